This is an optimization exercise on Yosys and OpenROAD, whose aim is small area, not a production implementation. At most, simulation tests tie the RTL to the original design; equivalence was not proved. The runs stand in the order in which they began. Some may have run side by side, so a run need not build on the results above it, and the first need not be the original design. Some runs may be left out. An edit can pass the tests and still lose a function that they never use. No functional check of the RTL was part of runs 3 to 12. The flow treats the clock pin as an ideal source, which a real chip does not have. Power figures rest on the tool's default switching activity, not on a simulated workload.

**flow/config.mk**
```make
export PLATFORM = sky130hd
export DESIGN_NAME = stopwatchController
export DESIGN_NICKNAME = stopwatchController
export VERILOG_FILES = /design/flow/design.v
export SDC_FILE = /design/flow/constraint.sdc
export NUM_CORES = 4
export LEC_CHECK = 0
export CAP_MARGIN = 20
export CORE_MARGIN = 2
export CORE_UTILIZATION = 40
export SLEW_MARGIN = 20
```
**flow/design.v**
```verilog
`timescale 1ns / 1ps
module sevensegdecoder(Seg,Val);
	output 	[0:6] Seg;
	input 	[3:0] Val;
	reg 	[0:6] Seg;
	always @(Val)
	begin
		case(Val)  
			4'h0: Seg = 7'b000_0001;
			4'h1: Seg = 7'b100_1111;  
			4'h2: Seg = 7'b001_0010;  
			4'h3: Seg = 7'b000_0110;  
			4'h4: Seg = 7'b100_1100;  
			4'h5: Seg = 7'b010_0100;  
			4'h6: Seg = 7'b010_0000;  
			4'h7: Seg = 7'b000_1111;  
			4'h8: Seg = 7'b000_0000;
			4'h9: Seg = 7'b000_0100;
			default: Seg = 7'b000_0000;
		endcase
	end
endmodule
`timescale 1ns / 1ps
module fourdigitdriver(A, B, C, D, clk, rst, dots, seg, an, dp, flashing);
    input clk;
    input rst;
    input [3:0] A, B, C, D;
    input [0:3] dots;
    input flashing;
    output reg [3:0] an;
    output [0:6] seg;
    output reg dp;
    reg [7:0] refreshCount;
    reg [15:0] flashingCount;
    reg [1:0] select;
    reg [3:0] Hex;
    reg flashState;
    sevensegdecoder  u1(.Seg(seg[0:6]), .Val(Hex));
    always @(posedge clk)
    if(rst)
    begin
        refreshCount = 0;
        flashingCount = 1;
        select = 0;
        flashState = 0;
        Hex = 0;
        an = 0;
        dp = 0;
    end
    else
    begin
        if(flashingCount == 0)
            flashState = !flashState;
        if(refreshCount == 0)
        begin
            case(select)
                2'b00:
                begin
                    Hex = A;
                    an = 4'b0111;
                    if(!dots[0]) dp = 1;
                    else dp = 0;
                end
                2'b01:
                begin
                    Hex = B;
                    an = 4'b1011;
                    if(!dots[1]) dp = 1;
                    else dp = 0;
                end
                2'b10:
                begin
                    Hex = C;
                    an = 4'b1101;
                    if(!dots[2]) dp = 1;
                    else dp = 0;
                end
                2'b11:
                begin
                    Hex = D;
                    an = 4'b1110;
                    if(!dots[3]) dp = 1;
                    else dp = 0;
                end
            endcase
            select = select + 1'b1;
        end
        if(flashState == 1 && flashing == 1)
            an = 4'b1111;
        refreshCount = refreshCount + 1'b1;
        flashingCount = flashingCount + 1'b1;
    end
endmodule
`timescale 1ns / 1ps
module counter(min,secmsd,seclsd,ten,clk,rst,tick,clr,en,up);
	output [3:0] min,secmsd,seclsd,ten;
	input  clk,rst,tick,clr,en,up;
	wire  upen,bken,mupen,mbken,minupen,minbken,lsden,msden,minen;
	count_to9 tenth(ten,clk,rst,tick,clr,en,up,upen,bken);
	count_to9 lsdig_second(seclsd,clk,rst,tick,clr,lsden,up,mupen,mbken);
	count_to5 msdig_second(secmsd,clk,rst,tick,clr,msden,up,minupen,minbken);
	count_to9 minute(min,clk,rst,tick,clr,minen,up, , );
	assign lsden = (clr && en) || upen || bken;
	assign msden = (clr && en) || mupen || mbken;
	assign minen = (clr && en) || minupen || minbken;
endmodule
module count_to9(cnt,clk,rst,tick,clr,en,up,upen,bken);
	output reg [3:0] cnt;
	output       upen, bken;
	input        clk, rst, tick, clr, en, up;
	reg    [3:0] ncnt;
	always @(posedge clk)
	begin
		if(rst)
			cnt <= 0;
		else if(tick)
		begin
		if(en)
			cnt <= ncnt;
		else
			cnt <= cnt;
        if(clr)
            cnt <= 0;
		end
	end
	always @(cnt or up)
	begin
		if(up)
			ncnt=(cnt==9) ? 0 : cnt+4'b0001;
		else
			ncnt=(cnt==0) ? 9 : cnt-4'b0001;
	end
	assign upen = (cnt==9) && up && en;
	assign bken = (cnt==0) && !up && en;
endmodule
module count_to5(cnt,clk,rst,tick,clr,en,up,upen,bken);
	output reg [3:0] cnt;
	output       upen, bken;
	input        clk, rst, tick, clr, en, up;
	reg    [3:0] ncnt;
	always @(posedge clk)
	begin
		if(rst)
			cnt <= 0;
		else if(tick)
		begin
		if(en)
            cnt <= ncnt;
        else
            cnt <= cnt;
        if(clr)
            cnt <= 0;
		end
	end
	always @(cnt or up)
	begin
		if(up)
			ncnt=(cnt==5) ? 0 : cnt+4'b0001;
		else
			ncnt=(cnt==0) ? 5 : cnt-4'b0001;
	end
	assign upen = (cnt==5) && up && en;
	assign bken = (cnt==0) && !up && en;
endmodule
`timescale 1ns / 1ps
module stopwatchController(seg, an, clk, dp, start, stop, up, reset, lap, set, rst);
    output [0:6] seg;
    output [3:0] an;
    output [0:0] dp;
    input clk;
    input start;
    input stop;
    input up;
    input reset;
    input lap;
    input set;
    input rst;
    wire [0:3] dots = 4'b1010;
    reg tick;
    reg tickLast;
    reg running;
    reg flashing;
    reg started;
    reg countDirection;
    reg resetState;
    reg lapState;
    reg setState;
    wire [3:0] A;
    wire [3:0] B;
    wire [3:0] C;
    wire [3:0] D;
    reg [3:0] lapA;
    reg [3:0] lapB;
    reg [3:0] lapC;
    reg [3:0] lapD;
    integer count;
    reg n_tick, n_running, n_flashing, n_started, n_countDirection;
    reg n_resetState, n_lapState, n_setState;
    reg [3:0] n_lapA, n_lapB, n_lapC, n_lapD;
    integer n_count;
    always @(posedge clk)
    begin
        if(rst)
        begin
            tick <= 1'b0;
            tickLast <= 1'b0;
            running <= 1'b0;
            flashing <= 1'b0;
            started <= 1'b0;
            countDirection <= 1'b1;
            resetState <= 1'b0;
            lapState <= 1'b0;
            setState <= 1'b0;
            lapA <= 4'd0;
            lapB <= 4'd0;
            lapC <= 4'd0;
            lapD <= 4'd0;
            count <= 0;
        end
        else
        begin
        n_tick = tick;
        n_running = running;
        n_flashing = flashing;
        n_started = started;
        n_countDirection = countDirection;
        n_resetState = resetState;
        n_lapState = lapState;
        n_setState = setState;
        n_lapA = lapA;
        n_lapB = lapB;
        n_lapC = lapC;
        n_lapD = lapD;
        n_count = count;
        if(start)
        begin
            n_running = 1'b1;
            n_flashing = 1'b0;
            n_lapState = 1'b0;
        end
        if(stop)
        begin
            n_running = 1'b0;
            n_flashing = 1'b0;
        end
        if(!n_running)
            n_countDirection = up;
        if(!n_running)
            n_resetState = reset;
        if(reset)
            n_started = 0;
        if(n_resetState)
            n_lapState = 0;
        if(A == 0 && B == 0 && C == 0 && D == 0 && n_started && n_setState == 0)
        begin
            n_running = 0;
            n_flashing = 1;
            n_started = 0;
        end
        if(A != 0 || B != 0 || C != 0 || D != 0)
        begin
            n_started = 1;
            n_flashing = 0;
        end
        if(lap)
            n_lapState = 1'b1;
        if(!n_lapState)
        begin
            n_lapA = A;
            n_lapB = B;
            n_lapC = C;
            n_lapD = D;
        end
        if(!n_running)
            n_setState = set;
        if(!n_setState)
            n_count = n_count + 1;
        else
            n_count = n_count + 5;
        if(n_count >= 5000)
        begin
            n_tick = n_tick + 1'b1;
            n_count = 0;
        end
        tick <= n_tick;
        tickLast <= tick;
        running <= n_running;
        flashing <= n_flashing;
        started <= n_started;
        countDirection <= n_countDirection;
        resetState <= n_resetState;
        lapState <= n_lapState;
        setState <= n_setState;
        lapA <= n_lapA;
        lapB <= n_lapB;
        lapC <= n_lapC;
        lapD <= n_lapD;
        count <= n_count;
        end
    end
    wire tickRise = tick & ~tickLast;
    counter counter1(A, B, C, D, clk, rst, tickRise, resetState, running, countDirection);
    fourdigitdriver driver1(lapA, lapB, lapC, lapD, clk, rst, dots, seg, an, dp, flashing);
endmodule
```
**flow/run.sh**
```bash
#!/bin/bash
# synth_recipe.tcl (not shown) runs the flow's synth.tcl, then flattens the netlist and writes it again
# the make line also repeats each setting of config.mk as NAME=value (left out here)
make -C /OpenROAD-flow-scripts/flow DESIGN_CONFIG=/design/flow/config.mk WORK_HOME=/design/flow/orfs CLKGATE_MAP_FILE= SYNTH_SCRIPT=/design/flow/synth_recipe.tcl finish
```
**flow/constraint.sdc**
```tcl
create_clock -name core_clock -period 10.0 [get_ports {clk}]
set_input_delay 2.0000 -clock core_clock [delete_from_list [all_inputs] [get_ports {clk}]]
set_output_delay 2.0000 -clock core_clock [all_outputs]
set_load 0.01 [all_outputs]
```
==> flow_summary.yaml, run 1 <==
run_status:
  outcome: "no timing/DRC/antenna violations"
place:
  gp_congestion: 0.834
  dp_slack_ns: 3.58
  port_buffers: 19
  placed_cells: 883
  dpl.hpwl_um: 8730
floorplanning:
  io_pins: 20
  rows: 45
  dieArea_sq_um: 16200
  die_h_um: 127
  core_area_sq_um: 15000
  fp.dieW_um: 127
  initial_utilization_pct: 40.4
route:
  via_per_inst: 5.45
  ant_nets: 0
  wl_per_cell_um: 14.2
  dr.pass1.iters: 4
  first_iter_violations: 367
  dr_total_vias: 4989
  wl_um: 13000
  remaining_drc_errors: 0
cts:
  clock_latency_ns: 0.41
  cts_made_buffers: 17
  cts_resized: 0
  postCtsSetupRepairBufs: 0
  cts.htree.levels: 4
  ctsHoldBuffers: 0
  root_buffer: "clkbuf_16"
  clockBufferDepth: 2
  clk_pin_slew_ns: 0.05
  clock_sinks: 116
  cts_tree: "yes"
logic_synthesis:
  synthCells: 721
  synth_top_family_by_area: "simple AND/OR/NAND/NOR gates"
  ys.warnings.count: 5
  synth_area_per_cell_sq_um: 8.43
  ys.flop_type: "dfxtp_1"
  postSynth.asyncResetShare_pct: 0
  ys_types: 66
  synth_compound_area_share_pct: 12.8
  synthXorXnorAreaFrac_pct: 8.64
  yosys.area_share.simple_pct: 28.2
  yosysTopAreaCellShare_pct: 38.2
  synth_nets: 747
  yosysTopAreaCell: "dfxtp_1"
  syn_area_sq_um: 6080
  synth_edf_count: 0
  yosysSeqAreaShare_pct: 38.2
  yosys-top-cells-area: "dfxtp_1 (38%), nor2_1 (6.1%), xnor2_1 (5.2%)"
  synth_mux_area_share_pct: 3.81
  synth_seq_cells: 116
  synthAdderAreaFrac_pct: 3.70
pwr:
  p_per_area_nw_per_um2: 174
  p_leak_nw: 2.52
  vdd_drop_max_mv: 0.0902
grt:
  gr-total-overflow: 0
  grt_pass1_vias: 4625
  grt_pass1_wl_um: 22100
  grt_max_degree: 70
  gr-usage-all-layers_pct: 16.6
  antenna_found_initial: 0
critical_path:
  cp.required_ns: 10.32
  endpoint_kind: "register"
  crit_fanout: 29
  cpMaxStageDelayCell: "nor4_1"
  arrival_ns: 6.33
  path_cells: "clkdlybuf4s50_1, o21bai_1, a21o_1, mux2_2, ha_1, a21oi_1, nor4_1, nand4_1, xnor2_1, a311oi_1, a31oi_4, nor3_1"
  cp_num_buf_inv: 1
  cpLargestDelayFamily: "compound AO/OA/AOI/OAI gates"
  startpoint_type: "primary input"
  critPathMaxStageDelay_ns: 0.63
  worstSetupPathType: "in2reg"
cells_and_area:
  final_cell_mix: "dfxtp_1 (116), nor2_1 (98), a21oi_1 (53), nor3_1 (43), nand2_1 (40)"
  final_common_cell: "dfxtp_1"
  nets: 740
  syn_to_final_growth_pct: 13.9
  seqCellArea_sq_um: 2320
  fillerInstances: 1401
  antenna_cells: 0
  layout-drive-gt1-share_pct: 8.25
  multi_input_comb_area_sq_um: 3480
  layout.cells.non_filler: 915
sta:
  timing.final.hold_violations: 0
  grt_setup_unrepaired: "no"
  period_needed_ns: 6.01
  worst_pin_slew_ns: 0.956
  final.setup_skew_ns: 0.00555
  slew_viol_final: 0
  setup_ws_ns: 3.99
  period_share_pct: 60.1
  max_freq_ghz: 0.166
  setup_viol: 0
  slew_headroom_pct: 36.3
  setup_tns_ns: 0
run:
  maxCapViolations: 0
min_path:
  hold_class: "reg2reg"
final timing paths:
path                                             startpoint                                   to  slack [ns]  cells after the start
setup / recovery                                      start                  count[4]$_SDFF_PP0_        3.99                     12
setup reg to reg  counter1.msdig_second.cnt[0]$_SDFFE_PP0P_                  count[4]$_SDFF_PP0_        4.49                     13
hold / removal          driver1.flashingCount[0]$_SDFF_PP1_  driver1.flashingCount[0]$_SDFF_PP1_        0.43                      1
hold reg to reg         driver1.flashingCount[0]$_SDFF_PP1_  driver1.flashingCount[0]$_SDFF_PP1_        0.43                      1
metrics by stage:
stage	hold slack (ns)	power (mW)	cell area [sq um]	util, %
finish	0.429	1.20	6920	46.1
floorplan	0.401	0.562	6080	-
global placement	0.416	0.586	6310	42.0
CTS	0.435	1.21	6920	46.1
detailed placement	0.422	0.589	6310	42.0
global route	0.458	1.25	6920	46.1
cell families after synthesis:
logic type	Yosys count
AND/OR/NAND/NOR	317
AO/OA/AOI/OAI	122
flip-flops	116
buffers and inverters	65
XOR/XNOR	60
multiplexers	23
adder cells (fa/ha/maj)	18
metal layers:
metal	vias to the layer above	share of wire, %	track usage (%)
met2	83	49	28.2
met4	0	1.4	6.08
met5	-	0	0
li1	2534	-	-
met1	2357	46	20.5
met3	15	3.3	4.10
Yosys cell counts (all sizes together) (4+ instances only):
cell / count
dfxtp: 116
o21ai: 22
nand4: 14
xor2: 24
nor3b: 5
and3: 8
a222oi: 4
ha: 18
o21bai: 4
or4: 6
xnor2: 36
nand3: 35
mux2i: 22
nor2b: 11
nand2b: 5
clkbuf: 31
nor3: 52
nor2: 98
buf: 17
nor4: 16
or3: 13
a21oi: 53
nand2: 40
inv: 17
a31oi: 6
registers in the layout, indices dropped and copies added (netlist names), 2 cells and up:
name / flops
counter1.minute.cnt: 4
driver1.an: 4
counter1.tenth.cnt: 4
counter1.lsdig_second.cnt: 4
lapA: 4
lapD: 4
seg: 7
driver1.refreshCount: 8
lapC: 4
counter1.msdig_second.cnt: 4
lapB: 4
driver1.select: 2
count: 32
driver1.Hex: 4
driver1.flashingCount: 16
worst reg2reg max path, delay by kind of cell (launching register included):
kind | cells | cell delay (ns)
xor gates and xnor gates | 1 | 0.19
muxes | 1 | 0.34
and+or+nand+nor | 6 | 2.63
adders and majority gates | 1 | 0.42
AOI/OAI and AO/OA | 4 | 1.44
DFF | 1 | 0.40
layout make-up:
class	instances	area share [%]
multi-input combinational	540	50.3
timing repair buffer	22	3.04
inverter	17	0.922
clock inverter	10	1.84
tap	188	3.40
sequential	116	33.5
clock buffer	22	6.99
power by group:
part | internal (mW) | switching, mW
clock | 0.415 | 0.208
combinational | 0.0373 | 0.0526
sequential | 0.475 | 0.0142
total | 0.928 | 0.275
==> run 2, diff against run 1 <==
==> flow/design.v (replaced) <==
`timescale 1ns / 1ps
module sevensegdecoder(Seg, Val);
    output reg [0:6] Seg;
    input [3:0] Val;
    always @*
        case (Val)  
            4'h0: Seg = 7'b000_0001;
            4'h1: Seg = 7'b100_1111;
            4'h2: Seg = 7'b001_0010;
            4'h3: Seg = 7'b000_0110;
            4'h4: Seg = 7'b100_1100;
            4'h5: Seg = 7'b010_0100;
            4'h6: Seg = 7'b010_0000;
            4'h7: Seg = 7'b000_1111;
            4'h8: Seg = 7'b000_0000;
            4'h9: Seg = 7'b000_0100;
            default: Seg = 7'bxxx_xxxx;
        endcase
endmodule
`timescale 1ns / 1ps
module fourdigitdriver(A, B, C, D, clk, rst, rstd, seg, an, dp, flashing);
    input clk;
    input rst;
    input rstd;
    input [3:0] A, B, C, D;
    input flashing;
    output [3:0] an;
    output [0:6] seg;
    output dp;
    reg [7:0] l;
    reg [8:0] u;
    reg [3:0] Hex;
    reg blank;
    wire z7 = ~|l[6:0];
    wire refresh = z7 & ~l[7];       
    wire last = z7 & l[7];           
    wire fb = l[7] ^ l[5] ^ l[4] ^ l[3] ^ z7;
    wire [8:0] un = u + {8'd0, last};
    reg [3:0] sel;
    always @*
        case (u[1:0])
            2'd0: sel = A;
            2'd1: sel = B;
            2'd2: sel = C;
            default: sel = D;
        endcase
    always @(posedge clk)
    begin
        l <= rst ? 8'd0 : {l[6:0], fb};
        u <= rst ? 9'd0 : un;
        if (rst | rstd)
            Hex <= 4'd0;
        else if (refresh)
            Hex <= sel;
        blank <= ~rst & ((un[8] & flashing) | (~refresh & blank));
    end
    wire [1:0] dd = u[1:0] - {1'b0, refresh};
    assign an = rstd ? 4'b0000 : (blank ? 4'b1111 : ~(4'b1000 >> dd));
    assign dp = ~rstd & dd[0];
    sevensegdecoder u1(.Seg(seg), .Val(Hex));
endmodule
`timescale 1ns / 1ps
module counter(min, secmsd, seclsd, ten, clk, rst, tick, clr, en, up);
    output [3:0] min, secmsd, seclsd, ten;
    input clk, rst, tick, clr, en, up;
    reg [3:0] d0, d1, d3;    
    reg [2:0] d2;            
    assign ten = d0;
    assign seclsd = d1;
    assign secmsd = {1'b0, d2};
    assign min = d3;
    wire clear = rst | (tick & clr);
    wire e0 = tick & en;
    function automatic endd(input [3:0] x, input u);
        endd = u ? (x[3] & x[0]) : ~|x;
    endfunction
    function automatic [3:0] tgl10(input [3:0] x, input u);
        tgl10 = u ? {(x[2] & x[1] & x[0]) | (x[3] & x[0]), x[1] & x[0], x[0] & ~x[3], 1'b1}
                  : {~|x[2:0], ~x[1] & ~x[0] & (x[3] | x[2]), ~x[0] & |x[3:1], 1'b1};
    endfunction
    wire e1 = e0 & endd(d0, up);
    wire e2 = e1 & endd(d1, up);
    wire e3 = e2 & (up ? (d2[2] & d2[0]) : ~|d2);
    wire [2:0] t2 = up ? {(d2[1] & d2[0]) | (d2[2] & d2[0]), d2[0] & ~d2[2], 1'b1}
                       : {~d2[1] & ~d2[0], ~d2[0] & (d2[1] | d2[2]), 1'b1};
    always @(posedge clk)
    begin
        d0 <= clear ? 4'd0 : d0 ^ ({4{e0}} & tgl10(d0, up));
        d1 <= clear ? 4'd0 : d1 ^ ({4{e1}} & tgl10(d1, up));
        d2 <= clear ? 3'd0 : d2 ^ ({3{e2}} & t2);
        d3 <= clear ? 4'd0 : d3 ^ ({4{e3}} & tgl10(d3, up));
    end
endmodule
`timescale 1ns / 1ps
module stopwatchController(seg, an, clk, dp, start, stop, up, reset, lap, set, rst);
    output [0:6] seg;
    output [3:0] an;
    output [0:0] dp;
    input clk;
    input start;
    input stop;
    input up;
    input reset;
    input lap;
    input set;
    input rst;
    reg running, flashing, started, countDirection, resetState, lapState, setState;
    reg rstd;            
    reg tickRise;
    reg [10:0] q;        
    reg [2:0] r;         
    wire [3:0] A, B, C, D;
    reg [3:0] lapA, lapC, lapD;
    reg [2:0] lapB;
    wire zero = ~|{A, B, C, D};
    wire run0   = stop ? 1'b0 : (start ? 1'b1 : running);
    wire flash0 = (start | stop) ? 1'b0 : flashing;
    wire lap0   = start ? 1'b0 : lapState;
    wire n_countDirection = run0 ? countDirection : up;
    wire n_resetState = run0 ? resetState : reset;
    wire started0 = reset ? 1'b0 : started;
    wire stopz = zero & started0 & ~setState;
    wire n_running = stopz ? 1'b0 : run0;
    wire n_flashing = ~zero ? 1'b0 : (stopz ? 1'b1 : flash0);
    wire n_started = ~zero | (started0 & setState);
    wire n_lapState = lap | (lap0 & ~n_resetState);
    wire n_setState = n_running ? setState : set;
    wire r4 = r[2] & ~r[0];
    wire qen = n_setState | r4;
    wire [10:0] qinc = q + {10'd0, qen};
    wire wrap = qen & (&q[9:0]);
    wire [2:0] rinc = {r[1] & r[0], r[0], ~r[2]};
    always @(posedge clk)
    begin
        if (rst)
        begin
            running <= 1'b0;
            flashing <= 1'b0;
            started <= 1'b0;
            countDirection <= 1'b1;
            resetState <= 1'b0;
            lapState <= 1'b0;
            setState <= 1'b0;
            tickRise <= 1'b0;
            q <= 11'd24;
            r <= 3'b000;
        end
        else
        begin
            running <= n_running;
            flashing <= n_flashing;
            started <= n_started;
            countDirection <= n_countDirection;
            resetState <= n_resetState;
            lapState <= n_lapState;
            setState <= n_setState;
            tickRise <= wrap & ~q[10];
            q <= wrap ? {qinc[10], 10'd24} : qinc;
            r <= wrap ? 3'b000 : (n_setState ? r : rinc);
        end
        rstd <= rst;
    end
    always @(posedge clk)
        if (rstd | ~n_lapState)
        begin
            lapA <= A;
            lapB <= B;
            lapC <= C;
            lapD <= D;
        end
    counter counter1(A, B, C, D, clk, rst, tickRise, resetState, running, countDirection);
    fourdigitdriver driver1(lapA, {1'b0, lapB}, lapC, lapD, clk, rst, rstd, seg, an, dp, flashing);
endmodule
==> run 2 against run 1 <==
Still clean on timing, DRC and antenna. Critical path depth decreased by 5. Sequential share of layout area increased by 9.4 points. Utilization decreased by 0.22 points. Die area decreased by 38%. Routed wire length decreased by 47%. First-iteration DRC count decreased by 80%. Maximum frequency increased by 25%. Clock-buffer cell count decreased by 10. Critical path type is now reg2out. Critical endpoint is now an[1].
==> flow_summary.yaml, run 2 <==
route:
  dr.pass1.iters: 4
  first_iter_violations: 74
  wl_um: 6880
  wl_per_cell_um: 13.4
  remaining_drc_errors: 0
  dr_total_vias: 2693
  ant_nets: 0
  via_per_inst: 5.24
sta:
  final.setup_skew_ns: 0.0104
  grt_setup_unrepaired: "no"
  slew_viol_final: 0
  max_freq_ghz: 0.208
  period_share_pct: 48.1
  setup_viol: 0
  setup_tns_ns: 0
  setup_ws_ns: 5.19
  period_needed_ns: 4.81
  slew_headroom_pct: 37.1
  finalHoldWorstSlack_ns: 0.463
  timing.final.hold_violations: 0
  worst_pin_slew_ns: 0.942
cts:
  root_buffer: "clkbuf_8"
  ctsHoldBuffers: 0
  clock_sinks: 82
  clk_pin_slew_ns: 0.08
  postCtsSetupRepairBufs: 0
  clockBufferDepth: 2
  clock_latency_ns: 0.34
  cts_made_buffers: 9
  cts_tree: "yes"
  cts_resized: 0
  cts.htree.levels: 3
logic_synthesis:
  synth_common_cells: "dfxtp_1 (67), nor2_1 (41), a21oi_1 (24)"
  synth_compound_area_share_pct: 11.0
  yosysSeqAreaShare_pct: 48.4
  synthXorXnorAreaFrac_pct: 6.39
  synth_seq_cells: 82
  synthCells: 384
  synth_edf_count: 15
  synth_area_per_cell_sq_um: 9.64
  synth_nets: 402
  postSynth.asyncResetShare_pct: 0
  yosysTopAreaCellShare_pct: 36.2
  ys_types: 53
  syn_area_sq_um: 3700
  ys.flop_type: "dfxtp_1"
  ys.warnings.count: 4
  synth_mux_area_share_pct: 4.39
  yosys.area_share.simple_pct: 23.0
  yosysMostFrequentCell: "dfxtp_1"
  synthAdderAreaFrac_pct: 3.38
  yosysTopAreaCell: "dfxtp_1"
  synth_top_family_by_area: "simple AND/OR/NAND/NOR gates"
  yosys-top-cells-area: "dfxtp_1 (36%), edfxtp_1 (12%), xnor2_1 (4.3%)"
cells_and_area:
  largest_register_ff_count: 11
  regMostFlops: "q"
  seqCellArea_sq_um: 1790
  final_common_cell: "dfxtp_1"
  fillerInstances: 892
  final_cell_mix: "dfxtp_1 (67), nor2_1 (41), a21oi_1 (24), nand3_1 (20)"
  antenna_cells: 0
  nets: 416
  syn_to_final_growth_pct: 12.7
  layout-drive-gt1-share_pct: 8.19
  multi_input_comb_area_sq_um: 1780
place:
  dpl.hpwl_um: 4880
  gp_congestion: 0.831
  dp_slack_ns: 5.54
  port_buffers: 19
pwr:
  p_per_area_nw_per_um2: 158
  vdd_drop_max_mv: 0.0656
  p_leak_nw: 1.49
  power.total_uw: 660
run:
  maxCapViolations: 0
critical_path:
  r2r_setup_slack_ns: 7.16
  r2r_end: "q[4]$_SDFF_PP1_"
  endpoint_kind: "output port"
  startpoint_type: "register"
  r2r_cells: 9
  cp.required_ns: 8.00
  arrival_ns: 2.81
  crit_fanout: 5
  cp-startpoint: "driver1.l[4]$_SDFF_PP0_"
  worstSetupPathType: "reg2out"
  rr_startpoint: "counter1.d0[0]$_SDFF_PP0_"
floorplanning:
  fp.dieW_um: 100
  rows: 35
  die_h_um: 100
  core_area_sq_um: 9110
  dieArea_sq_um: 10000
  io_pins: 20
  initial_utilization_pct: 40.7
min_path:
  hold_class: "reg2reg"
  min_to: "tickRise$_SDFF_PP0_"
  hold_depth: 1
  worstHoldStart: "q[10]$_SDFF_PP0_"
grt:
  grt_pass1_wl_um: 11900
  grt_max_degree: 43
  gr-total-overflow: 0
  grt_pass1_vias: 2520
  gr-usage-all-layers_pct: 14.9
  antenna_found_initial: 0
run_status:
  outcome: "no timing/DRC/antenna violations"
[run 2: cell count changes in the layout (fill, tap and decap cells not counted), moves of 9 or more]
cell       change
clkbuf_16     -16
edfxtp_1      +15
xnor2_1       -18
nor3_1        -24
dfxtp_1       -49
nand2_1       -22
nor3_2         -9
nand3_1       -12
o21ai_0       -12
xor2_1        -15
mux2i_1       -17
nor2_1        -57
a21oi_1       -29
[run 2: metal layers]
| metal | part of all wire (%) | track usage, % | up-vias |
|---|---|---|---|
| li1 | - | - | 1394 |
| met1 | 49 | 20.2 | 1254 |
| met2 | 47 | 23.3 | 41 |
| met3 | 2.8 | 4.32 | 4 |
| met4 | 1.2 | 3.79 | 0 |
| met5 | 0 | 0 | - |
[run 2: cell families (layout without fill, tap and decap cells)]
logic type | count (synthesis) | after routing
DFF | 82 | 82
and+or+nand+nor | 162 | 162
AOI/OAI and AO/OA | 62 | 62
buffers and inverters | 29 | 48
muxes | 12 | 12
xor gates and xnor gates | 27 | 27
adders and majority gates | 10 | 10
[run 2: worst max path at each step]
stage	depth (start not counted)	slack [ns]	endpoint
2_1_floorplan	9	6.19	q[4]$_SDFF_PP1_
3_3_place_gp	10	5.61	q[4]$_SDFF_PP1_
3_5_place_dp	10	5.54	q[4]$_SDFF_PP1_
4_1_cts	7	5.16	an[1]
5_1_grt	7	4.87	an[3]
6_report	7	5.19	an[1]
[run 2: report_power, final]
group          switching [mW]  total (mW)  internal [mW]
Combinational          0.0289      0.0563         0.0274
Sequential            0.00694       0.353          0.346
Clock                   0.114       0.251          0.137
[run 2: critical path, stage by stage, from the launching register on]
cell and delay [ns]:
dfxtp_1 0.33, nor4_1 0.62, nand2_1 0.31, inv_1 0.12, ha_1 0.25, nor2b_1 0.16
a21oi_1 0.14, clkdlybuf4s50_1 0.55
[run 2: cell type report]
class                           count  area share [%]
Clock inverter                      4            1.14
Inverter                           11           0.989
Clock buffer                       12            3.99
Sequential cell                    82            42.9
Tap cell                          111            3.33
Timing Repair Buffer               21            4.91
Multi-Input combinational cell    273            42.7
[run 2: per-stage QoR]
step           utilization [%]  cells  instance area [sq um]
5_1_grt                   45.8    514                   4180
6_report                  45.8    514                   4180
3_5_place_dp              43.5    498                   3960
3_3_place_gp              43.5    498                   3960
2_1_floorplan                -    384                   3700
4_1_cts                   45.8    514                   4180
==> run 3, diff against run 2 <==
--- a/flow/design.v
+++ b/flow/design.v
@@ -4,16 +4,16 @@
     input [3:0] Val;
     always @*
         case (Val)  
-            4'h0: Seg = 7'b000_0001;
-            4'h1: Seg = 7'b100_1111;
-            4'h2: Seg = 7'b001_0010;
-            4'h3: Seg = 7'b000_0110;
-            4'h4: Seg = 7'b100_1100;
-            4'h5: Seg = 7'b010_0100;
-            4'h6: Seg = 7'b010_0000;
-            4'h7: Seg = 7'b000_1111;
-            4'h8: Seg = 7'b000_0000;
-            4'h9: Seg = 7'b000_0100;
+            4'h3: Seg = 7'b000_0001;
+            4'h4: Seg = 7'b100_1111;
+            4'h5: Seg = 7'b001_0010;
+            4'h6: Seg = 7'b000_0110;
+            4'h7: Seg = 7'b100_1100;
+            4'h8: Seg = 7'b010_0100;
+            4'h9: Seg = 7'b010_0000;
+            4'ha: Seg = 7'b000_1111;
+            4'hb: Seg = 7'b000_0000;
+            4'hc: Seg = 7'b000_0100;
             default: Seg = 7'bxxx_xxxx;
         endcase
 endmodule
@@ -49,7 +49,7 @@
         l <= rst ? 8'd0 : {l[6:0], fb};
         u <= rst ? 9'd0 : un;
         if (rst | rstd)
-            Hex <= 4'd0;
+            Hex <= 4'd3;
         else if (refresh)
             Hex <= sel;
         blank <= ~rst & ((un[8] & flashing) | (~refresh & blank));
@@ -63,32 +63,27 @@
 module counter(min, secmsd, seclsd, ten, clk, rst, tick, clr, en, up);
     output [3:0] min, secmsd, seclsd, ten;
     input clk, rst, tick, clr, en, up;
-    reg [3:0] d0, d1, d3;    
-    reg [2:0] d2;            
-    assign ten = d0;
-    assign seclsd = d1;
-    assign secmsd = {1'b0, d2};
-    assign min = d3;
+    reg [3:0] d0, d1, d3; reg [2:0] d2;
+    assign ten = d0; assign seclsd = d1; assign secmsd = {1'b0, d2}; assign min = d3;
     wire clear = rst | (tick & clr);
+    wire dn = ~up;
     wire e0 = tick & en;
-    function automatic endd(input [3:0] x, input u);
-        endd = u ? (x[3] & x[0]) : ~|x;
+    wire [3:0] a0 = d0 ^ {4{dn}}, a1 = d1 ^ {4{dn}}, a3 = d3 ^ {4{dn}};
+    wire [2:0] a2 = d2 ^ {3{dn}};
+    wire w0 = a0[3] & a0[2], w1 = a1[3] & a1[2], w2 = a2[2] & a2[1], w3 = a3[3] & a3[2];
+    wire e1 = e0 & w0, e2 = e1 & w1, e3 = e2 & w2;
+    function automatic [3:0] t10(input [3:0] a, input w);
+        t10 = {(a[2] & a[1] & a[0]) | w, (a[1] & a[0]) | w, a[0] | w, 1'b1};
     endfunction
-    function automatic [3:0] tgl10(input [3:0] x, input u);
-        tgl10 = u ? {(x[2] & x[1] & x[0]) | (x[3] & x[0]), x[1] & x[0], x[0] & ~x[3], 1'b1}
-                  : {~|x[2:0], ~x[1] & ~x[0] & (x[3] | x[2]), ~x[0] & |x[3:1], 1'b1};
-    endfunction
-    wire e1 = e0 & endd(d0, up);
-    wire e2 = e1 & endd(d1, up);
-    wire e3 = e2 & (up ? (d2[2] & d2[0]) : ~|d2);
-    wire [2:0] t2 = up ? {(d2[1] & d2[0]) | (d2[2] & d2[0]), d2[0] & ~d2[2], 1'b1}
-                       : {~d2[1] & ~d2[0], ~d2[0] & (d2[1] | d2[2]), 1'b1};
-    always @(posedge clk)
-    begin
-        d0 <= clear ? 4'd0 : d0 ^ ({4{e0}} & tgl10(d0, up));
-        d1 <= clear ? 4'd0 : d1 ^ ({4{e1}} & tgl10(d1, up));
-        d2 <= clear ? 3'd0 : d2 ^ ({3{e2}} & t2);
-        d3 <= clear ? 4'd0 : d3 ^ ({4{e3}} & tgl10(d3, up));
+    wire [2:0] t2 = {(a2[1] & a2[0]) | w2, a2[0] | w2, 1'b1};
+    always @(posedge clk) begin
+        if (clear) begin d0 <= 4'd3; d1 <= 4'd3; d2 <= 3'd1; d3 <= 4'd3; end
+        else begin
+            d0 <= d0 ^ ({4{e0}} & t10(a0, w0));
+            d1 <= d1 ^ ({4{e1}} & t10(a1, w1));
+            d2 <= d2 ^ ({3{e2}} & t2);
+            d3 <= d3 ^ ({4{e3}} & t10(a3, w3));
+        end
     end
 endmodule
 `timescale 1ns / 1ps
@@ -112,7 +107,7 @@
     wire [3:0] A, B, C, D;
     reg [3:0] lapA, lapC, lapD;
     reg [2:0] lapB;
-    wire zero = ~|{A, B, C, D};
+    wire zero = (A == 4'd3) & (B == 4'd1) & (C == 4'd3) & (D == 4'd3);
     wire run0   = stop ? 1'b0 : (start ? 1'b1 : running);
     wire flash0 = (start | stop) ? 1'b0 : flashing;
     wire lap0   = start ? 1'b0 : lapState;
@@ -169,5 +164,5 @@
             lapD <= D;
         end
     counter counter1(A, B, C, D, clk, rst, tickRise, resetState, running, countDirection);
-    fourdigitdriver driver1(lapA, {1'b0, lapB}, lapC, lapD, clk, rst, rstd, seg, an, dp, flashing);
+    fourdigitdriver driver1(lapA, {lapB[2] & lapB[1], lapB[2] ^ lapB[1], ~lapB[1], lapB[0]}, lapC, lapD, clk, rst, rstd, seg, an, dp, flashing);
 endmodule
==> flow/flow/run.sh (new file) <==
#!/bin/bash
# Layout flow: the standard ORFS flow with three changes:
#  - synthesis maps the logic with an area-oriented ABC script (flow/area.abc)
#    in place of ORFS's delay-oriented one; everything else in synthesis,
#    including the registers, is the standard synthesis (synth_recipe.tcl);
#  - the port buffers are the smallest buffer cell;
#  - clock tree synthesis inserts no dummy loads and uses small buffers.
# Each tool's output goes to the ORFS logs under orfs/logs and make.log.
set -euo pipefail
here=$(pwd)
source flow/knobs.sh
# synthesis script: replace the ABC script, then the standard flow's own synthesis
{
  echo "proc abc {args} {"
  echo "  set i [lsearch -exact \$args -script]"
  echo "  if {\$i >= 0} { lset args [expr {\$i + 1}] {$here/flow/area.abc} }"
  echo "  yosys abc {*}\$args"
  echo "}"
  cat synth_recipe.tcl
} > flow_synth.tcl
bash standard.sh SYNTH_SCRIPT="$here/flow_synth.tcl" \
  BUFFER_PORTS_ARGS="$PORTBUF" \
  CTS_ARGS="$CTSARGS" \
  $EXTRA finish > make.log 2>&1
==> flow/flow/area.abc (new file) <==
strash
dc2
dch -f
amap
==> flow/flow/knobs.sh (new file) <==
PORTBUF="-buffer_cell sky130_fd_sc_hd__buf_1"
CTSARGS="-sink_clustering_enable -repair_clock_nets -dont_use_dummy_load -buf_list sky130_fd_sc_hd__clkbuf_4 sky130_fd_sc_hd__clkbuf_8"
EXTRA=""
==> flow/standard.sh (new file) <==
#!/bin/bash
# synth_recipe.tcl (not shown) runs the flow's synth.tcl, then flattens the netlist and writes it again
# the make line also repeats each setting of config.mk as NAME=value (left out here)
make -C /OpenROAD-flow-scripts/flow DESIGN_CONFIG=/design/flow/config.mk WORK_HOME=/design/flow/orfs CLKGATE_MAP_FILE= SYNTH_SCRIPT=/design/flow/synth_recipe.tcl "${@:-finish}"
removed: flow/run.sh
==> run 3 against run 2 <==
The flow now stops in clock tree synthesis (4_1_cts). Synthesized area shrank 11%. Synthesized cell count decreased by 4.4%.
==> flow_summary.yaml, run 3 <==
logic_synthesis:
  synth_common_cells: "dfxtp_1 (67), nor2_1 (65), clkinv_1 (57)"
  ys.flop_type: "dfxtp_1"
  synthCells: 367
  yosysMostFrequentCell: "dfxtp_1"
  ys.warnings.count: 4
  synth_nets: 385
  synth_seq_cells: 82
  yosysTopAreaCellShare_pct: 40.7
  synth_area_per_cell_sq_um: 8.97
  ys_types: 31
  yosysSeqAreaShare_pct: 54.4
  syn_area_sq_um: 3290
  postSynth.asyncResetShare_pct: 0
  yosysTopAreaCell: "dfxtp_1"
  synth_edf_count: 15
  yosys-top-cells-area: "dfxtp_1 (41%), edfxtp_1 (14%), nor2_1 (7.4%)"
floorplanning:
  io_pins: 20
  rows: 33
  die_h_um: 94.7
  fp.dieW_um: 94.7
  initial_utilization_pct: 40.7
run_status:
  error: "[ERROR STA-0564] clock_tree_synthesis positional arguments not supported."
  outcome: "stopped before the end"
  stop_stage: "clock tree synthesis (4_1_cts)"
place:
  gp_congestion: 0.768
  dpl.hpwl_um: 4440
  port_buffers: 19
  dp_slack_ns: 5.12
==> run 3: worst max path at each step <==
stage                  endpoint  slack, ns  cells after the start   from
3_3_place_gp   q[10]$_SDFF_PP0_       5.29                     19  start
3_5_place_dp   q[10]$_SDFF_PP0_       5.12                     19  start
2_1_floorplan  q[10]$_SDFF_PP0_       5.60                     18  start
==> run 3: cells by family after synthesis <==
logic type	after synthesis	synth area share [%]
buf+inv	59	6.73
fa+ha+maj	10	3.80
compound gates	97	18.6
xor+xnor	1	0.266
flops	82	54.4
simple gates	118	16.2
==> run 3: stage by stage <==
step | instances | instance area (sq um) | hold slack [ns] | power, mW
floorplan | 367 | 3290 | 0.400 | 0.390
global placement | 490 | 3490 | 0.421 | 0.404
detailed placement | 490 | 3490 | 0.426 | 0.405
==> run 3: power by group through the flow <==
stage | Sequential, mW | Combinational, mW | Clock [mW]
floorplan | 0.358 | 0.0324 | 0
global placement | 0.358 | 0.0459 | 0
detailed placement | 0.358 | 0.0467 | 0
==> run 4, diff against run 3 <==
==> flow/flow/knobs.sh (replaced) <==
PORTBUF="-buffer_cell sky130_fd_sc_hd__buf_1"
CTSARGS="-sink_clustering_enable -repair_clock_nets -dont_use_dummy_load -buf_list {sky130_fd_sc_hd__clkbuf_4 sky130_fd_sc_hd__clkbuf_8}"
EXTRA=""
==> run 4 against run 3 <==
Now clean on timing, DRC and antenna. Synthesized area unchanged. Synthesized cell count unchanged.
==> flow_summary.yaml, run 4 <==
logic_synthesis:
  synth_seq_cells: 82
  syn_area_sq_um: 3290
  synthAdderAreaFrac_pct: 3.80
  synth_mux_area_share_pct: 0
  synth_nets: 385
  synth_top_family_by_area: "compound AO/OA/AOI/OAI gates"
  ys.flop_type: "dfxtp_1"
  yosysMostFrequentCell: "dfxtp_1"
  synth_edf_count: 15
  yosysTopAreaCell: "dfxtp_1"
  ys.warnings.count: 4
  yosysTopAreaCellShare_pct: 40.7
  yosys-top-cells-area: "dfxtp_1 (41%), edfxtp_1 (14%), nor2_1 (7.4%)"
  ys_types: 31
  synth_common_cells: "dfxtp_1 (67), nor2_1 (65), clkinv_1 (57)"
  postSynth.asyncResetShare_pct: 0
  synthXorXnorAreaFrac_pct: 0.266
  synth_compound_area_share_pct: 18.6
  yosysSeqAreaShare_pct: 54.4
  synth_area_per_cell_sq_um: 8.97
  yosys.area_share.simple_pct: 16.2
  synthCells: 367
place:
  dp_slack_ns: 5.12
  port_buffers: 19
  placed_cells: 490
  gp_congestion: 0.768
  dpl_cell_area_sq_um: 3490
  dpl.hpwl_um: 4440
critical_path:
  path_cells: "buf_1, o21ai_0, clkinv_1, o31ai_1, a22oi_1, clkinv_1, nor2b_1, nor2_1, ha_1, ha_1, clkinv_1, nor3_1, nand2_1, nor2_1, nand2_1, nor2_1, nand3_1, o21ai_0, a21oi_1"
  cp.required_ns: 10.22
  rr_startpoint: "counter1.d0[1]$_SDFF_PP1_"
  crit_fanout: 5
  endpoint_kind: "register"
  worstSetupPathType: "in2reg"
  startpoint_type: "primary input"
  cpMaxStageDelayCell: "o21ai_0"
  critPathMaxStageDelay_ns: 0.35
  cp-startpoint: "start"
  arrival_ns: 4.80
sta:
  setup_viol: 0
  timing.final.hold_violations: 0
  final.setup_skew_ns: 0.0175
  max_freq_ghz: 0.218
  period_needed_ns: 4.58
  period_share_pct: 45.8
  slew_viol_final: 0
  grt_setup_unrepaired: "no"
  slew_headroom_pct: 36.4
  setup_tns_ns: 0
  setup_ws_ns: 5.42
  worst_pin_slew_ns: 0.954
min_path:
  hold_class: "reg2reg"
  worstHoldStart: "driver1.l[2]$_SDFF_PP0_"
route:
  via_per_inst: 5.08
  wl_per_cell_um: 11.9
  wl_um: 5950
  remaining_drc_errors: 0
  dr_total_vias: 2536
  ant_nets: 0
  first_iter_violations: 170
  dr.pass1.iters: 4
floorplanning:
  fp.dieW_um: 94.7
  die_h_um: 94.7
  dieArea_sq_um: 8970
  initial_utilization_pct: 40.7
  core_area_sq_um: 8090
  rows: 33
  io_pins: 20
pwr:
  p_per_area_nw_per_um2: 159
  p_leak_nw: 1.33
  vdd_drop_max_mv: 0.0784
cts:
  ctsHoldBuffers: 0
  clock_sinks: 82
  root_buffer: "clkbuf_8"
  cts.htree.levels: 3
  clock_latency_ns: 0.33
  clk_pin_slew_ns: 0.08
  cts_resized: 0
  cts_made_buffers: 9
  cts_tree: "yes"
  clockBufferDepth: 2
  postCtsSetupRepairBufs: 0
cells_and_area:
  fillerInstances: 776
  regMostFlops: "q"
  nets: 414
  final_common_cell: "dfxtp_1"
  layout-drive-gt1-share_pct: 2.54
  multi_input_comb_area_sq_um: 1280
  largest_register_ff_count: 11
  final_cell_mix: "dfxtp_1 (67), nor2_1 (65), clkinv_1 (57), o21ai_0 (28)"
  final_area_sq_um: 3620
  syn_to_final_growth_pct: 9.92
  antenna_cells: 0
  layout.cells.non_filler: 499
  seqCellArea_sq_um: 1790
run:
  maxCapViolations: 0
grt:
  gr-usage-all-layers_pct: 14.8
  grt_pass1_vias: 2432
  gr-total-overflow: 0
  grt_pass1_wl_um: 10500
  antenna_found_initial: 0
  grt_max_degree: 28
run_status:
  outcome: "no timing/DRC/antenna violations"
## run 4: cell counts after synthesis
No cell type changed its count.
## run 4: cell type report
class / count / area share, %
well taps: 105 / 3.63
multi-input cells: 226 / 35.3
repair buffers: 20 / 2.18
flip-flops and latches: 82 / 49.5
inverters: 57 / 5.91
clock buffers: 9 / 3.42
## run 4: layer usage
metal / global-route usage, % / part of all wire (%) / vias up
met2: 26.0 / 49 / 36
met1: 17.4 / 47 / 1147
met5: 0 / 0 / -
met4: 4.47 / 0.57 / 0
met3: 4.31 / 3.1 / 2
li1: - / - / 1351
## run 4: metrics by stage
step	utilization, %	hold slack (ns)	total power [mW]
after floorplan	-	0.400	0.390
after global placement	43.2	0.421	0.404
after detailed placement	43.2	0.426	0.405
after CTS	44.7	0.439	0.584
after global routing	44.7	0.452	0.605
final	44.7	0.433	0.575
## run 4: final timing paths
check	to	slack, ns	cells after the start
max reg2reg	q[10]$_SDFF_PP0_	6.15	19
min reg2reg	driver1.l[3]$_SDFF_PP0_	0.43	2
max	q[10]$_SDFF_PP0_	5.42	19
min	driver1.l[3]$_SDFF_PP0_	0.43	2
## run 4: logic make-up (layout without fill, tap and decap cells)
group	Yosys count	count (layout)
AND/OR/NAND/NOR	118	118
AO/OA/AOI/OAI	97	97
flip-flops	82	82
adder cells (fa/ha/maj)	10	10
XOR/XNOR	1	1
buffers and inverters	59	86
## run 4: critical path, delay by kind of cell
family | cells | cell delay, ns
compound gates | 5 | 0.85
buf+inv | 4 | 0.48
fa+ha+maj | 2 | 0.38
simple gates | 8 | 1.07
## run 4: power by group
group / total (mW) / switching, mW / leakage, nW / internal [mW]
Combinational: 0.0464 / 0.0307 / 0.579 / 0.0157
Clock: 0.178 / 0.0970 / 0.0647 / 0.0805
Sequential: 0.351 / 0.00519 / 0.685 / 0.345
==> run 5, diff against run 4 <==
==> flow/flow/area.abc (replaced) <==
strash
&get -n
&deepsyn -T 60
&put
dch -f
amap
==> run 5 against run 4 <==
Still clean. Clock power about the same. Synthesized cell count up 4.1%. Worst hold slack worse by 0.0076 ns. Via count up 1.5%. Register-to-register slack better by 0.64 ns. Sequential power about the same. Setup slack better by 0.099 ns. Synthesized area up 0.91%. Final area up 0.83%. Critical path type is now reg2out. Critical endpoint is now an[0]. Highest routed layer unchanged.
==> flow_summary.yaml, run 5 <==
run_status:
  outcome: "no timing/DRC/antenna violations"
critical_path:
  startpoint_type: "register"
  cp.required_ns: 8.00
  rr_startpoint: "counter1.d0[0]$_SDFF_PP1_"
  r2r_end: "q[8]$_SDFF_PP0_"
  worstSetupPathType: "reg2out"
  arrival_ns: 2.48
  r2r_setup_slack_ns: 6.79
  crit_fanout: 6
  endpoint_kind: "output port"
  r2r_cells: 15
floorplanning:
  initial_utilization_pct: 40.8
  dieArea_sq_um: 9050
  rows: 33
  fp.dieW_um: 95.1
  die_h_um: 95.1
  core_area_sq_um: 8130
  io_pins: 20
grt:
  grt_max_degree: 29
  antenna_found_initial: 0
  gr-usage-all-layers_pct: 14.3
  grt_pass1_wl_um: 10100
  grt_pass1_vias: 2363
  gr-total-overflow: 0
sta:
  period_share_pct: 44.8
  slew_headroom_pct: 37.0
  max_freq_ghz: 0.223
  setup_viol: 0
  timing.final.hold_violations: 0
  grt_setup_unrepaired: "no"
  period_needed_ns: 4.48
  finalHoldWorstSlack_ns: 0.425
  setup_tns_ns: 0
  slew_viol_final: 0
  final.setup_skew_ns: 0.0156
  worst_pin_slew_ns: 0.945
place:
  dpl.hpwl_um: 4390
  placed_cells: 505
  port_buffers: 19
  gp_congestion: 0.766
cts:
  cts_tree: "yes"
  root_buffer: "clkbuf_8"
  clk_pin_slew_ns: 0.08
  cts_resized: 0
  ctsHoldBuffers: 0
  postCtsSetupRepairBufs: 0
  cts.htree.levels: 3
  cts_made_buffers: 9
  clock_sinks: 82
  clockBufferDepth: 2
  clock_latency_ns: 0.33
min_path:
  hold_depth: 2
  worstHoldStart: "driver1.l[1]$_SDFF_PP0_"
  hold_class: "reg2reg"
  min_to: "driver1.l[2]$_SDFF_PP0_"
logic_synthesis:
  ys.warnings.count: 4
  synth_seq_cells: 82
  synthCells: 382
  yosys-top-cells-area: "dfxtp_1 (40%), edfxtp_1 (14%), nor2_1 (8.9%)"
  yosysSeqAreaShare_pct: 53.9
  yosysTopAreaCell: "dfxtp_1"
  yosysTopAreaCellShare_pct: 40.4
  ys_types: 38
  syn_area_sq_um: 3320
  ys.flop_type: "dfxtp_1"
  synth_edf_count: 15
  yosysMostFrequentCell: "nor2_1"
  postSynth.asyncResetShare_pct: 0
  synth_nets: 400
  synth_area_per_cell_sq_um: 8.70
  synth_common_cells: "nor2_1 (79), dfxtp_1 (67), clkinv_1 (50)"
pwr:
  p_sw_uw: 128
  power_frac_seq_pct: 61.5
  vdd_drop_max_mv: 0.0794
  p_leak_nw: 1.36
  p_per_area_nw_per_um2: 156
  power.clock.fraction_pct: 31.1
  pwr-share-comb_pct: 7.4
  swShare_pct: 22.5
  p_int_uw: 439
route:
  wl_um: 5840
  dr_total_vias: 2575
  dr.pass1.iters: 4
  first_iter_violations: 129
  via_per_inst: 5.01
  wl_per_cell_um: 11.4
  ant_nets: 0
  remaining_drc_errors: 0
cells_and_area:
  largest_register_ff_count: 11
  antenna_cells: 0
  final_cell_mix: "nor2_1 (79), dfxtp_1 (67), clkinv_1 (50), nand2_1 (30), o21ai_0 (25)"
  fin_util_pct: 44.9
  final_common_cell: "nor2_1"
  syn_to_final_growth_pct: 9.83
  layout.cells.non_filler: 514
  fillerInstances: 797
  layout-drive-gt1-share_pct: 2.44
  nets: 429
  regMostFlops: "q"
run:
  maxCapViolations: 0
==> run 5: changes by cell type after synthesis, moves of 3 or more <==
| cell | before | now |
|---|---|---|
| o21ai_0 | 28 | 25 |
| clkinv_1 | 57 | 50 |
| a211oi_1 | 8 | 11 |
| nor4_1 | 1 | 4 |
| and3_1 | 7 | 4 |
| a221oi_1 | 10 | 1 |
| nor2_1 | 65 | 79 |
| a22oi_1 | 7 | 1 |
| nand2_1 | 13 | 30 |
==> run 5: layout make-up <==
cell class	instances	area, sq um	share of cell area [%]
clock buffers	9	124	3.40
flip-flops and latches	82	1790	49.1
inverters	50	188	5.14
multi-input cells	248	1340	36.6
well taps	105	131	3.60
repair buffers	20	78.8	2.16
==> run 5: through the flow <==
| step | worst slack (ns) | instance area [sq um] | total power, mW |
|---|---|---|---|
| floorplan | 6.12 | 3320 | 0.385 |
| global placement | 5.93 | 3520 | 0.398 |
| detailed placement | 5.85 | 3520 | 0.399 |
| CTS | 5.48 | 3650 | 0.576 |
| global route | 5.12 | 3650 | 0.596 |
| finish | 5.52 | 3650 | 0.567 |
==> run 5: kinds of logic after synthesis <==
kind of cell	after synthesis	share of synthesized area (%)
simple gates	152	20.2
compound gates	85	15.9
xor+xnor	1	0.264
flops	82	53.9
fa+ha+maj	10	3.77
buf+inv	52	5.88
==> run 5: worst max path at each step <==
stage	startpoint	end	depth (start not counted)
5_1_grt	driver1.l[4]$_SDFF_PP0_	an[0]	11
6_report	driver1.l[4]$_SDFF_PP0_	an[0]	11
4_1_cts	driver1.l[4]$_SDFF_PP0_	an[0]	11
3_3_place_gp	start	q[8]$_SDFF_PP0_	16
3_5_place_dp	start	q[8]$_SDFF_PP0_	16
2_1_floorplan	driver1.l[4]$_SDFF_PP0_	an[0]	10
==> run 5: worst max-delay path, cell delays in order (launching register included) <==
cell	delay, ns
dfxtp_1	0.32
clkinv_1	0.06
nand4_1	0.09
nor4_1	0.27
clkinv_1	0.14
nor2_1	0.33
ha_1	0.23
nor2_1	0.04
a21oi_1	0.20
clkinv_1	0.12
a31oi_1	0.18
buf_1	0.17
==> run 5: power groups by stage <==
stage	clock (mW)	sequential (mW)	combinational, mW
after global routing	0.198	0.350	0.0489
after CTS	0.184	0.349	0.0424
final	0.176	0.349	0.0420
after global placement	0	0.357	0.0418
after floorplan	0	0.356	0.0292
after detailed placement	0	0.357	0.0422
==> run 5: routing by layer <==
metal	GRT usage [%]	up-vias	part of all wire [%]
met1	17.1	1157	48
met3	4.51	2	3.6
met2	24.5	40	47
met5	0	-	0
li1	-	1376	-
met4	4.35	0	0.51
==> run 6, diff against run 5 <==
==> flow/flow/area.abc (replaced) <==
&get -n
&st
&dch -f
&nf -R 1000 -p -F 8 -A 8
&put
==> run 6 against run 5 <==
Routed wire length decreased by 4.8%. Setup slack improved by 0.21 ns. Clock-buffer cell count unchanged. Combinational power increased by 24%. Worst hold slack improved by 0.028 ns. Still clean on timing, DRC and antenna. Global-route usage fell by 0.55 points. Via count decreased by 11%. Clock power about the same. Critical path type unchanged. Utilization unchanged.
==> flow_summary.yaml, run 6 <==
cts:
  ctsHoldBuffers: 0
  clk_pin_slew_ns: 0.08
  cts_tree: "yes"
  root_buffer: "clkbuf_8"
  cts_resized: 0
  cts_made_buffers: 9
  cts.htree.levels: 3
  clock_latency_ns: 0.35
  postCtsSetupRepairBufs: 0
  clockBufferDepth: 2
  clock_sinks: 82
critical_path:
  cpLargestDelayFamily: "simple AND/OR/NAND/NOR gates"
  cp-startpoint: "driver1.l[1]$_SDFF_PP0_"
  cp.depth: 7
  crit_fanout: 8
  worstSetupPathType: "reg2out"
  cpMaxStageDelayCell: "nor2_1"
  cp.required_ns: 8.00
  startpoint_type: "register"
  r2r_cells: 7
  endpoint_kind: "output port"
  arrival_ns: 2.27
  critPathMaxStageDelay_ns: 0.40
  r2r_end: "counter1.d3[3]$_SDFF_PP0_"
  path_cells: "nor4_1, nand2_1, nor2_1, ha_1, nor2b_1, a21oi_1, buf_1"
  cp_num_buf_inv: 1
  rr_startpoint: "countDirection$_SDFFE_PP1N_"
  r2r_setup_slack_ns: 6.86
  crit_end: "an[3]"
route:
  dr_total_vias: 2302
  wl_per_cell_um: 11.9
  first_iter_violations: 97
  via_per_inst: 4.92
  remaining_drc_errors: 0
  dr.pass1.iters: 4
  ant_nets: 0
  wl_um: 5560
min_path:
  worstHoldStart: "q[10]$_SDFF_PP0_"
  hold_class: "reg2reg"
floorplanning:
  dieArea_sq_um: 9030
  rows: 33
  fp.dieW_um: 95.0
  io_pins: 20
  initial_utilization_pct: 40.7
  core_area_sq_um: 8130
  die_h_um: 95.0
cells_and_area:
  fillerInstances: 799
  nets: 383
  final_common_cell: "dfxtp_1"
  layout.cells.non_filler: 468
  regMostFlops: "q"
  layout-drive-gt1-share_pct: 2.75
  seqCellArea_sq_um: 1790
  multi_input_comb_area_sq_um: 1490
  syn_to_final_growth_pct: 10.1
  largest_register_ff_count: 11
  final_cell_mix: "dfxtp_1 (67), nor2_1 (43), nand2_1 (26), xor2_1 (26), o21ai_0 (24)"
  antenna_cells: 0
  fin_util_pct: 44.9
sta:
  worst_pin_slew_ns: 0.968
  timing.final.hold_violations: 0
  slew_viol_final: 0
  setup_tns_ns: 0
  setup_ws_ns: 5.73
  setup_viol: 0
  final.setup_skew_ns: 0.0333
  slew_headroom_pct: 35.5
  grt_setup_unrepaired: "no"
  period_needed_ns: 4.27
  period_share_pct: 42.7
  max_freq_ghz: 0.234
place:
  placed_cells: 459
  gp_congestion: 0.777
  port_buffers: 19
  dp_slack_ns: 5.61
  dpl.hpwl_um: 4020
logic_synthesis:
  ys_types: 33
  synth_edf_count: 15
  yosysTopAreaCell: "dfxtp_1"
  yosysMostFrequentCell: "dfxtp_1"
  synth_common_cells: "dfxtp_1 (67), nor2_1 (43), nand2_1 (26), xor2_1 (26), o21ai_0 (24)"
  yosys-top-cells-area: "dfxtp_1 (40%), edfxtp_1 (14%), xor2_1 (6.9%)"
  synth_seq_cells: 82
  synthCells: 334
  ys.flop_type: "dfxtp_1"
  synth_area_per_cell_sq_um: 9.92
  ys.warnings.count: 4
  yosysSeqAreaShare_pct: 54.1
  yosysTopAreaCellShare_pct: 40.5
  postSynth.asyncResetShare_pct: 0
  syn_area_sq_um: 3310
  synth_nets: 352
grt:
  gr-total-overflow: 0
  met3_usage_pct: 5.38
  grt_pass1_wl_um: 9530
  gr-usage-all-layers_pct: 13.7
  grt_use_met1_pct: 15.9
  grt_pass1_vias: 2132
  use_met2_pct: 22.9
  antenna_found_initial: 0
  grt_max_degree: 34
  top_usage_layer: "met2"
pwr:
  p_per_area_nw_per_um2: 160
  p_leak_nw: 1.35
  vdd_drop_max_mv: 0.0870
run:
  maxCapViolations: 0
run_status:
  outcome: "no timing/DRC/antenna violations"
==> run 6: cell count changes after synthesis, sizes merged, moves of 4 or more <==
cell,previous run,this run
a211oi,11,2
nor2b,9,13
nand2b,1,5
nand2,30,26
nor2,79,43
nor3,4,14
xnor2,1,16
o22ai,9,0
mux2i,0,5
xor2,0,26
clkinv,50,8
==> run 6: worst min-delay path by stage <==
stage	to	slack, ns	cells past startpoint
after global routing	tickRise$_SDFF_PP0_	0.47	1
final	tickRise$_SDFF_PP0_	0.45	1
after detailed placement	tickRise$_SDFF_PP0_	0.44	1
after global placement	tickRise$_SDFF_PP0_	0.44	1
after CTS	tickRise$_SDFF_PP0_	0.45	1
after floorplan	tickRise$_SDFF_PP0_	0.42	1
==> run 6: area by class of cell <==
type	instances	area share, %
Clock buffer	9	3.40
Inverter	8	0.823
Multi-Input combinational cell	244	40.9
Sequential cell	82	49.1
Tap cell	105	3.60
Timing Repair Buffer	20	2.16
==> run 6: metal layers <==
| metal | vias to the layer above | routed length (um) |
|---|---|---|
| met2 | 36 | 2600 |
| met1 | 1038 | 2610 |
| met3 | 11 | 239 |
| met4 | 0 | 106 |
| met5 | - | 0 |
| li1 | 1217 | - |
==> run 6: kinds of logic (layout without fill, tap and decap cells) <==
family / after synthesis / count (layout) / share of synthesized area (%)
AOI/OAI and AO/OA: 56 / 56 / 9.48
xor gates and xnor gates: 42 / 42 / 11.1
adders and majority gates: 10 / 10 / 3.78
buffers and inverters: 8 / 37 / 0.906
DFF: 82 / 82 / 54.1
muxes: 5 / 5 / 1.51
and+or+nand+nor: 131 / 131 / 19.2
==> run 6: power by group <==
part / internal [mW] / leakage [nW] / switching, mW / total (mW)
clock network: 0.0803 / 0.0647 / 0.0984 / 0.179
registers: 0.346 / 0.685 / 0.00703 / 0.353
logic: 0.0204 / 0.603 / 0.0316 / 0.0520
==> run 6: through the flow <==
step	power, mW	instance area, sq um	hold slack [ns]
final	0.583	3650	0.454
after global routing	0.613	3650	0.471
after CTS	0.592	3650	0.450
after detailed placement	0.413	3520	0.439
after global placement	0.411	3520	0.445
after floorplan	0.396	3310	0.421
==> run 7, diff against run 6 <==
==> flow/flow/area.abc (replaced) <==
strash
&get -n
&deepsyn -T 20
&dch -f
&nf -R 1000 -p -F 8 -A 8
&put
==> run 7 against run 6 <==
Still clean on timing, DRC and antenna. Final area down 1.2%. Sequential cell count is the same. Clock skew fell by 0.015 ns. Maximum frequency is 3.7% lower. Critical path depth is the same. Die area decreased by 1.2%. Global-route usage up 0.46 points. Synthesized cell count fell by 2.4%. Sequential power about the same. Non-clock buffer count unchanged. Via count increased by 2.6%. Combinational power shrank 23%. Largest power group unchanged.
==> flow_summary.yaml, run 7 <==
grt:
  grt_pass1_wl_um: 9890
  gr-usage-all-layers_pct: 14.2
  gr-total-overflow: 0
  grt_pass1_vias: 2239
  grt_max_degree: 32
  antenna_found_initial: 0
sta:
  max_freq_ghz: 0.226
  setup_viol: 0
  grt_setup_unrepaired: "no"
  setup_tns_ns: 0
  period_needed_ns: 4.43
  final.setup_skew_ns: 0.0185
  slew_headroom_pct: 36.5
  setup_ws_ns: 5.57
  worst_pin_slew_ns: 0.953
  timing.final.hold_violations: 0
  period_share_pct: 44.3
  slew_viol_final: 0
cells_and_area:
  antenna_cells: 0
  final_common_cell: "dfxtp_1"
  regMostFlops: "q"
  layout-drive-gt1-share_pct: 3.66
  nets: 375
  fin_util_pct: 45.9
  layout.cells.non_filler: 457
  largest_register_ff_count: 11
  syn_to_final_growth_pct: 10.1
  final_cell_mix: "dfxtp_1 (67), nor2_1 (32), nand2_1 (30), a21oi_1 (25)"
logic_synthesis:
  synthCells: 326
  ys.warnings.count: 4
  syn_area_sq_um: 3270
  synth_area_per_cell_sq_um: 10.0
  yosysTopAreaCell: "dfxtp_1"
  yosys-top-cells-area: "dfxtp_1 (41%), edfxtp_1 (14%), a21oi_1 (3.8%)"
  synth_common_cells: "dfxtp_1 (67), nor2_1 (32), nand2_1 (30)"
  ys.flop_type: "dfxtp_1"
  synth_nets: 344
  yosysTopAreaCellShare_pct: 41.0
  postSynth.asyncResetShare_pct: 0
  synth_edf_count: 15
  yosysMostFrequentCell: "dfxtp_1"
  synth_seq_cells: 82
  ys_types: 39
  yosysSeqAreaShare_pct: 54.7
critical_path:
  startpoint_type: "register"
  arrival_ns: 2.43
  cpMaxStageDelayCell: "nor2_1"
  r2r_setup_slack_ns: 6.89
  cp_num_buf_inv: 1
  cpLargestDelayFamily: "simple AND/OR/NAND/NOR gates"
  critPathMaxStageDelay_ns: 0.48
  endpoint_kind: "output port"
  crit_fanout: 7
  path_cells: "nor4_1, nand2_1, nor2_1, ha_1, nor2b_1, a21oi_1, buf_1"
  cp.required_ns: 8.00
  worstSetupPathType: "reg2out"
run:
  maxCapViolations: 0
cts:
  clk_pin_slew_ns: 0.08
  root_buffer: "clkbuf_8"
  ctsHoldBuffers: 0
  postCtsSetupRepairBufs: 0
  cts.htree.levels: 3
  clockBufferDepth: 2
  clock_latency_ns: 0.35
  cts_made_buffers: 9
  cts_resized: 0
  clock_sinks: 82
  cts_tree: "yes"
floorplanning:
  initial_utilization_pct: 41.7
  dieArea_sq_um: 8930
  core_area_sq_um: 7850
  fp.dieW_um: 94.5
  io_pins: 20
  die_h_um: 94.5
  rows: 32
place:
  dpl.hpwl_um: 4100
  dp_slack_ns: 5.84
  placed_cells: 448
  port_buffers: 19
  gp_congestion: 0.853
pwr:
  p_leak_nw: 1.34
  p_int_uw: 440
  swShare_pct: 22.7
  power.total_uw: 569
  power_frac_seq_pct: 61.4
  p_per_area_nw_per_um2: 158
  power.clock.fraction_pct: 31.6
  pwr-share-comb_pct: 7.0
  p_sw_uw: 129
  vdd_drop_max_mv: 0.0581
route:
  dr.pass1.iters: 4
  dr_total_vias: 2361
  first_iter_violations: 69
  wl_um: 5670
  via_per_inst: 5.17
  ant_nets: 0
  remaining_drc_errors: 0
  wl_per_cell_um: 12.4
min_path:
  hold_class: "reg2reg"
run_status:
  outcome: "no timing/DRC/antenna violations"
## run 7: cell types whose count changed after synthesis, moves of 4 or more
cell / before / now
xor2_1: 26 / 10
nand2_1: 26 / 30
and3_1: 5 / 12
nor3_1: 14 / 21
nor2_1: 43 / 32
xnor2_1: 16 / 10
a21oi_1: 16 / 25
## run 7: logic make-up (layout without fill, tap and decap cells)
| group | after synthesis | in the layout | share of synthesized area, % |
|---|---|---|---|
| simple gates | 134 | 134 | 20.2 |
| flops | 82 | 82 | 54.7 |
| compound gates | 64 | 64 | 11.2 |
| xor+xnor | 20 | 20 | 5.35 |
| fa+ha+maj | 10 | 10 | 3.82 |
| mux | 9 | 9 | 3.90 |
| buf+inv | 7 | 36 | 0.803 |
## run 7: area by class of cell
cell class | instances | area (sq um)
Sequential cell | 82 | 1790
Multi-Input combinational cell | 237 | 1460
Clock buffer | 9 | 124
Fill cell | 767 | 4240
Inverter | 7 | 26.3
Timing Repair Buffer | 20 | 78.8
Tap cell | 102 | 128
## run 7: power by group through the flow
stage / logic [mW] / clock network [mW] / registers (mW)
2_1_floorplan: 0.0283 / 0 / 0.355
3_5_place_dp: 0.0401 / 0 / 0.357
4_1_cts: 0.0403 / 0.187 / 0.350
3_3_place_gp: 0.0392 / 0 / 0.357
5_1_grt: 0.0451 / 0.200 / 0.350
6_report: 0.0399 / 0.180 / 0.350
## run 7: worst reg2reg max path, delay by kind of cell (launching register included)
kind	cells	cell delay, ns
DFF	1	0.43
adders and majority gates	2	0.48
and+or+nand+nor	7	1.41
AOI/OAI and AO/OA	2	0.39
muxes	1	0.34
## run 7: metal layers
layer | GRT usage [%] | wire length [um]
met1 | 17.5 | 2770
met2 | 23.5 | 2610
met3 | 2.63 | 141
met4 | 7.97 | 146
met5 | 0 | 0
## run 7: final timing paths
check / cells past startpoint / endpoint / start
min: 2 / driver1.l[4]$_SDFF_PP0_ / driver1.l[3]$_SDFF_PP0_
min reg2reg: 2 / driver1.l[4]$_SDFF_PP0_ / driver1.l[3]$_SDFF_PP0_
max reg2reg: 12 / q[10]$_SDFF_PP0_ / counter1.d1[0]$_SDFF_PP1_
max: 7 / an[1] / driver1.l[1]$_SDFF_PP0_
## run 7: per-stage QoR
stage / hold slack, ns / instance area (sq um)
final: 0.461 / 3600
after global routing: 0.469 / 3600
after CTS: 0.458 / 3600
after detailed placement: 0.445 / 3480
after global placement: 0.436 / 3480
after floorplan: 0.413 / 3270
==> run 8, diff against run 7 <==
==> flow/flow/area.abc (replaced) <==
strash
dc2
dch -f
amap
==> flow/flow/knobs.sh (replaced) <==
PORTBUF="-buffer_cell sky130_fd_sc_hd__buf_1"
CTSARGS="-sink_clustering_enable -repair_clock_nets -dont_use_dummy_load -buf_list {sky130_fd_sc_hd__clkbuf_4}"
EXTRA=""
==> run 8 against run 7 <==
Still clean. Critical path depth up 12. Maximum frequency down 1.1%. Final area down 1.2%. Power down 6.5%. Routed wire length up 4.9%. Cell count up 9.2%. Critical path type is now in2reg. Critical endpoint is now q[10]$_SDFF_PP0_. Largest cell class unchanged.
==> flow_summary.yaml, run 8 <==
sta:
  period_share_pct: 44.8
  grt_setup_unrepaired: "no"
  setup_tns_ns: 0
  worst_pin_slew_ns: 0.958
  final.setup_skew_ns: 0.0300
  period_needed_ns: 4.48
  slew_headroom_pct: 36.1
  max_freq_ghz: 0.223
  slew_viol_final: 0
  setup_ws_ns: 5.52
  setup_viol: 0
  timing.final.hold_violations: 0
run_status:
  outcome: "no timing/DRC/antenna violations"
cts:
  root_buffer: "clkbuf_4"
  clock_latency_ns: 0.40
  cts_tree: "yes"
  cts.htree.levels: 3
  cts_made_buffers: 9
  cts_resized: 0
  clock_sinks: 82
  postCtsSetupRepairBufs: 0
  clk_pin_slew_ns: 0.12
  ctsHoldBuffers: 0
  clockBufferDepth: 2
floorplanning:
  initial_utilization_pct: 40.7
  fp.dieW_um: 94.7
  io_pins: 20
  rows: 33
  core_area_sq_um: 8090
  dieArea_sq_um: 8970
  die_h_um: 94.7
critical_path:
  r2r_end: "q[10]$_SDFF_PP0_"
  endpoint_kind: "register"
  rr_startpoint: "counter1.d0[1]$_SDFF_PP1_"
  r2r_setup_slack_ns: 6.16
  arrival_ns: 4.78
  crit_fanout: 5
  cp.required_ns: 10.30
  r2r_cells: 19
  worstSetupPathType: "in2reg"
  startpoint_type: "primary input"
pwr:
  p_leak_nw: 1.31
  vdd_drop_max_mv: 0.0434
  power.total_uw: 532
  p_per_area_nw_per_um2: 149
cells_and_area:
  nets: 414
  antenna_cells: 0
  regMostFlops: "q"
  final_cell_mix: "dfxtp_1 (67), nor2_1 (65), clkinv_1 (57), o21ai_0 (28)"
  syn_to_final_growth_pct: 8.21
  layout-drive-gt1-share_pct: 2.54
  largest_register_ff_count: 11
  final_area_sq_um: 3560
  final_common_cell: "dfxtp_1"
  layout.cells.non_filler: 499
min_path:
  worstHoldStart: "driver1.l[2]$_SDFF_PP0_"
  hold_class: "reg2reg"
  hold_depth: 2
  min_to: "driver1.l[3]$_SDFF_PP0_"
logic_synthesis:
  synth_seq_cells: 82
  yosys.area_share.simple_pct: 16.2
  synthXorXnorAreaFrac_pct: 0.266
  synthAdderAreaFrac_pct: 3.80
  yosysMostFrequentCell: "dfxtp_1"
  synth_edf_count: 15
  synth_area_per_cell_sq_um: 8.97
  postSynth.asyncResetShare_pct: 0
  synth_compound_area_share_pct: 18.6
  yosysTopAreaCellShare_pct: 40.7
  synth_nets: 385
  yosys-top-cells-area: "dfxtp_1 (41%), edfxtp_1 (14%), nor2_1 (7.4%)"
  ys.flop_type: "dfxtp_1"
  yosysTopAreaCell: "dfxtp_1"
  yosysSeqAreaShare_pct: 54.4
  synthCells: 367
  ys_types: 31
  synth_mux_area_share_pct: 0
  synth_common_cells: "dfxtp_1 (67), nor2_1 (65), clkinv_1 (57)"
  synth_top_family_by_area: "compound AO/OA/AOI/OAI gates"
  ys.warnings.count: 4
  syn_area_sq_um: 3290
route:
  dr.pass1.iters: 4
  dr_total_vias: 2521
  wl_per_cell_um: 11.9
  via_per_inst: 5.05
  ant_nets: 0
  first_iter_violations: 120
  wl_um: 5940
  remaining_drc_errors: 0
place:
  port_buffers: 19
  dp_slack_ns: 5.12
  dpl_cell_area_sq_um: 3490
  gp_congestion: 0.768
  dpl.hpwl_um: 4440
  placed_cells: 490
grt:
  grt_pass1_wl_um: 10500
  gr-total-overflow: 0
  gr-usage-all-layers_pct: 14.8
  grt_max_degree: 28
  grt_pass1_vias: 2419
  antenna_found_initial: 0
run:
  maxCapViolations: 0
==> run 8: cell count changes after synthesis, sizes merged, moves of 7 or more <==
cell and delta:
a211oi +8, a221oi +10, clkinv +50, nand2 -17
nor2 +33, nor3 -15, o21ai +7, o22ai +9
xnor2 -10, xor2 -9
==> run 8: through the flow <==
| stage | util (%) | hold WS (ns) |
|---|---|---|
| 4_1_cts | 44.0 | 0.446 |
| 3_3_place_gp | 43.2 | 0.421 |
| 2_1_floorplan | - | 0.400 |
| 5_1_grt | 44.0 | 0.459 |
| 6_report | 44.0 | 0.439 |
| 3_5_place_dp | 43.2 | 0.426 |
==> run 8: routing by layer <==
metal	track usage, %	up-vias	wire (um)
met5	0	-	0
met4	4.47	0	70
met3	4.55	5	239
met2	25.8	44	2860
met1	17.4	1127	2780
li1	-	1345	-
==> run 8: logic make-up (layout without fill, tap and decap cells) <==
logic type | after synthesis | count (layout)
buffers and inverters | 59 | 86
DFF | 82 | 82
and+or+nand+nor | 118 | 118
xor gates and xnor gates | 1 | 1
adders and majority gates | 10 | 10
AOI/OAI and AO/OA | 97 | 97
==> run 8: area by class of cell <==
type | count | area, sq um
Fill cell | 785 | 4530
Sequential cell | 82 | 1790
Multi-Input combinational cell | 226 | 1280
Inverter | 57 | 214
Tap cell | 105 | 131
Timing Repair Buffer | 20 | 78.8
Clock buffer | 9 | 67.6
==> run 8: critical path, stage by stage <==
cell and delay (ns):
buf_1 0.09, o21ai_0 0.35, clkinv_1 0.19, o31ai_1 0.12
a22oi_1 0.16, clkinv_1 0.11, nor2b_1 0.08, nor2_1 0.12
ha_1 0.20, ha_1 0.18, clkinv_1 0.09, nor3_1 0.27
nand2_1 0.12, nor2_1 0.12, nand2_1 0.07, nor2_1 0.16
nand3_1 0.11, o21ai_0 0.16, a21oi_1 0.05
==> run 8: worst max-delay path by stage <==
stage	from	endpoint	slack [ns]	depth (start not counted)
after floorplan	start	q[10]$_SDFF_PP0_	5.60	18
after global placement	start	q[10]$_SDFF_PP0_	5.29	19
after detailed placement	start	q[10]$_SDFF_PP0_	5.12	19
after CTS	driver1.l[3]$_SDFF_PP0_	an[2]	5.49	11
after global routing	start	q[10]$_SDFF_PP0_	5.07	19
final	start	q[10]$_SDFF_PP0_	5.52	19
==> run 8: power by group <==
| part | switching, mW | internal (mW) |
|---|---|---|
| Combinational | 0.0306 | 0.0157 |
| Sequential | 0.00524 | 0.345 |
| Clock | 0.0935 | 0.0420 |
| Total | 0.129 | 0.403 |
==> run 9, diff against run 8 <==
==> flow/flow/knobs.sh (replaced) <==
PORTBUF="-buffer_cell sky130_fd_sc_hd__buf_1"
CTSARGS="-sink_clustering_enable -repair_clock_nets -dont_use_dummy_load -buf_list {sky130_fd_sc_hd__clkbuf_8} -sink_clustering_size 25 -sink_clustering_max_diameter 200"
EXTRA=""
==> run 9 against run 8 <==
Largest cell class unchanged. Die area unchanged. Still clean on timing, DRC and antenna. Power grew 7.9%. Setup slack lost 0.10 ns.
==> flow_summary.yaml, run 9 <==
cells_and_area:
  largest_register_ff_count: 11
  layout-drive-gt1-share_pct: 2.54
  nets: 414
  antenna_cells: 0
  seqCellArea_sq_um: 1790
  final_cell_mix: "dfxtp_1 (67), nor2_1 (65), clkinv_1 (57), o21ai_0 (28)"
  multi_input_comb_area_sq_um: 1280
  fin_util_pct: 44.7
  syn_to_final_growth_pct: 9.92
  final_area_sq_um: 3620
  fillerInstances: 776
  final_common_cell: "dfxtp_1"
  regMostFlops: "q"
logic_synthesis:
  syn_area_sq_um: 3290
  ys.flop_type: "dfxtp_1"
  yosys-top-cells-area: "dfxtp_1 (41%), edfxtp_1 (14%), nor2_1 (7.4%)"
  yosys.area_share.simple_pct: 16.2
  synth_compound_area_share_pct: 18.6
  synth_edf_count: 15
  synthXorXnorAreaFrac_pct: 0.266
  synth_area_per_cell_sq_um: 8.97
  yosysMostFrequentCell: "dfxtp_1"
  yosysTopAreaCell: "dfxtp_1"
  postSynth.asyncResetShare_pct: 0
  ys.warnings.count: 4
  synth_common_cells: "dfxtp_1 (67), nor2_1 (65), clkinv_1 (57)"
  yosysTopAreaCellShare_pct: 40.7
  synth_nets: 385
  synthAdderAreaFrac_pct: 3.80
  synth_top_family_by_area: "compound AO/OA/AOI/OAI gates"
  yosysSeqAreaShare_pct: 54.4
  synth_mux_area_share_pct: 0
  synth_seq_cells: 82
  synthCells: 367
  ys_types: 31
critical_path:
  cp.required_ns: 10.22
  r2r_cells: 19
  crit_fanout: 5
  worstSetupPathType: "in2reg"
  r2r_end: "q[10]$_SDFF_PP0_"
  r2r_setup_slack_ns: 6.15
  endpoint_kind: "register"
  rr_startpoint: "counter1.d0[1]$_SDFF_PP1_"
  arrival_ns: 4.80
  startpoint_type: "primary input"
cts:
  cts.htree.levels: 3
  ctsHoldBuffers: 0
  clock_sinks: 82
  clockBufferDepth: 2
  cts_tree: "yes"
  root_buffer: "clkbuf_8"
  postCtsSetupRepairBufs: 0
  cts_resized: 0
  clock_latency_ns: 0.33
  clk_pin_slew_ns: 0.08
  cts_made_buffers: 9
floorplanning:
  rows: 33
  fp.dieW_um: 94.7
  core_area_sq_um: 8090
  initial_utilization_pct: 40.7
  io_pins: 20
  dieArea_sq_um: 8970
  die_h_um: 94.7
pwr:
  vdd_drop_max_mv: 0.0784
  power.total_uw: 575
  p_leak_nw: 1.33
  p_per_area_nw_per_um2: 159
route:
  dr.pass1.iters: 4
  ant_nets: 0
  first_iter_violations: 170
  wl_per_cell_um: 11.9
  dr_total_vias: 2536
  remaining_drc_errors: 0
  wl_um: 5950
  via_per_inst: 5.08
run:
  maxCapViolations: 0
grt:
  gr-total-overflow: 0
  antenna_found_initial: 0
  grt_pass1_vias: 2432
  grt_max_degree: 28
  gr-usage-all-layers_pct: 14.8
  grt_pass1_wl_um: 10500
sta:
  worst_pin_slew_ns: 0.954
  setup_tns_ns: 0
  slew_viol_final: 0
  slew_headroom_pct: 36.4
  grt_setup_unrepaired: "no"
  finalHoldWorstSlack_ns: 0.433
  max_freq_ghz: 0.218
  setup_viol: 0
  timing.final.hold_violations: 0
  period_needed_ns: 4.58
  period_share_pct: 45.8
  final.setup_skew_ns: 0.0175
place:
  dpl_cell_area_sq_um: 3490
  port_buffers: 19
  dpl.hpwl_um: 4440
  gp_congestion: 0.768
min_path:
  worstHoldStart: "driver1.l[2]$_SDFF_PP0_"
  hold_depth: 2
  hold_class: "reg2reg"
  min_to: "driver1.l[3]$_SDFF_PP0_"
run_status:
  outcome: "no timing/DRC/antenna violations"
==> run 9: worst max path at each step <==
stage                from                to  slack, ns  cells after the start
floorplan           start  q[10]$_SDFF_PP0_       5.60                     18
global placement    start  q[10]$_SDFF_PP0_       5.29                     19
detailed placement  start  q[10]$_SDFF_PP0_       5.12                     19
CTS                 start  q[10]$_SDFF_PP0_       5.48                     19
global route        start  q[10]$_SDFF_PP0_       4.98                     19
finish              start  q[10]$_SDFF_PP0_       5.42                     19
==> run 9: final cells by class <==
type / instances / share of cell area, %
clock buffer: 9 / 3.42
multi-input combinational: 226 / 35.3
timing repair buffer: 20 / 2.18
sequential: 82 / 49.5
tap: 105 / 3.63
inverter: 57 / 5.91
==> run 9: where the power goes <==
group,leakage [nW],internal (mW),total [mW],switching (mW)
Clock,0.0647,0.0805,0.178,0.0970
Combinational,0.579,0.0157,0.0464,0.0307
Sequential,0.685,0.345,0.351,0.00519
==> run 9: cells by family (layout without fill, tap and decap cells) <==
logic type      after synthesis  in the layout
simple gates                118            118
compound gates               97             97
flops                        82             82
buf+inv                      59             86
fa+ha+maj                    10             10
xor+xnor                      1              1
==> run 9: critical path, cell delays in order <==
cell and delay [ns]:
buf_1 0.09, o21ai_0 0.35, clkinv_1 0.19, o31ai_1 0.12
a22oi_1 0.16, clkinv_1 0.11, nor2b_1 0.08, nor2_1 0.13
ha_1 0.20, ha_1 0.18, clkinv_1 0.09, nor3_1 0.28
nand2_1 0.12, nor2_1 0.12, nand2_1 0.07, nor2_1 0.16
nand3_1 0.11, o21ai_0 0.17, a21oi_1 0.05
==> run 9: per-layer routing <==
layer,track usage (%),vias up,part of all wire (%)
li1,-,1351,-
met1,17.4,1147,47
met2,26.0,36,49
met3,4.31,2,3.1
met4,4.47,0,0.57
met5,0,-,0
==> run 9: metrics by stage <==
stage          worst slack (ns)  std cells
2_1_floorplan              5.60        367
3_3_place_gp               5.29        490
3_5_place_dp               5.12        490
4_1_cts                    5.48        499
5_1_grt                    4.98        499
6_report                   5.42        499
==> run 10, diff against run 9 <==
==> flow/flow/knobs.sh (replaced) <==
PORTBUF="-buffer_cell sky130_fd_sc_hd__buf_1"
CTSARGS="-sink_clustering_enable -repair_clock_nets -dont_use_dummy_load -buf_list {sky130_fd_sc_hd__clkbuf_4}"
EXTRA=""
--- a/flow/config.mk
+++ b/flow/config.mk
@@ -7,5 +7,5 @@
 export LEC_CHECK = 0
 export CAP_MARGIN = 20
 export CORE_MARGIN = 2
-export CORE_UTILIZATION = 40
+export CORE_UTILIZATION = 60
 export SLEW_MARGIN = 20
==> run 10 against run 9 <==
Register-to-register slack gained 0.07 ns. Power shrank 7.1%. Non-clock buffer count is the same. Worst hold slack gained 0.0083 ns. Critical endpoint is now an[2]. Critical path type is now reg2out. Routed wire length shrank 1.6%. Clock-buffer cell count is the same. Maximum frequency grew 2.5%. Critical path depth shrank 8. Global-route usage grew 6.5 points. Largest power group unchanged.
==> flow_summary.yaml, run 10 <==
cells_and_area:
  layout-drive-gt1-share_pct: 2.54
  final_cell_mix: "dfxtp_1 (67), nor2_1 (65), clkinv_1 (57), o21ai_0 (28)"
  syn_to_final_growth_pct: 6.88
  nets: 414
  largest_register_ff_count: 11
  final_common_cell: "dfxtp_1"
  antenna_cells: 0
  regMostFlops: "q"
logic_synthesis:
  ys_types: 31
  synth_common_cells: "dfxtp_1 (67), nor2_1 (65), clkinv_1 (57)"
  yosysTopAreaCell: "dfxtp_1"
  synth_area_per_cell_sq_um: 8.97
  synth_seq_cells: 82
  syn_area_sq_um: 3290
  yosysTopAreaCellShare_pct: 40.7
  postSynth.asyncResetShare_pct: 0
  synthCells: 367
  synth_nets: 385
  yosysSeqAreaShare_pct: 54.4
  ys.flop_type: "dfxtp_1"
  yosys-top-cells-area: "dfxtp_1 (41%), edfxtp_1 (14%), nor2_1 (7.4%)"
  synth_edf_count: 15
  ys.warnings.count: 4
  yosysMostFrequentCell: "dfxtp_1"
critical_path:
  worstSetupPathType: "reg2out"
  startpoint_type: "register"
  arrival_ns: 2.47
  crit_fanout: 6
  endpoint_kind: "output port"
  cp.required_ns: 8.00
place:
  port_buffers: 19
  dpl.hpwl_um: 4350
  gp_congestion: 0.803
  dp_slack_ns: 5.17
sta:
  setup_tns_ns: 0
  timing.final.hold_violations: 0
  setup_ws_ns: 5.53
  final.setup_skew_ns: 0.0145
  slew_headroom_pct: 36.4
  grt_setup_unrepaired: "no"
  slew_viol_final: 0
  setup_viol: 0
  period_needed_ns: 4.47
  period_share_pct: 44.7
  max_freq_ghz: 0.224
  worst_pin_slew_ns: 0.954
min_path:
  hold_class: "reg2reg"
grt:
  antenna_found_initial: 0
  gr-total-overflow: 0
  gr-usage-all-layers_pct: 21.3
  grt_max_degree: 28
  grt_pass1_vias: 2388
  grt_pass1_wl_um: 10200
floorplanning:
  dieArea_sq_um: 6090
  core_area_sq_um: 5200
  die_h_um: 78.1
  initial_utilization_pct: 63.2
  io_pins: 20
  rows: 26
  fp.dieW_um: 78.1
cts:
  cts.htree.levels: 3
  root_buffer: "clkbuf_4"
  cts_resized: 0
  ctsHoldBuffers: 0
  postCtsSetupRepairBufs: 0
  clock_sinks: 82
  cts_made_buffers: 9
  clk_pin_slew_ns: 0.11
  clock_latency_ns: 0.40
  cts_tree: "yes"
  clockBufferDepth: 2
route:
  via_per_inst: 5.61
  dr.pass1.iters: 4
  ant_nets: 0
  remaining_drc_errors: 0
  dr_total_vias: 2602
  first_iter_violations: 159
  wl_um: 5860
  wl_per_cell_um: 12.6
run_status:
  outcome: "no timing/DRC/antenna violations"
pwr:
  vdd_drop_max_mv: 0.0740
  p_leak_nw: 1.31
  p_per_area_nw_per_um2: 152
run:
  maxCapViolations: 0
## run 10: cell counts after synthesis
No cell type changed its count.
## run 10: power by group
part / switching, mW / internal, mW / leakage, nW
clock: 0.0945 / 0.0420 / 0.0414
sequential: 0.00514 / 0.345 / 0.685
combinational: 0.0306 / 0.0159 / 0.579
## run 10: worst paths after layout
| kind | startpoint | endpoint | slack (ns) | cells after the start |
|---|---|---|---|---|
| worst max-delay path | driver1.l[5]$_SDFF_PP0_ | an[2] | 5.53 | 11 |
| worst min-delay path | driver1.l[2]$_SDFF_PP0_ | driver1.l[3]$_SDFF_PP0_ | 0.44 | 2 |
| worst max register to register | counter1.d0[1]$_SDFF_PP1_ | q[10]$_SDFF_PP0_ | 6.22 | 19 |
| worst min register to register | driver1.l[2]$_SDFF_PP0_ | driver1.l[3]$_SDFF_PP0_ | 0.44 | 2 |
## run 10: final cells by class
type,instances,area [sq um]
Sequential cell,82,1790
Fill cell,431,1690
Multi-Input combinational cell,226,1280
Inverter,57,214
Tap cell,70,87.6
Timing Repair Buffer,20,78.8
Clock buffer,9,67.6
## run 10: worst max-delay path: stages, from the launching register on
cell	delay, ns
dfxtp_1	0.31
clkinv_1	0.06
nand2_1	0.06
nor3_1	0.13
nand4_1	0.15
nor2_1	0.34
ha_1	0.26
nor2_1	0.05
a21oi_1	0.22
clkinv_1	0.13
a31oi_1	0.18
buf_1	0.17
## run 10: metrics by stage
| step | total power, mW | std cells | area (sq um) | hold WS, ns | util, % |
|---|---|---|---|---|---|
| after floorplan | 0.390 | 367 | 3290 | 0.400 | - |
| after global placement | 0.404 | 455 | 3450 | 0.417 | 66.3 |
| after detailed placement | 0.405 | 455 | 3450 | 0.426 | 66.3 |
| after CTS | 0.537 | 464 | 3520 | 0.442 | 67.6 |
| after global routing | 0.558 | 464 | 3520 | 0.455 | 67.6 |
| final | 0.534 | 464 | 3520 | 0.441 | 67.6 |
## run 10: layer usage
| layer | track usage [%] | wire length (um) |
|---|---|---|
| met4 | 12.6 | 177 |
| met1 | 26.1 | 2800 |
| met5 | 0 | 0 |
| met3 | 3.33 | 194 |
| met2 | 35.5 | 2680 |
## run 10: cells by family (layout without fill, tap and decap cells)
kind of cell	Yosys count	count (layout)	synth area share [%]
adders and majority gates	10	10	3.80
AOI/OAI and AO/OA	97	97	18.6
DFF	82	82	54.4
and+or+nand+nor	118	118	16.2
xor gates and xnor gates	1	1	0.266
buffers and inverters	59	86	6.73
==> run 11, diff against run 10 <==
==> flow/flow/knobs.sh (replaced) <==
PORTBUF="-buffer_cell sky130_fd_sc_hd__buf_1"
CTSARGS="-sink_clustering_enable -repair_clock_nets -dont_use_dummy_load -buf_list {sky130_fd_sc_hd__clkbuf_4} -sink_buffer_max_cap_derate 0.6"
EXTRA=""
==> run 11 against run 10 <==
First-iteration DRC count unchanged. Non-clock buffer count stayed put. Final area unchanged. Register-to-register slack about the same. Clock-buffer cell count unchanged. Routed wire length did not move. Critical path depth unchanged. Clock power about the same. Power did not move. Global-route usage did not move. Combinational power hardly changed.
==> flow_summary.yaml, run 11 <==
cells_and_area:
  nets: 414
  final_cell_mix: "dfxtp_1 (67), nor2_1 (65), clkinv_1 (57), o21ai_0 (28)"
  fillerInstances: 431
  antenna_cells: 0
  syn_to_final_growth_pct: 6.88
  fin_util_pct: 67.6
  largest_register_ff_count: 11
  regMostFlops: "q"
  layout-drive-gt1-share_pct: 2.54
  final_common_cell: "dfxtp_1"
pwr:
  p_leak_nw: 1.31
  swShare_pct: 24.4
  p_int_uw: 403
  p_per_area_nw_per_um2: 152
  power_frac_seq_pct: 65.7
  pwr-share-comb_pct: 8.7
  vdd_drop_max_mv: 0.0740
  power.clock.fraction_pct: 25.6
  p_sw_uw: 130
place:
  gp_congestion: 0.803
  dpl.hpwl_um: 4350
  port_buffers: 19
  dp_slack_ns: 5.17
min_path:
  hold_class: "reg2reg"
  min_to: "driver1.l[3]$_SDFF_PP0_"
  worstHoldStart: "driver1.l[2]$_SDFF_PP0_"
  hold_depth: 2
sta:
  setup_viol: 0
  timing.final.hold_violations: 0
  period_needed_ns: 4.47
  final.setup_skew_ns: 0.0145
  grt_setup_unrepaired: "no"
  max_freq_ghz: 0.224
  setup_ws_ns: 5.53
  setup_tns_ns: 0
  slew_headroom_pct: 36.4
  slew_viol_final: 0
  worst_pin_slew_ns: 0.954
  period_share_pct: 44.7
route:
  via_per_inst: 5.61
  dr_total_vias: 2602
  remaining_drc_errors: 0
  dr.pass1.iters: 4
  ant_nets: 0
  first_iter_violations: 159
  wl_per_cell_um: 12.6
  wl_um: 5860
floorplanning:
  core_area_sq_um: 5200
  dieArea_sq_um: 6090
  io_pins: 20
  rows: 26
  fp.dieW_um: 78.1
  initial_utilization_pct: 63.2
  die_h_um: 78.1
critical_path:
  r2r_cells: 19
  startpoint_type: "register"
  cpLargestDelayFamily: "simple AND/OR/NAND/NOR gates"
  path_cells: "clkinv_1, nand2_1, nor3_1, nand4_1, nor2_1, ha_1, nor2_1, a21oi_1, clkinv_1, a31oi_1, buf_1"
  critPathMaxStageDelay_ns: 0.34
  cp.depth: 11
  cp.required_ns: 8.00
  arrival_ns: 2.47
  crit_fanout: 6
  cpMaxStageDelayCell: "nor2_1"
  r2r_setup_slack_ns: 6.22
  rr_startpoint: "counter1.d0[1]$_SDFF_PP1_"
  cp_num_buf_inv: 3
  worstSetupPathType: "reg2out"
  r2r_end: "q[10]$_SDFF_PP0_"
  endpoint_kind: "output port"
logic_synthesis:
  synth_common_cells: "dfxtp_1 (67), nor2_1 (65), clkinv_1 (57)"
  synth_seq_cells: 82
  synth_nets: 385
  ys_types: 31
  yosysMostFrequentCell: "dfxtp_1"
  yosysSeqAreaShare_pct: 54.4
  synth_area_per_cell_sq_um: 8.97
  synthCells: 367
  synth_edf_count: 15
  ys.flop_type: "dfxtp_1"
  postSynth.asyncResetShare_pct: 0
  ys.warnings.count: 4
  yosysTopAreaCellShare_pct: 40.7
  yosys-top-cells-area: "dfxtp_1 (41%), edfxtp_1 (14%), nor2_1 (7.4%)"
  syn_area_sq_um: 3290
  yosysTopAreaCell: "dfxtp_1"
grt:
  antenna_found_initial: 0
  grt_pass1_wl_um: 10200
  gr-usage-all-layers_pct: 21.3
  gr-total-overflow: 0
  grt_pass1_vias: 2388
  grt_max_degree: 28
cts:
  clock_sinks: 82
  root_buffer: "clkbuf_4"
  cts_made_buffers: 9
  clock_latency_ns: 0.40
  ctsHoldBuffers: 0
  clk_pin_slew_ns: 0.11
  postCtsSetupRepairBufs: 0
  cts_resized: 0
  cts_tree: "yes"
  cts.htree.levels: 3
  clockBufferDepth: 2
run_status:
  outcome: "no timing/DRC/antenna violations"
run:
  maxCapViolations: 0
## run 11: cell counts after synthesis
Identical to the previous run, type by type.
## run 11: per-layer routing
metal | vias to the layer above | share of wire [%] | track usage (%) | wire length (um)
met5 | - | 0 | 0 | 0
met4 | 0 | 3.0 | 12.6 | 177
met3 | 13 | 3.3 | 3.33 | 194
met2 | 64 | 46 | 35.5 | 2680
met1 | 1180 | 48 | 26.1 | 2800
li1 | 1345 | - | - | -
## run 11: kinds of logic after synthesis
group / after synthesis / synth area share [%]
xor+xnor: 1 / 0.266
simple gates: 118 / 16.2
flops: 82 / 54.4
compound gates: 97 / 18.6
fa+ha+maj: 10 / 3.80
buf+inv: 59 / 6.73
## run 11: cell type report
class                      instances  area, sq um  share of cell area, %
clock buffer                       9         67.6                   1.92
multi-input combinational        226         1280                   36.3
sequential                        82         1790                   50.9
inverter                          57          214                   6.08
tap                               70         87.6                   2.49
timing repair buffer              20         78.8                   2.24
## run 11: power by group through the flow
| stage | clock, mW | sequential [mW] | combinational [mW] |
|---|---|---|---|
| detailed placement | 0 | 0.358 | 0.0468 |
| global placement | 0 | 0.358 | 0.0455 |
| global route | 0.153 | 0.352 | 0.0530 |
| floorplan | 0 | 0.358 | 0.0324 |
| finish | 0.137 | 0.351 | 0.0466 |
| CTS | 0.139 | 0.351 | 0.0470 |
## run 11: per-stage QoR
step                      total power [mW]  instance area [sq um]  hold WS (ns)  instances
after floorplan                      0.390                   3290         0.400        367
after global placement               0.404                   3450         0.417        455
after detailed placement             0.405                   3450         0.426        455
after CTS                            0.537                   3520         0.442        464
after global routing                 0.558                   3520         0.455        464
final                                0.534                   3520         0.441        464
## run 11: worst reg2reg max path, stage by stage, from the launching register on
cell,delay [ns]
dfxtp_1,0.38
clkinv_1,0.13
or4_1,0.52
or3_1,0.41
o31ai_1,0.28
a22oi_1,0.15
clkinv_1,0.11
nor2b_1,0.09
nor2_1,0.12
ha_1,0.20
ha_1,0.19
clkinv_1,0.09
nor3_1,0.23
nand2_1,0.11
nor2_1,0.12
nand2_1,0.08
nor2_1,0.16
nand3_1,0.11
o21ai_0,0.16
a21oi_1,0.06
## run 11: how the worst max path moves through the flow
stage	from	end	slack, ns
2_1_floorplan	start	q[10]$_SDFF_PP0_	5.60
3_3_place_gp	start	q[10]$_SDFF_PP0_	5.31
3_5_place_dp	start	q[10]$_SDFF_PP0_	5.17
4_1_cts	driver1.l[3]$_SDFF_PP0_	an[2]	5.52
5_1_grt	start	q[10]$_SDFF_PP0_	5.29
6_report	driver1.l[5]$_SDFF_PP0_	an[2]	5.53
==> run 12, diff against run 11 <==
--- a/flow/design.v
+++ b/flow/design.v
@@ -4,17 +4,22 @@
     input [3:0] Val;
     always @*
         case (Val)  
-            4'h3: Seg = 7'b000_0001;
-            4'h4: Seg = 7'b100_1111;
-            4'h5: Seg = 7'b001_0010;
-            4'h6: Seg = 7'b000_0110;
-            4'h7: Seg = 7'b100_1100;
-            4'h8: Seg = 7'b010_0100;
-            4'h9: Seg = 7'b010_0000;
-            4'ha: Seg = 7'b000_1111;
-            4'hb: Seg = 7'b000_0000;
-            4'hc: Seg = 7'b000_0100;
-            default: Seg = 7'bxxx_xxxx;
+            4'h0: Seg = 7'b110_1111;  
+            4'h1: Seg = 7'b011_1011;  
+            4'h2: Seg = 7'b000_0111;  
+            4'h3: Seg = 7'b000_0001;  
+            4'h4: Seg = 7'b100_1111;  
+            4'h5: Seg = 7'b001_0010;  
+            4'h6: Seg = 7'b000_0110;  
+            4'h7: Seg = 7'b100_1100;  
+            4'h8: Seg = 7'b010_0100;  
+            4'h9: Seg = 7'b010_0000;  
+            4'ha: Seg = 7'b000_1111;  
+            4'hb: Seg = 7'b000_0000;  
+            4'hc: Seg = 7'b000_0100;  
+            4'hd: Seg = 7'b100_0000;  
+            4'he: Seg = 7'b000_1110;  
+            4'hf: Seg = 7'b100_0100;  
         endcase
 endmodule
 `timescale 1ns / 1ps
@@ -35,7 +40,16 @@
     wire refresh = z7 & ~l[7];       
     wire last = z7 & l[7];           
     wire fb = l[7] ^ l[5] ^ l[4] ^ l[3] ^ z7;
-    wire [8:0] un = u + {8'd0, last};
+    wire [9:0] uc;
+    assign uc[0] = last;
+    genvar i;
+    generate
+        for (i = 0; i < 9; i = i + 1)
+        begin : ucarry
+            assign uc[i + 1] = uc[i] & u[i];
+        end
+    endgenerate
+    wire [8:0] un = u ^ uc[8:0];
     reg [3:0] sel;
     always @*
         case (u[1:0])
@@ -122,8 +136,17 @@
     wire n_setState = n_running ? setState : set;
     wire r4 = r[2] & ~r[0];
     wire qen = n_setState | r4;
-    wire [10:0] qinc = q + {10'd0, qen};
-    wire wrap = qen & (&q[9:0]);
+    wire [11:0] qc;
+    assign qc[0] = qen;
+    genvar i;
+    generate
+        for (i = 0; i < 11; i = i + 1)
+        begin : qcarry
+            assign qc[i + 1] = qc[i] & q[i];
+        end
+    endgenerate
+    wire [10:0] qinc = q ^ qc[10:0];
+    wire wrap = qc[10];
     wire [2:0] rinc = {r[1] & r[0], r[0], ~r[2]};
     always @(posedge clk)
     begin
==> flow/flow/area.abc (replaced) <==
strash
&get -n
&deepsyn -T 20
&dch -f
&nf -R 1000 -p -F 8 -A 8
&put
==> flow/flow/knobs.sh (replaced) <==
PORTBUF="-buffer_cell sky130_fd_sc_hd__buf_1"
CTSARGS="-sink_clustering_enable -repair_clock_nets -dont_use_dummy_load -buf_list {sky130_fd_sc_hd__clkbuf_4}"
EXTRA="ADDER_MAP_FILE="
==> run 12 against run 11 <==
Still clean. Register-to-register slack got worse by 0.48 ns. Die area fell by 4.7%. Sequential share of layout area rose by 2.3 points. Sequential power barely moved. Utilization fell by 1.3 points. Clock skew rose by 0.011 ns. Critical endpoint is now an[0].
==> flow_summary.yaml, run 12 <==
cts:
  clock_latency_ns: 0.41
  clock_sinks: 82
  cts_resized: 0
  cts_tree: "yes"
  postCtsSetupRepairBufs: 0
  clk_pin_slew_ns: 0.11
  root_buffer: "clkbuf_4"
  cts_made_buffers: 9
  cts.htree.levels: 3
  clockBufferDepth: 2
  ctsHoldBuffers: 0
grt:
  grt_use_met1_pct: 25.5
  antenna_found_initial: 0
  top_usage_layer: "met2"
  gr-usage-all-layers_pct: 20.0
  grt_pass1_vias: 2129
  grt_pass1_wl_um: 9250
  gr-total-overflow: 0
  met3_usage_pct: 3.91
  grt_max_degree: 36
  use_met2_pct: 31.9
critical_path:
  r2r_setup_slack_ns: 5.74
  rr_startpoint: "counter1.d0[2]$_SDFF_PP0_"
  r2r_end: "r[2]$_SDFFE_PP0P_"
  worstSetupPathType: "reg2out"
  cp-startpoint: "driver1.l[1]$_SDFF_PP0_"
  cp.required_ns: 8.00
  endpoint_kind: "output port"
  r2r_cells: 16
  crit_fanout: 10
  arrival_ns: 2.96
  startpoint_type: "register"
logic_synthesis:
  synth_nets: 332
  synth_seq_cells: 82
  syn_area_sq_um: 3130
  yosysTopAreaCellShare_pct: 42.8
  yosysTopAreaCell: "dfxtp_1"
  synth_common_cells: "dfxtp_1 (67), nor2_1 (44), nand2_1 (30)"
  postSynth.asyncResetShare_pct: 0
  yosysSeqAreaShare_pct: 57.2
  synth_area_per_cell_sq_um: 9.66
  synthCells: 324
  ys.flop_type: "dfxtp_1"
  ys_types: 38
  yosysMostFrequentCell: "dfxtp_1"
  synth_edf_count: 15
  yosys-top-cells-area: "dfxtp_1 (43%), edfxtp_1 (14%), nor2_1 (5.3%)"
  ys.warnings.count: 4
cells_and_area:
  layout-drive-gt1-share_pct: 3.12
  antenna_cells: 0
  final_area_sq_um: 3360
  largest_register_ff_count: 11
  regMostFlops: "q"
  nets: 363
  final_cell_mix: "dfxtp_1 (67), nor2_1 (44), nand2_1 (30), a21oi_1 (26), buf_1 (19)"
  layout.cells.non_filler: 423
  final_common_cell: "dfxtp_1"
  syn_to_final_growth_pct: 7.47
sta:
  setup_viol: 0
  slew_headroom_pct: 36.4
  timing.final.hold_violations: 0
  setup_tns_ns: 0
  slew_viol_final: 0
  final.setup_skew_ns: 0.0251
  period_share_pct: 49.6
  grt_setup_unrepaired: "no"
  period_needed_ns: 4.96
  setup_ws_ns: 5.04
  worst_pin_slew_ns: 0.953
  max_freq_ghz: 0.202
floorplanning:
  core_area_sq_um: 5070
  die_h_um: 76.2
  io_pins: 20
  rows: 26
  initial_utilization_pct: 61.7
  fp.dieW_um: 76.2
  dieArea_sq_um: 5810
pwr:
  p_int_uw: 402
  vdd_drop_max_mv: 0.0887
  power.clock.fraction_pct: 25.7
  p_per_area_nw_per_um2: 156
  pwr-share-comb_pct: 7.5
  p_sw_uw: 124
  swShare_pct: 23.6
  power_frac_seq_pct: 66.8
  p_leak_nw: 1.25
run:
  maxCapViolations: 0
route:
  dr_total_vias: 2308
  via_per_inst: 5.46
  dr.pass1.iters: 5
  wl_per_cell_um: 12.6
  wl_um: 5340
  first_iter_violations: 87
  remaining_drc_errors: 0
  ant_nets: 0
place:
  gp_congestion: 0.823
  dp_slack_ns: 5.35
  dpl_cell_area_sq_um: 3300
  port_buffers: 19
  placed_cells: 414
  dpl.hpwl_um: 3750
min_path:
  min_to: "r[1]$_SDFFE_PP0P_"
  worstHoldStart: "r[1]$_SDFFE_PP0P_"
  hold_class: "reg2reg"
  hold_depth: 2
run_status:
  outcome: "no timing/DRC/antenna violations"
## run 12: logic make-up (layout without fill, tap and decap cells)
logic type | count (synthesis) | count (layout) | share of synthesized area, %
compound gates | 69 | 69 | 13.2
xor+xnor | 18 | 18 | 5.04
buf+inv | 10 | 39 | 1.20
flops | 82 | 82 | 57.2
mux | 3 | 3 | 1.36
simple gates | 142 | 142 | 21.9
## run 12: worst max-delay path by stage
stage / endpoint / slack [ns] / depth (start not counted)
2_1_floorplan: an[1] / 5.80 / 6
3_3_place_gp: r[2]$_SDFFE_PP0P_ / 5.46 / 14
3_5_place_dp: r[2]$_SDFFE_PP0P_ / 5.35 / 14
4_1_cts: an[0] / 4.98 / 7
5_1_grt: an[2] / 4.69 / 7
6_report: an[0] / 5.04 / 7
## run 12: layout make-up
class / instances / area [sq um]
inverters: 10 / 37.5
fillers: 441 / 1710
well taps: 70 / 87.6
repair buffers: 20 / 78.8
clock buffers: 9 / 67.6
multi-input cells: 232 / 1300
flip-flops and latches: 82 / 1790
## run 12: metrics by stage
| stage | total power, mW | utilization [%] | hold WS [ns] |
|---|---|---|---|
| 5_1_grt | 0.548 | 66.3 | 0.490 |
| 2_1_floorplan | 0.386 | - | 0.409 |
| 3_3_place_gp | 0.398 | 65.0 | 0.435 |
| 6_report | 0.526 | 66.3 | 0.451 |
| 4_1_cts | 0.531 | 66.3 | 0.454 |
| 3_5_place_dp | 0.399 | 65.0 | 0.441 |
## run 12: per-layer routing
layer / part of all wire [%] / up-vias
li1: - / 1219
met1: 50 / 1044
met2: 44 / 32
met3: 2.3 / 13
met5: 0 / -
met4: 3.1 / 0
## run 12: power by group through the flow
stage | Sequential (mW) | Clock [mW] | Combinational, mW
final | 0.351 | 0.135 | 0.0395
after global routing | 0.352 | 0.150 | 0.0457
after CTS | 0.351 | 0.139 | 0.0402
after detailed placement | 0.359 | 0 | 0.0400
after global placement | 0.359 | 0 | 0.0389
after floorplan | 0.358 | 0 | 0.0272
## run 12: critical path, stage by stage, from the launching register on
cell and delay [ns]:
dfxtp_1 0.32, or4_1 0.51, nor4_1 0.48, nor2b_1 0.65
xnor2_1 0.21, nor2_1 0.09, a21oi_1 0.13, buf_1 0.16
==> run 13, diff against run 12 <==
--- a/flow/design.v
+++ b/flow/design.v
@@ -1,26 +1,17 @@
 `timescale 1ns / 1ps
 module sevensegdecoder(Seg, Val);
-    output reg [0:6] Seg;
+    output [0:6] Seg;
     input [3:0] Val;
-    always @*
-        case (Val)  
-            4'h0: Seg = 7'b110_1111;  
-            4'h1: Seg = 7'b011_1011;  
-            4'h2: Seg = 7'b000_0111;  
-            4'h3: Seg = 7'b000_0001;  
-            4'h4: Seg = 7'b100_1111;  
-            4'h5: Seg = 7'b001_0010;  
-            4'h6: Seg = 7'b000_0110;  
-            4'h7: Seg = 7'b100_1100;  
-            4'h8: Seg = 7'b010_0100;  
-            4'h9: Seg = 7'b010_0000;  
-            4'ha: Seg = 7'b000_1111;  
-            4'hb: Seg = 7'b000_0000;  
-            4'hc: Seg = 7'b000_0100;  
-            4'hd: Seg = 7'b100_0000;  
-            4'he: Seg = 7'b000_1110;  
-            4'hf: Seg = 7'b100_0100;  
-        endcase
+    function automatic any(input [15:0] codes, input [3:0] v);
+        any = codes[v];
+    endfunction
+    assign Seg[0] = any(16'b1010000010010001, Val);
+    assign Seg[1] = any(16'b0000001100000011, Val);
+    assign Seg[2] = any(16'b0000000000100010, Val);
+    assign Seg[3] = any(16'b0100010010010011, Val);
+    assign Seg[4] = any(16'b1101010111010101, Val);
+    assign Seg[5] = any(16'b0100010001110111, Val);
+    assign Seg[6] = any(16'b0000010000011111, Val);
 endmodule
 `timescale 1ns / 1ps
 module fourdigitdriver(A, B, C, D, clk, rst, rstd, seg, an, dp, flashing);
==> flow/flow/area.abc (replaced) <==
&get -n
&st
&dch -f
&nf -R 1000 -p -F 8 -A 8
&put
==> flow/flow/knobs.sh (replaced) <==
PORTBUF="-buffer_cell sky130_fd_sc_hd__buf_1"
CTSARGS="-sink_clustering_enable -repair_clock_nets -dont_use_dummy_load -buf_list {sky130_fd_sc_hd__clkbuf_8}"
EXTRA="ADDER_MAP_FILE="
==> run 13 against run 12 <==
Clock power rose by 26%. First-iteration DRC count fell by 14%. Via count fell by 7.0%. Largest cell class unchanged. Sequential power fell by 8.3%. Worst hold slack got worse by 0.015 ns. Register-to-register slack improved by 0.35 ns. Die area fell by 2.2%. Synthesized cell count fell by 2.8%. Sequential share of layout area fell by 3.1 points. Critical path depth rose by 7. Routed wire length fell by 4.6%.
==> flow_summary.yaml, run 13 <==
run_status:
  outcome: "no timing/DRC/antenna violations"
route:
  dr.pass1.iters: 4
  remaining_drc_errors: 0
  via_per_inst: 5.31
  first_iter_violations: 75
  wl_per_cell_um: 12.6
  dr_total_vias: 2146
  ant_nets: 0
  wl_um: 5090
sta:
  setup_tns_ns: 0
  period_needed_ns: 4.82
  setup_ws_ns: 5.18
  final.setup_skew_ns: 0.00918
  grt_setup_unrepaired: "no"
  slew_headroom_pct: 34.5
  worst_pin_slew_ns: 0.982
  setup_viol: 0
  timing.final.hold_violations: 0
  finalHoldWorstSlack_ns: 0.436
  period_share_pct: 48.2
  max_freq_ghz: 0.208
  slew_viol_final: 0
logic_synthesis:
  yosysSeqAreaShare_pct: 54.0
  postSynth.asyncResetShare_pct: 0
  yosys-top-cells-area: "dfxtp_1 (39%), edfxtp_1 (15%), xor2_1 (5.4%)"
  yosysTopAreaCell: "dfxtp_1"
  syn_area_sq_um: 3060
  yosysMostFrequentCell: "dfxtp_1"
  synth_common_cells: "dfxtp_1 (60), nor2_1 (43), nand2_1 (25)"
  synth_edf_count: 15
  yosysTopAreaCellShare_pct: 39.3
  synth_area_per_cell_sq_um: 9.70
  synth_nets: 323
  synthCells: 315
  synth_seq_cells: 75
  ys.flop_type: "dfxtp_1"
  ys_types: 31
  ys.warnings.count: 4
floorplanning:
  core_area_sq_um: 4820
  die_h_um: 75.4
  fp.dieW_um: 75.4
  io_pins: 20
  dieArea_sq_um: 5680
  initial_utilization_pct: 63.5
  rows: 25
cells_and_area:
  largest_register_ff_count: 11
  layout-drive-gt1-share_pct: 3.56
  antenna_cells: 0
  nets: 347
  final_common_cell: "dfxtp_1"
  final_cell_mix: "dfxtp_1 (60), nor2_1 (43), nand2_1 (25), a21oi_1 (22), o21ai_0 (20)"
  syn_to_final_growth_pct: 7.65
  regMostFlops: "q"
cts:
  cts_made_buffers: 9
  clockBufferDepth: 2
  ctsHoldBuffers: 0
  clk_pin_slew_ns: 0.06
  clock_latency_ns: 0.33
  cts.htree.levels: 3
  postCtsSetupRepairBufs: 0
  cts_resized: 0
  root_buffer: "clkbuf_8"
  cts_tree: "yes"
  clock_sinks: 75
critical_path:
  cpMaxStageDelayCell: "mux2i_1"
  arrival_ns: 5.04
  cp.required_ns: 10.22
  startpoint_type: "primary input"
  crit_top_cell: "and3_1"
  crit_fanout: 11
  worstSetupPathType: "in2reg"
  path_cells: "buf_1, clkinv_1, nand3b_1, o21ai_0, mux2i_1, o21ai_0, and3_1, and3_1, and3_1, and2_0, and3_1, nand2_1, nand2b_1, o21bai_1"
  critPathMaxStageDelay_ns: 0.50
  endpoint_kind: "register"
pwr:
  p_leak_nw: 1.21
  p_per_area_nw_per_um2: 162
  vdd_drop_max_mv: 0.128
place:
  gp_congestion: 0.813
  dp_slack_ns: 4.82
  dpl.hpwl_um: 3650
  port_buffers: 19
grt:
  grt_max_degree: 35
  grt_pass1_wl_um: 8600
  antenna_found_initial: 0
  grt_pass1_vias: 1935
  gr-usage-all-layers_pct: 20.4
  gr-total-overflow: 0
run:
  maxCapViolations: 0
min_path:
  hold_class: "reg2reg"
==> run 13: area by class of cell <==
type,count,area (sq um)
clock buffers,9,124
multi-input cells,227,1330
fillers,413,1530
flip-flops and latches,75,1650
inverters,6,22.5
repair buffers,20,78.8
well taps,67,83.8
==> run 13: power by group <==
| part | total, mW | internal, mW | switching (mW) |
|---|---|---|---|
| registers | 0.322 | 0.316 | 0.00688 |
| clock network | 0.170 | 0.0802 | 0.0896 |
| logic | 0.0420 | 0.0164 | 0.0256 |
==> run 13: worst paths after layout <==
kind                            cells past startpoint  slack (ns)                      start                   to
worst max-delay path                               14        5.18                      reset      q[3]$_SDFF_PP1_
worst min-delay path                                1        0.44           q[10]$_SDFF_PP0_  tickRise$_SDFF_PP0_
worst max register to register                     13        6.09  counter1.d3[1]$_SDFF_PP1_      q[3]$_SDFF_PP1_
worst min register to register                      1        0.44           q[10]$_SDFF_PP0_  tickRise$_SDFF_PP0_
==> run 13: cells by family (layout without fill, tap and decap cells) <==
group                     after synthesis  in the layout  share of synthesized area (%)
and+or+nand+nor                       128            128                           20.1
AOI/OAI and AO/OA                      57             57                           10.3
buffers and inverters                  13             35                           2.46
DFF                                    75             75                           54.0
muxes                                   7              7                           3.11
xor gates and xnor gates               35             35                           10.0
==> run 13: critical path, delay by kind of cell <==
kind                   cells  cell delay (ns)
AND/OR/NAND/NOR            8             1.60
multiplexers               1             0.50
buffers and inverters      2             0.13
AO/OA/AOI/OAI              3             0.79
==> run 13: routing by layer <==
layer  track usage (%)  vias to the layer above  share of wire (%)
met3              6.22                       13                4.0
met4              9.75                        0                2.5
met1              27.5                      969                 50
met2              30.2                       35                 44
li1                  -                     1129                  -
met5                 0                        -                  0
==> run 13: through the flow <==
stage | cells | power, mW | area (sq um) | utilization, %
2_1_floorplan | 315 | 0.361 | 3060 | -
3_3_place_gp | 395 | 0.370 | 3170 | 65.7
3_5_place_dp | 395 | 0.371 | 3170 | 65.7
4_1_cts | 404 | 0.541 | 3290 | 68.3
5_1_grt | 404 | 0.556 | 3290 | 68.3
6_report | 404 | 0.534 | 3290 | 68.3
==> run 14, diff against run 13 <==
==> flow/flow/area.abc (replaced) <==
strash
&get -n
&deepsyn -T 20
&dch -f
&nf -R 1000 -p -F 8 -A 8
&put
==> run 14 against run 13 <==
Sequential share of layout area is 0.50 points higher. Die area down 1.0%. Worst hold slack worse by 0.00090 ns. Sequential power barely moved. Sequential cell count did not move. Final area fell by 0.99%. Combinational power down 25%. Global-route usage grew 0.42 points. Non-clock buffer count did not move. Routed wire length grew 2.7%. Critical endpoint is now an[0]. Largest power group unchanged. Highest routed layer unchanged.
==> flow_summary.yaml, run 14 <==
grt:
  grt_max_degree: 37
  grt_pass1_vias: 1966
  top_usage_layer: "met2"
  met3_usage_pct: 4.15
  gr-usage-all-layers_pct: 20.8
  use_met2_pct: 30.9
  grt_use_met1_pct: 28.5
  gr-total-overflow: 0
  antenna_found_initial: 0
  grt_pass1_wl_um: 8790
cells_and_area:
  final_cell_mix: "dfxtp_1 (60), nor2_1 (31), nand2_1 (30), a21oi_1 (24), nor3_1 (23)"
  regMostFlops: "q"
  layout-drive-gt1-share_pct: 2.94
  syn_to_final_growth_pct: 7.74
  fin_util_pct: 68.1
  largest_register_ff_count: 11
  final_common_cell: "dfxtp_1"
  nets: 350
  antenna_cells: 0
logic_synthesis:
  syn_area_sq_um: 3020
  synth_edf_count: 15
  synth_compound_area_share_pct: 14.1
  synth_common_cells: "dfxtp_1 (60), nor2_1 (31), nand2_1 (30)"
  yosysTopAreaCellShare_pct: 39.7
  synth_top_family_by_area: "simple AND/OR/NAND/NOR gates"
  synth_area_per_cell_sq_um: 9.51
  ys_types: 39
  yosys.area_share.simple_pct: 23.1
  synth_seq_cells: 75
  postSynth.asyncResetShare_pct: 0
  synthCells: 318
  synth_mux_area_share_pct: 0.662
  yosysMostFrequentCell: "dfxtp_1"
  ys.warnings.count: 4
  yosys-top-cells-area: "dfxtp_1 (40%), edfxtp_1 (15%), a21oi_1 (4.0%)"
  synthXorXnorAreaFrac_pct: 5.21
  yosysSeqAreaShare_pct: 54.6
  yosysTopAreaCell: "dfxtp_1"
  synthAdderAreaFrac_pct: 0
  ys.flop_type: "dfxtp_1"
  synth_nets: 326
cts:
  clock_sinks: 75
  clock_latency_ns: 0.34
  postCtsSetupRepairBufs: 0
  cts_made_buffers: 9
  root_buffer: "clkbuf_8"
  cts.htree.levels: 3
  clk_pin_slew_ns: 0.08
  clockBufferDepth: 2
  cts_tree: "yes"
  ctsHoldBuffers: 0
  cts_resized: 0
route:
  wl_um: 5230
  via_per_inst: 5.49
  remaining_drc_errors: 0
  wl_per_cell_um: 12.9
  dr_total_vias: 2234
  first_iter_violations: 108
  dr.pass1.iters: 4
  ant_nets: 0
critical_path:
  crit_fanout: 6
  cp.required_ns: 8.00
  endpoint_kind: "output port"
  startpoint_type: "register"
  worstSetupPathType: "reg2out"
  critPathMaxStageDelay_ns: 0.51
  arrival_ns: 2.68
  cpMaxStageDelayCell: "or4_1"
  cpLargestDelayFamily: "simple AND/OR/NAND/NOR gates"
  cp_num_buf_inv: 1
  path_cells: "or4_1, nor4_1, nor2b_1, xnor2_1, nor2_1, a31oi_1, buf_1"
floorplanning:
  core_area_sq_um: 4790
  fp.dieW_um: 75.0
  dieArea_sq_um: 5620
  rows: 25
  io_pins: 20
  initial_utilization_pct: 63.2
  die_h_um: 75.0
sta:
  worst_pin_slew_ns: 0.976
  period_needed_ns: 4.68
  max_freq_ghz: 0.214
  timing.final.hold_violations: 0
  setup_tns_ns: 0
  grt_setup_unrepaired: "no"
  period_share_pct: 46.8
  final.setup_skew_ns: 0.0316
  slew_viol_final: 0
  setup_viol: 0
  slew_headroom_pct: 34.9
pwr:
  power.clock.fraction_pct: 32.7
  swShare_pct: 22.0
  p_per_area_nw_per_um2: 160
  vdd_drop_max_mv: 0.0913
  p_leak_nw: 1.22
  pwr-share-comb_pct: 6.0
  p_int_uw: 407
  p_sw_uw: 115
  power_frac_seq_pct: 61.3
place:
  gp_congestion: 0.903
  dpl.hpwl_um: 3740
  port_buffers: 19
run:
  maxCapViolations: 0
min_path:
  hold_class: "reg2reg"
run_status:
  outcome: "no timing/DRC/antenna violations"
## run 14: cell count changes after synthesis, moves of 5 or more
cell	change
nor2_1	-12
xor2_1	-10
xnor2_1	-7
nor3_1	+6
nand2_1	+5
## run 14: power groups by stage
stage	logic, mW	clock network, mW	registers [mW]
2_1_floorplan	0.0239	0	0.325
3_3_place_gp	0.0312	0	0.327
3_5_place_dp	0.0318	0	0.326
4_1_cts	0.0318	0.177	0.320
5_1_grt	0.0359	0.189	0.321
6_report	0.0315	0.171	0.320
## run 14: cells by family after synthesis
group | after synthesis
AO/OA/AOI/OAI | 70
XOR/XNOR | 18
buffers and inverters | 12
flip-flops | 75
multiplexers | 2
AND/OR/NAND/NOR | 141
## run 14: path summary, 6_finish.rpt
kind / slack, ns / startpoint / depth (start not counted) / to
hold reg to reg: 0.43 / q[10]$_SDFF_PP0_ / 1 / tickRise$_SDFF_PP0_
setup / recovery: 5.32 / driver1.l[1]$_SDFF_PP0_ / 7 / an[0]
setup reg to reg: 6.39 / counter1.d0[2]$_SDFF_PP0_ / 15 / r[2]$_SDFFE_PP0P_
hold / removal: 0.43 / q[10]$_SDFF_PP0_ / 1 / tickRise$_SDFF_PP0_
## run 14: stage by stage
step	hold WS, ns	power (mW)	setup WS, ns	instances	area, sq um
3_3_place_gp	0.430	0.358	5.46	398	3130
5_1_grt	0.444	0.545	5.11	407	3260
4_1_cts	0.434	0.528	5.30	407	3260
6_report	0.435	0.522	5.32	407	3260
3_5_place_dp	0.423	0.358	5.34	398	3130
2_1_floorplan	0.411	0.349	5.80	318	3020
## run 14: area by class of cell
type                       count  area [sq um]
clock buffer                   9           124
fill                         400          1530
inverter                       5          18.8
multi-input combinational    231          1300
sequential                    75          1650
tap                           67          83.8
timing repair buffer          20          78.8
## run 14: metal layers
layer	routed length [um]	part of all wire, %	up-vias
li1	-	-	1190
met1	2630	50	999
met2	2340	45	34
met3	147	2.8	11
met4	112	2.1	0
met5	0	0	-
==> run 15, diff against run 14 <==
--- a/flow/flow/run.sh
+++ b/flow/flow/run.sh
@@ -4,7 +4,9 @@
 #    in place of ORFS's delay-oriented one; everything else in synthesis,
 #    including the registers, is the standard synthesis (synth_recipe.tcl);
 #  - the port buffers are the smallest buffer cell;
-#  - clock tree synthesis inserts no dummy loads and uses small buffers.
+#  - clock tree synthesis inserts no dummy loads, and afterwards each clock
+#    buffer is swapped for a smaller one where the flip-flop clock pins keep
+#    a low slew (flow/clkdown.tcl).
 # Each tool's output goes to the ORFS logs under orfs/logs and make.log.
 set -euo pipefail
 here=$(pwd)
@@ -21,4 +23,5 @@
 bash standard.sh SYNTH_SCRIPT="$here/flow_synth.tcl" \
   BUFFER_PORTS_ARGS="$PORTBUF" \
   CTS_ARGS="$CTSARGS" \
+  POST_CTS_TCL="$here/flow/clkdown.tcl" \
   $EXTRA finish > make.log 2>&1
==> flow/flow/clkdown.tcl (new file) <==
# After clock tree synthesis: swap each clock buffer for the smaller
# clkbuf_4 where the flip-flop clock pins keep a slew (placement estimate)
# at or below clkdown_limit ns; otherwise keep the original cell.
set clkdown_limit 0.105
proc clkdown_worst {} {
  set w 0.0
  foreach p [get_pins -hierarchical */CLK] {
    set s [get_property $p slew_max]
    if {$s > $w} { set w $s }
  }
  return $w
}
estimate_parasitics -placement
puts "clkdown: worst clock pin slew before [clkdown_worst]"
set bufs {}
foreach inst [get_cells *] {
  set ref [get_property $inst ref_name]
  if {[string match sky130_fd_sc_hd__clkbuf_* $ref] && $ref ne "sky130_fd_sc_hd__clkbuf_4"} {
    lappend bufs $inst
  }
}
# leaves (many sinks) first, the root last
set order {}
foreach inst $bufs { lappend order [list [llength [get_pins -of_objects [get_nets -of_objects [get_pins -of_objects $inst -filter "direction == output"]]]] $inst] }
foreach item [lsort -integer -decreasing -index 0 $order] {
  set inst [lindex $item 1]
  set ref [get_property $inst ref_name]
  replace_cell $inst sky130_fd_sc_hd__clkbuf_4
  estimate_parasitics -placement
  set w [clkdown_worst]
  if {$w > $clkdown_limit} {
    replace_cell $inst $ref
    estimate_parasitics -placement
    puts "clkdown: keep [get_full_name $inst] $ref ($w)"
  } else {
    puts "clkdown: [get_full_name $inst] $ref -> clkbuf_4 ($w)"
  }
}
puts "clkdown: worst clock pin slew after [clkdown_worst]"
==> run 15 against run 14 <==
Worst hold slack gained 0.0042 ns. Utilization is 0.78 points lower. Synthesized cell count unchanged. Synthesized area did not move. Global-route usage is 0.056 points higher. Register-to-register slack hardly changed. Combinational power about the same. Cell count unchanged. Sequential cell count unchanged. Sequential share of layout area up 0.59 points. Routed wire length is 0.21% lower.
==> flow_summary.yaml, run 15 <==
place:
  port_buffers: 19
  dpl.hpwl_um: 3740
  dp_slack_ns: 5.34
  gp_congestion: 0.903
  dpl_cell_area_sq_um: 3130
logic_synthesis:
  ys_types: 39
  ys.flop_type: "dfxtp_1"
  yosysMostFrequentCell: "dfxtp_1"
  yosysTopAreaCell: "dfxtp_1"
  yosysSeqAreaShare_pct: 54.6
  yosysTopAreaCellShare_pct: 39.7
  synth_edf_count: 15
  postSynth.asyncResetShare_pct: 0
  ys.warnings.count: 4
  yosys-top-cells-area: "dfxtp_1 (40%), edfxtp_1 (15%), a21oi_1 (4.0%)"
  syn_area_sq_um: 3020
  synth_seq_cells: 75
  synthCells: 318
  synth_nets: 326
  synth_common_cells: "dfxtp_1 (60), nor2_1 (31), nand2_1 (30)"
  synth_area_per_cell_sq_um: 9.51
pwr:
  p_leak_nw: 1.20
  vdd_drop_max_mv: 0.0804
  p_per_area_nw_per_um2: 153
  power.total_uw: 493
sta:
  setup_tns_ns: 0
  max_freq_ghz: 0.211
  setup_viol: 0
  period_needed_ns: 4.73
  final.setup_skew_ns: 0.0311
  period_share_pct: 47.3
  setup_ws_ns: 5.27
  slew_viol_final: 0
  slew_headroom_pct: 35.9
  worst_pin_slew_ns: 0.961
  timing.final.hold_violations: 0
  grt_setup_unrepaired: "no"
cells_and_area:
  syn_to_final_growth_pct: 6.50
  largest_register_ff_count: 11
  nets: 350
  final_common_cell: "dfxtp_1"
  regMostFlops: "q"
  final_cell_mix: "dfxtp_1 (60), nor2_1 (31), nand2_1 (30), a21oi_1 (24), nor3_1 (23)"
  antenna_cells: 0
  final_area_sq_um: 3220
  layout-drive-gt1-share_pct: 2.94
  fin_util_pct: 67.3
run:
  maxCapViolations: 0
floorplanning:
  rows: 25
  fp.dieW_um: 75.0
  io_pins: 20
  core_area_sq_um: 4790
  die_h_um: 75.0
  dieArea_sq_um: 5620
  initial_utilization_pct: 63.2
run_status:
  outcome: "no timing/DRC/antenna violations"
critical_path:
  endpoint_kind: "output port"
  startpoint_type: "register"
  r2r_setup_slack_ns: 6.38
  rr_startpoint: "counter1.d0[2]$_SDFF_PP0_"
  crit_fanout: 6
  cp.required_ns: 8.00
  arrival_ns: 2.73
  worstSetupPathType: "reg2out"
  r2r_cells: 15
  r2r_end: "r[2]$_SDFFE_PP0P_"
grt:
  gr-usage-all-layers_pct: 20.9
  antenna_found_initial: 0
  gr-total-overflow: 0
  grt_pass1_wl_um: 8810
  grt_max_degree: 37
  grt_pass1_vias: 1965
route:
  ant_nets: 0
  first_iter_violations: 103
  via_per_inst: 5.51
  dr_total_vias: 2244
  remaining_drc_errors: 0
  wl_um: 5220
  dr.pass1.iters: 4
  wl_per_cell_um: 12.8
cts:
  cts_tree: "yes"
  clock_latency_ns: 0.41
  clk_pin_slew_ns: 0.09
  clock_sinks: 75
min_path:
  hold_depth: 1
  worstHoldStart: "q[10]$_SDFF_PP0_"
  min_to: "tickRise$_SDFF_PP0_"
  hold_class: "reg2reg"
-- run 15: cell counts after synthesis --
Identical to the previous run, type by type.
-- run 15: how the worst max path moves through the flow --
| stage | start | end | slack, ns | cells after the start |
|---|---|---|---|---|
| after detailed placement | start | r[0]$_SDFFE_PP0P_ | 5.34 | 16 |
| final | driver1.l[1]$_SDFF_PP0_ | an[0] | 5.27 | 7 |
| after floorplan | reset | r[2]$_SDFFE_PP0P_ | 5.80 | 14 |
| after global routing | driver1.l[1]$_SDFF_PP0_ | an[0] | 5.06 | 7 |
| after global placement | start | q[2]$_SDFF_PP0_ | 5.46 | 14 |
-- run 15: layout make-up --
class	count	area (sq um)
flip-flops and latches	75	1650
fillers	412	1570
multi-input cells	231	1300
clock buffers	9	86.3
well taps	67	83.8
repair buffers	20	78.8
inverters	5	18.8
-- run 15: metal layers --
layer,share of wire (%),GRT usage [%]
met1,50,28.7
met2,44,30.9
met3,3.0,4.15
met4,2.9,11.9
met5,0,0
-- run 15: report_power, final --
part           switching (mW)  internal, mW
clock network          0.0877        0.0545
logic                  0.0195        0.0120
registers             0.00478         0.315
-- run 15: logic make-up (layout without fill, tap and decap cells) --
logic type	count (synthesis)	in the layout	share of synthesized area (%)
buf+inv	12	34	2.36
compound gates	70	70	14.1
simple gates	141	141	23.1
flops	75	75	54.6
xor+xnor	18	18	5.21
mux	2	2	0.662
-- run 15: metrics by stage --
| step | instances | hold WS [ns] |
|---|---|---|
| floorplan | 318 | 0.411 |
| global placement | 398 | 0.430 |
| detailed placement | 398 | 0.423 |
| global route | 407 | 0.449 |
| finish | 407 | 0.439 |
-- run 15: critical path: stages (launching register included) --
cell and delay, ns:
dfxtp_1 0.31, or4_1 0.51, nor4_1 0.48, nor2b_1 0.44, xnor2_1 0.19, nor2_1 0.07, a31oi_1 0.16, buf_1 0.16
==> run 16, diff against run 15 <==
--- a/flow/flow/run.sh
+++ b/flow/flow/run.sh
@@ -1,8 +1,10 @@
 #!/bin/bash
-# Layout flow: the standard ORFS flow with three changes:
+# Layout flow: the standard ORFS flow (standard.sh) with these changes:
 #  - synthesis maps the logic with an area-oriented ABC script (flow/area.abc)
-#    in place of ORFS's delay-oriented one; everything else in synthesis,
-#    including the registers, is the standard synthesis (synth_recipe.tcl);
+#    in place of ORFS's delay-oriented one, and leaves adders to ABC rather
+#    than to half-adder cells (ADDER_MAP_FILE empty); everything else in
+#    synthesis, including the registers, is the standard synthesis
+#    (synth_recipe.tcl);
 #  - the port buffers are the smallest buffer cell;
 #  - clock tree synthesis inserts no dummy loads, and afterwards each clock
 #    buffer is swapped for a smaller one where the flip-flop clock pins keep
==> run 16 against run 15 <==
Global-route usage stayed put. Register-to-register slack about the same. Setup slack did not move. Sequential cell count stayed put. Critical path type unchanged. Critical endpoint unchanged. Largest power group unchanged. Highest routed layer unchanged.
==> flow_summary.yaml, run 16 <==
run_status:
  outcome: "no timing/DRC/antenna violations"
pwr:
  p_leak_nw: 1.20
  power.total_uw: 493
  p_per_area_nw_per_um2: 153
  p_sw_uw: 112
  power_frac_seq_pct: 64.8
  pwr-share-comb_pct: 6.4
  vdd_drop_max_mv: 0.0804
  swShare_pct: 22.7
  power.clock.fraction_pct: 28.8
  p_int_uw: 381
route:
  dr_total_vias: 2244
  remaining_drc_errors: 0
  wl_um: 5220
  ant_nets: 0
  via_per_inst: 5.51
  first_iter_violations: 103
  dr.pass1.iters: 4
  wl_per_cell_um: 12.8
grt:
  gr-usage-all-layers_pct: 20.9
  antenna_found_initial: 0
  grt_pass1_wl_um: 8810
  grt_max_degree: 37
  gr-total-overflow: 0
  grt_pass1_vias: 1965
logic_synthesis:
  ys_types: 39
  yosysSeqAreaShare_pct: 54.6
  postSynth.asyncResetShare_pct: 0
  synth_edf_count: 15
  ys.flop_type: "dfxtp_1"
  yosysMostFrequentCell: "dfxtp_1"
  synth_common_cells: "dfxtp_1 (60), nor2_1 (31), nand2_1 (30)"
  yosysTopAreaCellShare_pct: 39.7
  syn_area_sq_um: 3020
  synth_nets: 326
  synth_area_per_cell_sq_um: 9.51
  synth_seq_cells: 75
  ys.warnings.count: 4
  synthCells: 318
  yosys-top-cells-area: "dfxtp_1 (40%), edfxtp_1 (15%), a21oi_1 (4.0%)"
  yosysTopAreaCell: "dfxtp_1"
sta:
  slew_headroom_pct: 35.9
  max_freq_ghz: 0.211
  setup_viol: 0
  setup_tns_ns: 0
  slew_viol_final: 0
  final.setup_skew_ns: 0.0311
  period_share_pct: 47.3
  period_needed_ns: 4.73
  timing.final.hold_violations: 0
  worst_pin_slew_ns: 0.961
  grt_setup_unrepaired: "no"
floorplanning:
  io_pins: 20
  rows: 25
  die_h_um: 75.0
  initial_utilization_pct: 63.2
  core_area_sq_um: 4790
  dieArea_sq_um: 5620
  fp.dieW_um: 75.0
cells_and_area:
  largest_register_ff_count: 11
  syn_to_final_growth_pct: 6.50
  antenna_cells: 0
  nets: 350
  layout-drive-gt1-share_pct: 2.94
  final_common_cell: "dfxtp_1"
  final_cell_mix: "dfxtp_1 (60), nor2_1 (31), nand2_1 (30), a21oi_1 (24), nor3_1 (23)"
  regMostFlops: "q"
place:
  dpl.hpwl_um: 3740
  port_buffers: 19
  gp_congestion: 0.903
critical_path:
  startpoint_type: "register"
  endpoint_kind: "output port"
  worstSetupPathType: "reg2out"
  cp.required_ns: 8.00
  arrival_ns: 2.73
  crit_fanout: 6
cts:
  clock_sinks: 75
  clk_pin_slew_ns: 0.09
  clock_latency_ns: 0.41
  cts_tree: "yes"
min_path:
  hold_class: "reg2reg"
run:
  maxCapViolations: 0
==> run 16: worst max-delay path, stage by stage (launching register included) <==
cell and delay, ns:
dfxtp_1 0.31, or4_1 0.51, nor4_1 0.48, nor2b_1 0.44
xnor2_1 0.19, nor2_1 0.07, a31oi_1 0.16, buf_1 0.16
==> run 16: final cells by class <==
class                           count  area (sq um)
Clock buffer                        9          86.3
Multi-Input combinational cell    231          1300
Tap cell                           67          83.8
Inverter                            5          18.8
Sequential cell                    75          1650
Timing Repair Buffer               20          78.8
Fill cell                         412          1570
==> run 16: kinds of logic (layout without fill, tap and decap cells) <==
group,count (synthesis),after routing,share of synthesized area [%]
flops,75,75,54.6
xor+xnor,18,18,5.21
mux,2,2,0.662
simple gates,141,141,23.1
compound gates,70,70,14.1
buf+inv,12,34,2.36
==> run 16: per-layer routing <==
metal  routed length (um)  vias to the layer above  GRT usage, %
met5                    0                        -             0
met4                  149                        0          11.9
met3                  159                       16          4.15
met2                 2320                       34          30.9
met1                 2590                     1003          28.7
li1                     -                     1191             -
==> run 16: final timing paths <==
check                                               start             endpoint  slack, ns  depth (start not counted)
worst max-delay path              driver1.l[1]$_SDFF_PP0_                an[0]       5.27                          7
worst min-delay path                     q[10]$_SDFF_PP0_  tickRise$_SDFF_PP0_       0.44                          1
worst max register to register  counter1.d0[2]$_SDFF_PP0_    r[2]$_SDFFE_PP0P_       6.38                         15
worst min register to register           q[10]$_SDFF_PP0_  tickRise$_SDFF_PP0_       0.44                          1
==> run 16: power groups by stage <==
stage / sequential, mW / combinational [mW] / clock, mW
after floorplan: 0.325 / 0.0239 / 0
after global placement: 0.327 / 0.0312 / 0
after detailed placement: 0.326 / 0.0318 / 0
after global routing: 0.321 / 0.0359 / 0.161
final: 0.320 / 0.0314 / 0.142
==> run 16: through the flow <==
step                instances  area [sq um]  setup slack, ns  hold slack (ns)  utilization, %
global route              407          3220             5.06            0.449            67.3
global placement          398          3130             5.46            0.430            65.5
finish                    407          3220             5.27            0.439            67.3
floorplan                 318          3020             5.80            0.411               -
detailed placement        398          3130             5.34            0.423            65.5
==> run 17, diff against run 16 <==
--- a/flow/design.v
+++ b/flow/design.v
@@ -41,22 +41,16 @@
         end
     endgenerate
     wire [8:0] un = u ^ uc[8:0];
-    reg [3:0] sel;
-    always @*
-        case (u[1:0])
-            2'd0: sel = A;
-            2'd1: sel = B;
-            2'd2: sel = C;
-            default: sel = D;
-        endcase
+    wire s0 = refresh & (u[1:0] == 2'd0);
+    wire s1 = refresh & (u[1:0] == 2'd1);
+    wire s2 = refresh & (u[1:0] == 2'd2);
+    wire s3 = refresh & (u[1:0] == 2'd3);
+    wire [3:0] hn = ({4{s0}} & A) | ({4{s1}} & B) | ({4{s2}} & C) | ({4{s3}} & D) | ({4{~refresh}} & Hex);
     always @(posedge clk)
     begin
         l <= rst ? 8'd0 : {l[6:0], fb};
         u <= rst ? 9'd0 : un;
-        if (rst | rstd)
-            Hex <= 4'd3;
-        else if (refresh)
-            Hex <= sel;
+        Hex <= (rst | rstd) ? 4'd3 : hn;
         blank <= ~rst & ((un[8] & flashing) | (~refresh & blank));
     end
     wire [1:0] dd = u[1:0] - {1'b0, refresh};
==> flow/flow/area.abc (replaced) <==
&get -n
&st
&dch -f
&nf -R 1000 -p -F 8 -A 8
&put
==> run 17 against run 16 <==
Still clean on timing, DRC and antenna. Sequential share of layout area grew 0.20 points. Via count down 6.8%. Power grew 3.1%. Critical path depth grew 5. Largest power group unchanged.
==> flow_summary.yaml, run 17 <==
sta:
  period_needed_ns: 4.90
  final.setup_skew_ns: 0.0214
  grt_setup_unrepaired: "no"
  slew_headroom_pct: 32.3
  worst_pin_slew_ns: 1.02
  max_freq_ghz: 0.204
  finalHoldWorstSlack_ns: 0.447
  period_share_pct: 49.0
  timing.final.hold_violations: 0
  slew_viol_final: 0
  setup_tns_ns: 0
  setup_viol: 0
place:
  port_buffers: 19
  dpl_cell_area_sq_um: 3130
  dpl.hpwl_um: 3540
  gp_congestion: 0.851
logic_synthesis:
  yosysTopAreaCellShare_pct: 39.7
  yosys-top-cells-area: "dfxtp_1 (40%), edfxtp_1 (15%), xnor2_1 (8.1%)"
  ys.flop_type: "dfxtp_1"
  yosysSeqAreaShare_pct: 54.6
  postSynth.asyncResetShare_pct: 0
  yosysMostFrequentCell: "dfxtp_1"
  ys_types: 32
  ys.warnings.count: 4
  synth_seq_cells: 75
  yosysTopAreaCell: "dfxtp_1"
  synth_common_cells: "dfxtp_1 (60), nor2_1 (40), nand2_1 (30)"
  synthCells: 309
  synth_nets: 317
  synth_edf_count: 15
  synth_area_per_cell_sq_um: 9.79
  syn_area_sq_um: 3020
cts:
  cts_tree: "yes"
  clock_latency_ns: 0.39
  clk_pin_slew_ns: 0.09
  clock_sinks: 75
pwr:
  vdd_drop_max_mv: 0.101
  p_leak_nw: 1.18
  p_per_area_nw_per_um2: 158
cells_and_area:
  syn_to_final_growth_pct: 6.08
  largest_register_ff_count: 11
  regMostFlops: "q"
  final_common_cell: "dfxtp_1"
  nets: 341
  antenna_cells: 0
  layout-drive-gt1-share_pct: 3.02
  final_cell_mix: "dfxtp_1 (60), nor2_1 (40), nand2_1 (30), xnor2_1 (28), buf_1 (19)"
  final_area_sq_um: 3210
  fillerInstances: 424
  fin_util_pct: 67.0
critical_path:
  r2r_end: "q[3]$_SDFF_PP1_"
  crit_fanout: 11
  r2r_setup_slack_ns: 5.81
  r2r_cells: 15
  critPathMaxStageDelay_ns: 0.53
  arrival_ns: 5.18
  worstSetupPathType: "in2reg"
  cpMaxStageDelayCell: "o41ai_1"
  cp.required_ns: 10.28
  crit_end: "q[3]$_SDFF_PP1_"
  crit_top_cell: "and3_1"
  rr_startpoint: "counter1.d3[3]$_SDFF_PP0_"
  path_cells: "buf_1, o41ai_1, mux2i_1, o21ai_0, and3_1, and3_1, and3_1, and2_0, and3_1, nand2_1, nand2b_1, o21bai_1"
  cp-startpoint: "reset"
  endpoint_kind: "register"
  startpoint_type: "primary input"
grt:
  grt_pass1_wl_um: 8110
  grt_pass1_vias: 1855
  grt_max_degree: 35
  gr-total-overflow: 0
  antenna_found_initial: 0
  gr-usage-all-layers_pct: 19.5
floorplanning:
  dieArea_sq_um: 5620
  fp.dieW_um: 75.0
  io_pins: 20
  rows: 25
  core_area_sq_um: 4790
  die_h_um: 75.0
  initial_utilization_pct: 63.2
min_path:
  hold_class: "reg2reg"
route:
  via_per_inst: 5.25
  dr.pass1.iters: 4
  wl_um: 4840
  ant_nets: 0
  first_iter_violations: 101
  wl_per_cell_um: 12.2
  dr_total_vias: 2091
  remaining_drc_errors: 0
run:
  maxCapViolations: 0
run_status:
  outcome: "no timing/DRC/antenna violations"
## run 17: changes by cell type in the layout (fill, tap and decap cells not counted), moves of 4 or more
cell,previous run,this run
a21oi_1,24,18
a22oi_1,0,5
nor2_1,31,40
nor3_1,23,15
o21a_1,5,1
o21ai_0,16,7
or3_1,4,0
xnor2_1,9,28
## run 17: worst min-delay path by stage
stage,start,endpoint,slack [ns],depth (start not counted)
after detailed placement,q[10]$_SDFF_PP0_,tickRise$_SDFF_PP0_,0.42,1
after global placement,q[10]$_SDFF_PP0_,tickRise$_SDFF_PP0_,0.43,1
after floorplan,q[10]$_SDFF_PP0_,tickRise$_SDFF_PP0_,0.41,1
after global routing,r[2]$_SDFFE_PP0P_,r[0]$_SDFFE_PP0P_,0.48,1
final,q[10]$_SDFF_PP0_,tickRise$_SDFF_PP0_,0.45,1
## run 17: final cells by class
class | instances | area [sq um] | share of cell area, %
sequential | 75 | 1650 | 51.5
multi-input combinational | 222 | 1300 | 40.6
tap | 67 | 83.8 | 2.61
timing repair buffer | 20 | 78.8 | 2.46
clock buffer | 9 | 73.8 | 2.30
inverter | 5 | 18.8 | 0.585
## run 17: critical path, delay by kind of cell
kind / cells / cell delay [ns]
AND/OR/NAND/NOR: 7 / 1.52
AO/OA/AOI/OAI: 3 / 1.04
buffers and inverters: 1 / 0.11
multiplexers: 1 / 0.51
## run 17: cells by family (layout without fill, tap and decap cells)
logic type / Yosys count / count (layout) / share of synthesized area (%)
simple gates: 128 / 128 / 19.9
flops: 75 / 75 / 54.6
compound gates: 52 / 52 / 10.8
xor+xnor: 39 / 39 / 11.3
buf+inv: 12 / 34 / 2.36
mux: 3 / 3 / 0.993
## run 17: power breakdown
group / switching (mW) / internal, mW
combinational: 0.0324 / 0.0209
clock: 0.0851 / 0.0461
sequential: 0.00785 / 0.316
## run 17: per-layer routing
metal  GRT usage, %  wire [um]
met1           26.5       2480
met2           28.4       2080
met3           4.82        164
met4           11.1        109
met5              0          0
## run 17: stage by stage
stage	cells	worst slack (ns)	total power, mW
3_5_place_dp	389	4.65	0.384
3_3_place_gp	389	4.78	0.383
6_report	398	5.10	0.508
5_1_grt	398	4.73	0.530
2_1_floorplan	309	5.16	0.373
==> run 18, diff against run 17 <==
==> flow/flow/clkdown.tcl (replaced) <==
# After clock tree synthesis: give each clock buffer the smallest clkbuf
# cell that keeps every flip-flop clock pin's slew (placement estimate) at
# or below clkdown_limit ns; a buffer keeps its cell when none does.
set clkdown_limit 0.105
set clkdown_sizes {sky130_fd_sc_hd__clkbuf_1 sky130_fd_sc_hd__clkbuf_2 sky130_fd_sc_hd__clkbuf_4}
proc clkdown_worst {} {
  set w 0.0
  foreach p [get_pins -hierarchical */CLK] {
    set s [get_property $p slew_max]
    if {$s > $w} { set w $s }
  }
  return $w
}
estimate_parasitics -placement
puts "clkdown: worst clock pin slew before [clkdown_worst]"
set order {}
foreach inst [get_cells *] {
  set ref [get_property $inst ref_name]
  if {[string match sky130_fd_sc_hd__clkbuf_* $ref]} {
    set out [get_pins -of_objects $inst -filter "direction == output"]
    lappend order [list [llength [get_pins -of_objects [get_nets -of_objects $out]]] $inst]
  }
}
# leaves (many sinks) first, the root last
foreach item [lsort -integer -decreasing -index 0 $order] {
  set inst [lindex $item 1]
  set ref [get_property $inst ref_name]
  set done 0
  foreach size $clkdown_sizes {
    if {$size eq $ref} { break }
    replace_cell $inst $size
    estimate_parasitics -placement
    set w [clkdown_worst]
    if {$w <= $clkdown_limit} {
      puts "clkdown: [get_full_name $inst] $ref -> $size ($w)"
      set done 1
      break
    }
  }
  if {!$done} {
    replace_cell $inst $ref
    estimate_parasitics -placement
    puts "clkdown: keep [get_full_name $inst] $ref"
  }
}
puts "clkdown: worst clock pin slew after [clkdown_worst]"
==> run 18 against run 17 <==
Still clean. Non-clock buffer count stayed put. Maximum frequency is 1.4% higher. Synthesized cell count stayed put. Critical path depth stayed put. Register-to-register slack hardly changed. Sequential cell count stayed put. Setup slack better by 0.066 ns. Cell count stayed put. Largest power group unchanged.
==> flow_summary.yaml, run 18 <==
route:
  via_per_inst: 5.25
  dr_total_vias: 2091
  top_layer: "met4"
  dr.pass1.iters: 4
  wl_per_cell_um: 12.2
  ant_nets: 0
  remaining_drc_errors: 0
  wirelength_met1_um: 2480
  first_iter_violations: 101
  wl_met2_um: 2080
  met3_wirelength_um: 164
  wl_um: 4840
critical_path:
  arrival_ns: 5.18
  crit_top_cell: "and3_1"
  crit_fanout: 11
  critPathMaxStageDelay_ns: 0.53
  cpMaxStageDelayCell: "o41ai_1"
  path_cells: "buf_1, o41ai_1, mux2i_1, o21ai_0, and3_1, and3_1, and3_1, and2_0, and3_1, nand2_1, nand2b_1, o21bai_1"
  cp.required_ns: 10.35
  endpoint_kind: "register"
  startpoint_type: "primary input"
  worstSetupPathType: "in2reg"
logic_synthesis:
  synth_area_per_cell_sq_um: 9.79
  ys.warnings.count: 4
  synth_common_cells: "dfxtp_1 (60), nor2_1 (40), nand2_1 (30)"
  synth_seq_cells: 75
  yosys-top-cells-area: "dfxtp_1 (40%), edfxtp_1 (15%), xnor2_1 (8.1%)"
  yosysSeqAreaShare_pct: 54.6
  synth_nets: 317
  syn_area_sq_um: 3020
  postSynth.asyncResetShare_pct: 0
  synth_edf_count: 15
  yosysMostFrequentCell: "dfxtp_1"
  ys.flop_type: "dfxtp_1"
  synthCells: 309
  yosysTopAreaCell: "dfxtp_1"
  yosysTopAreaCellShare_pct: 39.7
  ys_types: 32
sta:
  slew_viol_final: 0
  grt_setup_unrepaired: "no"
  setup_viol: 0
  worst_pin_slew_ns: 1.02
  finalHoldWorstSlack_ns: 0.447
  setup_tns_ns: 0
  max_freq_ghz: 0.207
  setup_ws_ns: 5.17
  slew_headroom_pct: 32.3
  timing.final.hold_violations: 0
  period_needed_ns: 4.83
  final.setup_skew_ns: 0.0233
  period_share_pct: 48.3
place:
  port_buffers: 19
  gp_congestion: 0.851
  dpl.hpwl_um: 3540
  dp_slack_ns: 4.65
cells_and_area:
  largest_register_ff_count: 11
  nets: 341
  layout-drive-gt1-share_pct: 3.02
  final_common_cell: "dfxtp_1"
  regMostFlops: "q"
  fin_util_pct: 67.0
  antenna_cells: 0
  syn_to_final_growth_pct: 6.00
  final_cell_mix: "dfxtp_1 (60), nor2_1 (40), nand2_1 (30), xnor2_1 (28), buf_1 (19)"
run_status:
  outcome: "no timing/DRC/antenna violations"
run:
  maxCapViolations: 0
floorplanning:
  dieArea_sq_um: 5620
  rows: 25
  die_h_um: 75.0
  fp.dieW_um: 75.0
  core_area_sq_um: 4790
  io_pins: 20
  initial_utilization_pct: 63.2
cts:
  clock_sinks: 75
  clock_latency_ns: 0.46
  cts_tree: "yes"
  clk_pin_slew_ns: 0.09
pwr:
  p_per_area_nw_per_um2: 158
  power.total_uw: 506
  p_leak_nw: 1.18
  vdd_drop_max_mv: 0.101
grt:
  gr-total-overflow: 0
  grt_max_degree: 35
  antenna_found_initial: 0
  grt_pass1_wl_um: 8110
  gr-usage-all-layers_pct: 19.5
  grt_pass1_vias: 1855
min_path:
  hold_class: "reg2reg"
[run 18: changes by cell type in the layout (fill, tap and decap cells not counted)]
| cell | previous run | this run |
|---|---|---|
| clkbuf_4 | 8 | 7 |
| clkbuf_2 | 0 | 1 |
[run 18: layout make-up]
cell class / count / area [sq um]
inverter: 5 / 18.8
clock buffer: 9 / 71.3
tap: 67 / 83.8
timing repair buffer: 20 / 78.8
sequential: 75 / 1650
multi-input combinational: 222 / 1300
fill: 425 / 1580
[run 18: metal layers]
| layer | global-route usage, % | vias to the layer above |
|---|---|---|
| met3 | 4.82 | 9 |
| li1 | - | 1109 |
| met1 | 26.5 | 939 |
| met2 | 28.4 | 34 |
| met5 | 0 | - |
| met4 | 11.1 | 0 |
[run 18: worst max-delay path, delay by kind of cell]
family          cells  cell delay, ns
compound gates      3            1.04
mux                 1            0.51
buf+inv             1            0.11
simple gates        7            1.52
[run 18: worst paths after layout]
kind / start / end / slack, ns / cells after the start
min: q[10]$_SDFF_PP0_ / tickRise$_SDFF_PP0_ / 0.45 / 1
max: reset / q[3]$_SDFF_PP1_ / 5.17 / 12
max reg2reg: counter1.d3[3]$_SDFF_PP0_ / q[3]$_SDFF_PP1_ / 5.81 / 15
min reg2reg: q[10]$_SDFF_PP0_ / tickRise$_SDFF_PP0_ / 0.45 / 1
[run 18: kinds of logic (layout without fill, tap and decap cells)]
kind of cell | Yosys count | count (layout) | share of synthesized area (%)
AOI/OAI and AO/OA | 52 | 52 | 10.8
xor gates and xnor gates | 39 | 39 | 11.3
buffers and inverters | 12 | 34 | 2.36
DFF | 75 | 75 | 54.6
muxes | 3 | 3 | 0.993
and+or+nand+nor | 128 | 128 | 19.9
[run 18: through the flow]
stage	std cells	instance area, sq um
floorplan	309	3020
global placement	389	3130
detailed placement	389	3130
global route	398	3210
finish	398	3210
[run 18: where the power goes]
group	internal, mW	switching (mW)	total [mW]
sequential	0.316	0.00785	0.324
clock	0.0435	0.0851	0.129
combinational	0.0209	0.0324	0.0534
total	0.380	0.125	0.506
==> run 19, diff against run 18 <==
--- a/flow/config.mk
+++ b/flow/config.mk
@@ -7,5 +7,5 @@
 export LEC_CHECK = 0
 export CAP_MARGIN = 20
 export CORE_MARGIN = 2
-export CORE_UTILIZATION = 60
+export CORE_UTILIZATION = 75
 export SLEW_MARGIN = 20
==> run 19 against run 18 <==
Via count up 4.2%. Still clean. Highest routed layer unchanged. Global-route usage up 5.7 points. Clock skew up 0.0069 ns. Critical path type unchanged.
==> flow_summary.yaml, run 19 <==
run_status:
  outcome: "no timing/DRC/antenna violations"
sta:
  setup_tns_ns: 0
  max_freq_ghz: 0.206
  period_share_pct: 48.6
  slew_viol_final: 0
  grt_setup_unrepaired: "no"
  timing.final.hold_violations: 0
  slew_headroom_pct: 35.7
  worst_pin_slew_ns: 0.964
  period_needed_ns: 4.86
  finalHoldWorstSlack_ns: 0.446
  final.setup_skew_ns: 0.0302
  setup_viol: 0
logic_synthesis:
  yosysSeqAreaShare_pct: 54.6
  yosys-top-cells-area: "dfxtp_1 (40%), edfxtp_1 (15%), xnor2_1 (8.1%)"
  synthCells: 309
  yosysTopAreaCell: "dfxtp_1"
  synth_seq_cells: 75
  ys.warnings.count: 4
  ys_types: 32
  synth_nets: 317
  synth_common_cells: "dfxtp_1 (60), nor2_1 (40), nand2_1 (30)"
  postSynth.asyncResetShare_pct: 0
  synth_area_per_cell_sq_um: 9.79
  yosysTopAreaCellShare_pct: 39.7
  synth_edf_count: 15
  syn_area_sq_um: 3020
  yosysMostFrequentCell: "dfxtp_1"
  ys.flop_type: "dfxtp_1"
route:
  ant_nets: 0
  wl_um: 5160
  via_per_inst: 5.72
  dr.pass1.iters: 6
  first_iter_violations: 151
  dr_total_vias: 2179
  remaining_drc_errors: 0
  wl_per_cell_um: 13.5
floorplanning:
  die_h_um: 67.5
  initial_utilization_pct: 76.7
  dieArea_sq_um: 4560
  io_pins: 20
  rows: 23
  fp.dieW_um: 67.5
  core_area_sq_um: 3940
min_path:
  hold_class: "reg2reg"
  worstHoldStart: "r[2]$_SDFFE_PP0P_"
critical_path:
  worstSetupPathType: "in2reg"
  arrival_ns: 5.23
  endpoint_kind: "register"
  cp-startpoint: "reset"
  crit_fanout: 11
  rr_startpoint: "counter1.d3[3]$_SDFF_PP0_"
  startpoint_type: "primary input"
  cp.required_ns: 10.37
grt:
  use_met2_pct: 42.8
  antenna_found_initial: 0
  gr-total-overflow: 0
  top_usage_layer: "met2"
  grt_pass1_vias: 1897
  grt_max_degree: 35
  grt_use_met1_pct: 30.4
  grt_pass1_wl_um: 8340
  gr-usage-all-layers_pct: 25.2
  met3_usage_pct: 8.50
cells_and_area:
  antenna_cells: 0
  syn_to_final_growth_pct: 5.50
  final_common_cell: "dfxtp_1"
  final_cell_mix: "dfxtp_1 (60), nor2_1 (40), nand2_1 (30), xnor2_1 (28), buf_1 (19)"
  seqCellArea_sq_um: 1650
  regMostFlops: "q"
  nets: 341
  layout-drive-gt1-share_pct: 3.02
  fillerInstances: 255
  largest_register_ff_count: 11
  multi_input_comb_area_sq_um: 1300
run:
  maxCapViolations: 0
pwr:
  p_per_area_nw_per_um2: 160
  p_leak_nw: 1.18
  vdd_drop_max_mv: 0.127
cts:
  clock_latency_ns: 0.49
  cts_tree: "yes"
  clk_pin_slew_ns: 0.07
  clock_sinks: 75
place:
  port_buffers: 19
  dpl.hpwl_um: 3620
  gp_congestion: 0.776
[run 19: changes by cell type in the layout (fill, tap and decap cells not counted)]
cell | before | now
clkbuf_4 | 7 | 6
clkbuf_8 | 1 | 2
[run 19: worst paths after layout]
| kind | depth (start not counted) | end | slack, ns |
|---|---|---|---|
| setup / recovery | 12 | r[0]$_SDFFE_PP0P_ | 5.14 |
| hold / removal | 1 | r[0]$_SDFFE_PP0P_ | 0.45 |
| setup reg to reg | 15 | r[0]$_SDFFE_PP0P_ | 5.80 |
| hold reg to reg | 1 | r[0]$_SDFFE_PP0P_ | 0.45 |
[run 19: per-stage QoR]
step	worst slack [ns]	utilization, %	cell area, sq um	total power [mW]	instances
after detailed placement	4.65	79.0	3110	0.384	372
after floorplan	5.16	-	3020	0.373	309
after global routing	4.78	80.9	3190	0.534	381
after global placement	4.79	79.0	3110	0.382	372
final	5.14	80.9	3190	0.509	381
[run 19: final cells by class]
cell class | count | area share [%]
repair buffers | 20 | 2.47
flip-flops and latches | 75 | 51.8
multi-input cells | 222 | 40.8
well taps | 50 | 1.96
clock buffers | 9 | 2.43
inverters | 5 | 0.588
[run 19: where the power goes]
group          leakage [nW]  switching [mW]  internal [mW]
sequential            0.629         0.00781          0.316
combinational         0.506          0.0331         0.0209
clock                0.0461          0.0835         0.0475
total                  1.18           0.124          0.384
[run 19: layer usage]
layer / vias to the layer above / routed length (um)
met5: - / 0
met4: 0 / 63
met3: 8 / 250
met2: 53 / 2550
met1: 1006 / 2290
li1: 1112 / -
[run 19: worst max-delay path, cell delays in order]
cell and delay, ns:
buf_1 0.11, o41ai_1 0.51, mux2i_1 0.51, o21ai_0 0.27
and3_1 0.30, and3_1 0.24, and3_1 0.23, and2_0 0.22
and3_1 0.23, nand2_1 0.10, nand2b_1 0.23, a211oi_1 0.27
[run 19: kinds of logic after synthesis]
family | count (synthesis) | share of synthesized area, %
simple gates | 128 | 19.9
compound gates | 52 | 10.8
flops | 75 | 54.6
buf+inv | 12 | 2.36
mux | 3 | 0.993
xor+xnor | 39 | 11.3
==> run 20, diff against run 19 <==
==> flow/flow/area.abc (replaced) <==
strash
balance -l
resub -K 6 -l
rewrite -l
resub -K 6 -N 2 -l
refactor -l
resub -K 8 -l
balance -l
resub -K 8 -N 2 -l
rewrite -l
resub -K 10 -l
rewrite -z -l
resub -K 10 -N 2 -l
balance -l
resub -K 12 -l
refactor -z -l
resub -K 12 -N 2 -l
rewrite -z -l
balance -l
balance -l
resub -K 6 -l
rewrite -l
resub -K 6 -N 2 -l
refactor -l
resub -K 8 -l
balance -l
resub -K 8 -N 2 -l
rewrite -l
resub -K 10 -l
rewrite -z -l
resub -K 10 -N 2 -l
balance -l
resub -K 12 -l
refactor -z -l
resub -K 12 -N 2 -l
rewrite -z -l
balance -l
&get -n
&dch -f
&nf -R 1000 -p -F 8 -A 8 -E 10
&put
--- a/flow/config.mk
+++ b/flow/config.mk
@@ -7,5 +7,5 @@
 export LEC_CHECK = 0
 export CAP_MARGIN = 20
 export CORE_MARGIN = 2
-export CORE_UTILIZATION = 75
+export CORE_UTILIZATION = 60
 export SLEW_MARGIN = 20
==> run 20 against run 19 <==
Still clean on timing, DRC and antenna. Clock power shrank 4%. Non-clock buffer count is the same. Global-route usage shrank 5.3 points. First-iteration DRC count shrank 36%. Clock skew shrank 0.011 ns. Routed wire length shrank 3.2%. Power shrank 2.9%. Clock-buffer cell count is the same. Synthesized cell count shrank 1.3%. Largest power group unchanged.
==> flow_summary.yaml, run 20 <==
run_status:
  outcome: "no timing/DRC/antenna violations"
logic_synthesis:
  yosysSeqAreaShare_pct: 55.7
  synth_area_per_cell_sq_um: 9.73
  ys_types: 35
  syn_area_sq_um: 2970
  yosys.area_share.simple_pct: 18.5
  postSynth.asyncResetShare_pct: 0
  ys.flop_type: "dfxtp_1"
  yosys-top-cells-area: "dfxtp_1 (40%), edfxtp_1 (15%), a21oi_1 (6.6%)"
  synthAdderAreaFrac_pct: 0
  synth_top_family_by_area: "simple AND/OR/NAND/NOR gates"
  yosysTopAreaCellShare_pct: 40.5
  synth_common_cells: "dfxtp_1 (60), a21oi_1 (39), nor2_1 (34)"
  ys.warnings.count: 4
  synth_edf_count: 15
  synth_compound_area_share_pct: 16.4
  synth_mux_area_share_pct: 0.337
  yosysMostFrequentCell: "dfxtp_1"
  synth_seq_cells: 75
  synth_nets: 313
  synthXorXnorAreaFrac_pct: 6.79
  yosysTopAreaCell: "dfxtp_1"
  synthCells: 305
pwr:
  p_leak_nw: 1.15
  p_int_uw: 376
  power.clock.fraction_pct: 25.5
  power_frac_seq_pct: 65.3
  vdd_drop_max_mv: 0.0911
  p_sw_uw: 118
  p_per_area_nw_per_um2: 157
  power.total_uw: 494
  swShare_pct: 24.0
  pwr-share-comb_pct: 9.2
critical_path:
  r2r_cells: 17
  startpoint_type: "register"
  endpoint_kind: "output port"
  r2r_end: "q[5]$_SDFF_PP0_"
  worstSetupPathType: "reg2out"
  r2r_setup_slack_ns: 6.38
  cp-startpoint: "driver1.l[6]$_SDFF_PP0_"
  arrival_ns: 3.14
  rr_startpoint: "counter1.d1[2]$_SDFF_PP0_"
  crit_end: "an[2]"
  cp.required_ns: 8.00
  crit_fanout: 9
sta:
  grt_setup_unrepaired: "no"
  worst_pin_slew_ns: 1.00
  slew_headroom_pct: 33.1
  timing.final.hold_violations: 0
  setup_viol: 0
  max_freq_ghz: 0.195
  period_share_pct: 51.4
  final.setup_skew_ns: 0.0197
  setup_tns_ns: 0
  slew_viol_final: 0
  period_needed_ns: 5.14
grt:
  grt_pass1_wl_um: 8200
  gr-total-overflow: 0
  grt_pass1_vias: 1887
  grt_max_degree: 35
  gr-usage-all-layers_pct: 19.9
  antenna_found_initial: 0
floorplanning:
  rows: 25
  dieArea_sq_um: 5520
  io_pins: 20
  die_h_um: 74.3
  initial_utilization_pct: 62.4
  core_area_sq_um: 4750
  fp.dieW_um: 74.3
route:
  first_iter_violations: 96
  ant_nets: 0
  wl_per_cell_um: 12.7
  dr_total_vias: 2137
  remaining_drc_errors: 0
  via_per_inst: 5.42
  wl_um: 5000
  dr.pass1.iters: 4
cells_and_area:
  multi_input_comb_area_sq_um: 1250
  final_common_cell: "dfxtp_1"
  seqCellArea_sq_um: 1650
  layout-drive-gt1-share_pct: 3.06
  nets: 337
  antenna_cells: 0
  fillerInstances: 404
  final_cell_mix: "dfxtp_1 (60), a21oi_1 (39), nor2_1 (34), o21ai_0 (21), buf_1 (19)"
  regMostFlops: "q"
  syn_to_final_growth_pct: 6.12
  largest_register_ff_count: 11
run:
  maxCapViolations: 0
cts:
  clock_latency_ns: 0.46
  cts_tree: "yes"
  clk_pin_slew_ns: 0.09
  clock_sinks: 75
place:
  port_buffers: 19
  gp_congestion: 0.788
  dpl.hpwl_um: 3590
min_path:
  hold_class: "reg2reg"
-- run 20: worst max-delay path: stages, from the launching register on --
cell     delay, ns
dfxtp_1       0.31
or4_1         0.52
nor4_1        0.52
nand2_1       0.35
nor3_1        0.52
nor2b_1       0.12
a21oi_1       0.18
buf_1         0.16
-- run 20: through the flow --
stage          instance area [sq um]  std cells  setup WS (ns)  util (%)  hold WS [ns]
2_1_floorplan                   2970        305           5.67         -         0.411
3_3_place_gp                    3080        385           5.33      64.7         0.435
3_5_place_dp                    3080        385           5.16      64.7         0.438
5_1_grt                         3150        394           4.55      66.2         0.454
6_report                        3150        394           4.86      66.2         0.436
-- run 20: cell families after synthesis --
family | after synthesis
buffers and inverters | 11
xor gates and xnor gates | 23
muxes | 1
AOI/OAI and AO/OA | 84
DFF | 75
and+or+nand+nor | 111
-- run 20: layout make-up --
class,instances,area share (%)
well taps,67,2.66
repair buffers,20,2.50
inverters,4,0.477
multi-input cells,219,39.6
flip-flops and latches,75,52.5
clock buffers,9,2.27
-- run 20: worst min path at each step --
stage                     start             endpoint  slack (ns)  depth (start not counted)
3_3_place_gp   q[10]$_SDFF_PP0_  tickRise$_SDFF_PP0_        0.43                          1
2_1_floorplan  q[10]$_SDFF_PP0_  tickRise$_SDFF_PP0_        0.41                          1
6_report       q[10]$_SDFF_PP0_  tickRise$_SDFF_PP0_        0.44                          1
3_5_place_dp   q[10]$_SDFF_PP0_  tickRise$_SDFF_PP0_        0.44                          1
5_1_grt        q[10]$_SDFF_PP0_  tickRise$_SDFF_PP0_        0.45                          1
-- run 20: metal layers --
layer,part of all wire [%],routed length (um),track usage (%)
met1,51,2540,26.5
met2,44,2210,30.3
met3,3.4,170,4.20
met4,1.6,80,11.1
met5,0,0,0
-- run 20: power groups by stage --
| stage | combinational (mW) | clock, mW | sequential, mW |
|---|---|---|---|
| after global routing | 0.0518 | 0.141 | 0.324 |
| after floorplan | 0.0373 | 0 | 0.327 |
| after global placement | 0.0448 | 0 | 0.329 |
| after detailed placement | 0.0456 | 0 | 0.330 |
| final | 0.0454 | 0.126 | 0.323 |

==> port drivers added, routing unchanged <==
How much do the figures lean on ideal ports? The routed layouts below were timed once more, with nothing changed but the port constraints.
Step 1 sets driving cells, clkbuf_16 on the clock port and buf_2 on the other inputs (assumed; they add their load-dependent delay and slew).
Step 2 moves the port delays by t, midway between the first and last clock arrival at a register: inputs arrive t later, outputs are due t later. That takes back most of the time a late clock gives input paths.
Slacks: ideal / step 1 / step 2; pairs: ideal / step 1.
run | t (ns) | setup WS [ns] | worst setup path after step 2 | clock arrival spread, ns | worst register clock-pin slew, ns
run 1 | 0.450 | 3.991 / 4.012 / 3.562 | input to register | 0.006 / 0.005 | 0.05 / 0.05
run 2 | 0.365 | 5.192 / 5.162 / 5.527 | register to output | 0.010 / 0.010 | 0.09 / 0.09
run 4 | 0.354 | 5.419 / 5.430 / 5.076 | input to register | 0.022 / 0.023 | 0.08 / 0.08
run 5 | 0.355 | 5.518 / 5.487 / 5.825 | input to register | 0.022 / 0.022 | 0.08 / 0.08
run 6 | 0.360 | 5.729 / 5.699 / 5.589 | input to register | 0.033 / 0.033 | 0.08 / 0.08
run 7 | 0.369 | 5.566 / 5.536 / 5.864 | input to register | 0.019 / 0.019 | 0.08 / 0.08
run 8 | 0.418 | 5.519 / 5.499 / 5.110 | input to register | 0.037 / 0.037 | 0.12 / 0.12
run 9 | 0.354 | 5.419 / 5.430 / 5.076 | input to register | 0.022 / 0.023 | 0.08 / 0.08
run 10 | 0.423 | 5.532 / 5.504 / 5.180 | input to register | 0.016 / 0.016 | 0.11 / 0.11
run 11 | 0.423 | 5.532 / 5.504 / 5.180 | input to register | 0.016 / 0.016 | 0.11 / 0.11
run 12 | 0.425 | 5.043 / 5.014 / 5.322 | input to register | 0.025 / 0.025 | 0.12 / 0.12
run 13 | 0.358 | 5.182 / 5.178 / 4.819 | input to register | 0.009 / 0.009 | 0.07 / 0.07
run 14 | 0.358 | 5.324 / 5.295 / 5.300 | input to register | 0.031 / 0.031 | 0.08 / 0.08
run 15 | 0.424 | 5.271 / 5.244 / 5.271 | input to register | 0.031 / 0.031 | 0.10 / 0.10
run 16 | 0.424 | 5.271 / 5.244 / 5.271 | input to register | 0.031 / 0.031 | 0.10 / 0.10
run 17 | 0.409 | 5.103 / 5.109 / 4.700 | input to register | 0.023 / 0.023 | 0.10 / 0.10
run 18 | 0.474 | 5.169 / 5.175 / 4.701 | input to register | 0.025 / 0.024 | 0.10 / 0.10
run 19 | 0.492 | 5.144 / 5.146 / 4.654 | input to register | 0.034 / 0.034 | 0.10 / 0.10
run 20 | 0.473 | 4.860 / 4.833 / 5.138 | input to register | 0.021 / 0.021 | 0.10 / 0.10
After both steps setup and hold are still met in every run listed. The setup slack of run 19, which loses most, moves by +0.002 ns with the drivers and by -0.490 ns with both steps.
